Background: an optimization exercise with open tools, aiming at a short achievable clock period and few clock cycles. Do not read the settings as production practice.
The RTL was checked by simulation tests, not by an equivalence proof against the original design.
Runs are listed by start time; runs that overlapped did not see each other's results, and the first one shown may already differ from the original design.
Some runs may be left out. An edit can pass the tests and still lose a function that they never use.
No activity file was given, so power comes from the tool's default toggle rates.

==> flow/design.v <==
`timescale 1ns / 1ps
module MUX2to1
    #(parameter LEN = 32)
    (
	input   wire i_selector,
	input   wire [LEN - 1 : 0] i_entradaMUX_0,
	input   wire [LEN - 1 : 0] i_entradaMUX_1,
	output  wire [LEN - 1 : 0] o_salidaMUX
    );
    assign o_salidaMUX = i_selector ? i_entradaMUX_1:
                                         i_entradaMUX_0;
endmodule
`timescale 1ns / 1ps
module MUX3to1
    #(parameter LEN = 32)
    (
	input   wire [1       : 0] i_selector,
	input   wire [LEN - 1 : 0] i_entradaMUX_0,
	input   wire [LEN - 1 : 0] i_entradaMUX_1,
    input   wire [LEN - 1 : 0] i_entradaMUX_2,
	output  wire [LEN - 1 : 0] o_salidaMUX
    );
    assign o_salidaMUX = i_selector == 2'b10 ? i_entradaMUX_2:
                         i_selector == 2'b01 ? i_entradaMUX_1:
                                               i_entradaMUX_0;
endmodule
`timescale 1ns / 1ps
module adder_pc(
	input wire  [31:0] i_adder,
	output wire [31:0] o_adder
    );
	assign o_adder = i_adder + 1'b1;
endmodule
`timescale 1ns / 1ps
module PC(
	input   wire clk,
	input   wire rst,
    input   wire i_PC_write,
	input   wire [31:0] i_PC,
    input   wire        i_step,
	output  wire [31:0] o_PC
    );
    reg [31:0] PC_temp;
    always @(posedge clk) begin
        if (~rst)begin
            PC_temp <= 32'b00000000000000000000000000000000;  
        end
        else begin 
            if(i_PC_write && i_step) begin
                PC_temp <= i_PC;
            end
            else begin 
                PC_temp <= PC_temp;
            end
        end
    end 
    assign o_PC = PC_temp;
endmodule
`timescale 1ns / 1ps
module BRAM(
            input                clk,
            input                i_w_enable,
            input  wire [7  : 0] i_address,
            input  wire [31 : 0] i_data,
            output wire [31 : 0] o_data
            );
    reg [31 : 0] memoria[0 : 255];
    always@(posedge clk)
        begin
            if(i_w_enable) begin
                memoria[i_address] <= i_data;
            end
    end
    assign o_data = memoria[i_address];
endmodule
`timescale 1ns / 1ps
module stop_pipe(
                input wire [31 : 0] i_instruction,
                output reg          os_stop_pipe
                );
    always@(*)begin
        if(i_instruction == 'hffffffff) begin
            os_stop_pipe = 1;
        end
        else begin
            os_stop_pipe = 0;
        end
    end
endmodule
`timescale 1ns / 1ps
module Stage_Fetch(
    input   wire            clk,
	input   wire            rst,
    input   wire            i_step,
    input   wire            i_program_memory_write,
    input   wire [31 : 0]   i_instruction_write,
    input   wire [7  : 0]   i_address_write,
	input   wire            i_taken,
    input   wire [31 : 0]   i_branch_address,
	input   wire            i_PC_write,
	output  wire [31 : 0]   o_pc,
    output  wire [31 : 0]   o_instruction,
    output  wire            os_stop_pipe
    );
    wire [31:0] bus1;  
    wire [31:0] bus2;  
    wire [31:0] bus3;  
    wire [31:0] bus4;  
    wire [7 :0] bus_mux_memory;  
    MUX2to1 #(.LEN(32))
            u_MUX_PC(
            .i_selector(i_taken),
            .i_entradaMUX_0(bus1),
            .i_entradaMUX_1(i_branch_address),
            .o_salidaMUX(bus2)
            );
    PC     u_PC(
            .clk(clk),
            .rst(rst),
            .i_step(i_step),
            .i_PC_write(i_PC_write),
            .i_PC(bus2),
            .o_PC(bus3)
            );
    adder_pc   u_addr_pc(
            .i_adder(bus3),  
            .o_adder(bus1)  
            );
    MUX2to1 #(.LEN(8))
            u_MUX_memory_address(
            .i_selector(i_program_memory_write),
            .i_entradaMUX_0(bus3[7:0]),
            .i_entradaMUX_1(i_address_write),
            .o_salidaMUX(bus_mux_memory)
            );
    BRAM u_instruction_memory(
                        .clk(clk),
                        .i_w_enable(i_program_memory_write),
                        .i_address(bus_mux_memory),
                        .i_data(i_instruction_write),
                        .o_data(bus4)
                        );
    stop_pipe u_stop_pipe(
             .i_instruction(bus4),
             .os_stop_pipe(os_stop_pipe)
             );
    assign o_pc             = bus1;
    assign o_instruction    = bus4;
endmodule
`timescale 1ns / 1ps
module Latch_IF_ID(
    input wire clk,
    input wire rst,
    input wire i_step,
    input wire          is_jump_taken, 
    input wire [31 : 0] i_pc,
    input wire [31 : 0] i_instruction,
    input wire          is_stop_pipe,
    input wire          is_write_IF_ID, 
    output reg [31 : 0] o_pc,
    output reg [31 : 0] o_instruction,
    output reg          os_stop_pipe
    );
    always@(posedge clk)
    begin
        if(~rst)begin
            o_instruction <= 0;
            o_pc          <= 0;
            os_stop_pipe  <= 0;
        end
        else begin
            if(i_step)begin
                if(is_jump_taken)begin
                    o_instruction <= 0;
                    o_pc          <= 0;
                    os_stop_pipe  <= 0;
                end
                else begin
                    if(is_write_IF_ID)begin
                        o_pc          <= i_pc;
                        o_instruction <= i_instruction;
                        os_stop_pipe  <= is_stop_pipe;
                    end
                end
            end
        end
    end
endmodule
`timescale 1ns / 1ps
module hazard_unit(
                  input  wire         is_ID_EX_MemRead,
                  input  wire [4 : 0] i_ID_EX_Rt,
                  input  wire [4 : 0] i_IF_ID_Rs,
                  input  wire [4 : 0] i_IF_ID_Rt,
                  output reg          os_PC_write,
                  output reg          os_write_IF_ID,
                  output reg          os_mux_control
                  );
    always@(*)begin
        if(is_ID_EX_MemRead == 1'b1 && ((i_ID_EX_Rt == i_IF_ID_Rs) || 
        (i_ID_EX_Rt == i_IF_ID_Rt)))begin
            os_PC_write    = 0; 
            os_write_IF_ID = 0; 
            os_mux_control = 0; 
        end
        else begin
            os_PC_write    = 1;
            os_write_IF_ID = 1;
            os_mux_control = 1;
        end
    end
endmodule
`timescale 1ns / 1ps
module registers(
        input wire clk,
        input wire i_wenable,
        input wire i_commit,
        input wire [4:0] i_address_rs,
        input wire [4:0] i_address_rt,
        input wire [4:0] i_address_data,
        input wire [31:0] i_data,
        output wire [31:0] o_data_rs,
        output wire [31:0] o_data_rt,
        output wire [1023 : 0] o_registers
    );
    reg [31:0]register_file[0:31];
    always@(posedge clk) begin
        register_file[0] <= 0;
        if(i_wenable && i_commit && (i_address_data != 0)) begin
            register_file[i_address_data] <= i_data;
        end
    end
    assign o_data_rs = (i_wenable && i_address_rs == i_address_data && (i_address_rs != 0)) ?
                       i_data : register_file[i_address_rs];
    assign o_data_rt = (i_wenable && i_address_rt == i_address_data && (i_address_rt != 0)) ?
                       i_data : register_file[i_address_rt];
        assign o_registers = {register_file[0],
                          register_file[1],
                          register_file[2],
                          register_file[3],
                          register_file[4],
                          register_file[5],
                          register_file[6],
                          register_file[7],
                          register_file[8],
                          register_file[9],
                          register_file[10],
                          register_file[11],
                          register_file[12],
                          register_file[13],
                          register_file[14],
                          register_file[15],
                          register_file[16],
                          register_file[17],
                          register_file[18],
                          register_file[19],
                          register_file[20],
                          register_file[21],
                          register_file[22],
                          register_file[23],
                          register_file[24],
                          register_file[25],
                          register_file[26],
                          register_file[27],
                          register_file[28],
                          register_file[29],
                          register_file[30],
                          register_file[31]
                        };
endmodule
`timescale 1ns / 1ps
module sign_extension(
    input wire [15:0] i_entrada,
    output wire [31:0] o_salida
    );
    assign o_salida = $signed(i_entrada);
endmodule
`timescale 1ns / 1ps
module control(
            input wire [5 : 0] i_op,
            input wire [5 : 0] i_func,
            output reg         RegDst,
            output reg         MemRead,
            output reg         MemWrite,
            output reg         MemtoReg,
            output reg [3 : 0] ALUop,
            output reg         ALUsrc,
            output reg         RegWrite,
            output reg         shmat,
            output reg [2 : 0] load_store_type
            );
    always@(*) begin
        load_store_type  = i_op[2 : 0];
        case(i_op[5 : 3])
            3'b100: begin
                RegDst      = 0;
                MemRead     = 1;
                MemWrite    = 0;
                MemtoReg    = 1;
                ALUop       = 4'b0001;
                ALUsrc      = 1;
                RegWrite    = 1;
                shmat       = 0;
            end
            3'b101: begin
                RegDst      = 0;
                MemRead     = 0;
                MemWrite    = 1;
                MemtoReg    = 0;
                ALUop       = 4'b0001;
                ALUsrc      = 1;
                RegWrite    = 0;
                shmat       = 0;
            end
            3'b001: begin
                RegDst      = 0;
                MemRead     = 0;
                MemWrite    = 0;
                MemtoReg    = 0;
                ALUop       = {1'b1,i_op[2:0]};
                ALUsrc      = 1;
                RegWrite    = 1;
                shmat       = 0;
            end
            3'b000: begin
                if(i_op[2])begin
                    RegDst      = 0;
                    MemRead     = 0;
                    MemWrite    = 0;
                    MemtoReg    = 0;
                    ALUop       = 4'b0000; 
                    ALUsrc      = 0;
                    RegWrite    = 0;
                    shmat       = 0;
                end
                else begin
                    if(i_op[1])begin
                        RegDst      = 0;
                        MemRead     = 0;
                        MemWrite    = 0;
                        MemtoReg    = 0;
                        ALUop       = 4'b0000; 
                        ALUsrc      = 0;
                        RegWrite    = i_op[0];
                        shmat       = 0;
                    end
                    else begin
                        if(i_func[5:1]== 5'b00100) begin
                            RegDst      = i_func[0];
                            MemRead     = 0;
                            MemWrite    = 0;
                            MemtoReg    = 0;
                            ALUop       = 4'b0000; 
                            ALUsrc      = 0;
                            RegWrite    = i_func[0];
                            shmat       = 0;
                        end
                        else begin
                            RegDst      = 1;
                            MemRead     = 0;
                            MemWrite    = 0;
                            MemtoReg    = 0;
                            ALUop       = 4'b0000; 
                            ALUsrc      = 0;
                            RegWrite    = 1;
                            shmat       = (i_func[5:2]==0);
                        end
                    end
                end
            end
            default: begin
                RegDst      = 0;
                MemRead     = 0;
                MemWrite    = 0;
                MemtoReg    = 0;
                ALUop       = 4'b0000;
                ALUsrc      = 0;
                RegWrite    = 0;
                shmat       = 0;
            end
        endcase
    end
endmodule
`timescale 1ns / 1ps
module MUX_control(
            input wire         is_selector,
            input wire         is_RegDst,
            input wire         is_MemRead,
            input wire         is_MemWrite,
            input wire         is_MemtoReg,
            input wire [3 : 0] is_ALUop,
            input wire         is_ALUsrc,
            input wire         is_RegWrite,
            input wire         is_shmat,
            input wire [2 : 0] is_load_store_type,
            output reg         os_RegDst,
            output reg         os_MemRead,
            output reg         os_MemWrite,
            output reg         os_MemtoReg,
            output reg [3 : 0] os_ALUop,
            output reg         os_ALUsrc,
            output reg         os_RegWrite,
            output reg         os_shmat,
            output reg [2 : 0] os_load_store_type
                  );
    always@(*)begin
        if(is_selector)begin
            os_RegDst           = is_RegDst;                   
            os_MemRead          = is_MemRead;
            os_MemWrite         = is_MemWrite;
            os_MemtoReg         = is_MemtoReg;
            os_ALUop            = is_ALUop;
            os_ALUsrc           = is_ALUsrc;
            os_RegWrite         = is_RegWrite;
            os_shmat            = is_shmat;
            os_load_store_type  = is_load_store_type;
        end
        else begin
            os_RegDst           = 0;                   
            os_MemRead          = 0;
            os_MemWrite         = 0;
            os_MemtoReg         = 0;
            os_ALUop            = 0;
            os_ALUsrc           = 0;
            os_RegWrite         = 0;
            os_shmat            = 0;
            os_load_store_type  = 0;
        end
    end
endmodule
`timescale 1ns / 1ps
module Stage_Decode(
                    input wire           clk,
                    input wire  [4  : 0] i_addr_data, 
                    input wire  [31 : 0] i_data,  
                    input wire           i_RegWrite,
                    input wire           is_commit, 
                    input wire  [31 : 0] i_pc,
                    input wire  [31 : 0] i_instruction,
                    input wire           is_stop_pipe,
                    input wire  [4  : 0] i_ID_EX_rt,
                    input wire           is_ID_EX_MemRead,
                    output wire [4  : 0] o_rt_addr,
                    output wire [4  : 0] o_rd_addr,
                    output wire [4  : 0] o_rs_addr,
                    output wire [31 : 0] o_sig_extended, 
                    output wire [31 : 0] o_rs_reg, 
                    output wire [31 : 0] o_rt_reg, 
                    output wire [31 : 0] o_pc,
                    output wire [31 : 0] o_jump_address,
                    output wire          os_RegDst,
                    output wire          os_MemRead,
                    output wire          os_MemWrite,
                    output wire          os_MemtoReg,
                    output wire [3 : 0]  os_ALUop,
                    output wire          os_ALUsrc,
                    output wire          os_RegWrite,
                    output wire          os_shmat,
                    output wire [2 : 0]  os_load_store_type,
                    output wire [5 : 0]  o_op,
                    output wire          os_pc_write, 
                    output wire          os_write_IF_ID, 
                    output wire          os_stall, 
                    output wire          os_stop_pipe,
                    output wire [1023 : 0] o_register_to_debug
);
    wire [5  : 0]  op;
    wire [4  : 0]  rs;
    wire [4  : 0]  rt;
    wire [4  : 0]  rd;
    wire [15 : 0]  address;
    wire [31:0] rs_reg;
    wire [31:0] rt_reg;
    wire [31:0] signExt; 
    wire [31:0] jump_address;
    wire         bus_RegDst;
    wire         bus_MemRead;
    wire         bus_MemWrite;
    wire         bus_MemtoReg;
    wire [3 : 0] bus_ALUop;
    wire         bus_ALUsrc;
    wire         bus_RegWrite;
    wire         bus_shmat;
    wire [2 : 0] bus_load_store_type;
    wire         bus_mux_control;
    assign op     = i_instruction[31 -: 6];
    assign rs     = i_instruction[25 -: 5];
    assign rt     = i_instruction[20 -: 5];
    assign rd     = i_instruction[15 -: 5];
    assign address = i_instruction[15 -: 16];
    assign jump_address = {{24{1'b0}}, i_instruction[7 -: 8]};
    hazard_unit u_hazard_unit(
                             .is_ID_EX_MemRead(is_ID_EX_MemRead),
                             .i_ID_EX_Rt(i_ID_EX_rt),
                             .i_IF_ID_Rs(rs),
                             .i_IF_ID_Rt(rt),
                             .os_PC_write(os_pc_write),
                             .os_write_IF_ID(os_write_IF_ID),
                             .os_mux_control(bus_mux_control)
                             );
    registers u_register (
                    .clk(clk),
                    .i_wenable(i_RegWrite),
                    .i_commit(is_commit),
                    .i_address_rs(rs),
                    .i_address_rt(rt),
                    .i_address_data(i_addr_data),
                    .i_data(i_data),
                    .o_data_rs(rs_reg),
                    .o_data_rt(rt_reg),
                    .o_registers(o_register_to_debug)
                    );
    sign_extension u_signext_ri_type(
                            .i_entrada(address),
                            .o_salida(signExt)
                            );
    control u_control(
                    .i_op(op),
                    .i_func(address[5:0]),
                    .RegDst(bus_RegDst),
                    .MemRead(bus_MemRead),
                    .MemWrite(bus_MemWrite),
                    .MemtoReg(bus_MemtoReg),
                    .ALUop(bus_ALUop),
                    .ALUsrc(bus_ALUsrc),
                    .RegWrite(bus_RegWrite),
                    .shmat(bus_shmat),
                    .load_store_type(bus_load_store_type)
                    );
    MUX_control u_MUX_control(
                    .is_selector(bus_mux_control),
                    .is_RegDst(bus_RegDst),
                    .is_MemRead(bus_MemRead),
                    .is_MemWrite(bus_MemWrite),
                    .is_MemtoReg(bus_MemtoReg),
                    .is_ALUop(bus_ALUop),
                    .is_ALUsrc(bus_ALUsrc),
                    .is_RegWrite(bus_RegWrite),
                    .is_shmat(bus_shmat),
                    .is_load_store_type(bus_load_store_type),
                    .os_RegDst(os_RegDst),
                    .os_MemRead(os_MemRead),
                    .os_MemWrite(os_MemWrite),
                    .os_MemtoReg(os_MemtoReg),
                    .os_ALUop(os_ALUop),
                    .os_ALUsrc(os_ALUsrc),
                    .os_RegWrite(os_RegWrite),
                    .os_shmat(os_shmat),
                    .os_load_store_type (os_load_store_type)
                    );
    assign o_rt_addr = rt;
    assign o_rd_addr = rd;
    assign o_rs_addr = rs;
    assign o_sig_extended = signExt;
    assign o_rs_reg = rs_reg;
    assign o_rt_reg = rt_reg;
    assign o_pc = i_pc;
    assign o_jump_address = jump_address;
    assign o_op = op;
    assign os_stall = bus_mux_control;
    assign os_stop_pipe = is_stop_pipe;
endmodule
`timescale 1ns / 1ps
module Latch_ID_EX(
    input wire clk,
    input wire rst,
    input wire i_step,
    input wire          is_jump_taken, 
    input wire [4  : 0] i_rt_addr,
    input wire [4  : 0] i_rd_addr,
    input wire [4  : 0] i_rs_addr, 
    input wire [31 : 0] i_sig_extended, 
    input wire [31 : 0] i_rs_reg, 
    input wire [31 : 0] i_rt_reg, 
    input wire [31 : 0] i_pc,
    input wire [31 : 0] i_jump_address,
    input wire [5  : 0] i_op,
    input wire          is_RegDst,
    input wire          is_MemRead,
    input wire          is_MemWrite,
    input wire          is_MemtoReg,
    input wire [3  : 0] is_ALUop,
    input wire          is_ALUsrc,
    input wire          is_RegWrite,
    input wire          is_shmat,
    input wire [2  : 0] is_load_store_type,
    input wire          is_stall, 
    input wire          is_stop_pipe,
    output reg [4  : 0] o_rt_addr,
    output reg [4  : 0] o_rd_addr,
    output reg [4  : 0] o_rs_addr,
    output reg [31 : 0] o_sig_extended,
    output reg [31 : 0] o_rs_reg,
    output reg [31 : 0] o_rt_reg,
    output reg [31 : 0] o_pc,
    output reg [31 : 0] o_jump_address,
    output reg [5 : 0]  o_op,
    output reg          os_RegDst,
    output reg          os_MemRead,
    output reg          os_MemWrite,
    output reg          os_MemtoReg,
    output reg [3 : 0]  os_ALUop,
    output reg          os_ALUsrc,
    output reg          os_RegWrite,
    output reg          os_shmat,
    output reg [2 : 0]  os_load_store_type,
    output reg          os_stall,
    output reg          os_stop_pipe
    );
    always@(posedge clk)
    begin
        if(~rst)begin
            o_rt_addr           <= 0;
            o_rd_addr           <= 0;
            o_rs_addr           <= 0;
            o_sig_extended      <= 0;
            o_rs_reg            <= 0;
            o_rt_reg            <= 0;
            o_pc                <= 0;
            o_jump_address      <= 0;
            os_RegDst           <= 0;
            os_MemRead          <= 0;
            os_MemWrite         <= 0;
            os_MemtoReg         <= 0;
            os_ALUop            <= 0;
            os_ALUsrc           <= 0;
            os_RegWrite         <= 0;
            os_shmat            <= 0;
            os_load_store_type  <= 0;
            o_op                <= 0; 
            os_stall            <= 0;
            os_stop_pipe        <= 0;
        end
        else begin
            if(i_step)begin
                if(is_jump_taken)begin
                    o_rt_addr           <= 0;
                    o_rd_addr           <= 0;
                    o_rs_addr           <= 0;
                    o_sig_extended      <= 0;
                    o_rs_reg            <= 0;
                    o_rt_reg            <= 0;
                    o_pc                <= 0;
                    o_jump_address      <= 0;
                    os_RegDst           <= 0;
                    os_MemRead          <= 0;
                    os_MemWrite         <= 0;
                    os_MemtoReg         <= 0;
                    os_ALUop            <= 0;
                    os_ALUsrc           <= 0;
                    os_RegWrite         <= 0;
                    os_shmat            <= 0;
                    os_load_store_type  <= 0;
                    o_op                <= 0; 
                    os_stall            <= 0;
                    os_stop_pipe        <= 0;
                end
                else begin
                    o_rt_addr           <= i_rt_addr;
                    o_rd_addr           <= i_rd_addr;
                    o_rs_addr           <= i_rs_addr;
                    o_sig_extended      <= i_sig_extended;
                    o_rs_reg            <= i_rs_reg;
                    o_rt_reg            <= i_rt_reg;
                    o_pc                <= i_pc;
                    o_jump_address      <= i_jump_address;
                    os_RegDst           <= is_RegDst;
                    os_MemRead          <= is_MemRead;
                    os_MemWrite         <= is_MemWrite;
                    os_MemtoReg         <= is_MemtoReg;
                    os_ALUop            <= is_ALUop;
                    os_ALUsrc           <= is_ALUsrc;
                    os_RegWrite         <= is_RegWrite;
                    os_shmat            <= is_shmat;
                    os_load_store_type  <= is_load_store_type;
                    o_op                <= i_op;
                    os_stall            <= is_stall;
                    os_stop_pipe        <= is_stop_pipe;
                end
            end
        end
    end
endmodule
`timescale 1ns / 1ps
module foward_unit (
                   input wire         EX_MEM_RegWrite,
                   input wire [4 : 0] EX_MEM_Rd,
                   input wire [4 : 0] ID_EX_Rs,
                   input wire [4 : 0] ID_EX_Rt,
                   input wire         MEM_WB_RegWrite,
                   input wire [4 : 0] MEM_WB_Rd,
                   output wire [1 : 0] o_MUX_A_signal,
                   output wire [1 : 0] o_MUX_B_signal
                   ); 
    assign o_MUX_A_signal = (EX_MEM_RegWrite && EX_MEM_Rd != 5'b00000 && EX_MEM_Rd == ID_EX_Rs) ? 2'b10 :
                            (MEM_WB_RegWrite && MEM_WB_Rd != 5'b00000 && MEM_WB_Rd == ID_EX_Rs) ? 2'b01 :
                                                                                                  2'b00;
    assign o_MUX_B_signal = (EX_MEM_RegWrite && EX_MEM_Rd != 5'b00000 && EX_MEM_Rd == ID_EX_Rt) ? 2'b10 :
                            (MEM_WB_RegWrite && MEM_WB_Rd != 5'b00000 && MEM_WB_Rd == ID_EX_Rt) ? 2'b01 :
                                                                                                  2'b00;
endmodule
`timescale 1ns / 1ps
module branch_unit(
    input wire           rst,
    input wire  [5  : 0] i_op,
    input wire  [31 : 0] i_sign_ext,
    input wire  [31 : 0] i_jump_address,
    input wire  [31 : 0] i_pc,
    input wire  [31 : 0] i_rs_reg,
    input wire  [31 : 0] i_rt_reg,
    input wire           is_stall,
    output reg          os_taken,
    output reg          os_write_pc,
    output reg          os_select_addr_reg,
    output reg  [31 : 0] o_jump_address,
    output reg  [31 : 0] o_pc_to_reg
    );
    always@(*)
    begin
        if(~rst)begin
            os_taken           = 0;
            os_write_pc        = 0;
            os_select_addr_reg = 0;
            o_jump_address     = 0;
            o_pc_to_reg        = 0;
        end
        else begin
            if(is_stall) begin
                case(i_op)
                    6'b000000: begin
                        case(i_sign_ext[5 -: 6])
                            6'b001000:begin
                                os_taken           = 1;
                                os_write_pc        = 0;
                                os_select_addr_reg = 0;
                                o_jump_address     = i_rs_reg;
                                o_pc_to_reg        = 0;
                            end                      
                            6'b001001:begin
                                os_taken           = 1;
                                os_write_pc        = 1;
                                os_select_addr_reg = 0; 
                                o_jump_address     = i_rs_reg;
                                o_pc_to_reg        = i_pc; 
                            end
                            default:begin
                                os_taken           = 0;
                                os_write_pc        = 0;
                                os_select_addr_reg = 0;
                                o_jump_address     = 0;
                                o_pc_to_reg        = 0; 
                            end
                        endcase
                    end
                    6'b000100:begin
                        if(i_rs_reg == i_rt_reg)begin
                            os_taken           = 1;
                            os_write_pc        = 0;
                            os_select_addr_reg = 0;
                            o_jump_address     = i_pc + i_sign_ext;
                            o_pc_to_reg        = 0; 
                        end 
                        else begin
                            os_taken           = 0;
                            os_write_pc        = 0;
                            os_select_addr_reg = 0;
                            o_jump_address     = 0;
                            o_pc_to_reg        = 0; 
                        end
                    end
                    6'b000101:begin
                        if(i_rs_reg == i_rt_reg)begin
                            os_taken           = 0;
                            os_write_pc        = 0;
                            os_select_addr_reg = 0;
                            o_jump_address     = 0;
                            o_pc_to_reg        = 0; 
                        end 
                        else begin
                            os_taken           = 1;
                            os_write_pc        = 0;
                            os_select_addr_reg = 0;
                            o_jump_address     = i_pc + i_sign_ext;
                            o_pc_to_reg        = 0; 
                        end
                    end
                    6'b000010:begin
                        os_taken           = 1;
                        os_write_pc        = 0;
                        os_select_addr_reg = 0;
                        o_jump_address     = i_jump_address;
                        o_pc_to_reg        = 0;
                    end
                    6'b000011:begin
                        os_taken           = 1;
                        os_write_pc        = 1;
                        os_select_addr_reg = 1; 
                        o_jump_address     = i_jump_address;
                        o_pc_to_reg        = i_pc;
                    end
                    default:begin
                        os_taken           = 0;
                        os_write_pc        = 0;
                        os_select_addr_reg = 0;
                        o_jump_address     = 0;
                        o_pc_to_reg        = 0; 
                    end
                endcase
            end
            else begin 
                os_taken           = 0;
                os_write_pc        = 0;
                os_select_addr_reg = 0;
                o_jump_address     = 0;
                o_pc_to_reg        = 0;
            end
        end
    end
endmodule
`timescale 1ns / 1ps
module ALU(
    input wire  [31 : 0] i_A,
    input wire  [31 : 0] i_B,
    input wire  [3  : 0] i_operation,
    output reg  [31 : 0] o_res
    );
    parameter [3 : 0] ADD  = 4'b0000;  
    parameter [3 : 0] SUB  = 4'b0001;  
    parameter [3 : 0] AND  = 4'b0010;  
    parameter [3 : 0] OR   = 4'b0011;  
    parameter [3 : 0] XOR  = 4'b0100;  
    parameter [3 : 0] NOR  = 4'b0101;  
    parameter [3 : 0] SLT  = 4'b0110;  
    parameter [3 : 0] SLL  = 4'b0111;  
    parameter [3 : 0] SRL  = 4'b1000;  
    parameter [3 : 0] SRA  = 4'b1001;  
    parameter [3 : 0] SLLV = 4'b1010;  
    parameter [3 : 0] SRLV = 4'b1011;  
    parameter [3 : 0] SRAV = 4'b1100;  
    parameter [3 : 0] LUI  = 4'b1101;  
    always @(*) begin
        case(i_operation)
            ADD:  o_res <= i_A + i_B;
            SUB:  o_res <= i_A - i_B;
            AND:  o_res <= i_A & i_B;
            OR :  o_res <= i_A | i_B;
            XOR:  o_res <= i_A ^ i_B;
            NOR:  o_res <= ~(i_A | i_B);
            SLT:  o_res <= {31'b0,{$signed(i_A)<$signed(i_B)}};
            SLL:  o_res <= i_B << i_A[10 -: 5];
            SRL:  o_res <= i_B >> i_A[10 -: 5];
            SRA:  o_res <= $signed(i_B) >>> i_A[10 -: 5];
            SLLV: o_res <= i_B << i_A;
            SRLV: o_res <= i_B >> i_A;
            SRAV: o_res <= $signed(i_B) >>> i_A;
            LUI:  o_res <= {i_B[15 : 0], 16'b0000000000000000};
            default: o_res <= 0;
        endcase
    end
endmodule
`timescale 1ns / 1ps
module ALU_control(
                input wire [3 : 0] is_ALUop,
                input wire [5 : 0] i_func,
                output reg [3 : 0] o_operation  
                 );
    parameter [3 : 0] ADD  = 4'b0000;  
    parameter [3 : 0] SUB  = 4'b0001;  
    parameter [3 : 0] AND  = 4'b0010;  
    parameter [3 : 0] OR   = 4'b0011;  
    parameter [3 : 0] XOR  = 4'b0100;  
    parameter [3 : 0] NOR  = 4'b0101;  
    parameter [3 : 0] SLT  = 4'b0110;  
    parameter [3 : 0] SLL  = 4'b0111;  
    parameter [3 : 0] SRL  = 4'b1000;  
    parameter [3 : 0] SRA  = 4'b1001;  
    parameter [3 : 0] SLLV = 4'b1010;  
    parameter [3 : 0] SRLV = 4'b1011;  
    parameter [3 : 0] SRAV = 4'b1100;  
    parameter [3 : 0] LUI  = 4'b1101;
    always@(*)begin
        case(is_ALUop)
            4'b0000:begin
                case(i_func)
                    6'b100000: o_operation = ADD; 
                    6'b100010: o_operation = SUB;
                    6'b100100: o_operation = AND;
                    6'b100101: o_operation = OR;
                    6'b100110: o_operation = XOR;
                    6'b100111: o_operation = NOR;
                    6'b101010: o_operation = SLT;
                    6'b000000: o_operation = SLL;
                    6'b000010: o_operation = SRL;
                    6'b000011: o_operation = SRA;
                    6'b000100: o_operation = SLLV;
                    6'b000110: o_operation = SRLV;
                    6'b000111: o_operation = SRAV;
                    6'b100001: o_operation = ADD;
                    6'b100011: o_operation = SUB;
                    default: o_operation = 4'b0000;
                endcase
            end
            4'b0001: o_operation = ADD;
            4'b1000: o_operation = ADD;               
            4'b1100: o_operation = AND;
            4'b1101: o_operation = OR;
            4'b1110: o_operation = XOR;
            4'b1010: o_operation = SLT;
            4'b1111: o_operation = LUI;
            default: o_operation = 4'b0000;
        endcase
    end
endmodule
`timescale 1ns / 1ps
module Stage_Execution(
                input  wire          rst,
                input  wire [4  : 0] i_rt_addr,
                input  wire [4  : 0] i_rd_addr,
                input  wire [31 : 0] i_sig_extended, 
                input  wire [31 : 0] i_rs_reg, 
                input  wire [31 : 0] i_rt_reg, 
                input  wire [31 : 0] i_jump_address,
                input  wire [31 : 0] i_pc,
                input  wire [5 : 0]  i_op,
                input  wire          is_RegDst,
                input  wire          is_MemRead,
                input  wire          is_MemWrite,
                input  wire          is_MemtoReg,
                input  wire [3 : 0]  is_ALUop,
                input  wire          is_ALUsrc,
                input  wire          is_RegWrite,
                input  wire          is_shmat,
                input  wire [2  : 0] is_load_store_type,
                input  wire          is_stall,
                input  wire          is_stop_pipe,
                input  wire [4  : 0] i_rs_addr,
                input  wire          i_EX_MEM_RegWrite,
                input  wire [4  : 0] i_EX_MEM_Rd,
                input  wire          i_MEM_WB_RegWrite,
                input  wire [4  : 0] i_MEM_WB_Rd,
                input  wire [31 : 0] i_MEM_WB_reg, 
                input  wire [31 : 0] i_EX_MEM_reg, 
                output wire [31 : 0] o_jump, 
                output wire [31 : 0] o_pc_to_reg, 
                output wire [31 : 0] o_ALU_res,
                output wire [31 : 0] o_rt_reg,
                output wire [4  : 0] o_addr_reg_dst, 
                output wire          os_write_pc,
                output wire          os_taken,
                output wire          os_RegWrite,
                output wire          os_MemtoReg,
                output wire          os_MemWrite,
                output wire          os_MemRead,
                output wire          os_stop_pipe,
                output wire [2  : 0] os_load_store_type
                );
    wire [31 : 0] bus_input_A_ALU;
    wire [31 : 0] bus_input_B_ALU;
    wire [3  : 0] bus_ALU_operation;
    wire [1  : 0] bus_MUX3to1_A;
    wire [1  : 0] bus_MUX3to1_B;
    wire [31 : 0] bus_MUX_MUX_A;
    wire [31 : 0] bus_MUX_MUX_B;
    wire [4  : 0] bus_addr_reg_dst;
    wire          bus_select_addr_reg;
    foward_unit u_foward_unit(
                            .EX_MEM_RegWrite(i_EX_MEM_RegWrite),
                            .EX_MEM_Rd(i_EX_MEM_Rd),
                            .ID_EX_Rs(i_rs_addr),
                            .ID_EX_Rt(i_rt_addr),
                            .MEM_WB_RegWrite(i_MEM_WB_RegWrite),
                            .MEM_WB_Rd(i_MEM_WB_Rd),
                            .o_MUX_A_signal(bus_MUX3to1_A),
                            .o_MUX_B_signal(bus_MUX3to1_B)
                             );
    branch_unit u_branch_unit(
                            .rst(rst),
                            .i_op(i_op),
                            .i_sign_ext(i_sig_extended),
                            .i_jump_address(i_jump_address),
                            .i_pc(i_pc),
                            .i_rs_reg(bus_MUX_MUX_A),
                            .i_rt_reg(bus_MUX_MUX_B),
                            .is_stall(is_stall),
                            .os_taken(os_taken),
                            .os_write_pc(os_write_pc),
                            .os_select_addr_reg(bus_select_addr_reg),
                            .o_jump_address(o_jump),
                            .o_pc_to_reg(o_pc_to_reg)
                            );
    MUX3to1#(.LEN(32)) 
            u_mux3to1_A(
                       .i_selector(bus_MUX3to1_A),
                       .i_entradaMUX_0(i_rs_reg),
                       .i_entradaMUX_1(i_MEM_WB_reg),
                       .i_entradaMUX_2(i_EX_MEM_reg),
                       .o_salidaMUX(bus_MUX_MUX_A)
                       );                        
    MUX3to1#(.LEN(32)) 
            u_mux3to1_B(
                       .i_selector(bus_MUX3to1_B),
                       .i_entradaMUX_0(i_rt_reg),
                       .i_entradaMUX_1(i_MEM_WB_reg),
                       .i_entradaMUX_2(i_EX_MEM_reg),
                       .o_salidaMUX(bus_MUX_MUX_B)
                       );                        
    MUX2to1#(.LEN(32))
            u_mux_input_A_ALU(
                             .i_selector(is_shmat),
                             .i_entradaMUX_0(bus_MUX_MUX_A),
                             .i_entradaMUX_1(i_sig_extended),
                             .o_salidaMUX(bus_input_A_ALU)
                             );
    MUX2to1#(.LEN(32))
            u_mux_input_B_ALU(
                             .i_selector(is_ALUsrc),
                             .i_entradaMUX_0(bus_MUX_MUX_B),
                             .i_entradaMUX_1(i_sig_extended),
                             .o_salidaMUX(bus_input_B_ALU)
                             );
    ALU u_ALU(
             .i_A(bus_input_A_ALU),
             .i_B(bus_input_B_ALU),
             .i_operation(bus_ALU_operation),
             .o_res(o_ALU_res)
             );                       
    ALU_control u_ALU_control(
                             .is_ALUop(is_ALUop),
                             .i_func(i_sig_extended[5 -: 6]),
                             .o_operation(bus_ALU_operation)
                             );
    MUX2to1#(.LEN(5))
            u_mux_RegDst(
                        .i_selector(is_RegDst),
                        .i_entradaMUX_0(i_rt_addr),
                        .i_entradaMUX_1(i_rd_addr),
                        .o_salidaMUX(bus_addr_reg_dst)
                        );
    MUX2to1#(.LEN(5))
           u_mux_inst_jal(
                   .i_selector(bus_select_addr_reg), 
                   .i_entradaMUX_0(bus_addr_reg_dst),
                   .i_entradaMUX_1(5'b11111), 
                   .o_salidaMUX(o_addr_reg_dst)
                   );
    assign o_rt_reg             = bus_MUX_MUX_B;
    assign os_RegWrite          = is_RegWrite;
    assign os_MemtoReg          = is_MemtoReg;
    assign os_MemWrite          = is_MemWrite;
    assign os_MemRead           = is_MemRead; 
    assign os_load_store_type   = is_load_store_type;
    assign os_stop_pipe         = is_stop_pipe;
endmodule
`timescale 1ns / 1ps
module Latch_EX_MEM(
                input wire          rst,
                input wire          clk,
                input wire          i_step,
                input wire          is_jump_taken, 
                input wire [31 : 0] i_jump, 
                input wire [31 : 0] i_pc_to_reg,
                input wire [31 : 0] i_ALU_res,
                input wire [31 : 0] i_rt_reg,
                input wire [4  : 0] i_addr_reg_dst, 
                input wire          is_write_pc,
                input wire          is_taken,
                input wire          is_RegWrite,
                input wire          is_MemtoReg,
                input wire          is_MemWrite,
                input wire          is_MemRead,    
                input wire          is_stop_pipe,
                input wire [2  : 0] is_load_store_type,
                output reg [31 : 0] o_jump, 
                output reg [31 : 0] o_pc_to_reg,
                output reg [31 : 0] o_ALU_res,
                output reg [31 : 0] o_rt_reg,
                output reg [4  : 0] o_addr_reg_dst, 
                output reg          os_write_pc,
                output reg          os_taken,
                output reg          os_RegWrite,
                output reg          os_MemtoReg,
                output reg          os_MemWrite,
                output reg          os_MemRead,    
                output reg          os_stop_pipe,
                output reg [2  : 0] os_load_store_type
                    );
    always@(posedge clk)begin
        if(~rst)begin
            o_jump              <= 0;
            o_pc_to_reg         <= 0;
            o_ALU_res           <= 0;
            o_rt_reg            <= 0;
            o_addr_reg_dst      <= 0;
            os_write_pc         <= 0;
            os_taken            <= 0;
            os_RegWrite         <= 0;
            os_MemtoReg         <= 0;
            os_MemWrite         <= 0;              
            os_MemRead          <= 0; 
            os_load_store_type  <= 0;
            os_stop_pipe        <= 0;
        end
        else begin
            if(i_step) begin
                if(is_jump_taken)begin
                    o_jump              <= 0;
                    o_pc_to_reg         <= 0;
                    o_ALU_res           <= 0;
                    o_rt_reg            <= 0;
                    o_addr_reg_dst      <= 0;
                    os_write_pc         <= 0;
                    os_taken            <= 0;
                    os_RegWrite         <= 0;
                    os_MemtoReg         <= 0;
                    os_MemWrite         <= 0;              
                    os_MemRead          <= 0; 
                    os_load_store_type  <= 0;
                    os_stop_pipe        <= 0;
                end
                else begin
                    o_jump              <= i_jump;
                    o_pc_to_reg         <= i_pc_to_reg;
                    o_ALU_res           <= i_ALU_res;
                    o_rt_reg            <= i_rt_reg;
                    o_addr_reg_dst      <= i_addr_reg_dst;
                    os_write_pc         <= is_write_pc;
                    os_taken            <= is_taken;
                    os_RegWrite         <= is_RegWrite;
                    os_MemtoReg         <= is_MemtoReg;
                    os_MemWrite         <= is_MemWrite;              
                    os_MemRead          <= is_MemRead; 
                    os_load_store_type  <= is_load_store_type;
                    os_stop_pipe        <= is_stop_pipe;
                end
            end
        end
    end
endmodule
`timescale 1ns / 1ps
module store_instruction_type(
                            input  wire [2  : 0] is_load_store_type,
                            input  wire [31 : 0] i_data_to_mem,
                            output reg  [31 : 0] o_store
                            );
    always@(*)begin
        case(is_load_store_type)
            3'b000: o_store = {{24{i_data_to_mem[7]}},i_data_to_mem[7:0]}; 
            3'b001: o_store = {{16{i_data_to_mem[15]}},i_data_to_mem[15:0]};
            3'b011: o_store = i_data_to_mem;
            default: o_store = 0;
        endcase
    end
endmodule
`timescale 1ns / 1ps
module load_instruction_type(
                            input  wire [2  : 0] is_load_store_type,
                            input  wire [31 : 0] i_mem_data,
                            output reg [31 : 0] o_load
                            );
    always@(*)begin
        case(is_load_store_type)
            3'b000: o_load = {{24{i_mem_data[7]}},i_mem_data[7:0]}; 
            3'b001: o_load = {{16{i_mem_data[15]}},i_mem_data[15:0]};
            3'b011: o_load = i_mem_data;
            3'b100: o_load = {{24'b0},i_mem_data[7:0]};
            3'b101: o_load = {{16'b0},i_mem_data[15:0]};
            3'b111: o_load = i_mem_data;
            default: o_load = 0;
        endcase
    end
endmodule
`timescale 1ns / 1ps
module data_memory(
        input wire clk,
        input wire i_Read,
        input wire i_wenable,
        input wire [4:0] i_address,
        input wire [31:0] i_data,
        output wire [31:0] o_data,
        output wire [1023 : 0] o_data_to_debug
    );
    reg [31:0]memory[0:31];
    always@(posedge clk) begin
        if(i_wenable) begin
            memory[i_address] <= i_data;
        end
    end
    assign o_data = memory[i_address];
    assign o_data_to_debug = { memory[0],
                               memory[1],
                               memory[2],
                               memory[3],
                               memory[4],
                               memory[5],
                               memory[6],
                               memory[7],
                               memory[8],
                               memory[9],
                               memory[10],
                               memory[11],
                               memory[12],
                               memory[13],
                               memory[14],
                               memory[15],
                               memory[16],
                               memory[17],
                               memory[18],
                               memory[19],
                               memory[20],
                               memory[21],
                               memory[22],
                               memory[23],
                               memory[24],
                               memory[25],
                               memory[26],
                               memory[27],
                               memory[28],
                               memory[29],
                               memory[30],
                               memory[31]};
endmodule
`timescale 1ns / 1ps
module Stage_Memory(
                input  wire          clk,
                input  wire [31 : 0] i_ALU_res,
                input  wire [31 : 0] i_rt_reg,
                input  wire [4  : 0] i_addr_reg_dst,
                input  wire [31 : 0] i_pc_to_reg,
                input  wire          is_write_pc,
                input  wire          is_RegWrite,
                input  wire          is_MemtoReg,
                input  wire          is_MemWrite,
                input  wire          is_MemRead,
                input  wire [2  : 0] is_load_store_type,
                input  wire          is_stop_pipe,
                output wire [31 : 0] o_output_mem,
                output wire [31 : 0] o_ALU_res,
                output wire [4  : 0] o_addr_reg_dst,
                output wire [31 : 0] o_pc_to_reg,
                output wire          os_write_pc,
                output wire          os_RegWrite,
                output wire          os_MemtoReg,
                output wire          os_stop_pipe, 
                output wire [1023 : 0] o_data_to_debug
                );
    wire [31 : 0] bus_store_memory;
    wire [31 : 0] bus_memory_load;
    data_memory u_data_memory(
                             .clk(clk),
                             .i_Read(is_MemRead),
                             .i_wenable(is_MemWrite),
                             .i_address(i_ALU_res[4:0]),
                             .i_data(bus_store_memory),
                             .o_data(bus_memory_load),
                             .o_data_to_debug(o_data_to_debug)
                             );
    store_instruction_type
            u_store_instruction_type(
                                    .is_load_store_type(is_load_store_type),
                                    .i_data_to_mem(i_rt_reg),
                                    .o_store(bus_store_memory)
                                    );
    load_instruction_type
            u_load_instruction_type(
                                    .is_load_store_type(is_load_store_type),
                                    .i_mem_data(bus_memory_load),
                                    .o_load(o_output_mem)
                                    );
    assign o_ALU_res          = i_ALU_res;
    assign o_addr_reg_dst     = i_addr_reg_dst;
    assign o_pc_to_reg        = i_pc_to_reg;
    assign os_RegWrite        = is_RegWrite;
    assign os_MemtoReg        = is_MemtoReg;
    assign os_write_pc        = is_write_pc;
    assign os_stop_pipe       = is_stop_pipe;
endmodule
`timescale 1ns / 1ps
module Latch_MEM_WB(
                input  wire          clk,
                input  wire          rst,
                input  wire          i_step,
                input  wire [31 : 0] i_output_mem,
                input  wire [31 : 0] i_ALU_res,
                input  wire [4  : 0] i_addr_reg_dst,
                input  wire [31 : 0] i_pc_to_reg,
                input  wire          is_RegWrite,
                input  wire          is_MemtoReg,
                input  wire          is_write_pc,
                input  wire          is_stop_pipe,
                output reg [31 : 0]  o_output_mem,
                output reg [31 : 0]  o_ALU_res,
                output reg [4  : 0]  o_addr_reg_dst,
                output reg [31 : 0]  o_pc_to_reg,
                output reg           os_write_pc,
                output reg           os_RegWrite,
                output reg           os_MemtoReg,
                output reg           os_stop_pipe
                   );
    always@(posedge clk)begin
        if(~rst)begin
            o_output_mem        <= 0;
            o_ALU_res           <= 0;
            o_addr_reg_dst      <= 0;
            o_pc_to_reg         <= 0;
            os_RegWrite         <= 0;
            os_MemtoReg         <= 0;
            os_write_pc         <= 0;
            os_stop_pipe        <= 0;
        end
        else begin
            if(i_step) begin
                o_output_mem        <= i_output_mem;
                o_ALU_res           <= i_ALU_res;
                o_addr_reg_dst      <= i_addr_reg_dst;
                o_pc_to_reg         <= i_pc_to_reg;
                os_RegWrite         <= is_RegWrite;
                os_MemtoReg         <= is_MemtoReg;
                os_write_pc         <= is_write_pc;
                os_stop_pipe        <= is_stop_pipe;
            end
        end
    end
endmodule
`timescale 1ns / 1ps
module Stage_WriteBack(
                      input  wire [31 : 0] i_output_mem,
                      input  wire [31 : 0] i_ALU_res,
                      input  wire [4  : 0] i_addr_reg_dst,
                      input  wire [31 : 0] i_pc_to_reg,
                      input  wire          is_RegWrite,
                      input  wire          is_MemtoReg,
                      input  wire          is_write_pc,
                      input  wire          is_stop_pipe,
                      output wire [31 : 0] o_reg_dst,
                      output wire [4  : 0] o_addr_reg_dst,
                      output wire          os_RegWrite,
                      output  wire          os_stop_pipe
                      );
    wire [31 : 0] bus_data_wb;
    MUX2to1#(.LEN(32))
           u_MUX_ALU_MEM(
                   .i_selector(is_MemtoReg),
                   .i_entradaMUX_0(i_ALU_res),
                   .i_entradaMUX_1(i_output_mem),
                   .o_salidaMUX(bus_data_wb)
                   );
    MUX2to1#(.LEN(32))
           u_MUX_ADDR(
                   .i_selector(is_write_pc),
                   .i_entradaMUX_0(bus_data_wb),
                   .i_entradaMUX_1(i_pc_to_reg),
                   .o_salidaMUX(o_reg_dst)
                   );
    assign os_RegWrite    = is_RegWrite;
    assign o_addr_reg_dst = i_addr_reg_dst;
    assign os_stop_pipe = is_stop_pipe;
endmodule
`timescale 1ns / 1ps
module MIPS(
            input  wire          clk,
            input  wire          rst,
            input  wire          i_step,
            input  wire          i_program_memory_write,
            input  wire [31 : 0] i_instruction_write,
            input  wire [7  : 0] i_address_write,
            output wire [1023 : 0] o_registers,
            output wire [1023 : 0] o_data_memory,
            output wire            o_stop_signal
            );
    wire          bus_taken;
    wire [31 : 0] bus_jump;
    wire [31 : 0] bus_reg_dst;
    wire [4  : 0] bus_addr_reg_dst;
    wire          bus_RegWrite;
    wire          bus_PC_write; 
    wire          bus_write_IF_ID; 
    wire [31 : 0] pc_if_latch;
    wire [31 : 0] instruction_if_latch;
    wire          stop_pipe_if_latch;
    wire [31 : 0] pc_latch_id;
    wire [31 : 0] instruction_latch_id;
    wire          stop_pipe_latch_id;
    wire [4  : 0] rt_addr_id_latch;
    wire [4  : 0] rd_addr_id_latch;
    wire [4  : 0] rs_addr_id_latch;
    wire [31 : 0] sig_extended_id_latch;
    wire [31 : 0] rs_reg_id_latch;
    wire [31 : 0] rt_reg_id_latch;
    wire [31 : 0] pc_id_latch;
    wire [31 : 0] jump_address_id_latch;
    wire          RegDst_id_latch;
    wire [2 : 0] load_store_id_latch;
    wire          MemRead_id_latch;
    wire          MemWrite_id_latch;
    wire          MemtoReg_id_latch;
    wire [3 : 0]  ALUop_id_latch;
    wire          ALUsrc_id_latch;
    wire          RegWrite_id_latch;
    wire          shmat_id_latch;
    wire [5 : 0]  op_id_latch;         
    wire          stall_id_latch;
    wire          stop_pipe_id_latch;
    wire [4  : 0] rt_addr_latch_ex;
    wire [4  : 0] rd_addr_latch_ex;
    wire [4  : 0] rs_addr_latch_ex;
    wire [31 : 0] sig_extended_latch_ex;
    wire [31 : 0] rs_reg_latch_ex;
    wire [31 : 0] rt_reg_latch_ex;
    wire [31 : 0] pc_latch_ex;
    wire [31 : 0] jump_address_latch_ex;
    wire          RegDst_latch_ex;
    wire          MemRead_latch_ex;
    wire          MemWrite_latch_ex;
    wire          MemtoReg_latch_ex;
    wire [3 : 0]  ALUop_latch_ex;
    wire          ALUsrc_latch_ex;
    wire          RegWrite_latch_ex;
    wire          shmat_latch_ex; 
    wire [5 : 0]  op_latch_ex;
    wire [2 : 0]  load_store_latch_id;
    wire          stall_latch_ex;
    wire          stop_pipe_latch_ex;
    wire [31 : 0] jump_ex_latch;
    wire [4  : 0] addr_jump_ex_latch;
    wire [31 : 0] ALU_res_ex_latch;
    wire [31 : 0] rt_reg_ex_latch;
    wire [4  : 0] addr_reg_dst_ex_latch;
    wire          zero_ex_latch;
    wire          write_jump_ex_latch;
    wire          taken_ex_latch;
    wire          RegWrite_ex_latch;
    wire          MemtoReg_ex_latch;
    wire          MemWrite_ex_latch;
    wire          MemRead_ex_latch;
    wire [31 : 0] pc_to_reg_ex_latch;
    wire          write_pc_ex_latch;
    wire          select_addr_reg_ex_latch;
    wire [2  : 0] load_store_type_ex_latch;
    wire          stop_pipe_ex_latch;
    wire [31 : 0] ALU_res_latch_mem;
    wire [31 : 0] rt_reg_latch_mem;
    wire [4  : 0] addr_reg_dst_latch_mem;
    wire          zero_latch_mem;
    wire          RegWrite_latch_mem;
    wire          MemtoReg_latch_mem;
    wire          MemWrite_latch_mem;
    wire          MemRead_latch_mem; 
    wire [31 : 0] pc_to_reg_latch_me;
    wire          write_pc_latch_mem;
    wire          select_addr_reg_latch_mem;
    wire [2  : 0] load_store_type_latch_mem;
    wire          stop_pipe_latch_mem;
    wire [31 : 0] output_mem_mem_latch; 
    wire [31 : 0] ALU_res_mem_latch;   
    wire [4  : 0] addr_reg_dst_mem_latch; 
    wire          RegWrite_mem_latch; 
    wire          MemtoReg_mem_latch; 
    wire [31 : 0] pc_to_reg_mem_latch;
    wire          select_addr_reg_mem_latch;
    wire          write_pc_mem_latch;
    wire          stop_pipe_mem_latch;
    wire [31 : 0] output_mem_latch_wb; 
    wire [31 : 0] ALU_res_latch_wb;   
    wire [4  : 0] addr_reg_dst_latch_wb; 
    wire          RegWrite_latch_wb; 
    wire          MemtoReg_latch_wb; 
    wire [31 : 0] pc_to_reg_latch_wb;
    wire          select_addr_reg_latch_wb;
    wire          write_pc_latch_wb;
    wire          stop_pipe_latch_wb;
    wire          bus_stop_pipe;
    wire          bus_MUX_stop_pipe;
    wire          step_eff;
    wire          commit;
    wire [1023 : 0] bus_register_to_debug;
    wire [1023 : 0] bus_data_to_debug;
    MUX2to1#(.LEN(1))
            u_MUX_stop_pipe(
                           .i_selector(bus_stop_pipe),
                           .i_entradaMUX_0(bus_PC_write | bus_taken),
                           .i_entradaMUX_1(1'b0),
                           .o_salidaMUX(bus_MUX_stop_pipe)
                           );
    Stage_Fetch u_Stege_Fetch(
                            .clk(clk),
                            .rst(rst),
                            .i_step(step_eff),
                            .i_program_memory_write(i_program_memory_write),
                            .i_instruction_write(i_instruction_write),
                            .i_address_write(i_address_write),
                            .i_taken(bus_taken),
                            .i_branch_address(bus_jump),
                            .i_PC_write(bus_MUX_stop_pipe),
                            .o_pc(pc_if_latch),
                            .o_instruction(instruction_if_latch),
                            .os_stop_pipe(stop_pipe_if_latch)
                            );
    Latch_IF_ID u_latch_if_id(
                            .clk(clk),
                            .rst(rst),
                            .i_step(step_eff),
                            .is_jump_taken(bus_taken),
                            .i_pc(pc_if_latch),
                            .i_instruction(instruction_if_latch),
                            .is_write_IF_ID(bus_write_IF_ID),
                            .is_stop_pipe(stop_pipe_if_latch),
                            .o_pc(pc_latch_id),
                            .o_instruction(instruction_latch_id),
                            .os_stop_pipe(stop_pipe_latch_id)
                            );
    Stage_Decode u_Stage_Decode(
                            .clk(clk),
                            .i_addr_data(bus_addr_reg_dst),
                            .i_data(bus_reg_dst), 
                            .i_RegWrite(bus_RegWrite),
                            .is_commit(commit),
                            .i_pc(pc_latch_id),
                            .i_instruction(instruction_latch_id),
                            .i_ID_EX_rt(rt_addr_latch_ex),
                            .is_ID_EX_MemRead(MemRead_latch_ex),
                            .is_stop_pipe(stop_pipe_latch_id),
                            .o_rt_addr(rt_addr_id_latch),
                            .o_rd_addr(rd_addr_id_latch),
                            .o_rs_addr(rs_addr_id_latch),
                            .o_sig_extended(sig_extended_id_latch),
                            .o_rs_reg(rs_reg_id_latch),
                            .o_rt_reg(rt_reg_id_latch),
                            .o_pc(pc_id_latch),
                            .o_jump_address(jump_address_id_latch),
                            .os_RegDst(RegDst_id_latch),
                            .os_MemRead(MemRead_id_latch),
                            .os_MemWrite(MemWrite_id_latch),
                            .os_MemtoReg(MemtoReg_id_latch),
                            .os_ALUop(ALUop_id_latch),
                            .os_ALUsrc(ALUsrc_id_latch),
                            .os_RegWrite(RegWrite_id_latch),
                            .os_shmat(shmat_id_latch),
                            .os_load_store_type(load_store_id_latch),
                            .o_op(op_id_latch),
                            .os_pc_write(bus_PC_write),
                            .os_write_IF_ID(bus_write_IF_ID),
                            .os_stall(stall_id_latch),
                            .os_stop_pipe(stop_pipe_id_latch),
                            .o_register_to_debug(bus_register_to_debug)
                            );
    Latch_ID_EX u_latch_id_ex(
                            .clk(clk),
                            .rst(rst),
                            .i_step(step_eff),
                            .is_jump_taken(bus_taken),
                            .i_rt_addr(rt_addr_id_latch),
                            .i_rd_addr(rd_addr_id_latch),
                            .i_rs_addr(rs_addr_id_latch),
                            .i_sig_extended(sig_extended_id_latch),
                            .i_rs_reg(rs_reg_id_latch),
                            .i_rt_reg(rt_reg_id_latch),
                            .i_pc(pc_id_latch),
                            .i_jump_address(jump_address_id_latch),
                            .is_RegDst(RegDst_id_latch),
                            .is_MemRead(MemRead_id_latch),
                            .is_MemWrite(MemWrite_id_latch),
                            .is_MemtoReg(MemtoReg_id_latch),
                            .is_ALUop(ALUop_id_latch),
                            .is_ALUsrc(ALUsrc_id_latch),
                            .is_RegWrite(RegWrite_id_latch),
                            .is_shmat(shmat_id_latch),
                            .is_load_store_type(load_store_id_latch),
                            .i_op(op_id_latch),
                            .is_stall(stall_id_latch),
                            .is_stop_pipe(stop_pipe_id_latch),
                            .o_rt_addr(rt_addr_latch_ex),
                            .o_rd_addr(rd_addr_latch_ex),
                            .o_rs_addr(rs_addr_latch_ex),
                            .o_sig_extended(sig_extended_latch_ex),
                            .o_rs_reg(rs_reg_latch_ex),
                            .o_rt_reg(rt_reg_latch_ex),
                            .o_pc(pc_latch_ex),
                            .o_jump_address(jump_address_latch_ex),
                            .o_op(op_latch_ex),
                            .os_RegDst(RegDst_latch_ex),
                            .os_MemRead(MemRead_latch_ex),
                            .os_MemWrite(MemWrite_latch_ex),
                            .os_MemtoReg(MemtoReg_latch_ex),
                            .os_ALUop(ALUop_latch_ex),
                            .os_ALUsrc(ALUsrc_latch_ex),
                            .os_RegWrite(RegWrite_latch_ex),
                            .os_shmat(shmat_latch_ex),
                            .os_load_store_type(load_store_latch_id),
                            .os_stop_pipe(stop_pipe_latch_ex),
                            .os_stall(stall_latch_ex)
                            );
    Stage_Execution u_Stage_Execution(
                            .rst(rst),
                            .i_rt_addr(rt_addr_latch_ex),
                            .i_rd_addr(rd_addr_latch_ex),
                            .i_sig_extended(sig_extended_latch_ex),
                            .i_rs_reg(rs_reg_latch_ex),
                            .i_rt_reg(rt_reg_latch_ex),
                            .i_jump_address(jump_address_latch_ex),
                            .i_pc(pc_latch_ex),
                            .i_op(op_latch_ex),
                            .is_RegDst(RegDst_latch_ex),
                            .is_MemRead(MemRead_latch_ex),
                            .is_MemWrite(MemWrite_latch_ex),
                            .is_MemtoReg(MemtoReg_latch_ex),
                            .is_ALUop(ALUop_latch_ex),
                            .is_ALUsrc(ALUsrc_latch_ex),
                            .is_RegWrite(RegWrite_latch_ex),
                            .is_shmat(shmat_latch_ex),
                            .is_load_store_type(load_store_latch_id),
                            .is_stall(stall_latch_ex),
                            .i_rs_addr(rs_addr_latch_ex),
                            .i_EX_MEM_RegWrite(RegWrite_latch_mem),
                            .i_EX_MEM_Rd(addr_reg_dst_latch_mem),
                            .i_MEM_WB_RegWrite(RegWrite_latch_wb),
                            .i_MEM_WB_Rd(addr_reg_dst_latch_wb),
                            .i_MEM_WB_reg(bus_reg_dst),
                            .i_EX_MEM_reg(ALU_res_latch_mem),
                            .is_stop_pipe(stop_pipe_latch_ex),
                            .o_jump(jump_ex_latch),
                            .o_pc_to_reg(pc_to_reg_ex_latch),
                            .o_ALU_res(ALU_res_ex_latch),
                            .o_rt_reg(rt_reg_ex_latch),
                            .o_addr_reg_dst(addr_reg_dst_ex_latch),
                            .os_write_pc(write_pc_ex_latch),
                            .os_taken(taken_ex_latch),
                            .os_RegWrite(RegWrite_ex_latch),
                            .os_MemtoReg(MemtoReg_ex_latch),
                            .os_MemWrite(MemWrite_ex_latch),
                            .os_MemRead(MemRead_ex_latch),
                            .os_stop_pipe(stop_pipe_ex_latch),
                            .os_load_store_type(load_store_type_ex_latch)
                            );
    Latch_EX_MEM u_latch_ex_mem(
                           .clk(clk),
                           .rst(rst),
                           .i_step(step_eff),
                           .is_jump_taken(bus_taken),
                           .i_jump(jump_ex_latch),
                           .i_pc_to_reg(pc_to_reg_ex_latch),
                           .i_ALU_res(ALU_res_ex_latch),
                           .i_rt_reg(rt_reg_ex_latch),
                           .i_addr_reg_dst(addr_reg_dst_ex_latch),
                           .is_write_pc(write_pc_ex_latch),
                           .is_taken(taken_ex_latch),
                           .is_RegWrite(RegWrite_ex_latch),
                           .is_MemtoReg(MemtoReg_ex_latch),
                           .is_MemWrite(MemWrite_ex_latch),
                           .is_MemRead(MemRead_ex_latch),    
                           .is_load_store_type(load_store_type_ex_latch),
                           .is_stop_pipe(stop_pipe_ex_latch),
                           .o_jump(bus_jump),
                           .o_pc_to_reg(pc_to_reg_latch_me),
                           .o_ALU_res(ALU_res_latch_mem),
                           .o_rt_reg(rt_reg_latch_mem),
                           .o_addr_reg_dst(addr_reg_dst_latch_mem),
                           .os_write_pc(write_pc_latch_mem),
                           .os_taken(bus_taken),
                           .os_RegWrite(RegWrite_latch_mem),
                           .os_MemtoReg(MemtoReg_latch_mem),
                           .os_MemWrite(MemWrite_latch_mem),
                           .os_MemRead(MemRead_latch_mem),
                           .os_load_store_type(load_store_type_latch_mem),
                           .os_stop_pipe(stop_pipe_latch_mem)
                           );
    Stage_Memory u_Stage_Memory(
                           .clk(clk),
                           .i_ALU_res(ALU_res_latch_mem), 
                           .i_rt_reg(rt_reg_latch_mem),
                           .i_addr_reg_dst(addr_reg_dst_latch_mem),
                           .i_pc_to_reg(pc_to_reg_latch_me),
                           .is_write_pc(write_pc_latch_mem),
                           .is_RegWrite(RegWrite_latch_mem), 
                           .is_MemtoReg(MemtoReg_latch_mem),
                           .is_MemWrite(MemWrite_latch_mem & commit), 
                           .is_MemRead(MemRead_latch_mem),
                           .is_load_store_type(load_store_type_latch_mem),  
                           .is_stop_pipe(stop_pipe_latch_mem),
                           .o_output_mem(output_mem_mem_latch), 
                           .o_ALU_res(ALU_res_mem_latch),   
                           .o_addr_reg_dst(addr_reg_dst_mem_latch), 
                           .o_pc_to_reg(pc_to_reg_mem_latch),
                           .os_write_pc(write_pc_mem_latch),
                           .os_RegWrite(RegWrite_mem_latch), 
                           .os_MemtoReg(MemtoReg_mem_latch),  
                           .o_data_to_debug(bus_data_to_debug),
                           .os_stop_pipe(stop_pipe_mem_latch)
                          );
    Latch_MEM_WB u_latch_mem_wb(
                           .clk(clk),
                           .rst(rst),
                           .i_step(step_eff),
                           .i_output_mem(output_mem_mem_latch),
                           .i_ALU_res(ALU_res_mem_latch),
                           .i_addr_reg_dst(addr_reg_dst_mem_latch),
                           .i_pc_to_reg(pc_to_reg_mem_latch),
                           .is_RegWrite(RegWrite_mem_latch),
                           .is_MemtoReg(MemtoReg_mem_latch),
                           .is_write_pc(write_pc_mem_latch),
                           .is_stop_pipe(stop_pipe_mem_latch),
                           .o_output_mem(output_mem_latch_wb),
                           .o_ALU_res(ALU_res_latch_wb),
                           .o_addr_reg_dst(addr_reg_dst_latch_wb),
                           .o_pc_to_reg(pc_to_reg_latch_wb),
                           .os_write_pc(write_pc_latch_wb),
                           .os_RegWrite(RegWrite_latch_wb),
                           .os_MemtoReg(MemtoReg_latch_wb),
                           .os_stop_pipe(stop_pipe_latch_wb)
                           );
    Stage_WriteBack u_Stage_WriteBack(
                           .i_output_mem(output_mem_latch_wb),
                           .i_ALU_res(ALU_res_latch_wb),
                           .i_addr_reg_dst(addr_reg_dst_latch_wb),
                           .i_pc_to_reg(pc_to_reg_latch_wb),
                           .is_RegWrite(RegWrite_latch_wb),
                           .is_MemtoReg(MemtoReg_latch_wb),
                           .is_write_pc(write_pc_latch_wb),
                           .is_stop_pipe(stop_pipe_latch_wb),
                           .o_reg_dst(bus_reg_dst),
                           .o_addr_reg_dst(bus_addr_reg_dst),
                           .os_RegWrite(bus_RegWrite),
                           .os_stop_pipe(bus_stop_pipe)
                           );
    assign step_eff      = i_step & ~bus_stop_pipe;
    assign commit        = step_eff & rst;
    assign o_registers   = bus_register_to_debug;
    assign o_data_memory = bus_data_to_debug;
    assign o_stop_signal = ~bus_stop_pipe; 
endmodule   
`timescale 1ns / 1ps
module mips_top(
            input  wire          clk,
            input  wire          rst,                     
            input  wire          i_step,                  
            input  wire          i_program_memory_write,  
            input  wire [7  : 0] i_address_write,         
            input  wire [31 : 0] i_instruction_write,     
            input  wire          i_dbg_mem,               
            input  wire [4  : 0] i_dbg_addr,              
            output wire          o_halted,                
            output reg  [31 : 0] o_dbg_data               
            );
    wire [1023 : 0] registers;
    wire [1023 : 0] data_memory;
    wire            stop_signal;
    MIPS u_MIPS(
               .clk(clk),
               .rst(rst),
               .i_step(i_step),
               .i_program_memory_write(i_program_memory_write),
               .i_instruction_write(i_instruction_write),
               .i_address_write(i_address_write),
               .o_registers(registers),
               .o_data_memory(data_memory),
               .o_stop_signal(stop_signal)
               );
    always@(posedge clk) begin
        if(i_dbg_mem)
            o_dbg_data <= data_memory[1023 - 32 * i_dbg_addr -: 32];
        else
            o_dbg_data <= registers[1023 - 32 * i_dbg_addr -: 32];
    end
    assign o_halted = ~stop_signal;
endmodule
==> flow/run.sh <==
#!/bin/bash
# synth_recipe.tcl (not shown) runs the flow's synth.tcl, then flattens the netlist and writes it again
# the make line also repeats each setting of config.mk as NAME=value (left out here)
make -C /OpenROAD-flow-scripts/flow DESIGN_CONFIG=/design/flow/config.mk WORK_HOME=/design/flow/orfs CLKGATE_MAP_FILE= SYNTH_SCRIPT=/design/flow/synth_recipe.tcl finish
==> flow/config.mk <==
export PLATFORM = sky130hd
export DESIGN_NAME = mips_top
export DESIGN_NICKNAME = mips_top
export VERILOG_FILES = /design/flow/design.v
export SDC_FILE = /design/flow/constraint.sdc
export NUM_CORES = 8
export LEC_CHECK = 0
export CAP_MARGIN = 20
export CORE_MARGIN = 2
export CORE_UTILIZATION = 40
export SLEW_MARGIN = 20
export SYNTH_MEMORY_MAX_BITS = 16384
==> flow/constraint.sdc <==
create_clock -name core_clock -period 8.0 [get_ports {clk}]
set_input_delay 1.6000 -clock core_clock [delete_from_list [all_inputs] [get_ports {clk}]]
set_output_delay 1.6000 -clock core_clock [all_outputs]
set_load 0.01 [all_outputs]
==> results of run 1 <==
==> final timing paths <==
kind / startpoint / to / slack (ns) / cells past startpoint
hold / removal: u_MIPS.u_latch_ex_mem.o_pc_to_reg[25]$_SDFFE_PN0P_ / u_MIPS.u_latch_mem_wb.o_pc_to_reg[25]$_SDFFE_PN0P_ / 0.43 / 2
setup reg to reg: u_MIPS.u_latch_mem_wb.o_addr_reg_dst[3]$_SDFFE_PN0P_ / u_MIPS.u_latch_ex_mem.o_ALU_res[25]$_SDFFE_PN0P_ / 0.68 / 19
hold reg to reg: u_MIPS.u_latch_ex_mem.o_pc_to_reg[25]$_SDFFE_PN0P_ / u_MIPS.u_latch_mem_wb.o_pc_to_reg[25]$_SDFFE_PN0P_ / 0.43 / 2
setup / recovery: u_MIPS.u_latch_mem_wb.o_addr_reg_dst[3]$_SDFFE_PN0P_ / u_MIPS.u_latch_ex_mem.o_ALU_res[25]$_SDFFE_PN0P_ / 0.68 / 19
==> per-layer routing <==
layer / track usage (%) / share of wire (%) / up-vias
met3: 8.51 / 14 / 4164
met2: 42.0 / 43 / 23100
met4: 14.7 / 6.2 / 60
met1: 37.9 / 37 / 163000
met5: 0.00812 / 0.024 / -
li1: - / - / 133000
==> cell usage after synthesis, types with 306 or more instances <==
master / number
dfxtp_1: 570
nand2_1: 9133
nor4_1: 399
and3_1: 439
a21oi_1: 2092
o21ai_0: 485
nand3_1: 3628
o22ai_1: 372
a31oi_1: 447
clkbuf_1: 1314
mux2i_1: 306
edfxtp_1: 10200
buf_2: 584
mux4_2: 1539
nor2_1: 591
buf_1: 610
==> stage by stage <==
step	util, %	std cells	total power, uW	setup WS [ns]	hold WS [ns]
2_1_floorplan	-	35000	72800	1.83	0.436
3_3_place_gp	42.9	49800	81000	0.0571	0.441
3_5_place_dp	42.9	49800	81100	0.0651	0.456
4_1_cts	46.2	51900	135000	1.07	0.438
5_1_grt	46.2	51900	138000	0.619	0.452
6_report	46.2	52000	135000	0.680	0.430
==> where the power goes <==
part           leakage, uW  switching [uW]  internal (uW)
Sequential          0.0966             595          62000
Combinational       0.0639           12100           5750
Clock               0.0185           22600          31700
Total                0.179           35300          99500
==> kinds of logic (layout without fill, tap and decap cells) <==
kind of cell / Yosys count / after routing / share of synthesized area (%)
AOI/OAI and AO/OA: 4490 / 4490 / 5.80
xor gates and xnor gates: 148 / 148 / 0.281
adders and majority gates: 135 / 135 / 0.371
buffers and inverters: 2635 / 4262 / 2.31
DFF: 10800 / 10800 / 68.9
muxes: 1966 / 1966 / 8.47
other: 1 / 98 / 0.000813
and+or+nand+nor: 14800 / 14800 / 13.9
==> layout by cell type (no fill, tap or decap), drive strengths merged, types with 428 or more instances in the layout <==
cell type      n
clkbuf      1505
nor2         593
a31oi        447
nand3       3628
mux4        1540
edfxtp     10200
nand2       9134
dfxtp        570
a21oi       2093
and3         439
o21ai        524
buf         2009
clkinv       428
==> cell type report <==
| type | count | area [um^2] |
|---|---|---|
| antenna | 66 | 165 |
| clock buffer | 1502 | 32400 |
| clock inverter | 582 | 5460 |
| fill | 100000 | 619000 |
| inverter | 120 | 450 |
| multi-input combinational | 21600 | 137000 |
| sequential | 10800 | 318000 |
| tap | 15200 | 19100 |
| timing repair buffer | 2058 | 19400 |
==> tightest hold or removal path: stages (launching register included) <==
cell,delay (ns)
dfxtp_1,0.31
nand2_1,0.05
a21boi_0,0.06
==> results.py, run 1 <==
metrics = {
    "clock_tree": {
        "cts-root-buf": "clkbuf_16",
        "cts-buffers-inserted": 1221,
        "path_clk_slew_ns": 0.07,
        "clock_latency_ns": 1.30,
        "clock_path_buffers": 6,
        "postCtsHoldBufs": 0,
        "post-cts-setup-buffer-count": 0,
        "cts.sinks": 10800,
        "cts_resized": 0,
        "cts_max_level": 7,
        "tritoncts": "done",
    },
    "floorplanning": {
        "dieArea_mm2": 1.16,
        "ios": 83,
        "fp.dieH_um": 1080,
        "core-area_mm2": 1.15,
        "die_w_um": 1080,
        "rows": 394,
        "start_util_pct": 40.1,
    },
    "status": {
        "outcome": "finished clean",
    },
    "timing": {
        "worst_slew_pin_slew_ns": 1.35,
        "finalHoldViolations": 0,
        "tns_ns": 0,
        "period_needed_ns": 7.32,
        "setup_violations": 0,
        "min_period_over_period_pct": 91.5,
        "relSlewSlack_pct": 9.85,
        "fmax_mhz": 137,
        "grt_setup_unrepaired": "false",
        "clock_skew_ns": 0.176,
        "slew_violations": 0,
    },
    "logic_synthesis": {
        "ys_types": 98,
        "synth-edff-count": 10200,
        "yosysWarningCount": 18,
        "synth_seq_area_share_pct": 68.9,
        "async_reset_ff_share_pct": 0,
        "synth_top_area_share_pct": 66.4,
        "synth_top_cell_by_area": "edfxtp_1",
        "yosys-top-cells-area": "edfxtp_1 (66%), mux4_2 (7.5%), nand2_1 (7.4%)",
        "syn_inst": 35000,
        "synth_seq_cells": 10800,
        "ys.flop_type": "edfxtp_1",
        "syn-cell-area_mm2": 0.461,
        "syn_area_per_cell_um2": 13.2,
    },
    "placement": {
        "globalplace.congestion": 0.983,
        "place_hpwl_um": 1030000,
        "io_buffers": 82,
        "placed_cell_area_mm2": 0.494,
    },
    "pwr": {
        "powerDensity_mw_per_mm2": 253,
        "p_leak_uw": 0.179,
        "ir_drop_v": 0.000183,
    },
    "flow_run": {
        "drv_cap": 0,
    },
    "setup_path": {
        "crit_top_cell": "a31oi_1",
        "crit_chain": "or4_4 > o21ai_2 > o31ai_1 > a31oi_1 > mux2_2 > inv_1 > ha_1 > a21oi_1 > o21a_1 > o2111ai_1 > nand4b_1 > a2111oi_0 > buf_4 > o41ai_1 > o21ba_2 > nor2_1 > o32ai_1 > o21bai_1 > a31oi_1",
        "cp-end-kind": "flip-flop",
        "cp_max_fo": 20,
        "arrival_ns": 8.48,
        "cp_num_buf_inv": 2,
        "startpoint_type": "flip-flop",
        "slowest_stage": "o21ai_2",
        "cp_top_family": "compound AO/OA/AOI/OAI gates",
        "worstPathRequired_ns": 9.16,
        "crit_type": "reg -> reg",
        "max_stage_delay_ns": 0.91,
    },
    "hold_path": {
        "hold_path_class": "reg -> reg",
    },
    "drt": {
        "drtIter0Drc": 54500,
        "via_per_inst": 6.21,
        "num_vias": 323000,
        "first_pass_iters": 12,
        "ant_nets": 0,
        "wl_per_cell_um": 32.9,
        "drc": 0,
        "wl_um": 1710000,
    },
    "cells_and_area": {
        "nets": 36000,
        "postLayoutCellArea_mm2": 0.532,
        "largest_registers": "u_MIPS.u_Stege_Fetch.u_instruction_memory.memoria: 8192 flops, u_MIPS.u_Stage_Decode.u_register.register_file: 1024 flops, u_MIPS.u_Stage_Memory.u_data_memory.memory: 1024 flops",
        "area_delta_synth_final_pct": 15.3,
        "largest_reg_flops": 8192,
        "drive_above_1_share_pct": 16.2,
        "top_register": "u_MIPS.u_Stege_Fetch.u_instruction_memory.memoria",
    },
    "global_route": {
        "grt_start_max_net_pins": 167,
        "antenna_found_initial": 130,
        "track_usage_pct": 28.3,
        "gr-total-overflow": 0,
        "grt_pass1_wl_um": 2360000,
        "grt_pass1_vias": 304000,
    },
}
Testbench counts, summed over its fixed seeds: cycles 752,890.
==> run 2, diff against run 1 <==
==> flow/design.v (replaced) <==
`timescale 1ns / 1ps
module mips_top(
            input  wire          clk,
            input  wire          rst,                     
            input  wire          i_step,                  
            input  wire          i_program_memory_write,  
            input  wire [7  : 0] i_address_write,         
            input  wire [31 : 0] i_instruction_write,     
            input  wire          i_dbg_mem,               
            input  wire [4  : 0] i_dbg_addr,              
            output wire          o_halted,                
            output wire [31 : 0] o_dbg_data               
            );
    function [15:0] dec16;
        input [3:0] v;
        integer k;
        begin
            for (k = 0; k < 16; k = k + 1) dec16[k] = (v == k);
        end
    endfunction
    function [31:0] dec32;
        input [4:0] v;
        integer k;
        begin
            for (k = 0; k < 32; k = k + 1) dec32[k] = (v == k);
        end
    endfunction
    function [255:0] dec256;
        input [7:0] v;
        reg [15:0] h, l;
        integer k;
        begin
            h = dec16(v[7:4]);
            l = dec16(v[3:0]);
            for (k = 0; k < 256; k = k + 1) dec256[k] = h[k / 16] & l[k % 16];
        end
    endfunction
    reg rq;              
    always @(posedge clk) rq <= rst;
    reg          wq_we;
    reg  [7:0]   wq_a;
    reg  [31:0]  wq_d;
    always @(posedge clk) begin
        wq_we <= i_program_memory_write;
        wq_a  <= i_address_write;
        wq_d  <= i_instruction_write;
    end
    wire [5:0]  p_op   = wq_d[31:26];
    wire [5:0]  p_fn   = wq_d[5:0];
    wire        p_j    = (p_op[5:1] == 5'b00001);
    wire        p_beq  = (p_op == 6'b000100);
    wire        p_bne  = (p_op == 6'b000101);
    wire        p_jr   = (p_op == 6'b000000) && (p_fn == 6'b001000);
    wire        p_rseq = (wq_d[25:21] == wq_d[20:16]);
    wire        p_pt   = p_j | p_jr | (p_beq & p_rseq) | (p_bne & ~p_rseq);
    wire [7:0]  p_tgt  = p_j ? wq_d[7:0] : (wq_a + 8'd1 + wq_d[7:0]);
    wire        p_loop = (p_beq | p_bne) & p_pt & wq_d[15];
    wire [255:0] w_sel = dec256(wq_a);
    reg [256*32-1:0] imem;           
    reg [255:0]      pm_pt, pm_jr;   
    reg [256*8-1:0]  pm_tgt;         
    reg [255:0]      pm_loop;        
    reg [256*4-1:0]  pm_c, pm_t;     
    reg [255:0]      pm_l;           
    reg          u_br, u_taken, u_jalr;
    reg  [7:0]   u_pc, u_tgt;
    wire [255:0] u_sel = dec256(u_pc);
    genvar gi;
    generate
        for (gi = 0; gi < 256; gi = gi + 1) begin : g_imem
            wire [3:0] c  = pm_c[gi*4 +: 4];
            wire [3:0] t  = pm_t[gi*4 +: 4];
            wire [3:0] nc = u_taken ? ((c == 4'hf) ? c : c + 4'd1) : 4'd0;
            wire [3:0] nt = u_taken ? t : c;
            wire       nl = pm_l[gi] | ~u_taken;
            always @(posedge clk) begin
                if (wq_we & w_sel[gi]) begin
                    imem[gi*32 +: 32]    <= wq_d;
                    pm_pt[gi]            <= p_pt;
                    pm_jr[gi]            <= p_jr;
                    pm_loop[gi]          <= p_loop;
                    pm_tgt[gi*8 +: 8]    <= p_tgt;
                    pm_c[gi*4 +: 4]      <= 4'd0;
                    pm_t[gi*4 +: 4]      <= 4'd0;
                    pm_l[gi]             <= 1'b0;
                end else if (u_sel[gi] & u_br & pm_loop[gi]) begin
                    pm_c[gi*4 +: 4]      <= nc;
                    pm_t[gi*4 +: 4]      <= nt;
                    pm_l[gi]             <= nl;
                    pm_pt[gi]            <= ~(nl & (nc == nt) & (nt != 4'hf));
                end else if (u_sel[gi] & u_jalr) begin
                    pm_tgt[gi*8 +: 8]    <= u_tgt;
                    pm_pt[gi]            <= 1'b1;
                end
            end
        end
    endgenerate
    reg [255:0] pc_oh;       
    reg [7:0]   pc_bin;      
    reg [7:0]   ras;         
    reg [31:0]  f_ins;
    reg         f_pt, f_jr;
    reg [7:0]   f_tg;
    integer fi;
    always @(*) begin
        f_ins = 32'd0;
        f_pt  = 1'b0;
        f_jr  = 1'b0;
        f_tg  = 8'd0;
        for (fi = 0; fi < 256; fi = fi + 1) begin
            f_ins = f_ins | ({32{pc_oh[fi]}} & imem[fi*32 +: 32]);
            f_pt  = f_pt  | (pc_oh[fi] & pm_pt[fi]);
            f_jr  = f_jr  | (pc_oh[fi] & pm_jr[fi]);
            f_tg  = f_tg  | ({8{pc_oh[fi]}} & pm_tgt[fi*8 +: 8]);
        end
    end
    wire [7:0]  f_ptg = f_jr ? ras : f_tg;
    reg         fd_v;
    reg [31:0]  fd_ins;
    reg         fd_pt;
    reg [7:0]   fd_pc, fd_ptg;
    reg         de_v;
    reg         de_sa_em, de_sa_mw, de_sa_b, de_sb_em, de_sb_mw, de_sb_b;
    reg [31:0]  de_a, de_b;
    reg [10:0]  de_op;
    reg [4:0]   de_dst;
    reg         de_we, de_ld, de_st, de_br, de_bne, de_jr, de_jalr, de_pt, de_halt;
    reg [2:0]   de_ls;
    reg [4:0]   de_off;
    reg [7:0]   de_ptg, de_alt, de_pc;
    reg         em_v;
    reg [31:0]  em_res, em_sd;
    reg [4:0]   em_dst, em_ab;
    reg [31:0]  em_ah;
    reg         em_we, em_ld, em_st, em_halt;
    reg [2:0]   em_ls;
    reg [7:0]   em_pc;
    reg         cw_v, cs_v;
    reg [4:0]   cw_dst, cs_ab;
    reg [31:0]  cw_data, cs_data;
    reg [31:0]  cs_ah;
    reg         halted;
    reg         replay;
    reg [7:0]   replay_pc;
    reg [1023:32] rf_r;
    wire [1023:0] rf = {rf_r, 32'd0};        
    reg [1023:0]  dm;
    wire [31:0]   cw_sel = dec32(cw_dst);
    generate
        for (gi = 1; gi < 32; gi = gi + 1) begin : g_rf
            always @(posedge clk)
                if (cw_v & cw_sel[gi]) rf_r[gi*32 +: 32] <= cw_data;
        end
        for (gi = 0; gi < 32; gi = gi + 1) begin : g_dm
            always @(posedge clk)
                if (cs_v & cs_ah[gi]) dm[gi*32 +: 32] <= cs_data;
        end
    endgenerate
    function [31:0] rd32;
        input [1023:0] f;
        input [31:0]   sel;
        integer k;
        begin
            rd32 = 32'd0;
            for (k = 0; k < 32; k = k + 1)
                rd32 = rd32 | ({32{sel[k]}} & f[k*32 +: 32]);
        end
    endfunction
    wire [5:0]  d_opc = fd_ins[31:26];
    wire [5:0]  d_fn  = fd_ins[5:0];
    wire [4:0]  d_rs  = fd_ins[25:21];
    wire [4:0]  d_rt  = fd_ins[20:16];
    wire [4:0]  d_rd  = fd_ins[15:11];
    wire [4:0]  d_sh  = fd_ins[10:6];
    wire [15:0] d_imm = fd_ins[15:0];
    wire [31:0] d_simm = {{16{d_imm[15]}}, d_imm};
    wire d_load  = (d_opc[5:3] == 3'b100);
    wire d_store = (d_opc[5:3] == 3'b101);
    wire d_immc  = (d_opc[5:3] == 3'b001);
    wire d_brc   = (d_opc[5:1] == 5'b00010);
    wire d_jc    = (d_opc[5:1] == 5'b00001);
    wire d_rc    = (d_opc[5:1] == 5'b00000);
    wire d_fjr   = (d_fn[5:1] == 5'b00100);
    wire d_jr    = d_rc & ~d_opc[0] & d_fjr;             
    wire d_jalr  = d_rc & ~d_opc[0] & (d_fn == 6'b001001);
    wire d_add2  = d_rc &  d_opc[0] & (d_fn == 6'b001001);
    wire d_ralu  = d_rc & ~d_fjr;
    wire d_shm   = d_ralu & (d_fn[5:2] == 4'b0000);
    wire d_lui   = d_immc & (d_opc[2:0] == 3'b111);
    wire d_jal   = d_jc & d_opc[0];
    wire d_halt  = (fd_ins == 32'hffffffff);
    wire [4:0] d_dst = (d_load | d_immc) ? d_rt : (d_jc ? 5'd31 : d_rd);
    wire       d_wr  = d_load | d_immc | d_jal | d_jalr | d_add2 | d_ralu;
    wire       d_we  = d_wr & (d_dst != 5'd0);
    wire       d_urs = d_load | d_store | (d_immc & ~d_lui) | d_brc | d_jr |
                       d_add2 | (d_ralu & ~d_shm);
    wire       d_urt = d_store | d_brc | d_add2 | d_ralu;
    reg [10:0] d_aop;
    always @(*) begin
        d_aop = 11'b0;
        if (d_immc) begin
            case (d_opc[2:0])
                3'b010:  d_aop[6]  = 1'b1;
                3'b100:  d_aop[2]  = 1'b1;
                3'b101:  d_aop[3]  = 1'b1;
                3'b110:  d_aop[4]  = 1'b1;
                3'b111:  d_aop[10] = 1'b1;
                default: d_aop[0]  = 1'b1;
            endcase
        end else if (d_ralu) begin
            case (d_fn)
                6'b100010, 6'b100011: d_aop[1] = 1'b1;
                6'b100100: d_aop[2] = 1'b1;
                6'b100101: d_aop[3] = 1'b1;
                6'b100110: d_aop[4] = 1'b1;
                6'b100111: d_aop[5] = 1'b1;
                6'b101010: d_aop[6] = 1'b1;
                6'b000000, 6'b000100: d_aop[7] = 1'b1;
                6'b000010, 6'b000110: d_aop[8] = 1'b1;
                6'b000011, 6'b000111: d_aop[9] = 1'b1;
                default: d_aop[0] = 1'b1;
            endcase
        end else if (d_jal | d_jalr) begin
            d_aop[10] = 1'b1;
        end else begin
            d_aop[0] = 1'b1;
        end
    end
    wire [8:0] d_link = {1'b0, fd_pc} + 9'd1;
    wire       d_aimm = d_shm;
    wire       d_bimm = d_immc | d_jal | d_jalr;
    wire [31:0] d_imma = (d_fn[1:0] == 2'b01) ? d_simm : {27'b0, d_sh};
    wire [31:0] d_immb = d_lui ? {d_imm, 16'b0} :
                         d_immc ? d_simm : {23'b0, d_link};
    wire [31:0] d_rsv = (cw_v && cw_dst == d_rs) ? cw_data : rd32(rf, dec32(d_rs));
    wire [31:0] d_rtv = (cw_v && cw_dst == d_rt) ? cw_data : rd32(rf, dec32(d_rt));
    wire d_fa_e = de_v & de_we & (de_dst == d_rs);
    wire d_fa_m = em_v & em_we & (em_dst == d_rs);
    wire d_fb_e = de_v & de_we & (de_dst == d_rt);
    wire d_fb_m = em_v & em_we & (em_dst == d_rt);
    wire d_stall = fd_v & de_v & de_ld & de_we &
                   ((d_urs & (de_dst == d_rs)) | (d_urt & (de_dst == d_rt)));
    wire [31:0] e_a = ({32{de_sa_em}} & em_res) | ({32{de_sa_mw}} & cw_data) |
                      ({32{de_sa_b}} & de_a);
    wire [31:0] e_b = ({32{de_sb_em}} & em_res) | ({32{de_sb_mw}} & cw_data) |
                      ({32{de_sb_b}} & de_b);
    wire [31:0] e_sum = e_a + e_b;
    wire [31:0] e_dif = e_a - e_b;
    wire [31:0] e_fast =
        ({32{de_op[0]}}  & e_sum) |
        ({32{de_op[1]}}  & e_dif) |
        ({32{de_op[2]}}  & (e_a & e_b)) |
        ({32{de_op[3]}}  & (e_a | e_b)) |
        ({32{de_op[4]}}  & (e_a ^ e_b)) |
        ({32{de_op[5]}}  & ~(e_a | e_b)) |
        ({32{de_op[10]}} & e_b);
    wire        e_slt = (e_a[31] ^ e_b[31]) ? e_a[31] : e_dif[31];
    wire        e_big = |e_a[31:5];
    wire [4:0]  e_amt = e_a[4:0];
    wire [31:0] e_shl = e_b << e_amt;
    wire [31:0] e_shr = e_b >> e_amt;
    wire [31:0] e_sra = $signed(e_b) >>> e_amt;
    wire [31:0] e_slow =
        ({32{de_op[6]}}  & {31'b0, e_slt}) |
        ({32{de_op[7] & ~e_big}} & e_shl) |
        ({32{de_op[8] & ~e_big}} & e_shr) |
        ({32{de_op[9]}}  & (e_big ? {32{e_b[31]}} : e_sra));
    wire [31:0] e_res = e_fast | e_slow;
    wire        e_live  = de_v & rq & ~replay;
    wire        e_eq    = (e_a == e_b);
    wire        e_taken = de_bne ^ e_eq;
    wire        e_mis   = e_live & ((de_br & (e_taken ^ de_pt)) |
                                    (de_jr & (~de_pt | (e_a[7:0] != de_ptg))));
    wire [7:0]  e_rdt   = de_jr ? e_a[7:0] : de_alt;
    wire [4:0]  e_ab = e_a[4:0] + de_off;
    reg  [31:0] e_sd;
    always @(*) begin
        case (de_ls)
            3'b000:  e_sd = {{24{e_b[7]}}, e_b[7:0]};
            3'b001:  e_sd = {{16{e_b[15]}}, e_b[15:0]};
            3'b011:  e_sd = e_b;
            default: e_sd = 32'd0;
        endcase
    end
    wire [31:0] m_mem = rd32(dm, em_ah);
    wire [31:0] m_raw = (cs_v && cs_ab == em_ab) ? cs_data : m_mem;
    reg  [31:0] m_ld;
    always @(*) begin
        case (em_ls)
            3'b000:  m_ld = {{24{m_raw[7]}}, m_raw[7:0]};
            3'b001:  m_ld = {{16{m_raw[15]}}, m_raw[15:0]};
            3'b011:  m_ld = m_raw;
            3'b100:  m_ld = {24'b0, m_raw[7:0]};
            3'b101:  m_ld = {16'b0, m_raw[15:0]};
            3'b111:  m_ld = m_raw;
            default: m_ld = 32'd0;
        endcase
    end
    wire [31:0] m_wb = em_ld ? m_ld : em_res;
    wire m_ok = em_v & ~replay & ~halted & rq;    
    wire f_go = rq & ~replay & ~d_stall;
    always @(posedge clk) begin
        cw_v    <= m_ok & em_we & i_step & rst;
        cs_v    <= m_ok & em_st & i_step & rst;
        halted  <= rst & (halted | (m_ok & em_halt & i_step));
        replay  <= rst & m_ok & ~i_step;
        replay_pc <= em_pc;
        cw_dst  <= em_dst;
        cw_data <= m_wb;
        cs_ab   <= em_ab;
        cs_ah   <= em_ah;
        cs_data <= em_sd;
        if (e_mis) begin
            pc_oh  <= dec256(e_rdt);
            pc_bin <= e_rdt;
        end else if (!rq) begin
            pc_oh  <= 256'd1;
            pc_bin <= 8'd0;
        end else if (replay) begin
            pc_oh  <= dec256(replay_pc);
            pc_bin <= replay_pc;
        end else if (d_stall) begin
            pc_oh  <= pc_oh;
            pc_bin <= pc_bin;
        end else if (f_pt) begin
            pc_oh  <= dec256(f_ptg);
            pc_bin <= f_ptg;
        end else begin
            pc_oh  <= {pc_oh[254:0], pc_oh[255]};
            pc_bin <= pc_bin + 8'd1;
        end
        if (!rq)
            ras <= 8'd0;
        else if (fd_v & (d_jal | d_jalr))
            ras <= d_link[7:0];
        if (!rq || replay || e_mis)
            fd_v <= 1'b0;
        else if (!d_stall)
            fd_v <= 1'b1;
        if (!d_stall) begin
            fd_ins <= f_ins;
            fd_pt  <= f_pt;
            fd_pc  <= pc_bin;
            fd_ptg <= f_ptg;
        end
        de_v     <= rq & ~replay & ~e_mis & ~d_stall & fd_v;
        de_sa_em <= d_fa_e & ~d_aimm;
        de_sa_mw <= d_fa_m & ~d_fa_e & ~d_aimm;
        de_sa_b  <= ~(d_fa_e | d_fa_m) | d_aimm;
        de_sb_em <= d_fb_e & ~d_bimm;
        de_sb_mw <= d_fb_m & ~d_fb_e & ~d_bimm;
        de_sb_b  <= ~(d_fb_e | d_fb_m) | d_bimm;
        de_a     <= d_aimm ? d_imma : d_rsv;
        de_b     <= d_bimm ? d_immb : d_rtv;
        de_op    <= d_aop;
        de_dst   <= d_dst;
        de_we    <= d_we;
        de_ld    <= d_load;
        de_st    <= d_store;
        de_br    <= d_brc;
        de_bne   <= d_opc[0];
        de_jr    <= d_jr;
        de_jalr  <= d_jalr;
        de_pt    <= fd_pt;
        de_halt  <= d_halt;
        de_ls    <= d_opc[2:0];
        de_off   <= d_imm[4:0];
        de_ptg   <= fd_ptg;
        de_alt   <= fd_pt ? d_link[7:0] : fd_ptg;
        de_pc    <= fd_pc;
        u_br    <= e_live & de_br;
        u_taken <= e_taken;
        u_jalr  <= e_live & de_jalr & e_mis;
        u_pc    <= de_pc;
        u_tgt   <= e_rdt;
        em_v    <= rq & ~replay & de_v;
        em_res  <= e_res;
        em_sd   <= e_sd;
        em_dst  <= de_dst;
        em_ab   <= e_ab;
        em_ah   <= dec32(e_ab);
        em_we   <= de_we;
        em_ld   <= de_ld;
        em_st   <= de_st;
        em_halt <= de_halt;
        em_ls   <= de_ls;
        em_pc   <= de_pc;
    end
    wire [31:0] g_rs = dec32(i_dbg_addr);
    reg  [31:0] dbg_q;
    always @(posedge clk)
        dbg_q <= i_dbg_mem ? rd32(dm, g_rs) : rd32(rf, g_rs);
    assign o_dbg_data = dbg_q;
    assign o_halted   = halted;
endmodule
--- a/flow/config.mk
+++ b/flow/config.mk
@@ -7,6 +7,8 @@
 export LEC_CHECK = 0
 export CAP_MARGIN = 20
 export CORE_MARGIN = 2
-export CORE_UTILIZATION = 40
+export CORE_UTILIZATION = 50
+export SETUP_SLACK_MARGIN = 4.0
 export SLEW_MARGIN = 20
 export SYNTH_MEMORY_MAX_BITS = 16384
+export TNS_END_PERCENT = 5
==> run 2 against run 1 <==
Effect of this change: area after synthesis grew 48%; the flow now stops in 5_1_grt; synthesized cell count grew 56%.
==> results.py, run 2 <==
metrics = {
    "status": {
        "outcome": "aborted with a tool error",
        "failed_stage": "5_1_grt",
        "firstError": "[ERROR GRT-0116] Global routing finished with congestion. Check the congestion regions in the DRC Viewer.",
    },
    "logic_synthesis": {
        "yosysMostFrequentCell": "edfxtp_1",
        "syn_inst": 54700,
        "synth_top_area_share_pct": 58.7,
        "synth_seq_cells": 16100,
        "syn_area_per_cell_um2": 12.5,
        "synth_top_cell_by_area": "edfxtp_1",
        "synth-edff-count": 13300,
        "yosys-top-cells-area": "edfxtp_1 (59%), dfxtp_1 (8.1%), a221oi_1 (3.7%)",
        "synth_seq_area_share_pct": 66.8,
        "async_reset_ff_share_pct": 0,
        "syn-cell-area_mm2": 0.683,
        "yosysWarningCount": 1,
        "ys_types": 88,
        "synth_common_cells": "edfxtp_1 (13300), nand2_1 (5158), o21ai_0 (4389), clkbuf_1 (3687), a21oi_1 (3028)",
        "ys.flop_type": "edfxtp_1",
    },
    "floorplanning": {
        "die_w_um": 1170,
        "fp.dieH_um": 1170,
        "rows": 429,
        "ios": 83,
        "start_util_pct": 50.1,
    },
    "clock_tree": {
        "cts-root-buf": "clkbuf_16",
        "postCtsHoldBufs": 0,
        "clock_path_buffers": 6,
        "cts.sinks": 16100,
        "cts_max_level": 7,
        "cts-buffers-inserted": 1709,
    },
    "global_route": {
        "track_usage_pct": 88.2,
        "grt_pass1_vias": 684000,
        "gr-total-overflow": 58300,
        "grt_pass1_wl_um": 8000000,
        "grt_start_max_net_pins": 233,
    },
    "placement": {
        "globalplace.congestion": 1.25,
        "io_buffers": 82,
        "place_hpwl_um": 3570000,
    },
}
run 2: cell types whose count changed after synthesis, sizes merged, moves of 2230 or more:
| cell | before | now |
|---|---|---|
| nand2 | 9134 | 5159 |
| o21ai | 524 | 4397 |
| edfxtp | 10208 | 13337 |
| a221oi | 48 | 2851 |
| a22o | 13 | 2810 |
| clkbuf | 1314 | 3690 |
| nor2 | 593 | 2951 |
| a22oi | 140 | 2370 |
run 2: worst max-delay path by stage:
stage                       endpoint  slack, ns  depth (start not counted)
2_1_floorplan   pm_loop[0]$_DFFE_PP_      -1.06                          8
3_3_place_gp     pc_oh[51]$_DFFE_PP_       1.14                         14
3_5_place_dp     pc_oh[51]$_DFFE_PP_       1.31                         14
4_1_cts        pm_tgt[764]$_DFFE_PP_       2.97                          9
run 2: logic make-up after synthesis:
kind of cell    Yosys count  synth area share, %
compound gates        17600                 17.8
mux                     819                 1.23
flops                 16100                 66.8
fa+ha+maj               370                0.683
simple gates          13800                 9.35
xor+xnor               1109                 1.42
buf+inv                4894                 2.70
run 2: per-stage QoR:
stage / utilization, % / total power, uW / setup WS (ns) / area [um^2] / std cells
after global placement: 53.1 / 128000 / 1.14 / 723000 / 71800
after floorplan: - / 115000 / -1.06 / 683000 / 54700
after detailed placement: 53.2 / 129000 / 1.31 / 725000 / 71900
after CTS: 58.0 / 208000 / 2.97 / 791000 / 75500
run 2: power by group through the flow:
stage               Clock (uW)  Sequential, uW  Combinational (uW)
floorplan                    0           97200               17500
global placement             0           97700               30300
detailed placement           0           97900               30700
CTS                      79900           96100               32100
run 2: metal layers:
metal	track usage, %	overflow
met2	97.5	21400
met4	81.4	7391
met3	80.3	10300
met5	65.6	1077
met1	90.1	18200
run 2: what timing repair did:
| action | in CTS |
|---|---|
| pin swaps | 304 |
| gates resized for setup | 1063 |
| buffers inserted | 494 |
| endpoints found under the setup margin | 7601 |
| gates cloned | 84 |
Testbench counts for the RTL of run 2, summed over its fixed seeds: cycles 509,799.
==> run 3, diff against run 2 <==
==> flow/design.v (replaced) <==
`timescale 1ns / 1ps
module mips_top(
            input  wire          clk,
            input  wire          rst,                     
            input  wire          i_step,                  
            input  wire          i_program_memory_write,  
            input  wire [7  : 0] i_address_write,         
            input  wire [31 : 0] i_instruction_write,     
            input  wire          i_dbg_mem,               
            input  wire [4  : 0] i_dbg_addr,              
            output wire          o_halted,                
            output wire [31 : 0] o_dbg_data               
            );
    function [15:0] dec16;
        input [3:0] v;
        integer k;
        begin
            for (k = 0; k < 16; k = k + 1) dec16[k] = (v == k);
        end
    endfunction
    function [31:0] dec32;
        input [4:0] v;
        integer k;
        begin
            for (k = 0; k < 32; k = k + 1) dec32[k] = (v == k);
        end
    endfunction
    function [255:0] dec256;
        input [7:0] v;
        reg [15:0] h, l;
        integer k;
        begin
            h = dec16(v[7:4]);
            l = dec16(v[3:0]);
            for (k = 0; k < 256; k = k + 1) dec256[k] = h[k / 16] & l[k % 16];
        end
    endfunction
    function [31:0] rd32;
        input [1023:0] f;
        input [31:0]   sel;
        integer k;
        begin
            rd32 = 32'd0;
            for (k = 0; k < 32; k = k + 1)
                rd32 = rd32 | ({32{sel[k]}} & f[k*32 +: 32]);
        end
    endfunction
    function [31:0] ldfmt;
        input [31:0] raw;
        input [2:0]  ls;
        begin
            case (ls)
                3'b000:  ldfmt = {{24{raw[7]}}, raw[7:0]};
                3'b001:  ldfmt = {{16{raw[15]}}, raw[15:0]};
                3'b011:  ldfmt = raw;
                3'b100:  ldfmt = {24'b0, raw[7:0]};
                3'b101:  ldfmt = {16'b0, raw[15:0]};
                3'b111:  ldfmt = raw;
                default: ldfmt = 32'd0;
            endcase
        end
    endfunction
    function [28:0] idec;
        input [31:0] ins;
        reg [5:0] opc, fn;
        reg ld, st, immc, brc, jc, rc, fjr, jr, jalr, add2, ralu, shm, lui, jal, wr;
        reg [4:0] dst;
        reg [10:0] aop;
        begin
            opc  = ins[31:26];
            fn   = ins[5:0];
            ld   = (opc[5:3] == 3'b100);
            st   = (opc[5:3] == 3'b101);
            immc = (opc[5:3] == 3'b001);
            brc  = (opc[5:1] == 5'b00010);
            jc   = (opc[5:1] == 5'b00001);
            rc   = (opc[5:1] == 5'b00000);
            fjr  = (fn[5:1] == 5'b00100);
            jr   = rc & ~opc[0] & fjr;
            jalr = rc & ~opc[0] & (fn == 6'b001001);
            add2 = rc &  opc[0] & (fn == 6'b001001);
            ralu = rc & ~fjr;
            shm  = ralu & (fn[5:2] == 4'b0000);
            lui  = immc & (opc[2:0] == 3'b111);
            jal  = jc & opc[0];
            dst  = (ld | immc) ? ins[20:16] : (jc ? 5'd31 : ins[15:11]);
            wr   = ld | immc | jal | jalr | add2 | ralu;
            aop  = 11'b0;
            if (immc) begin
                case (opc[2:0])
                    3'b010:  aop[6]  = 1'b1;
                    3'b100:  aop[2]  = 1'b1;
                    3'b101:  aop[3]  = 1'b1;
                    3'b110:  aop[4]  = 1'b1;
                    3'b111:  aop[10] = 1'b1;
                    default: aop[0]  = 1'b1;
                endcase
            end else if (ralu) begin
                case (fn)
                    6'b100010, 6'b100011: aop[1] = 1'b1;
                    6'b100100: aop[2] = 1'b1;
                    6'b100101: aop[3] = 1'b1;
                    6'b100110: aop[4] = 1'b1;
                    6'b100111: aop[5] = 1'b1;
                    6'b101010: aop[6] = 1'b1;
                    6'b000000, 6'b000100: aop[7] = 1'b1;
                    6'b000010, 6'b000110: aop[8] = 1'b1;
                    6'b000011, 6'b000111: aop[9] = 1'b1;
                    default: aop[0] = 1'b1;
                endcase
            end else if (jal | jalr) begin
                aop[10] = 1'b1;
            end else begin
                aop[0] = 1'b1;
            end
            idec[4:0]   = dst;
            idec[5]     = wr & (dst != 5'd0);
            idec[6]     = ld | st | (immc & ~lui) | brc | jr | add2 | (ralu & ~shm);
            idec[7]     = st | brc | add2 | ralu;
            idec[8]     = ld;
            idec[9]     = st;
            idec[10]    = brc | jc | jr;
            idec[11]    = (ins == 32'hffffffff);
            idec[12]    = brc;
            idec[13]    = jr;
            idec[14]    = jalr;
            idec[15]    = jal;
            idec[16]    = shm;
            idec[17]    = immc | jal | jalr;
            idec[28:18] = aop;
        end
    endfunction
    reg rq, rq2;
    always @(posedge clk) begin
        rq  <= rst;
        rq2 <= rq;
    end
    wire run = rq & rq2;
    reg          wq_we;
    reg  [7:0]   wq_a;
    reg  [31:0]  wq_d;
    always @(posedge clk) begin
        wq_we <= i_program_memory_write;
        wq_a  <= i_address_write;
        wq_d  <= i_instruction_write;
    end
    wire [5:0]  p_op   = wq_d[31:26];
    wire [5:0]  p_fn   = wq_d[5:0];
    wire        p_j    = (p_op[5:1] == 5'b00001);
    wire        p_beq  = (p_op == 6'b000100);
    wire        p_bne  = (p_op == 6'b000101);
    wire        p_jr   = (p_op == 6'b000000) && (p_fn == 6'b001000);
    wire        p_jalr = (p_op == 6'b000000) && (p_fn == 6'b001001);
    wire        p_rseq = (wq_d[25:21] == wq_d[20:16]);
    wire        p_pt   = p_j | p_jr | (p_beq & p_rseq) | (p_bne & ~p_rseq);
    wire        p_call = (p_j & p_op[0]) | p_jalr;
    wire [7:0]  p_tgt  = p_j ? wq_d[7:0] : (wq_a + 8'd1 + wq_d[7:0]);
    wire        p_loop = (p_beq | p_bne) & p_pt & wq_d[15];
    reg          w2_we;
    reg  [255:0] w2_sel;
    reg  [31:0]  w2_d;
    reg          w2_pt, w2_jr, w2_call, w2_loop;
    reg  [7:0]   w2_tgt;
    always @(posedge clk) begin
        w2_we   <= wq_we;
        w2_sel  <= dec256(wq_a);
        w2_d    <= wq_d;
        w2_pt   <= p_pt;
        w2_jr   <= p_jr;
        w2_call <= p_call;
        w2_loop <= p_loop;
        w2_tgt  <= p_tgt;
    end
    reg [256*32-1:0] imem;           
    reg [255:0]      pm_pt, pm_jr;   
    reg [255:0]      pm_call;        
    reg [256*8-1:0]  pm_tgt;         
    reg [255:0]      pm_loop;        
    reg          u_jalr, u_fb, u_ftk;
    reg  [7:0]   u_pc, u_tgt;
    wire [255:0] u_sel = dec256(u_pc);
    genvar gi;
    reg [255:0] pc_oh;       
    reg [7:0]   pc_bin;      
    reg [7:0]   ras;         
    wire [255:0] pc_oh1 = {pc_oh[254:0], pc_oh[255]};
    reg         f_pt0, f_jr0, f_call0, f_lp0, f_pt1, f_jr1, f_call1, f_lp1;
    reg [7:0]   f_tg0, f_tg1;
    integer fi;
    always @(*) begin
        f_pt0 = 1'b0; f_jr0 = 1'b0; f_call0 = 1'b0; f_lp0 = 1'b0; f_tg0 = 8'd0;
        f_pt1 = 1'b0; f_jr1 = 1'b0; f_call1 = 1'b0; f_lp1 = 1'b0; f_tg1 = 8'd0;
        for (fi = 0; fi < 256; fi = fi + 1) begin
            f_pt0   = f_pt0   | (pc_oh[fi] & pm_pt[fi]);
            f_jr0   = f_jr0   | (pc_oh[fi] & pm_jr[fi]);
            f_call0 = f_call0 | (pc_oh[fi] & pm_call[fi]);
            f_lp0   = f_lp0   | (pc_oh[fi] & pm_loop[fi]);
            f_tg0   = f_tg0   | ({8{pc_oh[fi]}} & pm_tgt[fi*8 +: 8]);
            f_pt1   = f_pt1   | (pc_oh1[fi] & pm_pt[fi]);
            f_jr1   = f_jr1   | (pc_oh1[fi] & pm_jr[fi]);
            f_call1 = f_call1 | (pc_oh1[fi] & pm_call[fi]);
            f_lp1   = f_lp1   | (pc_oh1[fi] & pm_loop[fi]);
            f_tg1   = f_tg1   | ({8{pc_oh1[fi]}} & pm_tgt[fi*8 +: 8]);
        end
    end
    reg  [127:0] f_es, f_os;
    reg [31:0]  f_insE, f_insO;
    always @(*) begin
        f_insE = 32'd0;
        f_insO = 32'd0;
        for (fi = 0; fi < 128; fi = fi + 1) begin
            f_insE = f_insE | ({32{f_es[fi]}} & imem[(2*fi)*32 +: 32]);
            f_insO = f_insO | ({32{f_os[fi]}} & imem[(2*fi+1)*32 +: 32]);
        end
    end
    wire        f_sw    = pc_bin[0];
    wire [31:0] f_ins0  = f_sw ? f_insO  : f_insE;
    wire [31:0] f_ins1  = f_sw ? f_insE  : f_insO;
    wire [7:0]  f_ptg0 = f_jr0 ? ras : f_tg0;
    wire [7:0]  f_ptg1 = f_jr1 ? ras : f_tg1;
    wire [7:0]  f_pc1  = pc_bin + 8'd1;
    wire [7:0]  f_pc2  = pc_bin + 8'd2;
    localparam QN = 6;
    localparam QW = 50;
    reg [QW-1:0] q [0:QN-1];
    reg [2:0]    qn;             
    wire [QW-1:0] f_e0 = {f_lp0, f_ptg0, f_pt0, pc_bin, f_ins0};
    wire [QW-1:0] f_e1 = {f_lp1, f_ptg1, f_pt1, f_pc1, f_ins1};
    wire [31:0] q0_ins = q[0][31:0];
    wire [7:0]  q0_pc  = q[0][39:32];
    wire        q0_pt  = q[0][40];
    wire [7:0]  q0_ptg = q[0][48:41];
    wire        q0_lp  = q[0][49];
    wire [31:0] q1_ins = q[1][31:0];
    wire [7:0]  q1_pc  = q[1][39:32];
    wire        q1_pt  = q[1][40];
    wire [7:0]  q1_ptg = q[1][48:41];
    wire        q1_lp  = q[1][49];
    reg         de_v0, de_v1;
    reg         de_lp0, de_lp1;
    reg         de_ea0, de_ea1;            
    reg [4:0]   de_eab0, de_eab1;
    reg [31:0]  de_eah0, de_eah1;
    reg [2:0]   de_sa0, de_sb0, de_sa1, de_sb1;    
    reg [31:0]  de_a0, de_b0, de_a1, de_b1;
    reg [10:0]  de_op0, de_op1;
    reg [4:0]   de_dst0, de_dst1;
    reg         de_we0, de_we1, de_ld0, de_ld1;
    reg         de_br0, de_br1, de_bne0, de_bne1, de_jr0, de_jr1, de_jalr0, de_jalr1;
    reg         de_pt0, de_pt1, de_halt;
    reg [7:0]   de_ptg0, de_ptg1, de_alt0, de_alt1, de_pc0, de_pc1;
    reg         de_st, de_ssl;             
    reg [2:0]   de_ls0, de_ls1;
    reg [4:0]   de_off0, de_off1;
    reg         em_v0, em_v1;
    reg [31:0]  em_r0, em_r1, em_sd;
    reg [4:0]   em_dst0, em_dst1, em_ab0, em_ab1, em_sab;
    reg [31:0]  em_ah0, em_ah1, em_sah;
    reg         em_we0, em_we1, em_ld0, em_ld1, em_st, em_st0, em_halt;
    reg [2:0]   em_ls0, em_ls1;
    reg [7:0]   em_pc;
    reg         cw_v0, cw_v1, cs_v;
    reg [4:0]   cw_dst0, cw_dst1, cs_ab;
    reg [31:0]  cw_d0, cw_d1, cs_data;
    reg [31:0]  cs_ah;
    reg         halted;
    reg         replay;
    reg [7:0]   replay_pc;
    reg [1023:32] rf_r;
    wire [1023:0] rf = {rf_r, 32'd0};        
    reg [1023:0]  dm;
    wire [31:0]   cw_sel0 = dec32(cw_dst0);
    wire [31:0]   cw_sel1 = dec32(cw_dst1);
    generate
        for (gi = 1; gi < 32; gi = gi + 1) begin : g_rf
            always @(posedge clk)
                if (cw_v1 & cw_sel1[gi]) rf_r[gi*32 +: 32] <= cw_d1;
                else if (cw_v0 & cw_sel0[gi]) rf_r[gi*32 +: 32] <= cw_d0;
        end
        for (gi = 0; gi < 32; gi = gi + 1) begin : g_dm
            always @(posedge clk)
                if (cs_v & cs_ah[gi]) dm[gi*32 +: 32] <= cs_data;
        end
    endgenerate
    wire [28:0] i0 = idec(q0_ins);
    wire [28:0] i1 = idec(q1_ins);
    wire [4:0]  rs0 = q0_ins[25:21], rt0 = q0_ins[20:16];
    wire [4:0]  rs1 = q1_ins[25:21], rt1 = q1_ins[20:16];
    wire        q0v = (qn != 3'd0);
    wire        q1v = (qn >= 3'd2);
    function lu;
        input [28:0] di;
        input [4:0] rs, rt;
        input v0, ld0, we0; input [4:0] d0;
        input v1, ld1, we1; input [4:0] d1;
        begin
            lu = (v0 & ld0 & we0 & ((di[6] & (d0 == rs)) | (di[7] & (d0 == rt)))) |
                 (v1 & ld1 & we1 & ((di[6] & (d1 == rs)) | (di[7] & (d1 == rt))));
        end
    endfunction
    wire d_lu0 = lu(i0, rs0, rt0, de_v0, de_ld0 & ~de_ea0, de_we0, de_dst0,
                    de_v1, de_ld1 & ~de_ea1, de_we1, de_dst1);
    wire d_lu1 = lu(i1, rs1, rt1, de_v0, de_ld0 & ~de_ea0, de_we0, de_dst0,
                    de_v1, de_ld1 & ~de_ea1, de_we1, de_dst1);
    wire d_pair = q1v & ~(i0[12] & i1[12]) & ~i0[11] & ~i1[11] &
                  ~(i0[9] & i1[9]) &
                  ~(i0[5] & ((i1[6] & (rs1 == i0[4:0])) | (i1[7] & (rt1 == i0[4:0]))));
    wire e_mis;
    wire d_go   = run & ~replay & ~e_mis;
    wire d_is0  = d_go & q0v & ~d_lu0;
    wire d_is1  = d_is0 & d_pair & ~d_lu1;
    wire [31:0] m_wb0, m_wb1;
    function [31:0] rdreg;
        input [4:0] r;
        input [1023:0] f;
        input v0; input [4:0] a0; input [31:0] x0;
        input v1; input [4:0] a1; input [31:0] x1;
        input mv0; input [4:0] ma0; input [31:0] mx0;
        input mv1; input [4:0] ma1; input [31:0] mx1;
        begin
            if (mv1 && ma1 == r)      rdreg = mx1;
            else if (mv0 && ma0 == r) rdreg = mx0;
            else if (v1 && a1 == r)   rdreg = x1;
            else if (v0 && a0 == r)   rdreg = x0;
            else                      rdreg = rd32(f, dec32(r));
        end
    endfunction
    wire m_we0 = em_v0 & em_we0;
    wire m_we1 = em_v1 & em_we1;
    wire [31:0] d_rs0 = rdreg(rs0, rf, cw_v0, cw_dst0, cw_d0, cw_v1, cw_dst1, cw_d1,
                              m_we0, em_dst0, m_wb0, m_we1, em_dst1, m_wb1);
    wire [31:0] d_rt0 = rdreg(rt0, rf, cw_v0, cw_dst0, cw_d0, cw_v1, cw_dst1, cw_d1,
                              m_we0, em_dst0, m_wb0, m_we1, em_dst1, m_wb1);
    wire [31:0] d_rs1 = rdreg(rs1, rf, cw_v0, cw_dst0, cw_d0, cw_v1, cw_dst1, cw_d1,
                              m_we0, em_dst0, m_wb0, m_we1, em_dst1, m_wb1);
    wire [31:0] d_rt1 = rdreg(rt1, rf, cw_v0, cw_dst0, cw_d0, cw_v1, cw_dst1, cw_d1,
                              m_we0, em_dst0, m_wb0, m_we1, em_dst1, m_wb1);
    function [2:0] fsel;
        input [4:0] r;
        input imm;
        input dv0, dwe0; input [4:0] dd0;
        input dv1, dwe1; input [4:0] dd1;
        reg e1, e0;
        begin
            e1 = ~imm & dv1 & dwe1 & (dd1 == r);
            e0 = ~imm & dv0 & dwe0 & (dd0 == r) & ~e1;
            fsel = {e1, e0, ~(e1 | e0)};
        end
    endfunction
    wire [2:0] d_sa0 = fsel(rs0, i0[16], de_v0, de_we0, de_dst0, de_v1, de_we1, de_dst1);
    wire [2:0] d_sb0 = fsel(rt0, i0[17], de_v0, de_we0, de_dst0, de_v1, de_we1, de_dst1);
    wire [2:0] d_sa1 = fsel(rs1, i1[16], de_v0, de_we0, de_dst0, de_v1, de_we1, de_dst1);
    wire [2:0] d_sb1 = fsel(rt1, i1[17], de_v0, de_we0, de_dst0, de_v1, de_we1, de_dst1);
    function [31:0] imma;
        input [31:0] ins;
        begin
            imma = (ins[1:0] == 2'b01) ? {{16{ins[15]}}, ins[15:0]} : {27'b0, ins[10:6]};
        end
    endfunction
    function [31:0] immb;
        input [31:0] ins;
        input [7:0] pc;
        reg [8:0] link;
        begin
            link = {1'b0, pc} + 9'd1;
            if (ins[31:26] == 6'b001111)   immb = {ins[15:0], 16'b0};
            else if (ins[31:29] == 3'b001) immb = {{16{ins[15]}}, ins[15:0]};
            else                           immb = {23'b0, link};
        end
    endfunction
    wire [7:0] d_link0 = q0_pc + 8'd1;
    wire [7:0] d_link1 = q1_pc + 8'd1;
    function [31:0] fwd;
        input [2:0] s;
        input [31:0] x1, x0, b;
        begin
            fwd = ({32{s[2]}} & x1) | ({32{s[1]}} & x0) | ({32{s[0]}} & b);
        end
    endfunction
    wire [31:0] e_a0 = fwd(de_sa0, em_r1, em_r0, de_a0);
    wire [31:0] e_b0 = fwd(de_sb0, em_r1, em_r0, de_b0);
    wire [31:0] e_a1 = fwd(de_sa1, em_r1, em_r0, de_a1);
    wire [31:0] e_b1 = fwd(de_sb1, em_r1, em_r0, de_b1);
    function [31:0] alu;
        input [31:0] a, b;
        input [10:0] op;
        reg [31:0] sum, dif, fast, slow, shl, shr, sra;
        reg slt, big;
        begin
            sum  = a + b;
            dif  = a - b;
            fast = ({32{op[2]}}  & (a & b)) |
                   ({32{op[3]}}  & (a | b)) |
                   ({32{op[4]}}  & (a ^ b)) |
                   ({32{op[5]}}  & ~(a | b)) |
                   ({32{op[10]}} & b);
            slt  = (a[31] ^ b[31]) ? a[31] : dif[31];
            big  = |a[31:5];
            shl  = b << a[4:0];
            shr  = b >> a[4:0];
            sra  = $signed(b) >>> a[4:0];
            slow = ({32{op[6]}}  & {31'b0, slt}) |
                   ({32{op[7] & ~big}} & shl) |
                   ({32{op[8] & ~big}} & shr) |
                   ({32{op[9]}}  & (big ? {32{b[31]}} : sra));
            alu  = ({32{op[0]}} & sum) | ({32{op[1]}} & dif) | (fast | slow);
        end
    endfunction
    wire        m_stv = em_v0 & em_st;
    wire [31:0] e_lr0 = (m_stv && em_sab == de_eab0) ? em_sd :
                        (cs_v && cs_ab == de_eab0) ? cs_data : rd32(dm, de_eah0);
    wire [31:0] e_lr1 = (m_stv && em_sab == de_eab1) ? em_sd :
                        (cs_v && cs_ab == de_eab1) ? cs_data : rd32(dm, de_eah1);
    wire [31:0] e_r0 = ({32{de_ea0}} & ldfmt(e_lr0, de_ls0)) | alu(e_a0, e_b0, de_op0);
    wire [31:0] e_r1 = ({32{de_ea1}} & ldfmt(e_lr1, de_ls1)) | alu(e_a1, e_b1, de_op1);
    wire        e_live   = run & ~replay;
    wire        e_tk0    = de_bne0 ^ (e_a0 == e_b0);
    wire        e_tk1    = de_bne1 ^ (e_a1 == e_b1);
    wire        e_mis0   = de_v0 & ((de_br0 & (e_tk0 ^ de_pt0)) |
                                    (de_jr0 & (~de_pt0 | (e_a0[7:0] != de_ptg0))));
    wire        e_mis1   = de_v1 & ((de_br1 & (e_tk1 ^ de_pt1)) |
                                    (de_jr1 & (~de_pt1 | (e_a1[7:0] != de_ptg1))));
    assign      e_mis    = e_live & (e_mis0 | e_mis1);
    wire [7:0]  e_rdt0   = de_jr0 ? e_a0[7:0] : de_alt0;
    wire [7:0]  e_rdt1   = de_jr1 ? e_a1[7:0] : de_alt1;
    wire [7:0]  e_rdt    = e_mis0 ? e_rdt0 : e_rdt1;
    wire [4:0]  e_ab0 = e_a0[4:0] + de_off0;
    wire [4:0]  e_ab1 = e_a1[4:0] + de_off1;
    wire [4:0]  e_sab = de_ssl ? e_ab1 : e_ab0;
    wire [31:0] e_sb  = de_ssl ? e_b1 : e_b0;
    wire [2:0]  e_sls = de_ssl ? de_ls1 : de_ls0;
    reg  [31:0] e_sd;
    always @(*) begin
        case (e_sls)
            3'b000:  e_sd = {{24{e_sb[7]}}, e_sb[7:0]};
            3'b001:  e_sd = {{16{e_sb[15]}}, e_sb[15:0]};
            3'b011:  e_sd = e_sb;
            default: e_sd = 32'd0;
        endcase
    end
    wire [31:0] m_raw0 = (cs_v && cs_ab == em_ab0) ? cs_data : rd32(dm, em_ah0);
    wire [31:0] m_raw1 = (em_st0 && em_sab == em_ab1) ? em_sd :
                         (cs_v && cs_ab == em_ab1) ? cs_data : rd32(dm, em_ah1);
    wire [31:0] m_ld0 = ldfmt(m_raw0, em_ls0);
    wire [31:0] m_ld1 = ldfmt(m_raw1, em_ls1);
    assign m_wb0 = em_ld0 ? m_ld0 : em_r0;
    assign m_wb1 = em_ld1 ? m_ld1 : em_r1;
    wire m_ok = em_v0 & ~replay & ~halted & run;    
    wire f_go = run & ~replay & (qn <= 3'd4);
    wire [1:0] d_n = {1'b0, d_is0} + {1'b0, d_is1};    
    wire [1:0] f_n = f_go ? (f_pt0 ? 2'd1 : 2'd2) : 2'd0;
    reg [255:0] f_noh;       
    always @(*) begin
        if (e_mis)        f_noh = dec256(e_rdt);
        else if (!run)    f_noh = 256'd1;
        else if (replay)  f_noh = dec256(replay_pc);
        else if (!f_go)   f_noh = dec256(pc_bin);
        else if (f_pt0)   f_noh = dec256(f_ptg0);
        else if (f_pt1)   f_noh = dec256(f_ptg1);
        else              f_noh = {pc_oh[253:0], pc_oh[255:254]};
    end
    integer qi;
    always @(posedge clk) begin
        cw_v0   <= m_ok & em_we0 & i_step & rst;
        cw_v1   <= m_ok & em_v1 & em_we1 & i_step & rst;
        cs_v    <= m_ok & em_st & i_step & rst;
        halted  <= rst & (halted | (m_ok & em_halt & i_step));
        replay  <= rst & m_ok & ~i_step;
        replay_pc <= em_pc;
        cw_dst0 <= em_dst0;
        cw_dst1 <= em_dst1;
        cw_d0   <= m_wb0;
        cw_d1   <= m_wb1;
        cs_ab   <= em_sab;
        cs_ah   <= em_sah;
        cs_data <= em_sd;
        pc_oh <= f_noh;
        for (qi = 0; qi < 128; qi = qi + 1) begin
            f_es[qi] <= f_noh[2*qi] | f_noh[(2*qi + 255) % 256];
            f_os[qi] <= f_noh[2*qi + 1] | f_noh[2*qi];
        end
        if (e_mis)
            pc_bin <= e_rdt;
        else if (!run)
            pc_bin <= 8'd0;
        else if (replay)
            pc_bin <= replay_pc;
        else if (!f_go)
            pc_bin <= pc_bin;
        else if (f_pt0)
            pc_bin <= f_ptg0;
        else if (f_pt1)
            pc_bin <= f_ptg1;
        else
            pc_bin <= pc_bin + 8'd2;
        if (!run)
            ras <= 8'd0;
        else if (f_go & f_call0)
            ras <= f_pc1;
        else if (f_go & ~f_pt0 & f_call1)
            ras <= pc_bin + 8'd2;
        if (!run || replay || e_mis) begin
            qn <= 3'd0;
        end else begin
            qn <= qn - {1'b0, d_n} + {1'b0, f_n};
            for (qi = 0; qi < QN; qi = qi + 1) begin
                if (qi + d_n < qn)
                    q[qi] <= (d_n == 2'd0) ? q[qi] :
                             (d_n == 2'd1) ? q[(qi + 1) % QN] : q[(qi + 2) % QN];
                else if (qi + d_n == qn)
                    q[qi] <= f_e0;
                else if (qi + d_n == qn + 1)
                    q[qi] <= f_e1;
            end
        end
        de_v0    <= d_is0;
        de_v1    <= d_is1;
        de_sa0   <= d_sa0;
        de_sb0   <= d_sb0;
        de_sa1   <= d_sa1;
        de_sb1   <= d_sb1;
        de_a0    <= i0[16] ? imma(q0_ins) : d_rs0;
        de_b0    <= i0[17] ? immb(q0_ins, q0_pc) : d_rt0;
        de_a1    <= i1[16] ? imma(q1_ins) : d_rs1;
        de_b1    <= i1[17] ? immb(q1_ins, q1_pc) : d_rt1;
        de_op0   <= (i0[8] & d_sa0[0]) ? 11'd0 : i0[28:18];
        de_op1   <= (i1[8] & d_sa1[0] & ~i0[9]) ? 11'd0 : i1[28:18];
        de_dst0  <= i0[4:0];
        de_dst1  <= i1[4:0];
        de_we0   <= i0[5];
        de_we1   <= i1[5];
        de_ld0   <= i0[8];
        de_ld1   <= i1[8];
        de_br0   <= i0[12];
        de_br1   <= i1[12];
        de_bne0  <= q0_ins[26];
        de_bne1  <= q1_ins[26];
        de_jr0   <= i0[13];
        de_jr1   <= i1[13];
        de_jalr0 <= i0[14];
        de_jalr1 <= i1[14];
        de_pt0   <= q0_pt;
        de_pt1   <= q1_pt;
        de_ptg0  <= q0_ptg;
        de_ptg1  <= q1_ptg;
        de_alt0  <= q0_pt ? d_link0 : q0_ptg;
        de_alt1  <= q1_pt ? d_link1 : q1_ptg;
        de_pc0   <= q0_pc;
        de_pc1   <= q1_pc;
        de_lp0   <= q0_lp;
        de_lp1   <= q1_lp;
        de_halt  <= i0[11];
        de_st    <= i0[9] | (d_is1 & i1[9]);
        de_ssl   <= ~i0[9];
        de_ls0   <= q0_ins[28:26];
        de_ls1   <= q1_ins[28:26];
        de_off0  <= q0_ins[4:0];
        de_off1  <= q1_ins[4:0];
        de_ea0   <= i0[8] & d_sa0[0];
        de_ea1   <= i1[8] & d_sa1[0] & ~i0[9];
        de_eab0  <= d_rs0[4:0] + q0_ins[4:0];
        de_eab1  <= d_rs1[4:0] + q1_ins[4:0];
        de_eah0  <= dec32(d_rs0[4:0] + q0_ins[4:0]);
        de_eah1  <= dec32(d_rs1[4:0] + q1_ins[4:0]);
        u_jalr  <= e_live & (e_mis0 ? de_jalr0 : (e_mis1 & de_jalr1));
        u_pc    <= e_mis0 ? de_pc0 : (e_mis1 ? de_pc1 : r_pc);
        u_fb    <= r_br & ~r_lp;
        u_ftk   <= r_tk;
        u_tgt   <= e_rdt;
        em_v0   <= run & ~replay & de_v0;
        em_v1   <= run & ~replay & de_v1 & ~e_mis0;
        em_r0   <= e_r0;
        em_r1   <= e_r1;
        em_sd   <= e_sd;
        em_dst0 <= de_dst0;
        em_dst1 <= de_dst1;
        em_ab0  <= e_ab0;
        em_ah0  <= dec32(e_ab0);
        em_ab1  <= e_ab1;
        em_ah1  <= dec32(e_ab1);
        em_sab  <= e_sab;
        em_sah  <= dec32(e_sab);
        em_we0  <= de_we0;
        em_we1  <= de_we1;
        em_ld0  <= de_ld0 & ~de_ea0;
        em_ld1  <= de_ld1 & ~de_ea1;
        em_st   <= de_st & ~(de_ssl & e_mis0);
        em_st0  <= de_st & ~de_ssl;
        em_halt <= de_halt;
        em_ls0  <= de_ls0;
        em_ls1  <= de_ls1;
        em_pc   <= de_pc0;
    end
    wire [31:0] g_rs = dec32(i_dbg_addr);
    reg  [31:0] dbg_q;
    always @(posedge clk)
        dbg_q <= i_dbg_mem ? rd32(dm, g_rs) : rd32(rf, g_rs);
    assign o_dbg_data = dbg_q;
    localparam LN = 4;
    reg [LN-1:0] lt_v, lt_l;
    reg [7:0]    lt_tag [0:LN-1];
    reg [3:0]    lt_c [0:LN-1];
    reg [3:0]    lt_s [0:LN-1];
    reg [3:0]    lt_t [0:LN-1];
    reg [1:0]    lt_vic;
    wire         r_br  = e_live & ((de_v0 & de_br0) | (de_v1 & de_br1 & ~e_mis0));
    wire         r_tk  = (de_v0 & de_br0) ? e_tk0 : e_tk1;
    wire [7:0]   r_pc  = (de_v0 & de_br0) ? de_pc0 : de_pc1;
    wire         r_lp  = (de_v0 & de_br0) ? de_lp0 : de_lp1;
    wire         r_lbr = r_br & r_lp;
    wire         p_fl  = ~run | replay | e_mis;
    wire         f_en0 = f_go & f_lp0;
    wire         f_en1 = f_go & ~f_pt0 & f_lp1;
    reg  [LN-1:0] lt_hit;
    integer li;
    always @(*)
        for (li = 0; li < LN; li = li + 1)
            lt_hit[li] = lt_v[li] & (lt_tag[li] == r_pc);
    wire         lt_miss = r_lbr & ~|lt_hit;
    reg  [3:0]   lt_nc [0:LN-1];
    reg  [3:0]   lt_nt [0:LN-1];
    reg  [3:0]   lt_ns [0:LN-1];
    reg  [LN-1:0] lt_nl, lt_al, lt_pred;
    reg  [255:0] lt_wr;      
    reg  [255:0] lt_wv;      
    reg  [255:0] lt_dec;
    always @(*) begin
        lt_wr = 256'd0;
        lt_wv = 256'd0;
        for (li = 0; li < LN; li = li + 1) begin
            lt_al[li] = lt_miss & (lt_vic == li);
            if (lt_al[li]) begin
                lt_nc[li] = r_tk ? 4'd1 : 4'd0;
                lt_nt[li] = 4'd0;
                lt_nl[li] = ~r_tk;
            end else if (r_lbr & lt_hit[li]) begin
                lt_nc[li] = r_tk ? ((lt_c[li] == 4'hf) ? lt_c[li] : lt_c[li] + 4'd1) : 4'd0;
                lt_nt[li] = r_tk ? lt_t[li] : lt_c[li];
                lt_nl[li] = lt_l[li] | ~r_tk;
            end else begin
                lt_nc[li] = lt_c[li];
                lt_nt[li] = lt_t[li];
                lt_nl[li] = lt_l[li];
            end
            if (p_fl | lt_al[li])
                lt_ns[li] = lt_nc[li];
            else if (f_en0 & (lt_tag[li] == pc_bin))
                lt_ns[li] = f_pt0 ? ((lt_s[li] == 4'hf) ? lt_s[li] : lt_s[li] + 4'd1) : 4'd0;
            else if (f_en1 & (lt_tag[li] == f_pc1))
                lt_ns[li] = f_pt1 ? ((lt_s[li] == 4'hf) ? lt_s[li] : lt_s[li] + 4'd1) : 4'd0;
            else
                lt_ns[li] = lt_s[li];
            lt_pred[li] = ~(lt_nl[li] & (lt_ns[li] == lt_nt[li]) & (lt_nt[li] != 4'hf));
            lt_dec = dec256(lt_tag[li]) & {256{lt_v[li]}};
            lt_wr = lt_wr | lt_dec;
            lt_wv = lt_wv | (lt_dec & {256{lt_pred[li]}});
        end
    end
    always @(posedge clk) begin
        if (!run) begin
            lt_v   <= {LN{1'b0}};
            lt_vic <= 2'd0;
        end else begin
            lt_v   <= lt_v | lt_al;
            lt_vic <= lt_vic + {1'b0, lt_miss};
        end
        for (li = 0; li < LN; li = li + 1) begin
            if (lt_al[li]) lt_tag[li] <= r_pc;
            lt_c[li] <= lt_nc[li];
            lt_t[li] <= lt_nt[li];
            lt_s[li] <= lt_ns[li];
        end
        lt_l <= lt_nl;
    end
    generate
        for (gi = 0; gi < 256; gi = gi + 1) begin : g_imem
            always @(posedge clk) begin
                if (w2_we & w2_sel[gi]) begin
                    imem[gi*32 +: 32]    <= w2_d;
                    pm_pt[gi]            <= w2_pt;
                    pm_jr[gi]            <= w2_jr;
                    pm_call[gi]          <= w2_call;
                    pm_loop[gi]          <= w2_loop;
                    pm_tgt[gi*8 +: 8]    <= w2_tgt;
                end else if (lt_wr[gi]) begin
                    pm_pt[gi]            <= lt_wv[gi];
                end else if (u_sel[gi] & u_jalr) begin
                    pm_tgt[gi*8 +: 8]    <= u_tgt;
                    pm_pt[gi]            <= 1'b1;
                end else if (u_sel[gi] & u_fb) begin
                    pm_pt[gi]            <= u_ftk;
                end
            end
        end
    endgenerate
    assign o_halted   = halted;
endmodule
--- a/flow/config.mk
+++ b/flow/config.mk
@@ -6,9 +6,11 @@
 export NUM_CORES = 8
 export LEC_CHECK = 0
 export CAP_MARGIN = 20
+export CELL_PAD_IN_SITES_GLOBAL_PLACEMENT = 1
 export CORE_MARGIN = 2
-export CORE_UTILIZATION = 50
-export SETUP_SLACK_MARGIN = 4.0
+export CORE_UTILIZATION = 35
+export PLACE_DENSITY = 0.45
+export SETUP_SLACK_MARGIN = 3.0
 export SLEW_MARGIN = 20
 export SYNTH_MEMORY_MAX_BITS = 16384
 export TNS_END_PERCENT = 5
==> run 3 against run 2 <==
Effect of this change: the flow again stops in 5_1_grt; synthesized cell count decreased by 0.96%; area after synthesis is 3.4% higher.
==> results.py, run 3 <==
metrics = {
    "floorplanning": {
        "rows": 521,
        "ios": 83,
        "start_util_pct": 35.1,
        "die_w_um": 1420,
        "fp.dieH_um": 1420,
    },
    "status": {
        "failed_stage": "5_1_grt",
        "firstError": "[ERROR GRT-0116] Global routing finished with congestion. Check the congestion regions in the DRC Viewer.",
        "outcome": "aborted with a tool error",
    },
    "logic_synthesis": {
        "syn-cell-area_mm2": 0.706,
        "synth-edff-count": 13600,
        "yosysMostFrequentCell": "edfxtp_1",
        "synth_seq_cells": 15300,
        "syn_inst": 54100,
        "synth_top_cell_by_area": "edfxtp_1",
        "synth_top_area_share_pct": 57.9,
        "yosys-top-cells-area": "edfxtp_1 (58%), a22oi_1 (5.3%), a221oi_1 (5.2%)",
        "ys_types": 95,
        "async_reset_ff_share_pct": 0,
        "syn_area_per_cell_um2": 13.0,
        "ys.flop_type": "edfxtp_1",
        "synth_common_cells": "edfxtp_1 (13600), a22oi_1 (4979), clkbuf_1 (4268), a221oi_1 (4162), a22o_1 (3706)",
        "synth_seq_area_share_pct": 62.8,
        "yosysWarningCount": 9,
    },
    "global_route": {
        "track_usage_pct": 79.7,
        "grt_start_max_net_pins": 205,
        "gr-total-overflow": 1776,
        "grt_pass1_vias": 736000,
        "grt_pass1_wl_um": 10200000,
    },
    "placement": {
        "io_buffers": 82,
        "globalplace.congestion": 1.31,
        "place_hpwl_um": 5380000,
        "dp_slack_ns": -0.444,
    },
    "clock_tree": {
        "cts_max_level": 7,
        "cts-buffers-inserted": 1663,
        "cts-root-buf": "clkbuf_16",
        "postCtsHoldBufs": 0,
        "cts.sinks": 15300,
        "clock_path_buffers": 6,
    },
}
-- run 3: worst max path at each step --
stage | from | to | slack, ns
after floorplan | de_sa1[2]$_DFF_P_ | q[2][0]$_DFFE_PP_ | 0.89
after global placement | de_sa0[0]$_DFF_P_ | pm_pt[159]$_DFFE_PP_ | -0.90
after detailed placement | de_sa1[2]$_DFF_P_ | pm_pt[159]$_DFFE_PP_ | -0.44
after CTS | de_sa1[2]$_DFF_P_ | pm_pt[197]$_DFFE_PP_ | 0.99
-- run 3: what timing repair did --
action | CTS
setup endpoints to repair | 1857
resized for setup | 239
pin swaps | 75
buffers inserted | 84
gates cloned | 20
-- run 3: cell families after synthesis --
| logic type | Yosys count | share of synthesized area (%) |
|---|---|---|
| AOI/OAI and AO/OA | 18800 | 20.7 |
| and+or+nand+nor | 9672 | 6.68 |
| muxes | 3579 | 5.64 |
| DFF | 15300 | 62.8 |
| buffers and inverters | 6104 | 3.25 |
| adders and majority gates | 262 | 0.478 |
| xor gates and xnor gates | 375 | 0.477 |
-- run 3: metal layers --
metal / global-route usage, % / overflow
met1: 80.5 / 26
met2: 89.4 / 1050
met3: 71.8 / 46
met4: 75.6 / 650
met5: 52.4 / 4
-- run 3: stage by stage --
step,cells,cell area (um^2)
after CTS,85000,847000
after detailed placement,81800,788000
after global placement,81700,785000
after floorplan,54100,706000
-- run 3: power by group through the flow --
| stage | sequential, uW | clock (uW) | combinational, uW |
|---|---|---|---|
| floorplan | 90700 | 0 | 10500 |
| global placement | 92500 | 0 | 26900 |
| detailed placement | 92500 | 0 | 27200 |
| CTS | 90800 | 82700 | 27400 |
Testbench counts for the RTL of run 3, summed over its fixed seeds: cycles 292,656.
==> run 4, diff against run 3 <==
--- a/flow/design.v
+++ b/flow/design.v
@@ -213,9 +213,8 @@
             f_insO = f_insO | ({32{f_os[fi]}} & imem[(2*fi+1)*32 +: 32]);
         end
     end
-    wire        f_sw    = pc_bin[0];
-    wire [31:0] f_ins0  = f_sw ? f_insO  : f_insE;
-    wire [31:0] f_ins1  = f_sw ? f_insE  : f_insO;
+    wire [31:0] f_ins0  = pc_bin[0] ? f_insO  : f_insE;
+    wire [31:0] f_ins1  = pc_bin[0] ? f_insE  : f_insO;
     wire [7:0]  f_ptg0 = f_jr0 ? ras : f_tg0;
     wire [7:0]  f_ptg1 = f_jr1 ? ras : f_tg1;
     wire [7:0]  f_pc1  = pc_bin + 8'd1;
@@ -256,7 +255,7 @@
     reg [31:0]  em_r0, em_r1, em_sd;
     reg [4:0]   em_dst0, em_dst1, em_ab0, em_ab1, em_sab;
     reg [31:0]  em_ah0, em_ah1, em_sah;
-    reg         em_we0, em_we1, em_ld0, em_ld1, em_st, em_st0, em_halt;
+    reg         em_we0, em_we1, em_st, em_st0, em_halt;
     reg [2:0]   em_ls0, em_ls1;
     reg [7:0]   em_pc;
     reg         cw_v0, cw_v1, cs_v;
@@ -298,17 +297,31 @@
                  (v1 & ld1 & we1 & ((di[6] & (d1 == rs)) | (di[7] & (d1 == rt))));
         end
     endfunction
-    wire d_lu0 = lu(i0, rs0, rt0, de_v0, de_ld0 & ~de_ea0, de_we0, de_dst0,
-                    de_v1, de_ld1 & ~de_ea1, de_we1, de_dst1);
-    wire d_lu1 = lu(i1, rs1, rt1, de_v0, de_ld0 & ~de_ea0, de_we0, de_dst0,
-                    de_v1, de_ld1 & ~de_ea1, de_we1, de_dst1);
     wire d_pair = q1v & ~(i0[12] & i1[12]) & ~i0[11] & ~i1[11] &
                   ~(i0[9] & i1[9]) &
                   ~(i0[5] & ((i1[6] & (rs1 == i0[4:0])) | (i1[7] & (rt1 == i0[4:0]))));
+    function [2:0] fsel;
+        input [4:0] r;
+        input imm;
+        input dv0, dwe0; input [4:0] dd0;
+        input dv1, dwe1; input [4:0] dd1;
+        reg e1, e0;
+        begin
+            e1 = ~imm & dv1 & dwe1 & (dd1 == r);
+            e0 = ~imm & dv0 & dwe0 & (dd0 == r) & ~e1;
+            fsel = {e1, e0, ~(e1 | e0)};
+        end
+    endfunction
+    wire [2:0] d_sa0 = fsel(rs0, i0[16], de_v0, de_we0, de_dst0, de_v1, de_we1, de_dst1);
+    wire [2:0] d_sb0 = fsel(rt0, i0[17], de_v0, de_we0, de_dst0, de_v1, de_we1, de_dst1);
+    wire [2:0] d_sa1 = fsel(rs1, i1[16], de_v0, de_we0, de_dst0, de_v1, de_we1, de_dst1);
+    wire [2:0] d_sb1 = fsel(rt1, i1[17], de_v0, de_we0, de_dst0, de_v1, de_we1, de_dst1);
     wire e_mis;
-    wire d_go   = run & ~replay & ~e_mis;
-    wire d_is0  = d_go & q0v & ~d_lu0;
-    wire d_is1  = d_is0 & d_pair & ~d_lu1;
+    wire d_go   = run & ~replay;
+    wire d_nb0  = i0[8] & ~d_sa0[0];
+    wire d_nb1  = i1[8] & (~d_sa1[0] | i0[9]);
+    wire d_is0  = d_go & q0v & ~d_nb0;
+    wire d_is1  = d_is0 & d_pair & ~d_nb1;
     wire [31:0] m_wb0, m_wb1;
     function [31:0] rdreg;
         input [4:0] r;
@@ -327,30 +340,18 @@
     endfunction
     wire m_we0 = em_v0 & em_we0;
     wire m_we1 = em_v1 & em_we1;
-    wire [31:0] d_rs0 = rdreg(rs0, rf, cw_v0, cw_dst0, cw_d0, cw_v1, cw_dst1, cw_d1,
-                              m_we0, em_dst0, m_wb0, m_we1, em_dst1, m_wb1);
+    wire [4:0]  d_ra0 = halted ? i_dbg_addr : rs0;
+    wire [31:0] d_rf0 = rd32(rf, dec32(d_ra0));
+    wire [31:0] d_rs0 = (m_we1 && em_dst1 == rs0) ? m_wb1 :
+                        (m_we0 && em_dst0 == rs0) ? m_wb0 :
+                        (cw_v1 && cw_dst1 == rs0) ? cw_d1 :
+                        (cw_v0 && cw_dst0 == rs0) ? cw_d0 : d_rf0;
     wire [31:0] d_rt0 = rdreg(rt0, rf, cw_v0, cw_dst0, cw_d0, cw_v1, cw_dst1, cw_d1,
                               m_we0, em_dst0, m_wb0, m_we1, em_dst1, m_wb1);
     wire [31:0] d_rs1 = rdreg(rs1, rf, cw_v0, cw_dst0, cw_d0, cw_v1, cw_dst1, cw_d1,
                               m_we0, em_dst0, m_wb0, m_we1, em_dst1, m_wb1);
     wire [31:0] d_rt1 = rdreg(rt1, rf, cw_v0, cw_dst0, cw_d0, cw_v1, cw_dst1, cw_d1,
                               m_we0, em_dst0, m_wb0, m_we1, em_dst1, m_wb1);
-    function [2:0] fsel;
-        input [4:0] r;
-        input imm;
-        input dv0, dwe0; input [4:0] dd0;
-        input dv1, dwe1; input [4:0] dd1;
-        reg e1, e0;
-        begin
-            e1 = ~imm & dv1 & dwe1 & (dd1 == r);
-            e0 = ~imm & dv0 & dwe0 & (dd0 == r) & ~e1;
-            fsel = {e1, e0, ~(e1 | e0)};
-        end
-    endfunction
-    wire [2:0] d_sa0 = fsel(rs0, i0[16], de_v0, de_we0, de_dst0, de_v1, de_we1, de_dst1);
-    wire [2:0] d_sb0 = fsel(rt0, i0[17], de_v0, de_we0, de_dst0, de_v1, de_we1, de_dst1);
-    wire [2:0] d_sa1 = fsel(rs1, i1[16], de_v0, de_we0, de_dst0, de_v1, de_we1, de_dst1);
-    wire [2:0] d_sb1 = fsel(rt1, i1[17], de_v0, de_we0, de_dst0, de_v1, de_we1, de_dst1);
     function [31:0] imma;
         input [31:0] ins;
         begin
@@ -384,17 +385,16 @@
     function [31:0] alu;
         input [31:0] a, b;
         input [10:0] op;
-        reg [31:0] sum, dif, fast, slow, shl, shr, sra;
+        reg [31:0] sum, fast, slow, shl, shr, sra;
         reg slt, big;
         begin
-            sum  = a + b;
-            dif  = a - b;
+            sum  = a + (b ^ {32{op[1] | op[6]}}) + {31'b0, op[1] | op[6]};
             fast = ({32{op[2]}}  & (a & b)) |
                    ({32{op[3]}}  & (a | b)) |
                    ({32{op[4]}}  & (a ^ b)) |
                    ({32{op[5]}}  & ~(a | b)) |
                    ({32{op[10]}} & b);
-            slt  = (a[31] ^ b[31]) ? a[31] : dif[31];
+            slt  = (a[31] ^ b[31]) ? a[31] : sum[31];
             big  = |a[31:5];
             shl  = b << a[4:0];
             shr  = b >> a[4:0];
@@ -403,12 +403,13 @@
                    ({32{op[7] & ~big}} & shl) |
                    ({32{op[8] & ~big}} & shr) |
                    ({32{op[9]}}  & (big ? {32{b[31]}} : sra));
-            alu  = ({32{op[0]}} & sum) | ({32{op[1]}} & dif) | (fast | slow);
+            alu  = ({32{op[0] | op[1]}} & sum) | (fast | slow);
         end
     endfunction
     wire        m_stv = em_v0 & em_st;
+    wire [31:0] e_dm0 = rd32(dm, halted ? dec32(i_dbg_addr) : de_eah0);
     wire [31:0] e_lr0 = (m_stv && em_sab == de_eab0) ? em_sd :
-                        (cs_v && cs_ab == de_eab0) ? cs_data : rd32(dm, de_eah0);
+                        (cs_v && cs_ab == de_eab0) ? cs_data : e_dm0;
     wire [31:0] e_lr1 = (m_stv && em_sab == de_eab1) ? em_sd :
                         (cs_v && cs_ab == de_eab1) ? cs_data : rd32(dm, de_eah1);
     wire [31:0] e_r0 = ({32{de_ea0}} & ldfmt(e_lr0, de_ls0)) | alu(e_a0, e_b0, de_op0);
@@ -438,13 +439,8 @@
             default: e_sd = 32'd0;
         endcase
     end
-    wire [31:0] m_raw0 = (cs_v && cs_ab == em_ab0) ? cs_data : rd32(dm, em_ah0);
-    wire [31:0] m_raw1 = (em_st0 && em_sab == em_ab1) ? em_sd :
-                         (cs_v && cs_ab == em_ab1) ? cs_data : rd32(dm, em_ah1);
-    wire [31:0] m_ld0 = ldfmt(m_raw0, em_ls0);
-    wire [31:0] m_ld1 = ldfmt(m_raw1, em_ls1);
-    assign m_wb0 = em_ld0 ? m_ld0 : em_r0;
-    assign m_wb1 = em_ld1 ? m_ld1 : em_r1;
+    assign m_wb0 = em_r0;
+    assign m_wb1 = em_r1;
     wire m_ok = em_v0 & ~replay & ~halted & run;    
     wire f_go = run & ~replay & (qn <= 3'd4);
     wire [1:0] d_n = {1'b0, d_is0} + {1'b0, d_is1};    
@@ -513,8 +509,8 @@
                     q[qi] <= f_e1;
             end
         end
-        de_v0    <= d_is0;
-        de_v1    <= d_is1;
+        de_v0    <= d_is0 & ~e_mis;
+        de_v1    <= d_is1 & ~e_mis;
         de_sa0   <= d_sa0;
         de_sb0   <= d_sb0;
         de_sa1   <= d_sa1;
@@ -523,8 +519,8 @@
         de_b0    <= i0[17] ? immb(q0_ins, q0_pc) : d_rt0;
         de_a1    <= i1[16] ? imma(q1_ins) : d_rs1;
         de_b1    <= i1[17] ? immb(q1_ins, q1_pc) : d_rt1;
-        de_op0   <= (i0[8] & d_sa0[0]) ? 11'd0 : i0[28:18];
-        de_op1   <= (i1[8] & d_sa1[0] & ~i0[9]) ? 11'd0 : i1[28:18];
+        de_op0   <= i0[8] ? 11'd0 : i0[28:18];
+        de_op1   <= i1[8] ? 11'd0 : i1[28:18];
         de_dst0  <= i0[4:0];
         de_dst1  <= i1[4:0];
         de_we0   <= i0[5];
@@ -556,8 +552,8 @@
         de_ls1   <= q1_ins[28:26];
         de_off0  <= q0_ins[4:0];
         de_off1  <= q1_ins[4:0];
-        de_ea0   <= i0[8] & d_sa0[0];
-        de_ea1   <= i1[8] & d_sa1[0] & ~i0[9];
+        de_ea0   <= i0[8];
+        de_ea1   <= i1[8];
         de_eab0  <= d_rs0[4:0] + q0_ins[4:0];
         de_eab1  <= d_rs1[4:0] + q1_ins[4:0];
         de_eah0  <= dec32(d_rs0[4:0] + q0_ins[4:0]);
@@ -582,8 +578,6 @@
         em_sah  <= dec32(e_sab);
         em_we0  <= de_we0;
         em_we1  <= de_we1;
-        em_ld0  <= de_ld0 & ~de_ea0;
-        em_ld1  <= de_ld1 & ~de_ea1;
         em_st   <= de_st & ~(de_ssl & e_mis0);
         em_st0  <= de_st & ~de_ssl;
         em_halt <= de_halt;
@@ -591,10 +585,9 @@
         em_ls1  <= de_ls1;
         em_pc   <= de_pc0;
     end
-    wire [31:0] g_rs = dec32(i_dbg_addr);
     reg  [31:0] dbg_q;
     always @(posedge clk)
-        dbg_q <= i_dbg_mem ? rd32(dm, g_rs) : rd32(rf, g_rs);
+        dbg_q <= i_dbg_mem ? e_dm0 : d_rf0;
     assign o_dbg_data = dbg_q;
     localparam LN = 4;
     reg [LN-1:0] lt_v, lt_l;
@@ -603,51 +596,60 @@
     reg [3:0]    lt_s [0:LN-1];
     reg [3:0]    lt_t [0:LN-1];
     reg [1:0]    lt_vic;
+    reg          ur_br, ur_tk, ur_fl, uf_0, uf_1, uf_pt0, uf_pt1;
+    reg  [7:0]   ur_pc, uf_pc;
     wire         r_br  = e_live & ((de_v0 & de_br0) | (de_v1 & de_br1 & ~e_mis0));
     wire         r_tk  = (de_v0 & de_br0) ? e_tk0 : e_tk1;
     wire [7:0]   r_pc  = (de_v0 & de_br0) ? de_pc0 : de_pc1;
     wire         r_lp  = (de_v0 & de_br0) ? de_lp0 : de_lp1;
-    wire         r_lbr = r_br & r_lp;
-    wire         p_fl  = ~run | replay | e_mis;
-    wire         f_en0 = f_go & f_lp0;
-    wire         f_en1 = f_go & ~f_pt0 & f_lp1;
+    always @(posedge clk) begin
+        ur_br  <= r_br & r_lp;
+        ur_tk  <= r_tk;
+        ur_pc  <= r_pc;
+        ur_fl  <= ~run | replay | e_mis;
+        uf_0   <= f_go & f_lp0;
+        uf_1   <= f_go & ~f_pt0 & f_lp1;
+        uf_pt0 <= f_pt0;
+        uf_pt1 <= f_pt1;
+        uf_pc  <= pc_bin;
+    end
+    wire [7:0]   uf_pc1 = uf_pc + 8'd1;
     reg  [LN-1:0] lt_hit;
     integer li;
     always @(*)
         for (li = 0; li < LN; li = li + 1)
-            lt_hit[li] = lt_v[li] & (lt_tag[li] == r_pc);
-    wire         lt_miss = r_lbr & ~|lt_hit;
+            lt_hit[li] = lt_v[li] & (lt_tag[li] == ur_pc);
+    wire         lt_miss = ur_br & ~|lt_hit;
     reg  [3:0]   lt_nc [0:LN-1];
     reg  [3:0]   lt_nt [0:LN-1];
     reg  [3:0]   lt_ns [0:LN-1];
     reg  [LN-1:0] lt_nl, lt_al, lt_pred;
-    reg  [255:0] lt_wr;      
-    reg  [255:0] lt_wv;      
-    reg  [255:0] lt_dec;
+    reg  [255:0] lt_wr, lt_wv, lt_dec;    
+    reg  [255:0] lq_wr, lq_wv;            
     always @(*) begin
         lt_wr = 256'd0;
         lt_wv = 256'd0;
         for (li = 0; li < LN; li = li + 1) begin
             lt_al[li] = lt_miss & (lt_vic == li);
             if (lt_al[li]) begin
-                lt_nc[li] = r_tk ? 4'd1 : 4'd0;
+                lt_nc[li] = ur_tk ? 4'd1 : 4'd0;
                 lt_nt[li] = 4'd0;
-                lt_nl[li] = ~r_tk;
-            end else if (r_lbr & lt_hit[li]) begin
-                lt_nc[li] = r_tk ? ((lt_c[li] == 4'hf) ? lt_c[li] : lt_c[li] + 4'd1) : 4'd0;
-                lt_nt[li] = r_tk ? lt_t[li] : lt_c[li];
-                lt_nl[li] = lt_l[li] | ~r_tk;
+                lt_nl[li] = ~ur_tk;
+            end else if (ur_br & lt_hit[li]) begin
+                lt_nc[li] = ur_tk ? ((lt_c[li] == 4'hf) ? lt_c[li] : lt_c[li] + 4'd1) : 4'd0;
+                lt_nt[li] = ur_tk ? lt_t[li] : lt_c[li];
+                lt_nl[li] = lt_l[li] | ~ur_tk;
             end else begin
                 lt_nc[li] = lt_c[li];
                 lt_nt[li] = lt_t[li];
                 lt_nl[li] = lt_l[li];
             end
-            if (p_fl | lt_al[li])
+            if (ur_fl | lt_al[li])
                 lt_ns[li] = lt_nc[li];
-            else if (f_en0 & (lt_tag[li] == pc_bin))
-                lt_ns[li] = f_pt0 ? ((lt_s[li] == 4'hf) ? lt_s[li] : lt_s[li] + 4'd1) : 4'd0;
-            else if (f_en1 & (lt_tag[li] == f_pc1))
-                lt_ns[li] = f_pt1 ? ((lt_s[li] == 4'hf) ? lt_s[li] : lt_s[li] + 4'd1) : 4'd0;
+            else if (uf_0 & (lt_tag[li] == uf_pc))
+                lt_ns[li] = uf_pt0 ? ((lt_s[li] == 4'hf) ? lt_s[li] : lt_s[li] + 4'd1) : 4'd0;
+            else if (uf_1 & (lt_tag[li] == uf_pc1))
+                lt_ns[li] = uf_pt1 ? ((lt_s[li] == 4'hf) ? lt_s[li] : lt_s[li] + 4'd1) : 4'd0;
             else
                 lt_ns[li] = lt_s[li];
             lt_pred[li] = ~(lt_nl[li] & (lt_ns[li] == lt_nt[li]) & (lt_nt[li] != 4'hf));
@@ -665,12 +667,14 @@
             lt_vic <= lt_vic + {1'b0, lt_miss};
         end
         for (li = 0; li < LN; li = li + 1) begin
-            if (lt_al[li]) lt_tag[li] <= r_pc;
+            if (lt_al[li]) lt_tag[li] <= ur_pc;
             lt_c[li] <= lt_nc[li];
             lt_t[li] <= lt_nt[li];
             lt_s[li] <= lt_ns[li];
         end
-        lt_l <= lt_nl;
+        lt_l  <= lt_nl;
+        lq_wr <= lt_wr & {256{run}};
+        lq_wv <= lt_wv;
     end
     generate
         for (gi = 0; gi < 256; gi = gi + 1) begin : g_imem
@@ -682,8 +686,8 @@
                     pm_call[gi]          <= w2_call;
                     pm_loop[gi]          <= w2_loop;
                     pm_tgt[gi*8 +: 8]    <= w2_tgt;
-                end else if (lt_wr[gi]) begin
-                    pm_pt[gi]            <= lt_wv[gi];
+                end else if (lq_wr[gi]) begin
+                    pm_pt[gi]            <= lq_wv[gi];
                 end else if (u_sel[gi] & u_jalr) begin
                     pm_tgt[gi*8 +: 8]    <= u_tgt;
                     pm_pt[gi]            <= 1'b1;
--- a/flow/config.mk
+++ b/flow/config.mk
@@ -6,10 +6,8 @@
 export NUM_CORES = 8
 export LEC_CHECK = 0
 export CAP_MARGIN = 20
-export CELL_PAD_IN_SITES_GLOBAL_PLACEMENT = 1
 export CORE_MARGIN = 2
 export CORE_UTILIZATION = 35
-export PLACE_DENSITY = 0.45
 export SETUP_SLACK_MARGIN = 3.0
 export SLEW_MARGIN = 20
 export SYNTH_MEMORY_MAX_BITS = 16384
==> run 4 against run 3 <==
Effect of this change: the run again fails in 5_1_grt; area after synthesis down 2.3%; synthesized cell count down 6.6%.
==> results.py, run 4 <==
metrics = {
    "global_route": {
        "gr-total-overflow": 570,
        "track_usage_pct": 78.9,
        "grt_pass1_vias": 662000,
        "grt_pass1_wl_um": 9820000,
        "grt_start_max_net_pins": 218,
    },
    "clock_tree": {
        "cts_max_level": 7,
        "cts-root-buf": "clkbuf_16",
        "cts-buffers-inserted": 1747,
        "cts.sinks": 15800,
        "clock_path_buffers": 6,
    },
    "logic_synthesis": {
        "yosysMostFrequentCell": "edfxtp_1",
        "synth_seq_cells": 15800,
        "syn-cell-area_mm2": 0.689,
        "async_reset_ff_share_pct": 0,
        "syn_inst": 50600,
        "yosys-top-cells-area": "edfxtp_1 (59%), dfxtp_1 (6.3%), mux2_2 (5.2%)",
        "synth_top_area_share_pct": 59.3,
        "synth_common_cells": "edfxtp_1 (13600), a22oi_1 (4372), clkbuf_1 (4245), a221oi_1 (3623), a22o_1 (3215)",
        "synth-edff-count": 13600,
        "synth_top_cell_by_area": "edfxtp_1",
        "ys_types": 107,
        "syn_area_per_cell_um2": 13.6,
        "ys.flop_type": "edfxtp_1",
        "synth_seq_area_share_pct": 65.6,
        "yosysWarningCount": 9,
    },
    "floorplanning": {
        "fp.dieH_um": 1410,
        "ios": 83,
        "die_w_um": 1410,
        "start_util_pct": 35.1,
        "rows": 515,
    },
    "placement": {
        "place_hpwl_um": 5070000,
        "io_buffers": 82,
        "placed_cell_area_mm2": 0.761,
        "globalplace.congestion": 1.31,
        "dpl.cell_count": 77100,
    },
    "status": {
        "firstError": "[ERROR GRT-0116] Global routing finished with congestion. Check the congestion regions in the DRC Viewer.",
        "failed_stage": "5_1_grt",
        "outcome": "aborted with a tool error",
    },
}
[run 4: cell types whose count changed after synthesis, sizes merged, moves of 392 or more]
| cell | previous run | this run |
|---|---|---|
| dfxtp | 1723 | 2172 |
| buf | 1086 | 694 |
| a22o | 3706 | 3215 |
| o22ai | 511 | 62 |
| a221oi | 4162 | 3628 |
| a22oi | 4979 | 4372 |
| a21oi | 1581 | 1060 |
[run 4: cell families after synthesis]
group | share of synthesized area [%]
and+or+nand+nor | 5.92
AOI/OAI and AO/OA | 18.4
adders and majority gates | 0.479
buffers and inverters | 3.10
DFF | 65.6
xor gates and xnor gates | 0.594
muxes | 5.84
[run 4: metrics by stage]
stage          util [%]  setup slack [ns]
3_3_place_gp       38.7            -0.374
3_5_place_dp       38.7             0.234
4_1_cts            42.1              2.46
2_1_floorplan         -              1.60
[run 4: per-layer routing]
layer | GRT usage (%) | overflow
met1 | 81.0 | 9
met2 | 88.8 | 347
met3 | 69.4 | 17
met4 | 74.1 | 193
met5 | 51.6 | 4
[run 4: how the worst max path moves through the flow]
stage | from | to | slack, ns | depth (start not counted)
after global placement | de_sa0[1]$_DFF_P_ | f_os[53]$_DFF_P_ | -0.37 | 18
after CTS | q[1][25]$_DFFE_PP_ | de_eah1[31]$_DFF_P_ | 2.46 | 21
after floorplan | q[0][29]$_DFFE_PP_ | flip-flop | 1.60 | 23
after detailed placement | i_dbg_addr[0] | de_eah0[11]$_DFF_P_ | 0.23 | 22
[run 4: power groups by stage]
stage | sequential [uW] | clock [uW] | combinational [uW]
after floorplan | 98600 | 0 | 39900
after global placement | 105000 | 0 | 88400
after detailed placement | 105000 | 0 | 88000
after CTS | 103000 | 83000 | 90400
[run 4: what timing repair did]
action                     4_1_cts
resized for setup             1201
buffers inserted               435
gates cloned                    22
hold buffers                     0
pin swaps                      335
setup endpoints to repair     2019
Testbench counts for the RTL of run 4, summed over its fixed seeds: cycles 298,550.
==> run 5, diff against run 4 <==
==> flow/design.v: back to that of run 1 <==
--- a/flow/config.mk
+++ b/flow/config.mk
@@ -7,7 +7,7 @@
 export LEC_CHECK = 0
 export CAP_MARGIN = 20
 export CORE_MARGIN = 2
-export CORE_UTILIZATION = 35
+export CORE_UTILIZATION = 40
 export SETUP_SLACK_MARGIN = 3.0
 export SLEW_MARGIN = 20
 export SYNTH_MEMORY_MAX_BITS = 16384
==> run 5 against run 4 <==
Effect of this change: the run now finishes clean; synthesized cell count decreased by 31%; area after synthesis is 33% lower.
==> results.py, run 5 <==
metrics = {
    "status": {
        "outcome": "finished clean",
    },
    "floorplanning": {
        "ios": 83,
        "dieArea_mm2": 1.16,
        "fp.dieH_um": 1080,
        "start_util_pct": 40.1,
        "rows": 394,
        "die_w_um": 1080,
        "core-area_mm2": 1.15,
    },
    "logic_synthesis": {
        "synth_seq_area_share_pct": 68.9,
        "syn_inst": 35000,
        "syn-cell-area_mm2": 0.461,
        "synthAdderAreaFrac_pct": 0.371,
        "synth_top_area_share_pct": 66.4,
        "ys.flop_type": "edfxtp_1",
        "ys_types": 98,
        "synth-edff-count": 10200,
        "synth_mux_area_share_pct": 8.47,
        "syn_area_per_cell_um2": 13.2,
        "synth_top_family_by_area": "simple AND/OR/NAND/NOR gates",
        "synth_xor_xnor_area_share_pct": 0.281,
        "synth_compound_area_share_pct": 5.80,
        "synth_top_cell_by_area": "edfxtp_1",
        "async_reset_ff_share_pct": 0,
        "synth_simple_gate_area_share_pct": 13.9,
        "yosysWarningCount": 18,
        "synth_common_cells": "edfxtp_1 (10200), nand2_1 (9133), nand3_1 (3628), a21oi_1 (2092), mux4_2 (1539)",
        "synth_seq_cells": 10800,
        "yosysMostFrequentCell": "edfxtp_1",
        "yosys-top-cells-area": "edfxtp_1 (66%), mux4_2 (7.5%), nand2_1 (7.4%)",
    },
    "timing": {
        "finalHoldViolations": 0,
        "slew_violations": 0,
        "fmax_mhz": 183,
        "postLayoutSetupSlackWorst_ns": 2.54,
        "clock_skew_ns": 0.174,
        "tns_ns": 0,
        "setup_violations": 0,
        "min_period_over_period_pct": 68.3,
        "period_needed_ns": 5.46,
        "grt_setup_unrepaired": "true",
        "worst_slew_pin_slew_ns": 1.45,
        "relSlewSlack_pct": 3.37,
    },
    "cells_and_area": {
        "layout.cells.non_filler": 52100,
        "final_core_util_pct": 46.6,
        "drive_above_1_share_pct": 17.4,
        "nets": 36100,
        "largest_registers": "u_MIPS.u_Stege_Fetch.u_instruction_memory.memoria: 8192 flops, u_MIPS.u_Stage_Decode.u_register.register_file: 1024 flops, u_MIPS.u_Stage_Memory.u_data_memory.memory: 1024 flops",
        "top_register": "u_MIPS.u_Stege_Fetch.u_instruction_memory.memoria",
        "area_delta_synth_final_pct": 16.3,
        "layout_commonest_cell": "edfxtp_1",
        "final_cell_mix": "edfxtp_1 (10200), nand2_1 (9100), nand3_1 (3621)",
        "largest_reg_flops": 8192,
    },
    "pwr": {
        "powerDensity_mw_per_mm2": 252,
        "p_leak_uw": 0.181,
        "ir_drop_v": 0.000180,
        "p_total_uw": 135000,
    },
    "global_route": {
        "grt_start_max_net_pins": 162,
        "grt_pass1_wl_um": 2390000,
        "gr-total-overflow": 0,
        "track_usage_pct": 28.7,
        "antenna_found_initial": 139,
        "grt_pass1_vias": 306000,
    },
    "drt": {
        "first_pass_iters": 9,
        "ant_nets": 0,
        "wl_per_cell_um": 33.3,
        "drc": 0,
        "wl_um": 1740000,
        "via_per_inst": 6.27,
        "num_vias": 327000,
        "drtIter0Drc": 56900,
    },
    "clock_tree": {
        "cts-root-buf": "clkbuf_16",
        "clock_path_buffers": 6,
        "clock_latency_ns": 1.30,
        "cts_max_level": 7,
        "path_clk_slew_ns": 0.07,
        "cts-buffers-inserted": 1219,
        "tritoncts": "done",
        "cts.sinks": 10800,
    },
    "placement": {
        "io_buffers": 82,
        "dpl.cell_count": 49700,
        "dp_slack_ns": -0.249,
        "globalplace.congestion": 0.994,
        "place_hpwl_um": 1020000,
    },
    "setup_path": {
        "cp-end-kind": "flip-flop",
        "startpoint_type": "primary input",
        "cp_max_fo": 58,
        "crit_type": "in -> reg",
        "worstPathRequired_ns": 9.24,
        "arrival_ns": 6.71,
    },
    "hold_path": {
        "hold_path_class": "reg -> reg",
    },
    "flow_run": {
        "drv_cap": 0,
    },
}
==> run 5: cell count changes after synthesis, moves of 976 or more <==
cell      previous run  this run
nand2_1           2764      9133
a22oi_1           4372       140
a221oi_1          3623        46
edfxtp_1         13620     10208
a22o_1            3215        13
mux2_2            3168       120
clkbuf_1          4245      1314
nand3_1            848      3628
dfxtp_1           2172       570
mux4_2               0      1539
nand4_1           1362        67
a21oi_1           1057      2092
nor2_1            1567       591
==> run 5: layer usage <==
layer / up-vias / GRT usage (%) / share of wire, %
met2: 24200 / 42.1 / 43
met5: - / 0.126 / 0.044
li1: 133000 / - / -
met4: 62 / 15.1 / 6.4
met1: 165000 / 38.6 / 37
met3: 4588 / 8.68 / 14
==> run 5: final cells by class <==
| cell class | count | area (um^2) |
|---|---|---|
| diodes | 49 | 123 |
| clock inverters | 582 | 5130 |
| inverters | 120 | 480 |
| clock buffers | 1496 | 32200 |
| flip-flops and latches | 10800 | 318000 |
| repair buffers | 2212 | 22000 |
| well taps | 15200 | 19100 |
| fillers | 100000 | 614000 |
| multi-input cells | 21600 | 140000 |
==> run 5: kinds of logic (layout without fill, tap and decap cells) <==
family                     Yosys count  in the layout
AOI/OAI and AO/OA                 4490           4493
xor gates and xnor gates           148            148
adders and majority gates          135            135
buffers and inverters             2635           4410
DFF                              10800          10800
muxes                             1966           1968
other                                1             81
and+or+nand+nor                  14800          14800
==> run 5: critical path, stage by stage <==
cell and delay, ns:
buf_16 0.20, mux2i_4 0.38, buf_12 0.30, buf_12 0.26
buf_12 0.30, nand2_1 0.10, nand3_1 0.09, a21oi_1 0.10
o41ai_1 0.98, a41oi_1 0.44, buf_4 0.34, nor4_4 0.36
nand4b_1 0.14, or4_4 0.44, o41ai_2 0.34, and2_1 0.16
==> run 5: timing repair <==
item                                   4_1_cts  5_1_grt
setup endpoints to repair                  183       97
buffers inserted                           177       55
cloned                                      34        8
resized for setup                          524      133
pin swaps                                   99       56
hold buffers                                 0        0
endpoints found under the hold margin        0        0
==> run 5: path summary, 6_finish.rpt <==
check,start,endpoint,slack [ns],cells after the start
min reg2reg,u_MIPS.u_latch_ex_mem.o_pc_to_reg[31]$_SDFFE_PN0P_,u_MIPS.u_latch_mem_wb.o_pc_to_reg[31]$_SDFFE_PN0P_,0.38,2
min,u_MIPS.u_latch_ex_mem.o_pc_to_reg[31]$_SDFFE_PN0P_,u_MIPS.u_latch_mem_wb.o_pc_to_reg[31]$_SDFFE_PN0P_,0.38,2
max,i_program_memory_write,u_MIPS.u_latch_if_id.os_stop_pipe$_SDFFE_PN0P_,2.54,16
max reg2reg,u_MIPS.u_latch_id_ex.o_rs_reg[19]$_SDFFE_PN0P_,u_MIPS.u_latch_ex_mem.o_ALU_res[9]$_SDFFE_PN0P_,2.57,15
==> run 5: where the power goes <==
group	internal (uW)	switching, uW
clock network	31300	22600
logic	6210	12600
registers	62000	580
==> run 5: stage by stage <==
stage          hold WS [ns]  cell area [um^2]
3_5_place_dp          0.455            492000
4_1_cts               0.415            535000
3_3_place_gp          0.451            492000
5_1_grt               0.477            536000
2_1_floorplan         0.436            462000
6_report              0.379            537000
Testbench counts for the RTL of run 5, summed over its fixed seeds: cycles 752,890.
==> run 6, diff against run 5 <==
==> flow/design.v (replaced) <==
`timescale 1ns / 1ps
module mips_top(
            input  wire          clk,
            input  wire          rst,                     
            input  wire          i_step,                  
            input  wire          i_program_memory_write,  
            input  wire [7  : 0] i_address_write,         
            input  wire [31 : 0] i_instruction_write,     
            input  wire          i_dbg_mem,               
            input  wire [4  : 0] i_dbg_addr,              
            output wire          o_halted,                
            output wire [31 : 0] o_dbg_data               
            );
    function [15:0] dec16;
        input [3:0] v;
        integer k;
        begin
            for (k = 0; k < 16; k = k + 1) dec16[k] = (v == k);
        end
    endfunction
    function [31:0] dec32;
        input [4:0] v;
        integer k;
        begin
            for (k = 0; k < 32; k = k + 1) dec32[k] = (v == k);
        end
    endfunction
    function [255:0] dec256;
        input [7:0] v;
        reg [15:0] h, l;
        integer k;
        begin
            h = dec16(v[7:4]);
            l = dec16(v[3:0]);
            for (k = 0; k < 256; k = k + 1) dec256[k] = h[k / 16] & l[k % 16];
        end
    endfunction
    reg rq;              
    always @(posedge clk) rq <= rst;
    reg          wq_we;
    reg  [7:0]   wq_a;
    reg  [31:0]  wq_d;
    always @(posedge clk) begin
        wq_we <= i_program_memory_write;
        wq_a  <= i_address_write;
        wq_d  <= i_instruction_write;
    end
    reg [31:0] imem [0:255];
    always @(posedge clk)
        if (wq_we) imem[wq_a] <= wq_d;
    reg [7:0]   pc_bin;      
    reg [7:0]   ras;         
    wire [31:0] f_ins = imem[pc_bin];
    localparam BN = 32;
    reg [BN-1:0] bt_v, bt_jr;
    reg [7:0]    bt_tag [0:BN-1];
    reg [7:0]    bt_tgt [0:BN-1];
    reg [4:0]    bt_vic;
    reg          f_bh;
    reg  [7:0]   f_btg;
    integer bi;
    always @(*) begin
        f_bh  = 1'b0;
        f_btg = 8'd0;
        for (bi = 0; bi < BN; bi = bi + 1)
            if (bt_v[bi] && bt_tag[bi] == pc_bin) begin
                f_bh  = 1'b1;
                f_btg = f_btg | (bt_jr[bi] ? ras : bt_tgt[bi]);
            end
    end
    reg         fd_v;
    reg [31:0]  fd_ins;
    reg [7:0]   fd_pc, fd_btg;
    reg         fd_bh;
    reg         de_v;
    reg         de_ea;       
    reg         de_sa_em, de_sa_mw, de_sa_b, de_sb_em, de_sb_mw, de_sb_b;
    reg [31:0]  de_a, de_b;
    reg [10:0]  de_op;
    reg [4:0]   de_dst;
    reg         de_we, de_ld, de_st, de_br, de_bne, de_jr, de_jalr, de_pt, de_halt, de_loop;
    reg [2:0]   de_ls;
    reg [4:0]   de_off;
    reg [7:0]   de_ptg, de_alt, de_pc;
    reg         em_v;
    reg [31:0]  em_res, em_sd;
    reg [4:0]   em_dst, em_ab;
    reg [31:0]  em_ah;
    reg         em_we, em_ld, em_st, em_halt;
    reg [2:0]   em_ls;
    reg [7:0]   em_pc;
    reg         cw_v, cs_v;
    reg [4:0]   cw_dst, cs_ab;
    reg [31:0]  cw_data, cs_data;
    reg [31:0]  cs_ah;
    reg         halted;
    reg         replay;
    reg [7:0]   replay_pc;
    genvar gi;
    reg [1023:32] rf_r;
    wire [1023:0] rf = {rf_r, 32'd0};        
    reg [1023:0]  dm;
    wire [31:0]   cw_sel = dec32(cw_dst);
    generate
        for (gi = 1; gi < 32; gi = gi + 1) begin : g_rf
            always @(posedge clk)
                if (cw_v & cw_sel[gi]) rf_r[gi*32 +: 32] <= cw_data;
        end
        for (gi = 0; gi < 32; gi = gi + 1) begin : g_dm
            always @(posedge clk)
                if (cs_v & cs_ah[gi]) dm[gi*32 +: 32] <= cs_data;
        end
    endgenerate
    function [31:0] rd32;
        input [1023:0] f;
        input [31:0]   sel;
        integer k;
        begin
            rd32 = 32'd0;
            for (k = 0; k < 32; k = k + 1)
                rd32 = rd32 | ({32{sel[k]}} & f[k*32 +: 32]);
        end
    endfunction
    localparam LN = 4;
    reg [LN-1:0] lt_v, lt_l;
    reg [7:0]    lt_tag [0:LN-1];
    reg [3:0]    lt_c [0:LN-1];
    reg [3:0]    lt_t [0:LN-1];
    reg [1:0]    lt_vic;
    reg          ur_br, ur_tk;
    reg  [7:0]   ur_pc;
    reg          lt_exit;
    integer li;
    always @(*) begin
        lt_exit = 1'b0;
        for (li = 0; li < LN; li = li + 1)
            if (lt_v[li] && lt_tag[li] == fd_pc && lt_l[li] &&
                lt_c[li] == lt_t[li] && lt_t[li] != 4'hf)
                lt_exit = 1'b1;
    end
    reg [LN-1:0] lt_hit;
    always @(*)
        for (li = 0; li < LN; li = li + 1)
            lt_hit[li] = lt_v[li] & (lt_tag[li] == ur_pc);
    wire lt_miss = ur_br & ~|lt_hit;
    always @(posedge clk) begin
        if (!rq) begin
            lt_v   <= {LN{1'b0}};
            lt_vic <= 2'd0;
        end else begin
            lt_vic <= lt_vic + {1'b0, lt_miss};
            for (li = 0; li < LN; li = li + 1) begin
                if (lt_miss && lt_vic == li) begin
                    lt_v[li]   <= 1'b1;
                    lt_tag[li] <= ur_pc;
                    lt_c[li]   <= ur_tk ? 4'd1 : 4'd0;
                    lt_t[li]   <= 4'd0;
                    lt_l[li]   <= ~ur_tk;
                end else if (ur_br && lt_hit[li]) begin
                    if (ur_tk) begin
                        if (lt_c[li] != 4'hf) lt_c[li] <= lt_c[li] + 4'd1;
                    end else begin
                        lt_t[li] <= lt_c[li];
                        lt_c[li] <= 4'd0;
                        lt_l[li] <= 1'b1;
                    end
                end
            end
        end
    end
    wire [5:0]  d_opc = fd_ins[31:26];
    wire [5:0]  d_fn  = fd_ins[5:0];
    wire [4:0]  d_rs  = fd_ins[25:21];
    wire [4:0]  d_rt  = fd_ins[20:16];
    wire [4:0]  d_rd  = fd_ins[15:11];
    wire [4:0]  d_sh  = fd_ins[10:6];
    wire [15:0] d_imm = fd_ins[15:0];
    wire [31:0] d_simm = {{16{d_imm[15]}}, d_imm};
    wire d_load  = (d_opc[5:3] == 3'b100);
    wire d_store = (d_opc[5:3] == 3'b101);
    wire d_immc  = (d_opc[5:3] == 3'b001);
    wire d_brc   = (d_opc[5:1] == 5'b00010);
    wire d_jc    = (d_opc[5:1] == 5'b00001);
    wire d_rc    = (d_opc[5:1] == 5'b00000);
    wire d_fjr   = (d_fn[5:1] == 5'b00100);
    wire d_jr    = d_rc & ~d_opc[0] & d_fjr;             
    wire d_jalr  = d_rc & ~d_opc[0] & (d_fn == 6'b001001);
    wire d_add2  = d_rc &  d_opc[0] & (d_fn == 6'b001001);
    wire d_ralu  = d_rc & ~d_fjr;
    wire d_shm   = d_ralu & (d_fn[5:2] == 4'b0000);
    wire d_lui   = d_immc & (d_opc[2:0] == 3'b111);
    wire d_jal   = d_jc & d_opc[0];
    wire d_halt  = (fd_ins == 32'hffffffff);
    wire [4:0] d_dst = (d_load | d_immc) ? d_rt : (d_jc ? 5'd31 : d_rd);
    wire       d_wr  = d_load | d_immc | d_jal | d_jalr | d_add2 | d_ralu;
    wire       d_we  = d_wr & (d_dst != 5'd0);
    wire       d_urs = d_load | d_store | (d_immc & ~d_lui) | d_brc | d_jr |
                       d_add2 | (d_ralu & ~d_shm);
    wire       d_urt = d_store | d_brc | d_add2 | d_ralu;
    reg [10:0] d_aop;
    always @(*) begin
        d_aop = 11'b0;
        if (d_immc) begin
            case (d_opc[2:0])
                3'b010:  d_aop[6]  = 1'b1;
                3'b100:  d_aop[2]  = 1'b1;
                3'b101:  d_aop[3]  = 1'b1;
                3'b110:  d_aop[4]  = 1'b1;
                3'b111:  d_aop[10] = 1'b1;
                default: d_aop[0]  = 1'b1;
            endcase
        end else if (d_ralu) begin
            case (d_fn)
                6'b100010, 6'b100011: d_aop[1] = 1'b1;
                6'b100100: d_aop[2] = 1'b1;
                6'b100101: d_aop[3] = 1'b1;
                6'b100110: d_aop[4] = 1'b1;
                6'b100111: d_aop[5] = 1'b1;
                6'b101010: d_aop[6] = 1'b1;
                6'b000000, 6'b000100: d_aop[7] = 1'b1;
                6'b000010, 6'b000110: d_aop[8] = 1'b1;
                6'b000011, 6'b000111: d_aop[9] = 1'b1;
                default: d_aop[0] = 1'b1;
            endcase
        end else if (d_jal | d_jalr) begin
            d_aop[10] = 1'b1;
        end else begin
            d_aop[0] = 1'b1;
        end
    end
    wire [8:0] d_link = {1'b0, fd_pc} + 9'd1;
    wire       d_rseq = (d_rs == d_rt);
    wire       d_spt  = d_jc | d_jr & ~d_jalr | (d_brc & (d_opc[0] ^ d_rseq)) |
                        (d_jalr & fd_bh);
    wire       d_loop = d_brc & (d_opc[0] ^ d_rseq) & d_imm[15];
    wire       d_pt   = d_spt & ~(d_loop & lt_exit);
    wire [7:0] d_btg  = d_link[7:0] + d_imm[7:0];
    wire [7:0] d_ptg  = d_jc ? fd_ins[7:0] : (d_jalr ? fd_btg : (d_jr ? ras : d_btg));
    wire       d_aimm = d_shm;
    wire       d_bimm = d_immc | d_jal | d_jalr;
    wire [31:0] d_imma = (d_fn[1:0] == 2'b01) ? d_simm : {27'b0, d_sh};
    wire [31:0] d_immb = d_lui ? {d_imm, 16'b0} :
                         d_immc ? d_simm : {23'b0, d_link};
    wire [31:0] d_rsv = (cw_v && cw_dst == d_rs) ? cw_data : rd32(rf, dec32(d_rs));
    wire [31:0] d_rtv = (cw_v && cw_dst == d_rt) ? cw_data : rd32(rf, dec32(d_rt));
    wire d_fa_e = de_v & de_we & (de_dst == d_rs);
    wire d_fa_m = em_v & em_we & (em_dst == d_rs);
    wire d_fb_e = de_v & de_we & (de_dst == d_rt);
    wire d_fb_m = em_v & em_we & (em_dst == d_rt);
    wire d_stall = fd_v & de_v & de_ld & ~de_ea & de_we &
                   ((d_urs & (de_dst == d_rs)) | (d_urt & (de_dst == d_rt)));
    wire [31:0] e_a = ({32{de_sa_em}} & em_res) | ({32{de_sa_mw}} & cw_data) |
                      ({32{de_sa_b}} & de_a);
    wire [31:0] e_b = ({32{de_sb_em}} & em_res) | ({32{de_sb_mw}} & cw_data) |
                      ({32{de_sb_b}} & de_b);
    wire        e_inv = de_op[1] | de_op[6];
    wire [31:0] e_sum = e_a + (e_b ^ {32{e_inv}}) + {31'b0, e_inv};
    wire [31:0] e_fast =
        ({32{de_op[2]}}  & (e_a & e_b)) |
        ({32{de_op[3]}}  & (e_a | e_b)) |
        ({32{de_op[4]}}  & (e_a ^ e_b)) |
        ({32{de_op[5]}}  & ~(e_a | e_b)) |
        ({32{de_op[10]}} & e_b);
    wire        e_slt = (e_a[31] ^ e_b[31]) ? e_a[31] : e_sum[31];
    wire        e_big = |e_a[31:5];
    wire [4:0]  e_amt = e_a[4:0];
    wire [31:0] e_shl = e_b << e_amt;
    wire [31:0] e_shr = e_b >> e_amt;
    wire [31:0] e_sra = $signed(e_b) >>> e_amt;
    wire [31:0] e_slow =
        ({32{de_op[6]}}  & {31'b0, e_slt}) |
        ({32{de_op[7] & ~e_big}} & e_shl) |
        ({32{de_op[8] & ~e_big}} & e_shr) |
        ({32{de_op[9]}}  & (e_big ? {32{e_b[31]}} : e_sra));
    wire [31:0] e_alu = ({32{de_op[0] | de_op[1]}} & e_sum) | e_fast | e_slow;
    wire        e_live  = de_v & rq & ~replay;
    wire        e_eq    = (e_a == e_b);
    wire        e_taken = de_bne ^ e_eq;
    wire        e_mis   = e_live & ((de_br & (e_taken ^ de_pt)) |
                                    (de_jr & (~de_pt | (e_a[7:0] != de_ptg))));
    wire [7:0]  e_rdt   = de_jr ? e_a[7:0] : de_alt;
    wire [4:0]  e_ab = e_a[4:0] + de_off;
    wire [31:0] e_raw = (em_v && em_st && em_ab == e_ab) ? em_sd :
                        (cs_v && cs_ab == e_ab) ? cs_data : rd32(dm, dec32(e_ab));
    reg  [31:0] e_ld;
    always @(*) begin
        case (de_ls)
            3'b000:  e_ld = {{24{e_raw[7]}}, e_raw[7:0]};
            3'b001:  e_ld = {{16{e_raw[15]}}, e_raw[15:0]};
            3'b011:  e_ld = e_raw;
            3'b100:  e_ld = {24'b0, e_raw[7:0]};
            3'b101:  e_ld = {16'b0, e_raw[15:0]};
            3'b111:  e_ld = e_raw;
            default: e_ld = 32'd0;
        endcase
    end
    wire [31:0] e_res = de_ea ? e_ld : e_alu;
    reg  [31:0] e_sd;
    always @(*) begin
        case (de_ls)
            3'b000:  e_sd = {{24{e_b[7]}}, e_b[7:0]};
            3'b001:  e_sd = {{16{e_b[15]}}, e_b[15:0]};
            3'b011:  e_sd = e_b;
            default: e_sd = 32'd0;
        endcase
    end
    wire [31:0] m_mem = rd32(dm, em_ah);
    wire [31:0] m_raw = (cs_v && cs_ab == em_ab) ? cs_data : m_mem;
    reg  [31:0] m_ld;
    always @(*) begin
        case (em_ls)
            3'b000:  m_ld = {{24{m_raw[7]}}, m_raw[7:0]};
            3'b001:  m_ld = {{16{m_raw[15]}}, m_raw[15:0]};
            3'b011:  m_ld = m_raw;
            3'b100:  m_ld = {24'b0, m_raw[7:0]};
            3'b101:  m_ld = {16'b0, m_raw[15:0]};
            3'b111:  m_ld = m_raw;
            default: m_ld = 32'd0;
        endcase
    end
    wire [31:0] m_wb = em_ld ? m_ld : em_res;
    wire m_ok = em_v & ~replay & ~halted & rq;    
    wire d_fix   = fd_bh ? (~d_pt | (d_ptg != fd_btg)) : d_pt;
    wire [7:0] d_ntg = d_pt ? d_ptg : d_link[7:0];
    wire d_redir = fd_v & d_fix & rq & ~replay & ~d_stall & ~e_mis;
    wire d_ins   = d_redir & d_pt;    
    reg        u_jalr;
    reg [7:0]  u_pc, u_tgt;
    always @(posedge clk) begin
        cw_v    <= m_ok & em_we & i_step & rst;
        cs_v    <= m_ok & em_st & i_step & rst;
        halted  <= rst & (halted | (m_ok & em_halt & i_step));
        replay  <= rst & m_ok & ~i_step;
        replay_pc <= em_pc;
        cw_dst  <= em_dst;
        cw_data <= m_wb;
        cs_ab   <= em_ab;
        cs_ah   <= em_ah;
        cs_data <= em_sd;
        if (e_mis)
            pc_bin <= e_rdt;
        else if (!rq)
            pc_bin <= 8'd0;
        else if (replay)
            pc_bin <= replay_pc;
        else if (d_stall)
            pc_bin <= pc_bin;
        else if (d_redir)
            pc_bin <= d_ntg;
        else if (f_bh)
            pc_bin <= f_btg;
        else
            pc_bin <= pc_bin + 8'd1;
        if (!rq) begin
            bt_v   <= {BN{1'b0}};
            bt_vic <= 5'd0;
        end else if (d_ins) begin
            bt_v[bt_vic]   <= 1'b1;
            bt_jr[bt_vic]  <= d_jr & ~d_jalr;
            bt_tag[bt_vic] <= fd_pc;
            bt_tgt[bt_vic] <= d_ptg;
            bt_vic         <= bt_vic + 5'd1;
        end else if (u_jalr) begin
            bt_v[bt_vic]   <= 1'b1;
            bt_jr[bt_vic]  <= 1'b0;
            bt_tag[bt_vic] <= u_pc;
            bt_tgt[bt_vic] <= u_tgt;
            bt_vic         <= bt_vic + 5'd1;
        end
        u_jalr <= e_mis & de_jalr;
        u_pc   <= de_pc;
        u_tgt  <= e_rdt;
        if (!rq)
            ras <= 8'd0;
        else if (fd_v & (d_jal | d_jalr))
            ras <= d_link[7:0];
        if (!rq || replay || e_mis || d_redir)
            fd_v <= 1'b0;
        else if (!d_stall)
            fd_v <= 1'b1;
        if (!d_stall) begin
            fd_ins <= f_ins;
            fd_pc  <= pc_bin;
            fd_bh  <= f_bh;
            fd_btg <= f_btg;
        end
        de_v     <= rq & ~replay & ~e_mis & ~d_stall & fd_v;
        de_sa_em <= d_fa_e & ~d_aimm;
        de_sa_mw <= d_fa_m & ~d_fa_e & ~d_aimm;
        de_sa_b  <= ~(d_fa_e | d_fa_m) | d_aimm;
        de_sb_em <= d_fb_e & ~d_bimm;
        de_sb_mw <= d_fb_m & ~d_fb_e & ~d_bimm;
        de_sb_b  <= ~(d_fb_e | d_fb_m) | d_bimm;
        de_a     <= d_aimm ? d_imma : d_rsv;
        de_b     <= d_bimm ? d_immb : d_rtv;
        de_op    <= d_aop;
        de_dst   <= d_dst;
        de_we    <= d_we;
        de_ld    <= d_load;
        de_ea    <= d_load & ~d_fa_e;
        de_st    <= d_store;
        de_br    <= d_brc;
        de_bne   <= d_opc[0];
        de_jr    <= d_jr;
        de_jalr  <= d_jalr;
        de_pt    <= d_pt;
        de_loop  <= d_loop;
        de_halt  <= d_halt;
        de_ls    <= d_opc[2:0];
        de_off   <= d_imm[4:0];
        de_ptg   <= d_ptg;
        de_alt   <= d_pt ? d_link[7:0] : d_btg;
        de_pc    <= fd_pc;
        ur_br   <= e_live & de_br & de_loop;
        ur_tk   <= e_taken;
        ur_pc   <= de_pc;
        em_v    <= rq & ~replay & de_v;
        em_res  <= e_res;
        em_sd   <= e_sd;
        em_dst  <= de_dst;
        em_ab   <= e_ab;
        em_ah   <= dec32(e_ab);
        em_we   <= de_we;
        em_ld   <= de_ld & ~de_ea;
        em_st   <= de_st;
        em_halt <= de_halt;
        em_ls   <= de_ls;
        em_pc   <= de_pc;
    end
    wire [31:0] g_rs = dec32(i_dbg_addr);
    reg  [31:0] dbg_q;
    always @(posedge clk)
        dbg_q <= i_dbg_mem ? rd32(dm, g_rs) : rd32(rf, g_rs);
    assign o_dbg_data = dbg_q;
    assign o_halted   = halted;
endmodule
==> run 6 against run 5 <==
Effect of this change: still clean on timing, DRC and antenna; clock skew shrank 0.032 ns; worst setup slack better by 0.18 ns; register-to-register slack better by 0.14 ns; clock power is 6.1% higher; critical path depth is 3 lower; clock-buffer cell count rose by 66; first-iteration DRC count up 1.3%; sequential cell count up 605; highest routed layer unchanged.
==> results.py, run 6 <==
metrics = {
    "floorplanning": {
        "ios": 83,
        "core-area_mm2": 1.16,
        "dieArea_mm2": 1.17,
        "fp.dieH_um": 1080,
        "start_util_pct": 40.1,
        "die_w_um": 1080,
        "rows": 396,
    },
    "pwr": {
        "ir_drop_v": 0.000402,
        "p_int_uw": 115000,
        "power_switching_uw": 59600,
        "seqPwrFrac_pct": 40.2,
        "powerDensity_mw_per_mm2": 324,
        "combPwrFrac_pct": 27.1,
        "p_clk_share_pct": 32.7,
        "switching_share_pct": 34.2,
        "p_leak_uw": 0.167,
    },
    "cells_and_area": {
        "postLayoutCellArea_mm2": 0.538,
        "area_delta_synth_final_pct": 15.7,
        "nets": 27500,
        "final_cell_mix": "edfxtp_1 (10900), mux4_2 (1800), a22oi_1 (1453)",
        "largest_registers": "imem: 8192 flops, dm: 1024 flops, rf_r: 992 flops",
        "fillers": 97900,
        "largest_reg_flops": 8192,
        "top_register": "imem",
        "drive_above_1_share_pct": 22.2,
        "layout_commonest_cell": "edfxtp_1",
        "layout.cells.non_filler": 44100,
    },
    "setup_path": {
        "cp-startpoint": "em_res[3]$_DFF_P_",
        "crit_top_cell": "a22oi_1",
        "reg2reg_setup_slack_ns": 2.71,
        "slowest_stage": "nor4_1",
        "worstPathRequired_ns": 9.15,
        "max_stage_delay_ns": 0.88,
        "startpoint_type": "flip-flop",
        "arrival_ns": 6.44,
        "cp_top_family": "simple AND/OR/NAND/NOR gates",
        "cp_max_fo": 17,
        "crit_chain": "a22oi_1 > nand2_2 > ha_2 > o2bb2ai_2 > xor2_4 > bufinv_16 > buf_6 > and2_2 > a22oi_1 > nand4_1 > nor4_1 > a31o_2 > a31oi_1",
        "rr_startpoint": "em_res[3]$_DFF_P_",
        "cp-end-kind": "flip-flop",
        "crit_type": "reg -> reg",
        "rr_worst_depth": 13,
        "cp_num_buf_inv": 2,
        "reg2reg_to": "em_res[21]$_DFF_P_",
    },
    "drt": {
        "drc": 0,
        "wl_um": 1970000,
        "num_vias": 304000,
        "first_pass_iters": 17,
        "ant_nets": 0,
        "via_per_inst": 6.91,
        "wl_per_cell_um": 44.7,
        "drtIter0Drc": 57600,
    },
    "flow_run": {
        "drv_cap": 0,
    },
    "global_route": {
        "grt_pass1_wl_um": 2600000,
        "antenna_found_initial": 212,
        "gr-total-overflow": 0,
        "grt_pass1_vias": 285000,
        "grt_start_max_net_pins": 176,
        "track_usage_pct": 32.6,
    },
    "clock_tree": {
        "tritoncts": "done",
        "postCtsHoldBufs": 0,
        "path_clk_slew_ns": 0.06,
        "cts-root-buf": "clkbuf_16",
        "clock_path_buffers": 6,
        "clock_latency_ns": 1.31,
        "cts.sinks": 11400,
        "cts_max_level": 7,
        "cts-buffers-inserted": 1276,
    },
    "logic_synthesis": {
        "synth_seq_cells": 11400,
        "synth_common_cells": "edfxtp_1 (10900), mux4_2 (1800), a22oi_1 (1454), mux2i_1 (1223), clkbuf_1 (1200)",
        "synth_top_cell_by_area": "edfxtp_1",
        "ys.flop_type": "edfxtp_1",
        "yosys-top-cells-area": "edfxtp_1 (70%), mux4_2 (8.7%), mux2i_1 (2.6%)",
        "synth-edff-count": 10900,
        "yosysWarningCount": 4,
        "syn_inst": 26200,
        "syn-cell-area_mm2": 0.465,
        "async_reset_ff_share_pct": 0,
        "ys_types": 100,
        "yosysMostFrequentCell": "edfxtp_1",
        "syn_area_per_cell_um2": 17.7,
        "synth_top_area_share_pct": 70.3,
        "synth_seq_area_share_pct": 72.5,
    },
    "timing": {
        "clock_skew_ns": 0.142,
        "slew_violations": 0,
        "setup_violations": 0,
        "period_needed_ns": 5.29,
        "grt_setup_unrepaired": "true",
        "fmax_mhz": 189,
        "worst_slew_pin_slew_ns": 1.40,
        "finalHoldViolations": 0,
        "tns_ns": 0,
        "relSlewSlack_pct": 6.65,
        "min_period_over_period_pct": 66.1,
        "finalHoldWorstSlack_ns": 0.304,
        "postLayoutSetupSlackWorst_ns": 2.71,
    },
    "hold_path": {
        "whs_path_depth": 0,
        "min_to": "u_pc[5]$_DFF_P_",
        "hold_path_class": "reg -> reg",
        "hp-start": "de_pc[5]$_DFF_P_",
    },
    "placement": {
        "placed_cell_area_mm2": 0.495,
        "globalplace.congestion": 1.07,
        "io_buffers": 82,
        "place_hpwl_um": 1180000,
        "dp_slack_ns": 1.12,
        "dpl.cell_count": 41500,
    },
    "status": {
        "outcome": "finished clean",
    },
}
==> run 6: changes by cell type in the layout (fill, tap and decap cells not counted), moves of 669 or more <==
cell	previous run	this run
mux2i_1	287	1220
a22oi_1	137	1453
nand2_1	9100	575
nand3_1	3621	496
edfxtp_1	10208	10877
a21oi_1	2063	709
==> run 6: through the flow <==
step	total power [uW]	util, %
after CTS	171000	46.1
after global placement	113000	42.6
after detailed placement	113000	42.6
after floorplan	90500	-
final	174000	46.3
after global routing	176000	46.3
==> run 6: layout make-up <==
| class | instances | area, um^2 | share of cell area [%] |
|---|---|---|---|
| clock buffers | 1562 | 33700 | 6.27 |
| repair inverters | 2 | 16.3 | 0.00303 |
| clock inverters | 648 | 5950 | 1.11 |
| multi-input cells | 12800 | 125000 | 23.2 |
| flip-flops and latches | 11400 | 337000 | 62.7 |
| well taps | 15500 | 19400 | 3.61 |
| diodes | 253 | 633 | 0.118 |
| repair buffers | 1700 | 15400 | 2.87 |
| inverters | 197 | 793 | 0.148 |
==> run 6: layer usage <==
layer | track usage (%) | vias to the layer above | part of all wire (%)
met1 | 41.9 | 158000 | 36
met4 | 19.6 | 80 | 7.5
met5 | 0.592 | - | 0.061
li1 | - | 113000 | -
met3 | 11.0 | 7331 | 13
met2 | 48.0 | 25700 | 43
==> run 6: cells by family (layout without fill, tap and decap cells) <==
logic type,count (synthesis),in the layout,share of synthesized area (%)
and+or+nand+nor,2989,2990,3.16
DFF,11400,11400,72.5
buffers and inverters,2052,4109,1.75
other,0,253,0
muxes,3306,3309,12.0
AOI/OAI and AO/OA,5902,5902,9.34
adders and majority gates,121,121,0.331
xor gates and xnor gates,480,480,0.921
==> run 6: how the worst max path moves through the flow <==
stage	endpoint	slack, ns	depth (start not counted)
floorplan	em_res[17]$_DFF_P_	2.88	17
global placement	em_res[20]$_DFF_P_	0.70	19
detailed placement	em_res[16]$_DFF_P_	1.12	18
CTS	bt_tag[7][7]$_DFFE_PP_	2.76	18
global route	em_res[31]$_DFF_P_	2.82	17
finish	em_res[21]$_DFF_P_	2.71	13
==> run 6: power groups by stage <==
stage	Sequential, uW	Clock (uW)	Combinational [uW]
6_report	70100	57100	47300
5_1_grt	70000	59600	46700
4_1_cts	69900	57400	43500
3_5_place_dp	71100	0	42300
3_3_place_gp	71100	0	42300
2_1_floorplan	70800	0	19700
==> run 6: repair_timing <==
| action | in CTS | in global routing |
|---|---|---|
| pin swaps | 25 | 35 |
| setup buffers | 61 | 75 |
| endpoints found under the hold margin | 0 | 0 |
| endpoints found under the setup margin | 1204 | 1142 |
| gates resized for setup | 133 | 121 |
| cloned | 8 | 0 |
Testbench counts for the RTL of run 6, summed over its fixed seeds: cycles 515,946.
==> run 7, diff against run 6 <==
--- a/flow/config.mk
+++ b/flow/config.mk
@@ -7,7 +7,7 @@
 export LEC_CHECK = 0
 export CAP_MARGIN = 20
 export CORE_MARGIN = 2
-export CORE_UTILIZATION = 40
+export CORE_UTILIZATION = 36
 export SETUP_SLACK_MARGIN = 3.0
 export SLEW_MARGIN = 20
 export SYNTH_MEMORY_MAX_BITS = 16384
==> run 7 against run 6 <==
Effect of this change: still clean; global-route usage is 3.0 points lower; cell count is 3.5% higher; worst setup slack worse by 0.077 ns; total power is 1.0% higher; critical path depth is 5 higher; synthesized cell count stayed put; maximum frequency is 1.4% lower; sequential share of layout area is 0.21 points lower; routed wire length is 1.4% higher; critical path type unchanged; highest routed layer unchanged.
==> results.py, run 7 <==
metrics = {
    "clock_tree": {
        "cts-root-buf": "clkbuf_16",
        "clock_path_buffers": 6,
        "tritoncts": "done",
        "cts-buffers-inserted": 1277,
        "cts.sinks": 11400,
        "path_clk_slew_ns": 0.06,
        "clock_latency_ns": 1.35,
        "postCtsHoldBufs": 0,
        "cts_max_level": 7,
    },
    "timing": {
        "fmax_mhz": 186,
        "min_period_over_period_pct": 67.0,
        "worst_slew_pin_slew_ns": 1.36,
        "relSlewSlack_pct": 8.76,
        "setup_violations": 0,
        "grt_setup_unrepaired": "true",
        "slew_violations": 0,
        "clock_skew_ns": 0.173,
        "period_needed_ns": 5.36,
        "postLayoutSetupSlackWorst_ns": 2.64,
        "finalHoldViolations": 0,
        "tns_ns": 0,
    },
    "hold_path": {
        "hold_path_class": "reg -> reg",
    },
    "global_route": {
        "track_usage_pct": 29.6,
        "antenna_found_initial": 219,
        "grt_start_max_net_pins": 182,
        "gr-total-overflow": 0,
        "grt_pass1_vias": 286000,
        "grt_pass1_wl_um": 2630000,
    },
    "setup_path": {
        "startpoint_type": "flip-flop",
        "max_stage_delay_ns": 0.63,
        "arrival_ns": 6.51,
        "crit_chain": "buf_6 > a222oi_1 > buf_4 > inv_1 > buf_4 > ha_1 > and3_4 > o21ai_4 > nand2_4 > buf_12 > nor3_4 > buf_4 > buf_4 > a22oi_1 > nand4_1 > nor4_4 > buf_4 > o22ai_1",
        "worstPathRequired_ns": 9.15,
        "slowest_stage": "nor3_4",
        "reg2reg_setup_slack_ns": 2.64,
        "crit_top_cell": "buf_4",
        "cp_max_fo": 16,
        "crit_type": "reg -> reg",
        "cp-end-kind": "flip-flop",
    },
    "pwr": {
        "powerDensity_mw_per_mm2": 327,
        "p_total_uw": 176000,
        "power_switching_uw": 61300,
        "seqPwrFrac_pct": 39.7,
        "p_leak_uw": 0.167,
        "p_clk_share_pct": 32.5,
        "combPwrFrac_pct": 27.7,
        "p_int_uw": 115000,
        "ir_drop_v": 0.000405,
        "switching_share_pct": 34.7,
    },
    "logic_synthesis": {
        "syn_area_per_cell_um2": 17.7,
        "yosys-top-cells-area": "edfxtp_1 (70%), mux4_2 (8.7%), mux2i_1 (2.6%)",
        "yosysWarningCount": 4,
        "synth_seq_area_share_pct": 72.5,
        "synth_top_cell_by_area": "edfxtp_1",
        "synth_seq_cells": 11400,
        "async_reset_ff_share_pct": 0,
        "syn_inst": 26200,
        "ys_types": 100,
        "yosysMostFrequentCell": "edfxtp_1",
        "synth_common_cells": "edfxtp_1 (10900), mux4_2 (1800), a22oi_1 (1454), mux2i_1 (1223), clkbuf_1 (1200)",
        "ys.flop_type": "edfxtp_1",
        "synth-edff-count": 10900,
        "synth_top_area_share_pct": 70.3,
        "syn-cell-area_mm2": 0.465,
    },
    "cells_and_area": {
        "nets": 27500,
        "largest_registers": "imem: 8192 flops, dm: 1024 flops, rf_r: 992 flops",
        "fillers": 113000,
        "final_cell_mix": "edfxtp_1 (10900), mux4_2 (1800), a22oi_1 (1453)",
        "layout.cells.non_filler": 45600,
        "final_core_util_pct": 41.9,
        "top_register": "imem",
        "layout_commonest_cell": "edfxtp_1",
        "multi_input_area_mm2": 0.125,
        "drive_above_1_share_pct": 22.2,
        "area_delta_synth_final_pct": 16.1,
        "seq_area_mm2": 0.337,
        "largest_reg_flops": 8192,
    },
    "floorplanning": {
        "dieArea_mm2": 1.30,
        "fp.dieH_um": 1140,
        "start_util_pct": 36.1,
        "die_w_um": 1140,
        "core-area_mm2": 1.29,
        "rows": 417,
        "ios": 83,
    },
    "drt": {
        "ant_nets": 0,
        "wl_um": 2000000,
        "drc": 0,
        "num_vias": 304000,
        "drtIter0Drc": 55300,
        "wl_per_cell_um": 43.8,
        "via_per_inst": 6.67,
        "first_pass_iters": 13,
    },
    "placement": {
        "globalplace.congestion": 1.01,
        "dp_slack_ns": 0.970,
        "place_hpwl_um": 1190000,
        "io_buffers": 82,
        "dpl.cell_count": 43100,
    },
    "status": {
        "outcome": "finished clean",
    },
    "flow_run": {
        "drv_cap": 0,
    },
}
## run 7: final cells by class
class	instances	area share (%)
diodes	219	0.102
clock buffers	1566	6.28
clock inverters	627	1.08
inverters	197	0.150
multi-input cells	12800	23.2
flip-flops and latches	11400	62.5
well taps	17200	3.98
repair buffers	1647	2.79
repair inverters	3	0.00464
## run 7: cells by family after synthesis
group / after synthesis / share of synthesized area (%)
buffers and inverters: 2052 / 1.75
AND/OR/NAND/NOR: 2989 / 3.16
multiplexers: 3306 / 12.0
flip-flops: 11400 / 72.5
adder cells (fa/ha/maj): 121 / 0.331
AO/OA/AOI/OAI: 5902 / 9.34
XOR/XNOR: 480 / 0.921
## run 7: worst paths after layout
check | cells past startpoint | from | to
setup / recovery | 18 | de_sa_em$_DFF_P_ | em_res[2]$_DFF_P_
hold reg to reg | 0 | de_pc[1]$_DFF_P_ | u_pc[1]$_DFF_P_
hold / removal | 0 | de_pc[1]$_DFF_P_ | u_pc[1]$_DFF_P_
setup reg to reg | 18 | de_sa_em$_DFF_P_ | em_res[2]$_DFF_P_
## run 7: critical path, delay by kind of cell (launching register included)
kind,cells,cell delay (ns)
fa+ha+maj,1,0.33
flops,1,0.39
buf+inv,8,1.81
simple gates,5,1.32
compound gates,4,1.27
## run 7: through the flow
step	area, um^2	hold WS [ns]
after global routing	539000	0.330
after floorplan	465000	0.310
after CTS	538000	0.326
after global placement	496000	0.310
final	540000	0.327
after detailed placement	497000	0.312
## run 7: power groups by stage
stage / Clock, uW / Sequential [uW] / Combinational, uW
2_1_floorplan: 0 / 70800 / 19700
3_3_place_gp: 0 / 71200 / 43800
3_5_place_dp: 0 / 71200 / 44000
4_1_cts: 57700 / 69900 / 45300
5_1_grt: 59900 / 70000 / 48200
6_report: 57300 / 70100 / 48900
## run 7: per-layer routing
layer	vias up	part of all wire (%)	wire, um	track usage [%]
met5	-	0.040	798	0.163
met4	82	6.8	137000	16.4
met3	6675	12	248000	9.26
met2	25100	43	868000	43.8
met1	159000	37	743000	38.8
li1	113000	-	-	-
## run 7: timing repair
item	4_1_cts	5_1_grt
pin swaps	29	35
cloned	8	1
setup endpoints to repair	1200	1158
buffers inserted	50	56
gates resized for setup	170	91
==> run 8, diff against run 7 <==
--- a/flow/design.v
+++ b/flow/design.v
@@ -129,14 +129,19 @@
     reg [1:0]    lt_vic;
     reg          ur_br, ur_tk;
     reg  [7:0]   ur_pc;
-    reg          lt_exit;
+    reg          lt_exit, f_lx;
     integer li;
     always @(*) begin
         lt_exit = 1'b0;
-        for (li = 0; li < LN; li = li + 1)
+        f_lx    = 1'b0;      
+        for (li = 0; li < LN; li = li + 1) begin
             if (lt_v[li] && lt_tag[li] == fd_pc && lt_l[li] &&
                 lt_c[li] == lt_t[li] && lt_t[li] != 4'hf)
                 lt_exit = 1'b1;
+            if (lt_v[li] && lt_tag[li] == pc_bin && lt_l[li] &&
+                lt_c[li] == lt_t[li] && lt_t[li] != 4'hf)
+                f_lx = 1'b1;
+        end
     end
     reg [LN-1:0] lt_hit;
     always @(*)
@@ -347,7 +352,7 @@
             pc_bin <= pc_bin;
         else if (d_redir)
             pc_bin <= d_ntg;
-        else if (f_bh)
+        else if (f_bh & ~f_lx)
             pc_bin <= f_btg;
         else
             pc_bin <= pc_bin + 8'd1;
@@ -381,7 +386,7 @@
         if (!d_stall) begin
             fd_ins <= f_ins;
             fd_pc  <= pc_bin;
-            fd_bh  <= f_bh;
+            fd_bh  <= f_bh & ~f_lx;
             fd_btg <= f_btg;
         end
         de_v     <= rq & ~replay & ~e_mis & ~d_stall & fd_v;
==> flow/config.mk (replaced) <==
export PLATFORM = sky130hd
export DESIGN_NAME = mips_top
export DESIGN_NICKNAME = mips_top
export VERILOG_FILES = /design/flow/design.v
export SDC_FILE = /design/flow/constraint.sdc
export NUM_CORES = 8
export LEC_CHECK = 0
export CAP_MARGIN = 35
export CORE_MARGIN = 2
export CORE_UTILIZATION = 40
export SETUP_SLACK_MARGIN = 3.0
export SLEW_MARGIN = 35
export SYNTH_MEMORY_MAX_BITS = 16384
export TNS_END_PERCENT = 5
==> run 8 against run 7 <==
Effect of this change: still clean on timing, DRC and antenna; maximum frequency up 1.0%; final area about the same; core utilization up 4.6 points; sequential cell count unchanged; clock power about the same; worst setup slack better by 0.055 ns; global-route usage up 3.0 points; non-clock buffer count up 25.
==> results.py, run 8 <==
metrics = {
    "timing": {
        "clock_skew_ns": 0.168,
        "worst_slew_pin_slew_ns": 1.12,
        "tns_ns": 0,
        "period_needed_ns": 5.31,
        "grt_setup_unrepaired": "true",
        "relSlewSlack_pct": 24.6,
        "fmax_mhz": 188,
        "finalHoldViolations": 0,
        "setup_violations": 0,
        "min_period_over_period_pct": 66.3,
        "slew_violations": 0,
    },
    "global_route": {
        "grt_use_met1_pct": 42.6,
        "use_met3_pct": 10.3,
        "grt_pass1_vias": 286000,
        "grt_pass1_wl_um": 2620000,
        "grt_busiest_layer": "met2",
        "grt_start_max_net_pins": 162,
        "antenna_found_initial": 210,
        "gr-total-overflow": 0,
        "met2_usage_pct": 48.0,
        "track_usage_pct": 32.6,
    },
    "setup_path": {
        "cp_max_fo": 67,
        "startpoint_type": "flip-flop",
        "cp.depth": 10,
        "cp_top_family": "buffers and inverters",
        "cp-startpoint": "pc_bin[1]$_DFFE_PP_",
        "reg2reg_setup_slack_ns": 2.69,
        "cp-end-kind": "flip-flop",
        "rr_worst_depth": 10,
        "crit_type": "reg -> reg",
        "rr_startpoint": "pc_bin[1]$_DFFE_PP_",
        "reg2reg_to": "fd_ins[11]$_DFFE_PN_",
        "arrival_ns": 6.33,
        "cp_num_buf_inv": 4,
        "endpoint": "fd_ins[11]$_DFFE_PN_",
        "worstPathRequired_ns": 9.03,
        "max_stage_delay_ns": 0.76,
        "crit_chain": "buf_4 > buf_12 > buf_12 > buf_6 > mux4_2 > o22ai_1 > a211oi_1 > a21oi_2 > mux4_2 > mux2i_1",
        "slowest_stage": "mux4_2",
    },
    "hold_path": {
        "hold_path_class": "reg -> reg",
        "whs_path_depth": 0,
    },
    "floorplanning": {
        "dieArea_mm2": 1.17,
        "fp.dieH_um": 1080,
        "rows": 396,
        "die_w_um": 1080,
        "start_util_pct": 40.1,
        "core-area_mm2": 1.16,
        "ios": 83,
    },
    "placement": {
        "io_buffers": 82,
        "place_hpwl_um": 1190000,
        "dpl.cell_count": 41500,
        "placed_cell_area_mm2": 0.496,
        "globalplace.congestion": 1.04,
    },
    "clock_tree": {
        "cts_max_level": 7,
        "cts-buffers-inserted": 1286,
        "clock_path_buffers": 6,
        "path_clk_slew_ns": 0.06,
        "tritoncts": "done",
        "clock_latency_ns": 1.32,
        "cts.sinks": 11400,
        "cts-root-buf": "clkbuf_16",
    },
    "drt": {
        "via_per_inst": 6.90,
        "wl_um": 1980000,
        "drc": 0,
        "wl_per_cell_um": 45.0,
        "drtIter0Drc": 58000,
        "first_pass_iters": 14,
        "ant_nets": 0,
        "num_vias": 304000,
    },
    "cells_and_area": {
        "final_core_util_pct": 46.5,
        "largest_registers": "imem: 8192 flops, dm: 1024 flops, rf_r: 992 flops",
        "layout_commonest_cell": "edfxtp_1",
        "postLayoutCellArea_mm2": 0.540,
        "fillers": 97700,
        "final_cell_mix": "edfxtp_1 (10900), mux4_2 (1798), a22oi_1 (1373)",
        "layout.cells.non_filler": 44100,
        "nets": 27500,
        "largest_reg_flops": 8192,
        "seq_area_mm2": 0.337,
        "top_register": "imem",
        "drive_above_1_share_pct": 22.3,
        "multi_input_area_mm2": 0.126,
        "area_delta_synth_final_pct": 15.8,
    },
    "pwr": {
        "powerDensity_mw_per_mm2": 338,
        "ir_drop_v": 0.000487,
        "p_leak_uw": 0.169,
        "switching_share_pct": 35.6,
        "p_clk_share_pct": 31.5,
        "p_total_uw": 183000,
        "power_switching_uw": 65000,
        "seqPwrFrac_pct": 38.3,
        "p_int_uw": 118000,
        "combPwrFrac_pct": 30.2,
    },
    "logic_synthesis": {
        "syn_inst": 26300,
        "synth_seq_area_share_pct": 72.3,
        "synth_top_area_share_pct": 70.1,
        "synth_simple_gate_area_share_pct": 3.19,
        "synth_mux_area_share_pct": 12.0,
        "synth_top_family_by_area": "multiplexers",
        "synth_common_cells": "edfxtp_1 (10900), mux4_2 (1798), a22oi_1 (1376), mux2i_1 (1280), clkbuf_1 (1168)",
        "synth_xor_xnor_area_share_pct": 0.992,
        "ys.flop_type": "edfxtp_1",
        "yosysWarningCount": 4,
        "yosys-top-cells-area": "edfxtp_1 (70%), mux4_2 (8.7%), mux2i_1 (2.7%)",
        "syn-cell-area_mm2": 0.466,
        "yosysMostFrequentCell": "edfxtp_1",
        "synth_compound_area_share_pct": 9.29,
        "synth-edff-count": 10900,
        "synthAdderAreaFrac_pct": 0.330,
        "synth_seq_cells": 11400,
        "syn_area_per_cell_um2": 17.7,
        "ys_types": 110,
        "synth_top_cell_by_area": "edfxtp_1",
        "async_reset_ff_share_pct": 0,
    },
    "flow_run": {
        "drv_cap": 0,
    },
    "status": {
        "outcome": "finished clean",
    },
}
## run 8: layout make-up
| cell class | count | area share [%] |
|---|---|---|
| Sequential cell | 11400 | 62.4 |
| Timing Repair inverter | 2 | 0.00325 |
| Antenna cell | 255 | 0.118 |
| Tap cell | 15500 | 3.60 |
| Clock inverter | 647 | 1.11 |
| Timing Repair Buffer | 1672 | 2.98 |
| Multi-Input combinational cell | 12800 | 23.3 |
| Clock buffer | 1590 | 6.33 |
| Inverter | 173 | 0.125 |
## run 8: layer usage
| metal | vias up | wire (um) | part of all wire, % |
|---|---|---|---|
| met1 | 158000 | 730000 | 37 |
| met4 | 72 | 145000 | 7.3 |
| met3 | 6893 | 248000 | 13 |
| li1 | 113000 | - | - |
| met5 | - | 557 | 0.028 |
| met2 | 25500 | 859000 | 43 |
## run 8: worst min path at each step
stage / endpoint / startpoint / slack, ns
after CTS: u_pc[2]$_DFF_P_ / de_pc[2]$_DFF_P_ / 0.31
after global placement: u_pc[4]$_DFF_P_ / de_pc[4]$_DFF_P_ / 0.31
after floorplan: em_halt$_DFF_P_ / de_halt$_DFF_P_ / 0.31
final: u_pc[2]$_DFF_P_ / de_pc[2]$_DFF_P_ / 0.31
after global routing: u_pc[2]$_DFF_P_ / de_pc[2]$_DFF_P_ / 0.32
after detailed placement: u_pc[4]$_DFF_P_ / de_pc[4]$_DFF_P_ / 0.31
## run 8: kinds of logic (layout without fill, tap and decap cells)
kind of cell | Yosys count | in the layout
AOI/OAI and AO/OA | 5864 | 5864
xor gates and xnor gates | 514 | 514
adders and majority gates | 121 | 121
buffers and inverters | 2047 | 4084
DFF | 11400 | 11400
muxes | 3315 | 3315
other | 0 | 255
and+or+nand+nor | 3025 | 3026
## run 8: what timing repair did
item,4_1_cts,5_1_grt
resized for setup,150,123
endpoints found under the setup margin,1208,1131
pin swaps,24,30
hold buffers,0,0
gates cloned,3,7
buffers inserted,57,51
## run 8: power by group through the flow
stage	sequential (uW)	combinational [uW]	clock, uW
after global placement	71000	49000	0
after detailed placement	71000	49700	0
final	69900	55200	57600
after global routing	69800	54600	60200
after floorplan	70800	22300	0
after CTS	69700	50600	57900
## run 8: metrics by stage
stage          setup WS [ns]  hold slack [ns]
6_report                2.69            0.308
5_1_grt                 2.84            0.320
3_5_place_dp            1.03            0.312
3_3_place_gp           0.629            0.311
2_1_floorplan           3.06            0.310
4_1_cts                 2.77            0.310
Testbench counts for the RTL of run 8, summed over its fixed seeds: cycles 504,894.

[afterwards: timing with drivers on the ports]
How much do the figures lean on ideal ports? The routed layouts below were timed once more, with nothing changed but the port constraints. Step 1 assumes that a clkbuf_16 drives the clock port and a buf_2 every other input. Step 2 moves the port delays by t, midway between the first and last clock arrival at a register: inputs arrive t later, outputs are due t later. That takes back most of the time a late clock gives input paths. Slacks: ideal ports / drivers / drivers and shift; pairs: ideal ports / drivers.
run	shift t [ns]	slack for setup (ns)	hold WS [ns]	cell pins on the clock port's net
run 1	1.406	0.680 / 0.680 / -0.478	0.430 / 0.430 / 0.430	1
run 5	1.381	2.537 / 2.387 / 1.007	0.379 / 0.379 / 0.379	1
run 6	1.440	2.715 / 2.715 / 1.356	0.304 / 0.304 / 0.304	1
run 7	1.438	2.638 / 2.638 / 1.368	0.327 / 0.327 / 0.327	1
run 8	1.434	2.693 / 2.693 / 1.978	0.308 / 0.308 / 0.308	1
Met with ideal ports but missed after step 2: setup timing in run 1. For run 5, which loses most, drivers alone change the setup slack by -0.150 ns; drivers and shift together by -1.530 ns.
